Source: an optimization exercise on an open RTL-to-GDS flow (aim: small area). Production flows keep margins and buffers that such runs may drop. At most, simulation tests tie the RTL to the original design; equivalence was not proved. Runs are listed by start time; runs that overlapped did not see each other's results, and the first one shown may already differ from the original design. Not every run is shown, and edits may drop behaviour that the tests do not exercise. The RTL of runs 4 to 6 was laid out without a check of its function.

## run.sh

```bash
#!/bin/bash
# synth_recipe.tcl (not shown) runs the flow's synth.tcl, then flattens the netlist and writes it again
# the make line also repeats each setting of config.mk as NAME=value (left out here)
make -C /OpenROAD-flow-scripts/flow DESIGN_CONFIG=/design/flow/config.mk WORK_HOME=/design/flow/orfs CLKGATE_MAP_FILE= SYNTH_SCRIPT=/design/flow/synth_recipe.tcl finish
```

## config.mk

```make
export PLATFORM = sky130hd
export DESIGN_NAME = tamagotchi
export DESIGN_NICKNAME = tamagotchi
export VERILOG_FILES = /design/flow/design.v
export SDC_FILE = /design/flow/constraint.sdc
export NUM_CORES = 4
export LEC_CHECK = 0
export CAP_MARGIN = 20
export CORE_MARGIN = 2
export CORE_UTILIZATION = 40
export PLACE_DENSITY = 0.6
export SLEW_MARGIN = 20
```

## design.v

```verilog
module BCDtoSSeg (BCD, SSeg);
  input [4:0] BCD;
  output reg [0:6] SSeg;
always @ ( * ) begin
  case (BCD)
   5'd0: SSeg = 7'b0000001; 	 
	5'd1: SSeg = 7'b1001111; 	 
	5'd2: SSeg = 7'b0010010; 	 
	5'd3: SSeg = 7'b0000110; 	 
	5'd4: SSeg = 7'b1001100; 	 
	5'd5: SSeg = 7'b0100100; 	 
	5'd6: SSeg = 7'b0100000; 	 
	5'd7: SSeg = 7'b0001111; 	 
	5'd8: SSeg = 7'b0000000; 	 
	5'd9: SSeg = 7'b0001100; 	 
   5'd10: SSeg = 7'b1001000;   
   5'd11: SSeg = 7'b0001001;	 
   5'd12: SSeg = 7'b0000100;	 
   5'd13: SSeg = 7'b0100100;	 
   5'd14: SSeg = 7'b1110001;	 
   5'd15: SSeg = 7'b0011000;	 
   5'd16: SSeg = 7'b1100000;   
   5'd17: SSeg = 7'b1110000;	 
   5'd18: SSeg = 7'b0111000;	 
   5'd19: SSeg = 7'b1000001;	 
   5'd20: SSeg = 7'b1001111;	 
   5'd21: SSeg = 7'b1000010;	 
   5'd22: SSeg = 7'b0110000;	 
   5'd23: SSeg = 7'b0001000;	 
   default:
   SSeg = 7'b1111110;
  endcase
end
endmodule
`timescale 1ns / 1ps
module display_hex(
    input [39:0] num,
    input clk,
    output [0:6] sseg,
    output reg [7:0] an,
	 input rst
    );
reg [4:0]bcd;
BCDtoSSeg bcdtosseg(.BCD(bcd), .SSeg(sseg));
reg [26:0] cfreq;
wire enable;
assign enable = (cfreq[6:0] == 7'b0111111);
always @(posedge clk or negedge rst) begin
  if(!rst) begin
		cfreq <= 0;
	end else begin
		cfreq <=cfreq+1;
	end
end
reg [2:0] count;
always @(posedge clk or negedge rst) begin
		if(!rst) begin
			count<= 0;
			an<=8'b11111111;
			bcd<=0;
		end else if (enable) begin 
			count<= count + 1;
			case (count) 
				3'h0: begin bcd <= num[4:0];   	an<=8'b11111110; end 
				3'h1: begin bcd <= num[9:5];   	an<=8'b11111101; end 
				3'h2: begin bcd <= num[14:10];  	an<=8'b11111011; end 
				3'h3: begin bcd <= num[19:15]; 	an<=8'b11110111; end 
				3'h4: begin bcd <= num[24:20];   an<=8'b11101111; end 
				3'h5: begin bcd <= num[29:25];   an<=8'b11011111; end 
				3'h6: begin bcd <= num[34:30];  	an<=8'b10111111; end 
				3'h7: begin bcd <= num[39:35]; 	an<=8'b01111111; end 
			endcase
		end
end
endmodule
module spi_master(
   input clk,                	 
   input reset,              	 
   input [7:0] data_in,      	 
   input start,              	 
   input [15:0] div_factor,    
   input  miso,          		 
	input cmd,
   output reg mosi,            
   output reg sclk,          	 
   output reg ce,            	 
   output reg [7:0] data_out,  
   output reg busy,          	 
   output reg avail,  			 
	output reg dc,
	output reg lcd_rst			 
);
   reg [7:0] shift_reg;
   reg [3:0] bit_count;
   reg [15:0] clk_count;
	reg active;
	always @(posedge clk or posedge reset) begin
	  if (reset) begin
			lcd_rst <= 0;
			mosi <= 0;
			dc <= 0;
			sclk <= 0;
			ce <= 1;
			shift_reg <= 0;
			bit_count <= 0;
			clk_count <= 0;
			active <= 0;
			busy <= 0;
			avail <= 0;
	  end else if (start && !active) begin
			lcd_rst <= 1;
			active <= 1;
			busy <= 1;
			avail <= 0;
			ce <= 0;
			dc <= cmd;
			shift_reg <= data_in;
			bit_count <= 7;
	  end else if (active) begin
			mosi <= shift_reg[7];
			if (clk_count < div_factor - 1) begin
				 clk_count <= clk_count + 1;
			end else begin
				 clk_count <= 0;
				 sclk <= !sclk;
				 if (!sclk) begin
						mosi <= shift_reg[7];
				 end else begin
					  if (bit_count > 0) begin
							bit_count <= bit_count - 1;
							shift_reg <= {shift_reg[6:0], miso};
					  end else begin
							data_out <= shift_reg;
							ce <= 1;
							active <= 0;
							busy <= 0;
							avail <= 1;
					  end
				 end
			end
	  end
	end
endmodule
module FSM_pet (
	input clk,                	 
   input reset,              	 
	input [2:0] face,
	input [2:0] icon,
	output mosi,                
   output sclk,          		 
   output ce,           		 
	output dc,					 
	output lcd_rst
);
   reg [7:0] data_in;
	reg start;
	reg cmd;
	wire [25:0] div_factor = 31; 
	reg [7:0] initline[0:5];
	reg [7:0] cmdline[0:5];
	reg [7:0] dataline[0:15];
	reg [7:0] iconline[0:7];
	reg [5:0] initindex;
	reg [5:0] cmdindex;
	reg [5:0] dataindex;
	reg [5:0] iconindex;
	reg [8:0] count;
	reg [8:0] line;
	reg [3:0] state;
   wire busy;
   wire avail;
	parameter INIT = 4'h0, WIPE = 4'h1, WAIT = 4'h2, DRAWPET = 4'h3, DRAWICON = 4'h4;
	spi_master spi (
       .clk(clk),
       .reset(~reset),
       .data_in(data_in),
       .start(start),
       .miso(1'b0),
       .div_factor(div_factor),
		 .cmd(cmd),
       .mosi(mosi),
       .sclk(sclk),
       .ce(ce),
       .data_out(data_out),
       .busy(busy),
       .avail(avail),
		 .dc(dc),
		 .lcd_rst(lcd_rst)
   );
   always @(posedge clk) begin
		 if (~reset) begin
           start <= 0;
			  cmdindex <= 0;
			  dataindex <= 0;	  
			  initindex <= 0;
			  iconindex <= 0;
			  state <= 0;
			  count <= 0;
			  line <= 0;
			  cmd <= 0;
			  data_in <= 0;
			  initline[0] <= 8'h21;
			  initline[1] <= 8'h90;
			  initline[2] <= 8'h20;
			  initline[3] <= 8'h0C;
			  initline[4] <= 8'h80;
			  initline[5] <= 8'h00;
			  cmdline[0] <= 8'hA0;			
			  cmdline[1] <= 8'h42;
			  cmdline[2] <= 8'hA0;	
			  cmdline[3] <= 8'h41;
			  cmdline[4] <= 8'hA4;	
			  cmdline[5] <= 8'h44;
       end else begin
			case(state)
				INIT: begin  
							case(count)
								0:	begin  
										start <= 1; 
										cmd <= 0;
										if (avail) begin
											count <= 1;
										end
									end
								1: begin
										data_in <= initline[initindex];
										if (avail) begin
											if (initindex < 5) begin
												initindex <= initindex + 1;
											end else begin
												state <= 1;
												initindex <= 0;
												count <= 0;
											end
										end
									end
								endcase
							end
		WIPE: begin  
					case(count)
						0: begin
								cmd <= 1;
								data_in <= 8'h0; 
								if (avail) begin
									if (line <= 510) begin 
										line <= line + 1;
									end else begin 
										state <= 2;
										line <= 0;
									end
								end
							end			
					endcase
				end
		WAIT: begin
						case (face)
							0: begin
										  dataline[0] <= 8'b00001110;
										  dataline[1] <= 8'b00010001;
									  	  dataline[2] <= 8'b01100000;
										  dataline[3] <= 8'b10000100;
										  dataline[4] <= 8'b10110010;
										  dataline[5] <= 8'b10000010;	
										  dataline[6] <= 8'b01100011; 
										  dataline[7] <= 8'b00100011; 
										  dataline[8] <= 8'b00001111; 
										  dataline[9] <= 8'b00010001;	
										  dataline[10] <= 8'b10100001;
										  dataline[11] <= 8'b10101110;
										  dataline[12] <= 8'b01000001;
										  dataline[13] <= 8'b00001001; 
										  dataline[14] <= 8'b00000110;	 
										  dataline[15] <= 8'b00000010; 
										end
							1: 	begin
										  dataline[0] <= 8'b00001110;
										  dataline[1] <= 8'b00010001;
									  	  dataline[2] <= 8'b01100000;
										  dataline[3] <= 8'b10000100;
										  dataline[4] <= 8'b10110110;
										  dataline[5] <= 8'b10000101;	
										  dataline[6] <= 8'b01100101; 
										  dataline[7] <= 8'b00100101;
										  dataline[8] <= 8'b00001111; 
										  dataline[9] <= 8'b00010001;	
										  dataline[10] <= 8'b10100001;
										  dataline[11] <= 8'b10101110;
										  dataline[12] <= 8'b01000001;
										  dataline[13] <= 8'b00001001; 
										  dataline[14] <= 8'b00000110;	 
										  dataline[15] <= 8'b00000010; 
										end
							2: 		begin
										  dataline[0] <= 8'b00001110;
										  dataline[1] <= 8'b00010001;
									  	  dataline[2] <= 8'b01100000;
										  dataline[3] <= 8'b10010010;
										  dataline[4] <= 8'b10110100;
										  dataline[5] <= 8'b10000100;	
										  dataline[6] <= 8'b01100111; 
										  dataline[7] <= 8'b00100101; 
										  dataline[8] <= 8'b00001111; 
										  dataline[9] <= 8'b00010001;	
										  dataline[10] <= 8'b10100001;
										  dataline[11] <= 8'b10101110;
										  dataline[12] <= 8'b01000001;
										  dataline[13] <= 8'b00001001; 
										  dataline[14] <= 8'b00000110;	 
										  dataline[15] <= 8'b00000010; 
										end
							3: 	begin
										  dataline[0] <= 8'b00001110;
										  dataline[1] <= 8'b00010001;
									  	  dataline[2] <= 8'b01100000;
										  dataline[3] <= 8'b10010000;
										  dataline[4] <= 8'b10001000;
										  dataline[5] <= 8'b10010000;	
										  dataline[6] <= 8'b01100000; 
										  dataline[7] <= 8'b00100001; 
										  dataline[8] <= 8'b00001111; 
										  dataline[9] <= 8'b00010001;	
										  dataline[10] <= 8'b10100001;
										  dataline[11] <= 8'b10101110;
										  dataline[12] <= 8'b01000001;
										  dataline[13] <= 8'b00001001; 
										  dataline[14] <= 8'b00000110;	 
										  dataline[15] <= 8'b00000010;
										end
							4: 	begin
										  dataline[0] <= 8'b00001110;
										  dataline[1] <= 8'b00010001;
									  	  dataline[2] <= 8'b01100000;
										  dataline[3] <= 8'b10010000;
										  dataline[4] <= 8'b10111000;
										  dataline[5] <= 8'b10010000;	
										  dataline[6] <= 8'b01100011; 
										  dataline[7] <= 8'b00100100; 
										  dataline[8] <= 8'b00001111; 
										  dataline[9] <= 8'b00010001;	
										  dataline[10] <= 8'b10100001;
										  dataline[11] <= 8'b10101110;
										  dataline[12] <= 8'b01000001;
										  dataline[13] <= 8'b00001001; 
										  dataline[14] <= 8'b00000110;	 
										  dataline[15] <= 8'b00000010; 
										end
							5: 	begin
										  dataline[0] <= 8'b00000000;
										  dataline[1] <= 8'b00000000;
										  dataline[2] <= 8'b00000011;	
										  dataline[3] <= 8'b00001100;
										  dataline[4] <= 8'b00010010;
										  dataline[5] <= 8'b00100001;	
										  dataline[6] <= 8'b00100010; 
										  dataline[7] <= 8'b00100000; 
										  dataline[8] <= 8'b00000111; 
										  dataline[9] <= 8'b00001001;	
										  dataline[10] <= 8'b11111111;
										  dataline[11] <= 8'b00000001;
										  dataline[12] <= 8'b10000001;
										  dataline[13] <= 8'b00011001; 
										  dataline[14] <= 8'b10100001;	 
										  dataline[15] <= 8'b00100001; 
										end
						endcase
						case (icon)			
							0: 	begin
										  iconline[0] <= 8'b00000000; 
										  iconline[1] <= 8'b00110010;	
										  iconline[2] <= 8'b00101010;
										  iconline[3] <= 8'b00100110;
										  iconline[4] <= 8'b00000000;
										  iconline[5] <= 8'b11001000; 
										  iconline[6] <= 8'b10101000;	 
										  iconline[7] <= 8'b10011000;  
										end
							1: 	begin
										  iconline[7] <= 8'b00011100; 
										  iconline[6] <= 8'b00100010;	
										  iconline[5] <= 8'b00100001;
										  iconline[4] <= 8'b01110001;
										  iconline[3] <= 8'b10010001;
										  iconline[2] <= 8'b10100001; 
										  iconline[1] <= 8'b00100010;	 
										  iconline[0] <= 8'b00011100; 
										end
							2: 	begin
										  iconline[7] <= 8'b01111100; 
										  iconline[6] <= 8'b10010010;	
										  iconline[5] <= 8'b01010001;
										  iconline[4] <= 8'b00010001;
										  iconline[3] <= 8'b00010001;
										  iconline[2] <= 8'b00010001; 
										  iconline[1] <= 8'b00010010;	 
										  iconline[0] <= 8'b00011100;  
										end
							3: 	begin
										  iconline[7] <= 8'b00000010; 
										  iconline[6] <= 8'b00000111;	
										  iconline[5] <= 8'b11111110;
										  iconline[4] <= 8'b10000000;
										  iconline[3] <= 8'b10000000;
										  iconline[2] <= 8'b10000010; 
										  iconline[1] <= 8'b10000111;	 
										  iconline[0] <= 8'b11111110;
										end
							4: 	begin
										  iconline[7] <= 8'b01111110; 
										  iconline[6] <= 8'b10000001;	
										  iconline[5] <= 8'b11111111;
										  iconline[4] <= 8'b00011000;
										  iconline[3] <= 8'b00011000;
										  iconline[2] <= 8'b11111111; 
										  iconline[1] <= 8'b10000001;	 
										  iconline[0] <= 8'b01111110; 
										end
							5: 	begin
										  iconline[7] <= 8'b00000000; 
										  iconline[6] <= 8'b00000000;	
										  iconline[5] <= 8'b00000000;
										  iconline[4] <= 8'b00000000;
										  iconline[3] <= 8'b00000000;
										  iconline[2] <= 8'b00000000; 
										  iconline[1] <= 8'b00000000;	 
										  iconline[0] <= 8'b00000000; 
										end
						endcase
						state <= 3;
				end
		DRAWPET: begin  
						case(count)
							0:	begin
									cmd <= 0;
									cmdindex <= 0;
									if (avail) begin
										count <= 1;
									end
								end
							1: begin
									data_in <= cmdline[cmdindex];
									if (avail) begin
										if (cmdindex < 1) begin
											cmdindex <= cmdindex + 1;
										end else begin
											count <= 2;
											dataindex <= 0;
											cmd <= 1;
										end
									end
								end
							2: begin
									data_in <= dataline[dataindex];
									if (avail) begin
										if (dataindex < 7) begin
											dataindex <= dataindex + 1;
										end else begin
											count <= 3;
											cmd <= 1;
											dataindex <= 7;
										end
									end
								end
							3: begin
									data_in <= dataline[dataindex];
									if (avail) begin
										if (dataindex > 0) begin
											dataindex <= dataindex - 1;
										end else begin
											count <= 4;
											cmd <= 0;
											cmdindex <= 2;
										end
									end
								end
							4: begin
									data_in <= cmdline[cmdindex];
									if (avail) begin
										if (cmdindex < 3) begin
											cmdindex <= cmdindex + 1;
										end else begin
											count <= 5;
											dataindex <= 8;
											cmd <= 1;
										end
									end
								end
							5: begin
									data_in <= dataline[dataindex];
									if (avail) begin
										if (dataindex < 15) begin
											dataindex <= dataindex + 1;
										end else begin
											count <= 6;
											cmd <= 1;
											dataindex <= 15;
										end
									end
								end
							6: begin
									data_in <= dataline[dataindex];
									if (avail) begin
										if (dataindex > 8) begin
											dataindex <= dataindex - 1;
										end else begin
											state <= 4;
											count <= 0;
											cmd <= 0;
										end
									end
								end
							endcase
						end
		DRAWICON: 	begin  
							case(count)
							0:	begin
									cmd <= 0;
									cmdindex <= 4;
									iconindex <= 0;
									if (avail) begin
										count <= 1;
									end
								end
							1: begin
									data_in <= cmdline[cmdindex];
									if (avail) begin
										if (cmdindex < 5) begin
											cmdindex <= cmdindex + 1;
										end else begin
											count <= 2;
											cmd <= 1;
										end
									end
								end
							2: begin
									data_in <= iconline[iconindex];
									if (avail) begin
										if (iconindex < 7) begin
											iconindex <= iconindex + 1;
										end else begin
											count <= 0;
											cmd <= 0;
											state <= 2;
										end
									end
								end
							endcase
						end
			endcase
       end
   end
endmodule
module buzzer(
    input clk,
    input reset,
    input trigger,
    output reg buzzer_out
);
    parameter CLK_FREQ = 50_000_000;   
    parameter DURATION = 1;            
    reg [31:0] counter;
    reg trigger_prev;
    reg active;
    wire trigger_posedge = trigger & ~trigger_prev;
    always @(posedge clk or negedge reset) begin
        if (~reset) begin
            counter <= 0;
            trigger_prev <= 0;
            active <= 0;
            buzzer_out <= 1;   
        end else begin
            trigger_prev <= trigger;
            if (trigger_posedge) begin
                active <= 1;
                counter <= 0;
                buzzer_out <= 0;   
            end else if (active) begin
                if (counter < CLK_FREQ * DURATION - 1) begin
                    counter <= counter + 1;
                end else begin
                    active <= 0;
                    buzzer_out <= 1;   
                end
            end
        end
    end
endmodule
module debounce #(parameter COUNT_BOT=50000)(
	input reset,
	input clk,
	input boton_in,
	output reg boton_out
);
reg [$clog2(COUNT_BOT)-1:0] counter;
always @(posedge clk) begin
	if (~reset)begin
		counter <=0;
		boton_out<=~boton_in;
	end else begin
		if (boton_in==boton_out) begin
			counter <= counter+1;			
		end else begin
			counter<=0;			
		end
		if (boton_in==0 && counter==COUNT_BOT)begin
	 			boton_out<=1;
				counter<=0;
		end
		if (boton_in==1 && counter==COUNT_BOT/100+1)begin
	 			boton_out<=0;
				counter<=0;
		end
	end
end	
endmodule
module i2c_master ( 
    input wire clk,
    input wire reset_n,
    input wire sync_reset,
    input wire internal_clk,
    input wire [7:0] data_in,
    output reg [7:0] data_out,
    input wire read_enable,
    input wire write_enable,
    output reg nack,
    output reg queued,
    output reg data_valid,
    output reg stop,
    output reg [2:0] status,
    input wire scl_in,
    output reg scl_out,
    input wire sda_in,
    output reg sda_out
);
    parameter DEVICE_ADDRESS = 8'h68;
    parameter IDLE = 5'b00000,
              START = 5'b00001,
              SEND_BIT = 5'b00010,
              WAIT_SCL_HIGH = 5'b00011,
              WAIT_SCL_LOW = 5'b00100,
              CHECK_ACK = 5'b00101,
              CHECK_ACK_HIGH = 5'b00110,
              CHECK_ACK_LOW = 5'b00111,
              WRITE = 5'b01000,
              PREP_STOP = 5'b01001,
              STOP = 5'b01010,
              READ = 5'b01011,
              RECEIVE_BIT = 5'b01100,
              RD_SCL_HIGH = 5'b01101,
              RD_SCL_LOW = 5'b01110,
              SEND_ACK = 5'b01111,
              SEND_ACK_HIGH = 5'b10000,
              SEND_ACK_LOW = 5'b10001,
              RESTART = 5'b10010;
    reg [4:0] state, next_state;
    reg [3:0] counter, next_counter;
    reg [7:0] shift;
    reg nack_detected;
    reg sda_in_q, sda_in_qq;
    always @(*) begin
        next_counter = counter + 1;
    end
    always @(posedge clk or negedge reset_n) begin
        if (!reset_n) begin
            sda_in_q <= 1'b1;
            sda_in_qq <= 1'b1;
        end else if (clk) begin
            sda_in_q <= sda_in;
            sda_in_qq <= sda_in_q;
        end
    end
    always @(posedge clk or negedge reset_n) begin
        if (!reset_n) begin
            status <= 3'b000;
            state <= IDLE;
            scl_out <= 1'b1;
            sda_out <= 1'b1;
            nack <= 1'b0;
            queued <= 1'b0;
            data_valid <= 1'b0;
            data_out <= 8'b0;
            counter <= 4'b0;
            nack_detected <= 1'b0;
            shift <= 8'b0;
            stop <= 1'b0;
        end else if (clk) begin
            if (sync_reset) begin
                state <= IDLE;
            end else begin
                case (state)
                    IDLE: begin
                        status <= 3'b000;
                        scl_out <= 1'b1;
                        sda_out <= 1'b1;
                        nack <= 1'b0;
                        queued <= 1'b0;
                        data_valid <= 1'b0;
                        data_out <= 8'h01;
                        counter <= 4'b0;
                        stop <= 1'b0;
                        if (internal_clk) begin
                            if (write_enable || read_enable) begin
                                state <= START;
                            end
                        end
                    end
                    START: begin
                        status <= 3'b001;
                        scl_out <= 1'b1;
                        sda_out <= 1'b0;
                        nack <= 1'b0;
                        queued <= 1'b0;
                        stop <= 1'b0;
                        data_valid <= 1'b0;
                        if (internal_clk) begin
                            scl_out <= 1'b0;
                            counter <= 4'b0000;
                            shift[7:1] <= DEVICE_ADDRESS[6:0];
                            if (write_enable) begin
                                shift[0] <= 1'b0;
                                next_state <= WRITE; 
                            end else begin
                                shift[0] <= 1'b1;
                                next_state <= READ;
                            end
                            state <= SEND_BIT;
                        end
                    end
                    SEND_BIT: begin
                        if (internal_clk) begin
                            status <= 3'b010;
                            scl_out <= 1'b0;
                            sda_out <= shift[7];
                            shift[7:1] <= shift[6:0];
                            counter <= next_counter; 
                            nack <= 1'b0;
                            queued <= 1'b0;
                            stop <= 1'b0;
                            data_valid <= 1'b0;
                            state <= WAIT_SCL_HIGH;
                        end
                    end
                    WAIT_SCL_HIGH: begin
                        if (internal_clk) begin
                            nack <= 1'b0;
                            queued <= 1'b0;
                            data_valid <= 1'b0;
                            scl_out <= 1'b1;
                            state <= WAIT_SCL_LOW;
                        end
                    end
                    WAIT_SCL_LOW: begin
                        if (internal_clk) begin
                            nack <= 1'b0;
                            queued <= 1'b0;
                            stop <= 1'b0;
                            data_valid <= 1'b0;
                            scl_out <= 1'b0;
                            if (counter[3]) begin
                                state <= CHECK_ACK;
                            end else begin
                                state <= SEND_BIT;
                            end
                        end
                    end
                    CHECK_ACK: begin
                        if (internal_clk) begin
                            status <= 3'b011;
                            sda_out <= 1'b1;
                            nack <= 1'b0;
                            queued <= 1'b0;
                            stop <= 1'b0;
                            data_valid <= 1'b0;
                            scl_out <= 1'b0;
                            state <= CHECK_ACK_HIGH;    
                        end
                    end
                    CHECK_ACK_HIGH: begin
                        if (internal_clk) begin
                            nack <= 1'b0;
                            queued <= 1'b0;
                            stop <= 1'b0;
                            scl_out <= 1'b1;
                            nack_detected <= (sda_in_qq == 1'b1) ? 1'b1 : 1'b0;
                            state <= CHECK_ACK_LOW;    
                        end
                    end
                    CHECK_ACK_LOW: begin
                        if (internal_clk) begin
                            nack <= 1'b0;
                            queued <= 1'b0;
                            stop <= 1'b0;
                            data_valid <= 1'b0;
                            scl_out <= 1'b0;
                            state <= next_state;
                        end
                    end
                    WRITE: begin
                        if (nack_detected) begin
                            nack <= 1'b1;
                            scl_out <= 1'b0;
                            if (internal_clk) begin
                                nack_detected <= 1'b0;
                                sda_out <= 1'b0;
                                state <= PREP_STOP;
                            end
                        end else begin
                            if (write_enable) begin
                                shift <= data_in;
                                counter <= 4'b0000;
                                queued <= 1'b1;
                                data_valid <= 1'b0;
                                state <= SEND_BIT;
                            end else if (read_enable) begin    
                                scl_out <= 1'b0;
                                sda_out <= 1'b1;
                                if (internal_clk) begin
                                    state <= RESTART;
                                end
                            end else begin
                                scl_out <= 1'b0;
                                if (internal_clk) begin
                                    sda_out <= 1'b0;
                                    state <= PREP_STOP;
                                end
                            end
                        end
                    end
                    RESTART: begin
                        if (internal_clk) begin
                            state <= IDLE;
                        end
                    end
                    READ: begin
                        if (nack_detected) begin
                            nack <= 1'b1;
                            scl_out <= 1'b0;
                            if (internal_clk) begin
                                nack_detected <= 1'b0;
                                sda_out <= 1'b0;
                                state <= PREP_STOP;
                            end
                        end else begin
                            if (read_enable) begin
                                shift <= 8'b0;
                                counter <= 4'b0000;
                                queued <= 1'b1;
                                state <= RECEIVE_BIT;
                            end else if (write_enable) begin    
                                scl_out <= 1'b0;
                                sda_out <= 1'b1;
                                if (internal_clk) begin
                                    state <= IDLE;
                                end
                            end else begin
                                scl_out <= 1'b0;
                                if (internal_clk) begin
                                    sda_out <= 1'b0;
                                    state <= PREP_STOP;
                                end
                            end
                        end
                    end
                    RECEIVE_BIT: begin
                        if (internal_clk) begin
                            status <= 3'b101;
                            sda_out <= 1'b1;
                            scl_out <= 1'b0;
                            counter <= next_counter; 
                            nack <= 1'b0;
                            queued <= 1'b0;
                            stop <= 1'b0;
                            data_valid <= 1'b0;
                            state <= RD_SCL_HIGH;
                        end
                    end
                    RD_SCL_HIGH: begin
                        if (internal_clk) begin
                            nack <= 1'b0;
                            queued <= 1'b0;
                            stop <= 1'b0;
                            data_valid <= 1'b0;
                            scl_out <= 1'b1;
                            shift[7:1] <= shift[6:0];
                            shift[0] <= sda_in_qq;
                            state <= RD_SCL_LOW;
                        end
                    end
                    RD_SCL_LOW: begin
                        if (internal_clk) begin
                            nack <= 1'b0;
                            queued <= 1'b0;
                            stop <= 1'b0;
                            data_valid <= 1'b0;
                            scl_out <= 1'b0;
                            if (counter[3]) begin
                                state <= SEND_ACK;
                            end else begin
                                state <= RECEIVE_BIT;
                            end
                        end
                    end
                    SEND_ACK: begin
                        if (internal_clk) begin
                            status <= 3'b110;
                            sda_out <= (read_enable) ? 1'b0 : 1'b1;
                            data_out <= shift;
                            nack <= 1'b0;
                            queued <= 1'b0;
                            stop <= 1'b0;
                            data_valid <= 1'b1;
                            scl_out <= 1'b0;
                            state <= SEND_ACK_HIGH;
                        end
                    end
                    SEND_ACK_HIGH: begin
                        if (internal_clk) begin
                            nack <= 1'b0;
                            queued <= 1'b0;
                            stop <= 1'b0;
                            data_valid <= 1'b0;
                            scl_out <= 1'b1;
                            state <= SEND_ACK_LOW;
                        end
                    end
                    SEND_ACK_LOW: begin
                        if (internal_clk) begin
                            nack <= 1'b0;
                            queued <= 1'b0;
                            stop <= 1'b0;
                            data_valid <= 1'b0;
                            scl_out <= 1'b0;
                            state <= READ;
                        end
                    end
                    PREP_STOP: begin
                        if (internal_clk) begin
                            status <= 3'b111;
                            stop <= 1'b1;
                            scl_out <= 1'b1;
                            sda_out <= 1'b0;
                            nack <= 1'b0;
                            state <= STOP;
                        end
                    end
                    STOP: begin
                        if (internal_clk) begin
                            scl_out <= 1'b1;
                            sda_out <= 1'b1;
                            state <= IDLE;
                        end
                    end
                    default: state <= IDLE;
                endcase
            end
        end
    end
endmodule
module mpu6050_controller (
    input wire clk,
    input wire reset_n,
    input wire internal_clk,
    output reg sync_reset,
    output reg [7:0] data_out,
    output reg read_enable,
    output reg write_enable,
    input wire queued,
    input wire nack,
    input wire stop,
    input wire data_valid,
    input wire [7:0] data_in,
    output reg [3:0] address,
    output reg [7:0] data,
    output reg load,
    output reg completed,
    input wire rescan
);
    localparam IDLE = 3'b000,
               POWER_MGMT_0 = 3'b001,
               POWER_MGMT_1 = 3'b010,
               READ_0 = 3'b011,
               READ_1 = 3'b100,
               STABLE = 3'b101;
    reg [2:0] state;
    reg [3:0] address_internal;
    always @(posedge clk or negedge reset_n) begin
        if (!reset_n) begin
            sync_reset <= 1'b0;
            data_out <= 8'b0;
            read_enable <= 1'b0;
            write_enable <= 1'b0;
            address_internal <= 4'b0;
            load <= 1'b0;
            data <= 8'b11111111;
            completed <= 1'b0;
            state <= IDLE;
        end else begin
            case (state)
                IDLE: begin
                    if (internal_clk) begin
                        sync_reset <= 1'b0;
                        data_out <= 8'b0;
                        read_enable <= 1'b0;
                        write_enable <= 1'b0;
                        address_internal <= 4'b0;
                        load <= 1'b0;
                        data <= 8'b11111111;
                        completed <= 1'b0;
                        state <= POWER_MGMT_0;
                    end
                end
                POWER_MGMT_0: begin
                    if (internal_clk) begin
                        data_out <= 8'h6B;
                        write_enable <= 1'b1;
                        read_enable <= 1'b0;
                        if (queued) begin
                            data_out <= 8'h00;
                            write_enable <= 1'b1;
                            read_enable <= 1'b0;
                            state <= POWER_MGMT_1;
                        end else if (nack) begin
                            state <= IDLE;
                        end
                    end
                end
                POWER_MGMT_1: begin
                    if (internal_clk) begin
                        if (queued) begin
                            data_out <= 8'h00;
                            write_enable <= 1'b0;
                            read_enable <= 1'b0;
                            state <= READ_0;
                        end else if (nack) begin
                            state <= IDLE;
                        end
                    end
                end
                READ_0: begin    
                    if (internal_clk) begin
                        if (stop) begin
                            data_out <= 8'h3B;
                            write_enable <= 1'b1;
                            read_enable <= 1'b0;
                        end else if (queued) begin
                            write_enable <= 1'b0;
                            read_enable <= 1'b1;
                            address_internal <= 4'b0;
                        end else if (data_valid) begin
                            load <= 1'b1;
                            data <= data_in;
                            state <= READ_1;
                        end else if (nack) begin
                            state <= IDLE;
                        end    
                    end
                end
                READ_1: begin
                    if (internal_clk) begin
                        if (data_valid) begin
                            load <= 1'b1;
                            data <= data_in;
                        end else if (queued) begin
                            address_internal <= address_internal + 1;
                            if (address_internal == 4'b1100) begin
                                write_enable <= 1'b0;
                                read_enable <= 1'b0;
                            end else begin
                                write_enable <= 1'b0;
                                read_enable <= 1'b1;
                            end
                        end else if (stop) begin
                            state <= STABLE;
                        end else begin
                            load <= 1'b0;
                        end
                    end
                end
                STABLE: begin
                    completed <= 1'b1;
                    if (internal_clk) begin
                        if (rescan) begin
                            state <= IDLE;
                        end
                    end
                end
            endcase
        end
    end
    always @* begin
        address = address_internal;
    end
endmodule
module movement_detect (
    input wire clk,
    input wire reset_n,
    input wire internal_clk,
    input wire completed,
    output reg rescan,
    input wire [7:0] x_reg,
    output reg movement
);
    function [7:0] magnitude;
        input [7:0] a;
        reg [7:0] ret;
        begin
            if (a[7] == 1'b1) begin
                ret = ~a + 1'b1;
            end else begin
                ret = a;
            end
            magnitude = ret;
        end
    endfunction
    wire [7:0] x_magnitude = magnitude(x_reg);
    wire x_greater = (x_magnitude > 80) ? 1'b1 : 1'b0;
    wire active = x_greater;
    always @(posedge clk or negedge reset_n) begin
        if (!reset_n) begin
            movement <= 1'b1;
            rescan <= 1'b0;
        end else begin
            if (internal_clk) begin
                if (completed) begin
                    movement <= 1'b0;
                    if (active) begin
                        movement <= ~x_reg[7];
                    end
                    rescan <= 1'b1;
                end else begin
                    rescan <= 1'b0;
                end
            end
        end
    end
endmodule
module mpu6050_interface (
    input wire clk,
    input wire reset_n,
    input wire sda_i,
    output wire sda_o,
    output wire scl_o,
    output wire movement
);
    wire internal_clk;
    wire sync_reset;
    wire [7:0] data_out;
    wire read_enable;
    wire write_enable;
    wire queued;
    wire nack;
    wire stop;
    wire data_valid;
    wire [7:0] data_in;
    wire [3:0] address;
    wire [7:0] data;
    wire load;
    wire completed;
    wire rescan;
    wire [2:0] status;
    wire scl_in;
    wire scl_out;
    wire sda_in;
    wire sda_out;
    reg [7:0] counter;
    reg [7:0] x_reg;
    mpu6050_controller mpu6050_ctrl (
        .clk(clk),
        .reset_n(reset_n),
        .internal_clk(internal_clk),
        .sync_reset(sync_reset),
        .data_out(data_in),
        .read_enable(read_enable),
        .write_enable(write_enable),
        .queued(queued),
        .nack(nack),
        .stop(stop),
        .data_valid(data_valid),
        .data_in(data_out),
        .address(address),
        .data(data),
        .load(load),
        .completed(completed),
        .rescan(rescan)
    );
    i2c_master #(.DEVICE_ADDRESS(8'h68)) i2c_master (
        .clk(clk),
        .reset_n(reset_n),
        .sync_reset(sync_reset),
        .internal_clk(internal_clk),
        .data_in(data_in),
        .data_out(data_out),
        .read_enable(read_enable),
        .write_enable(write_enable),
        .nack(nack),
        .queued(queued),
        .data_valid(data_valid),
        .stop(stop),
        .status(status),
        .scl_in(scl_in),
        .scl_out(scl_out),
        .sda_in(sda_in),
        .sda_out(sda_out)
    );
    movement_detect detector (
        .clk(clk),
        .reset_n(reset_n),
        .internal_clk(internal_clk),
        .completed(completed),
        .rescan(rescan),
        .x_reg(x_reg),
        .movement(movement)
    );
    assign internal_clk = counter[7] & counter[5];
    always @(posedge clk or negedge reset_n) begin
        if (!reset_n) begin
            counter <= 8'b0;
        end else if (internal_clk) begin
            counter <= 8'b0;
        end else begin
            counter <= counter + 1;
        end
    end
    always @(posedge clk or negedge reset_n) begin
        if (!reset_n) begin
            x_reg <= 8'b0;
        end else if (internal_clk && load) begin
            case (address)
                4'h0: x_reg <= data;
            endcase
        end
    end
    assign scl_o = scl_out;
    assign scl_in = scl_o;
    assign sda_o = sda_out;
    assign sda_in = sda_i;
endmodule
module tamagotchi (
    input clk,
    input reset,
    input b2, b3, b4,
    input light_sensor,
    input sound_sensor,
    input sda_i,
    output scl_o,
    output sda_o,
    output mosi,
    output sclk,
    output ce,
    output dc,
    output lcd_rst,
    output [0:6] sseg,
    output [7:0] an,
    output test_led,
    output buzzer_out
);
    localparam SLEEP = 3'd0, FOOD = 3'd1, BATH = 3'd2, MUSIC = 3'd3, EXERCISE = 3'd4, DEAD = 3'd5;
	 wire movement;
	 mpu6050_interface mpu6050 (
	 .clk(clk),
	 .reset_n(reset),
	 .sda_i(sda_i),
	 .sda_o(sda_o),
	 .scl_o(scl_o),
	 .movement(movement)
	 );
    wire b2_deb, b3_deb, b4_deb, movement_deb;
    debounce #(1500) b2_debounce (.reset(reset), .clk(clk), .boton_in(b2), .boton_out(b2_deb));
    debounce #(1500) b3_debounce (.reset(reset), .clk(clk), .boton_in(b3), .boton_out(b3_deb));
    debounce #(1500) b4_debounce (.reset(reset), .clk(clk), .boton_in(b4), .boton_out(b4_deb));
    debounce #(15000) movement_debounce (.reset(reset), .clk(clk), .boton_in(movement), .boton_out(movement_deb));
    reg [2:0] sleep_state, food_state, bath_state, music_state, exercise_state, health_state;
    reg [2:0] current, face;
    reg [27:0] test_timer, face_timer, sleep_hold_timer, music_hold_timer;
    reg sleep_hold_active, music_hold_active, sound_detected;
    reg test_mode;
    assign test_led = !test_mode;
    localparam ONE_SECOND = 50_000;   
    localparam SLEEP_TIME = 180;   
    localparam FOOD_TIME = 60;   
    localparam BATH_TIME = 120;   
    localparam MUSIC_TIME = 90;   
    localparam EXERCISE_TIME = 150;  
    localparam HOLD_TIME = 5 * ONE_SECOND;     
    localparam FACE_TIME = 2 * ONE_SECOND;     
    reg [27:0] second_counter;
    reg [7:0] sleep_timer, food_timer, bath_timer, music_timer, exercise_timer;
    FSM_pet pet_display (
        .clk(clk),
        .reset(reset),
        .face(face),
        .icon(current),
        .mosi(mosi),
        .sclk(sclk),
        .ce(ce),
        .dc(dc),
        .lcd_rst(lcd_rst)
    );
    reg [39:0] display_data;
    display_hex seg_display (
        .num(display_data),
        .clk(clk),
        .sseg(sseg),
        .an(an),
        .rst(reset)
    );
	 reg buzzer_trigger;
	 buzzer #(
        .CLK_FREQ(50_000),
        .DURATION(1)
    ) buzzer_inst (
        .clk(clk),
        .reset(reset),
        .trigger(buzzer_trigger),
        .buzzer_out(buzzer_out)
    );
    always @(*) begin
        case (current)
            SLEEP:   display_data = {5'd13, 5'd14, 5'd15, 2'b0, sleep_state[2:0], 5'd10, 5'd14, 5'd17, 2'b0, health_state[2:0]};
            FOOD:    display_data = {5'd10, 5'd11, 5'd12, 2'b0, food_state[2:0], 5'd10, 5'd14, 5'd17, 2'b0, health_state[2:0]};
            BATH:    display_data = {5'd16, 5'd17, 5'd10, 2'b0, bath_state[2:0], 5'd10, 5'd14, 5'd17, 2'b0, health_state[2:0]};
            MUSIC:   display_data = {5'd18, 5'd19, 5'd11, 2'b0, music_state[2:0], 5'd10, 5'd14, 5'd17, 2'b0, health_state[2:0]};
            EXERCISE: display_data = {5'd18, 5'd20, 5'd17, 2'b0, exercise_state[2:0], 5'd10, 5'd14, 5'd17, 2'b0, health_state[2:0]};
            default: display_data = {5'd21, 5'd22, 5'd23, 5'd21, 5'd21, 5'd22, 5'd23, 5'd21};
        endcase
    end
    reg b2_prev, b3_prev, b4_prev, movement_prev;
    wire b2_posedge, b3_posedge, b4_posedge, movement_posedge;
    always @(posedge clk or negedge reset) begin
        if (~reset) begin
            b2_prev <= 0;
            b3_prev <= 0;
            b4_prev <= 0;
				movement_prev <= 0;
        end else begin
            b2_prev <= b2_deb;
            b3_prev <= b3_deb;
				b4_prev <= b4_deb;
				movement_prev <= movement_deb;
        end
    end
    assign b2_posedge = b2_deb & ~b2_prev;
    assign b3_posedge = b3_deb & ~b3_prev;
	 assign b4_posedge = b4_deb & ~b4_prev;
	 assign movement_posedge = movement_deb & ~movement_prev;
    always @(posedge clk or negedge reset) begin
        if (~reset) begin
            second_counter <= 0;
            sleep_state <= 3'd7;
            food_state <= 3'd7;
            bath_state <= 3'd7;
            music_state <= 3'd7;
            exercise_state <= 3'd7;
            health_state <= 3'd7;
            current <= SLEEP;
            face <= 0;
            test_mode <= 0;
            test_timer <= 0;
            sleep_timer <= 0;
            food_timer <= 0;
            bath_timer <= 0;
            music_timer <= 0;
            exercise_timer <= 0;
            face_timer <= 0;
            sleep_hold_timer <= 0;
            sleep_hold_active <= 0;
            music_hold_timer <= 0;
            music_hold_active <= 0;
            sound_detected <= 0;
				buzzer_trigger <= 0;
        end else begin
				buzzer_trigger <= 0;
            if (second_counter < ONE_SECOND - 1) begin
                second_counter <= second_counter + 1;
            end else begin
                second_counter <= 0;
                sleep_timer <= sleep_timer + 1;
                food_timer <= food_timer + 1;
                bath_timer <= bath_timer + 1;
                music_timer <= music_timer + 1;
                exercise_timer <= exercise_timer + 1;
            end
            if (sleep_timer >= SLEEP_TIME) begin
                sleep_timer <= 0;
                if (sleep_state == 3'd7) begin
                    sleep_state <= sleep_state - 1;
                    if (health_state < 3'd7) health_state <= health_state + 1;
                end else if (sleep_state > 0) begin
                    sleep_state <= sleep_state - 1;
                end else if (health_state > 0) begin
                    health_state <= health_state - 1;
                end
            end
            if (food_timer >= FOOD_TIME) begin
                food_timer <= 0;
                if (food_state == 3'd7) begin
                    food_state <= food_state - 1;
                    if (health_state < 3'd7) health_state <= health_state + 1;
                end else if (food_state > 0) begin
                    food_state <= food_state - 1;
                end else if (health_state > 0) begin
                    health_state <= health_state - 1;
                end
            end
            if (bath_timer >= BATH_TIME) begin
                bath_timer <= 0;
                if (bath_state == 3'd7) begin
                    bath_state <= bath_state - 1;
                    if (health_state < 3'd7) health_state <= health_state + 1;
                end else if (bath_state > 0) begin
                    bath_state <= bath_state - 1;
                end else if (health_state > 0) begin
                    health_state <= health_state - 1;
                end
            end
            if (music_timer >= MUSIC_TIME) begin
                music_timer <= 0;
                if (music_state == 3'd7) begin
                    music_state <= music_state - 1;
                    if (health_state < 3'd7) health_state <= health_state + 1;
                end else if (music_state > 0) begin
                    music_state <= music_state - 1;
                end else if (health_state > 0) begin
                    health_state <= health_state - 1;
                end
            end
            if (exercise_timer >= EXERCISE_TIME) begin
                exercise_timer <= 0;
                if (exercise_state == 3'd7) begin
                    exercise_state <= exercise_state - 1;
                    if (health_state < 3'd7) health_state <= health_state + 1;
                end else if (exercise_state > 0) begin
                    exercise_state <= exercise_state - 1;
                end else if (health_state > 0) begin
                    health_state <= health_state - 1;
                end
            end
            if (b2_deb && current != DEAD) begin
                if (test_timer == HOLD_TIME - 1) begin
                    test_mode <= ~test_mode;
                    test_timer <= 0;
                end else begin
                    test_timer <= test_timer + 1;
                end
            end else begin
                test_timer <= 0;
            end
            if (b2_posedge && test_mode && current != DEAD) begin
                case (current)
                    SLEEP:   	if (sleep_state == 3'd7) begin
											sleep_state <= sleep_state - 1;
											if (health_state < 3'd7) health_state <= health_state + 1;
										end else if (sleep_state > 0) begin
											sleep_state <= sleep_state - 1;
										 end else if (health_state > 0) begin
											health_state <= health_state - 1;
										 end
                    FOOD:    	if (food_state == 3'd7) begin
											food_state <= food_state - 1;
											if (health_state < 3'd7) health_state <= health_state + 1;
										end else if (food_state > 0) begin
											food_state <= food_state - 1;
										 end else if (health_state > 0) begin
											health_state <= health_state - 1;
										 end
                    BATH:    	if (bath_state == 3'd7) begin
											bath_state <= bath_state - 1;
											if (health_state < 3'd7) health_state <= health_state + 1;
										end else if (bath_state > 0) begin
											bath_state <= bath_state - 1;
										 end else if (health_state > 0) begin
											health_state <= health_state - 1;
										 end
                    MUSIC:   	if (music_state == 3'd7) begin
											music_state <= music_state - 1;
											if (health_state < 3'd7) health_state <= health_state + 1;
										end else if (music_state > 0) begin
											music_state <= music_state - 1;
										 end else if (health_state > 0) begin
											health_state <= health_state - 1;
										 end
                    EXERCISE: if (exercise_state == 3'd7) begin
											exercise_state <= exercise_state - 1;
											if (health_state < 3'd7) health_state <= health_state + 1;
										end else if (exercise_state > 0) begin
											exercise_state <= exercise_state - 1;
										 end else if (health_state > 0) begin
											health_state <= health_state - 1;
										 end
                endcase
            end
            if (b3_posedge && current != DEAD) begin
                case (current)
                    SLEEP: current <= FOOD;
                    FOOD: current <= BATH;
                    BATH: current <= MUSIC;
                    MUSIC: current <= EXERCISE;
                    EXERCISE: current <= SLEEP;
                    default: current <= SLEEP;
                endcase
            end
            if (b4_posedge && current != DEAD) begin
                case (current)
                    FOOD: begin
                        if (food_state < 3'd7) begin
                            food_state <= food_state + 1;
                            face <= 1;
									 buzzer_trigger <= 1;
                            face_timer <= 0;
                        end else if (health_state > 0) begin
                            health_state <= health_state - 1;
                            face <= 2;
									 buzzer_trigger <= 1;
                            face_timer <= 0;
                        end
                    end
                    BATH: begin
                        if (bath_state < 3'd7) begin
                            bath_state <= bath_state + 1;
                            face <= 1;
									 buzzer_trigger <= 1;
                            face_timer <= 0;
                        end else if (health_state > 0) begin
                            health_state <= health_state - 1;
                            face <= 2;
									 buzzer_trigger <= 1;
                            face_timer <= 0;
                        end
                    end
                endcase
            end
            if (current == SLEEP && !sleep_hold_active) begin
                if (b4_posedge && light_sensor) begin
                    face <= 3;
                    sleep_hold_active <= 1;
                    sleep_hold_timer <= 0;
                end
            end
            if (sleep_hold_active) begin
                if (sleep_hold_timer < HOLD_TIME - 1) begin
                    sleep_hold_timer <= sleep_hold_timer + 1;
                end else begin
                    sleep_hold_active <= 0;
                    sleep_hold_timer <= 0;
                    if (sleep_state < 3'd7) begin
                        sleep_state <= sleep_state + 1;
                        face <= 1;
								buzzer_trigger <= 1;
                        face_timer <= 0;
                    end else if (health_state > 0) begin
                        health_state <= health_state - 1;
                        face <= 2;
								buzzer_trigger <= 1;
                        face_timer <= 0;
                    end
                end
            end
            if (current == MUSIC && !music_hold_active) begin
                if (b4_posedge) begin
                    music_hold_active <= 1;
                    music_hold_timer <= 0;
                    sound_detected <= 0;
                end
            end
            if (music_hold_active) begin
                if (music_hold_timer < HOLD_TIME - 1) begin
                    music_hold_timer <= music_hold_timer + 1;
                    if (music_hold_timer >= ONE_SECOND) begin
                        if (sound_sensor == 0 && !sound_detected) begin
                            sound_detected <= 1;
                        end
                    end
                end else begin
                    music_hold_active <= 0;
                    if (sound_detected) begin
                        if (music_state < 3'd7) begin
                            music_state <= music_state + 1;
                            face <= 1;
									 buzzer_trigger <= 1;
                            face_timer <= 0;
                        end else if (health_state > 0) begin
                            health_state <= health_state - 1;
                            face <= 2;
									 buzzer_trigger <= 1;
                            face_timer <= 0;
                        end
                    end
                    music_hold_timer <= 0;
                    sound_detected <= 0;
                end
            end
				if (current == EXERCISE && movement_posedge) begin
                        if (exercise_state < 3'd7) begin
                            exercise_state <= exercise_state + 1;
                            face <= 1;
									 buzzer_trigger <= 1;
                            face_timer <= 0;
                        end else if (health_state > 0) begin
                            health_state <= health_state - 1;
                            face <= 2;
									 buzzer_trigger <= 1;
                            face_timer <= 0;
                        end
                    end
            if (current != DEAD && !sleep_hold_active) begin
                if (face_timer < FACE_TIME - 1) begin
                    face_timer <= face_timer + 1;
                end else if (face != 0) begin
                    if (health_state <= 3) begin
                        face <= 4;
                    end else begin
                        face <= 0;
                    end
                    face_timer <= 0;
                end
            end
            if (current != DEAD && face != 1 && face != 2 && face != 3 && face != 5) begin
                if (health_state <= 3 && face != 4) begin
                    face <= 4;
                end else if (health_state > 3 && face == 4) begin
                    face <= 0;
                end
            end
            if (health_state == 0) begin
                current <= DEAD;
                face <= 5;
            end
        end
    end
endmodule
```

## constraint.sdc

```tcl
create_clock -name core_clock -period 20.0 [get_ports {clk}]
set_input_delay 4.0000 -clock core_clock [delete_from_list [all_inputs] [get_ports {clk}]]
set_output_delay 4.0000 -clock core_clock [all_outputs]
set_load 0.01 [all_outputs]
```

==> metrics list, run 1 <==
- Count of clock tree sinks: 542
- Share of synthesized area occupied by flip-flops and latches: 45.73%
- Initial core utilization: 40.31%
* Source of the worst hold timing path: mpu6050.i2c_master.sda_in_q
- Die Span Y: 274.7 um
* Register name with the most flops: buzzer_inst.counter
- Sorting the synthesized cells by how often they occur yields 482 x sky130_fd_sc_hd__nor2_1, 339 x sky130_fd_sc_hd__dfrtp_1, 328 x sky130_fd_sc_hd__nand2_1.
- Cells with a size suffix above 1 make up 7.179% of the layout.
- Number of buffers added on ports: 31
* TritonCTS clock tree: done
- In this run the worst path has a maximum fanout of 10.
- Max-cap violations in this run came to 0.
* Proportion of register bits with asynchronous set or reset after synthesis: 70.11%
* Most area-consuming cells after synthesis: sky130_fd_sc_hd__dfrtp_1 29%, sky130_fd_sc_hd__dfxtp_1 7.0%, sky130_fd_sc_hd__nor2_1 6.2%, sky130_fd_sc_hd__edfxtp_1 6.1%, sky130_fd_sc_hd__o21ai_0 4.4%
- Rows: 99
* Net count reported at finish: 3418
- Highest achievable clock rate: 152.7 MHz
- Share of the clock period used by the worst path: 32.74%
* Worst path arrival time: 2550 ps
* Largest buffer count on any clock path: 3
- In this run the remaining antenna-violating nets after routing total 0.
- Detailed-router iteration count before antenna repair: 6
- Capturing element type of the critical path: primary output
* Most frequent cell after synthesis: sky130_fd_sc_hd__nor2_1
* Cell at the root of the clock tree: sky130_fd_sc_hd__clkbuf_16
- Total half-perimeter wirelength after legalization and detailed placement: 46.06 mm
- Via count: 23840
* Worst Skew: 25.61 ps
- The floorplan step defined a core boundary enclosing 72710 um^2.
- Gates resized during post-CTS repair numbered 0.
- Combined area of all synthesized cells: 29310 um^2
- Overflow left after global routing: 0
* Number of flops mapped to enable cells by yosys: 60
* Quantity of hold-fixing buffers added after cts: 0
* Launching element type of the critical path: flop
* Maximum level of the CTS H-tree: 2
* Unrepaired setup endpoints after global routing: no
* Vias in the first global route: 22330
- Number of vias per cell after detailed routing: 5.506
- Synth Instances: 3342
* Chip width: 274.7 um
- Placer's final routability congestion estimate: 0.8841
- Slew Viols, Final: 0
* Antenna violations before repair: 0
- Worst reg2reg path endpoint: health_state[1]
- Required time of the critical path: 16000 ps
* Result of the run: no timing/DRC/antenna violations
- Summed over all layers, the routed wires come to 68.32 mm.
- Depth of the worst register-to-register path: 12
- Among all flip-flop cells after synthesis, the most frequent one is sky130_fd_sc_hd__dfrtp_1.
* End point of the most critical hold path: mpu6050.i2c_master.sda_in_qq
* Pin slew with the least headroom to its limit: 959.0 ps
- CTS buffer count: 61
- After layout, the minimum clock period comes to 6548 ps.
* Antenna Cells: 0
- In this run, synthesis produced a sequential element count of 542.
* Top-area cell type share of the netlist area: 28.94%
- Worst slew margin relative to its limit: 35.52%
- # DRC: 0
- The area growth from synthesis to layout is 11.36%.
- Hold path depth: 0
- For this design the top-level I/O count stands at 32.
- In this run the worst hold path is classified as flop to flop.
- Global routing consumed, over all layers together, 17.96% of the routing resources.
- Dividing the detail-routed wire length by the instance count gives 15.78 um.
* Number of fill cells in the layout: 6970
* Critical Setup Path Class: flop to primary output
- Mean Syn Cell Area: 8.770 um^2
- 1st-iter DRT viols: 1869
* Number of warning messages in the yosys log: 19
* R2R Path Start: health_state[0]
* Maximum number of pins on one net before global-route repair: 72
- sky130_fd_sc_hd__dfrtp_1 takes more of the synthesized area than any other cell.
- Biggest registers after layout: buzzer_inst.counter: 32 flops, pet_display.iconline: 29 flops
- Summed over all failing endpoints, the final setup total negative slack is 0 ps.
* Clock input transition at the sequential cells of the worst setup and hold paths: 60 ps
* Reg2reg setup slack: 16020 ps
- Unique masters post-synth: 102
* Flip-flop count of the largest register, all copies and words added: 32
- For the worst-skew pair, the clock arrives at the later sink with an insertion delay of 630 ps.
* Wire length of the first global-routing pass: 114.4 mm
- The die covers 75450 um^2.
* Count of final setup violators: 0
- Final hold violations: 0
* Number of buffers inserted by post-CTS setup repair: 0
## placed cells by master (no fill, tap or decap), types with 50 or more instances in the layout
cell	n
sky130_fd_sc_hd__dfxtp_1	102
sky130_fd_sc_hd__o21ai_0	260
sky130_fd_sc_hd__ha_1	92
sky130_fd_sc_hd__a31oi_1	61
sky130_fd_sc_hd__edfxtp_1	60
sky130_fd_sc_hd__nand4_1	50
sky130_fd_sc_hd__and3_1	58
sky130_fd_sc_hd__nor3_1	62
sky130_fd_sc_hd__xnor2_1	67
sky130_fd_sc_hd__xor2_1	94
sky130_fd_sc_hd__and2_1	61
sky130_fd_sc_hd__dfrtp_1	339
sky130_fd_sc_hd__inv_1	120
sky130_fd_sc_hd__nand2_1	328
sky130_fd_sc_hd__nor2_1	482
sky130_fd_sc_hd__a21oi_1	209
sky130_fd_sc_hd__clkbuf_16	63
sky130_fd_sc_hd__nand3_1	126
## layout make-up
cell class | count | area [um^2] | area share [%]
multi-input combinational | 2532 | 14920 | 45.71
tap | 959 | 1200 | 3.676
inverter | 125 | 469.2 | 1.437
sequential | 542 | 13400 | 41.07
timing repair buffer | 56 | 503.0 | 1.541
clock inverter | 31 | 374.1 | 1.146
clock buffer | 85 | 1769 | 5.420
## critical path: stages, from the launching register on
cell	delay [ps]
sky130_fd_sc_hd__dfrtp_1	510
sky130_fd_sc_hd__inv_1	120
sky130_fd_sc_hd__ha_1	310
sky130_fd_sc_hd__nand2_1	100
sky130_fd_sc_hd__o21ai_0	120
sky130_fd_sc_hd__a2bb2oi_1	190
sky130_fd_sc_hd__clkdlybuf4s50_1	560
## through the flow
| stage | util (%) | std cells | hold WS (ps) | setup slack (ps) | instance area [um^2] |
|---|---|---|---|---|---|
| global route | 44.89 | 4330 | 367.7 | 13200 | 32640 |
| floorplan | - | 3357 | 345.2 | 13470 | 29370 |
| CTS | 44.86 | 4330 | 365.0 | 13380 | 32620 |
| detailed placement | 41.91 | 4214 | 347.8 | 13240 | 30480 |
| global placement | 41.91 | 4214 | 358.0 | 13230 | 30470 |
| finish | 44.89 | 4330 | 362.3 | 13450 | 32640 |
## cells by family after synthesis
group,share of synthesized area (%)
multiplexers,1.349
AO/OA/AOI/OAI,17.67
adder cells (fa/ha/maj),3.996
flip-flops,45.73
other,0.01279
XOR/XNOR,4.811
buffers and inverters,3.710
AND/OR/NAND/NOR,22.72
## how the worst max path moves through the flow
stage | startpoint | to | slack, ps | cells past startpoint
after global routing | seg_display.bcd[1] | sseg[0] | 13200 | 8
after global placement | reset | pet_display.iconline[6][1] | 13230 | 5
final | seg_display.bcd[1] | sseg[3] | 13450 | 6
after detailed placement | reset | pet_display.iconline[5][0] | 13240 | 5
after CTS | seg_display.bcd[1] | sseg[0] | 13380 | 8
after floorplan | reset | pet_display.iconline[1][1] | 13470 | 5
## routing by layer
metal  part of all wire, %  global-route usage, %  vias to the layer above  wire (um)
met4                   2.3                  5.506                        0       1593
met5                     0                      0                        -          0
li1                      -                      -                    11830          -
met2                    45                  28.43                      587      30950
met3                   4.5                  2.514                      120       3068
met1                    48                  25.46                    11310      32700
Power of run 1 is not shown: the default activity estimate is doubtful for this run.
==> run 2, diff against run 1 <==
==> design.v (replaced) <==
module BCDtoSSeg (BCD, SSeg);
  input [4:0] BCD;
  output reg [0:6] SSeg;
always @ ( * ) begin
  case (BCD)
   5'd0: SSeg = 7'b0000001; 	 
	5'd1: SSeg = 7'b1001111; 	 
	5'd2: SSeg = 7'b0010010; 	 
	5'd3: SSeg = 7'b0000110; 	 
	5'd4: SSeg = 7'b1001100; 	 
	5'd5: SSeg = 7'b0100100; 	 
	5'd6: SSeg = 7'b0100000; 	 
	5'd7: SSeg = 7'b0001111; 	 
	5'd8: SSeg = 7'b0000000; 	 
	5'd9: SSeg = 7'b0001100; 	 
   5'd10: SSeg = 7'b1001000;   
   5'd11: SSeg = 7'b0001001;	 
   5'd12: SSeg = 7'b0000100;	 
   5'd13: SSeg = 7'b0100100;	 
   5'd14: SSeg = 7'b1110001;	 
   5'd15: SSeg = 7'b0011000;	 
   5'd16: SSeg = 7'b1100000;   
   5'd17: SSeg = 7'b1110000;	 
   5'd18: SSeg = 7'b0111000;	 
   5'd19: SSeg = 7'b1000001;	 
   5'd20: SSeg = 7'b1001111;	 
   5'd21: SSeg = 7'b1000010;	 
   5'd22: SSeg = 7'b0110000;	 
   5'd23: SSeg = 7'b0001000;	 
   default:
   SSeg = 7'b1111110;
  endcase
end
endmodule
module display_hex(
    input [39:0] num,
    input clk,
    input [9:0] k,
    output [0:6] sseg,
    output [7:0] an,
    input rst
    );
reg [4:0] bcd;
reg started;
BCDtoSSeg bcdtosseg(.BCD(bcd), .SSeg(sseg));
wire enable = &k[6:0];
wire [2:0] shown = k[9:7] - 3'd1;
assign an = started ? ~(8'b1 << shown) : 8'hff;
always @(posedge clk or negedge rst) begin
    if (!rst) begin
        bcd <= 0;
        started <= 0;
    end else if (enable) begin
        started <= 1;
        case (k[9:7])
            3'h0: bcd <= num[4:0];
            3'h1: bcd <= num[9:5];
            3'h2: bcd <= num[14:10];
            3'h3: bcd <= num[19:15];
            3'h4: bcd <= num[24:20];
            3'h5: bcd <= num[29:25];
            3'h6: bcd <= num[34:30];
            3'h7: bcd <= num[39:35];
        endcase
    end
end
endmodule
module spi_master(
   input clk,
   input reset,             
   input go,                
   input bit_in,
   input dc_in,
   output [2:0] bitsel,
   output load,             
   output fin,              
   output t0,               
   output reg mosi,
   output sclk,
   output ce,
   output reg dc,
   output reg lcd_rst
);
   reg [4:0] cc;
   reg [3:0] h;
   reg active;
   wire last = cc[4] & cc[3] & cc[2] & cc[1];    
   assign sclk   = h[0];
   assign ce     = ~active;
   assign bitsel = h[3:1];
   assign load   = ~active & (lcd_rst | go);
   assign fin    = active & last & (&h);
   assign t0     = active & ~(|cc) & ~(|h);
   always @(posedge clk or posedge reset) begin
      if (reset) begin
         cc <= 0;
         h <= 0;
         active <= 0;
         mosi <= 0;
         dc <= 0;
         lcd_rst <= 0;
      end else if (load) begin
         active <= 1;
         dc <= dc_in;
         lcd_rst <= 1;
      end else if (active) begin
         mosi <= bit_in;
         if (last) begin
            cc <= 0;
            h <= h + 1;
            if (&h) active <= 0;
         end else begin
            cc <= cc + 1;
         end
      end
   end
endmodule
module FSM_pet (
   input clk,
   input reset,           
   input go,
   input [2:0] face,
   input [2:0] icon,
   output mosi,
   output sclk,
   output ce,
   output dc,
   output lcd_rst
);
   reg [9:0] r;           
   reg [2:0] fs;          
   reg [2:0] ni;          
   reg [2:0] is;          
   wire load, fin, t0;
   wire [2:0] bs;
   function [7:0] dl;
      input [2:0] f;
      input [3:0] i;
      begin
         case (i)
            4'd0:  dl = (f == 5) ? 8'b00000000 : 8'b00001110;
            4'd1:  dl = (f == 5) ? 8'b00000000 : 8'b00010001;
            4'd2:  dl = (f == 5) ? 8'b00000011 : 8'b01100000;
            4'd3:  case (f)
                      0, 1:    dl = 8'b10000100;
                      2:       dl = 8'b10010010;
                      3, 4:    dl = 8'b10010000;
                      default: dl = 8'b00001100;
                   endcase
            4'd4:  case (f)
                      0:       dl = 8'b10110010;
                      1:       dl = 8'b10110110;
                      2:       dl = 8'b10110100;
                      3:       dl = 8'b10001000;
                      4:       dl = 8'b10111000;
                      default: dl = 8'b00010010;
                   endcase
            4'd5:  case (f)
                      0:       dl = 8'b10000010;
                      1:       dl = 8'b10000101;
                      2:       dl = 8'b10000100;
                      3, 4:    dl = 8'b10010000;
                      default: dl = 8'b00100001;
                   endcase
            4'd6:  case (f)
                      0, 4:    dl = 8'b01100011;
                      1:       dl = 8'b01100101;
                      2:       dl = 8'b01100111;
                      3:       dl = 8'b01100000;
                      default: dl = 8'b00100010;
                   endcase
            4'd7:  case (f)
                      0:       dl = 8'b00100011;
                      1, 2:    dl = 8'b00100101;
                      3:       dl = 8'b00100001;
                      4:       dl = 8'b00100100;
                      default: dl = 8'b00100000;
                   endcase
            4'd8:  dl = (f == 5) ? 8'b00000111 : 8'b00001111;
            4'd9:  dl = (f == 5) ? 8'b00001001 : 8'b00010001;
            4'd10: dl = (f == 5) ? 8'b11111111 : 8'b10100001;
            4'd11: dl = (f == 5) ? 8'b00000001 : 8'b10101110;
            4'd12: dl = (f == 5) ? 8'b10000001 : 8'b01000001;
            4'd13: dl = (f == 5) ? 8'b00011001 : 8'b00001001;
            4'd14: dl = (f == 5) ? 8'b10100001 : 8'b00000110;
            default: dl = (f == 5) ? 8'b00100001 : 8'b00000010;
         endcase
      end
   endfunction
   function [7:0] il;
      input [2:0] n;
      input [2:0] i;
      begin
         case (n)
            0: case (i)
                  0: il = 8'b00000000;
                  1: il = 8'b00110010;
                  2: il = 8'b00101010;
                  3: il = 8'b00100110;
                  4: il = 8'b00000000;
                  5: il = 8'b11001000;
                  6: il = 8'b10101000;
                  default: il = 8'b10011000;
               endcase
            1: case (i)
                  7: il = 8'b00011100;
                  6: il = 8'b00100010;
                  5: il = 8'b00100001;
                  4: il = 8'b01110001;
                  3: il = 8'b10010001;
                  2: il = 8'b10100001;
                  1: il = 8'b00100010;
                  default: il = 8'b00011100;
               endcase
            2: case (i)
                  7: il = 8'b01111100;
                  6: il = 8'b10010010;
                  5: il = 8'b01010001;
                  4: il = 8'b00010001;
                  3: il = 8'b00010001;
                  2: il = 8'b00010001;
                  1: il = 8'b00010010;
                  default: il = 8'b00011100;
               endcase
            3: case (i)
                  7: il = 8'b00000010;
                  6: il = 8'b00000111;
                  5: il = 8'b11111110;
                  4: il = 8'b10000000;
                  3: il = 8'b10000000;
                  2: il = 8'b10000010;
                  1: il = 8'b10000111;
                  default: il = 8'b11111110;
               endcase
            4: case (i)
                  7: il = 8'b01111110;
                  6: il = 8'b10000001;
                  5: il = 8'b11111111;
                  4: il = 8'b00011000;
                  3: il = 8'b00011000;
                  2: il = 8'b11111111;
                  1: il = 8'b10000001;
                  default: il = 8'b01111110;
               endcase
            default: il = 8'b00000000;
         endcase
      end
   endfunction
   wire fr = (r[9:6] == 4'd0);
   wire [2:0] g = r[5:3];
   wire [2:0] j = r[2:0];
   wire rev = (g == 3'd2) | (g == 3'd5);
   wire [3:0] di = {g[2], j ^ {3{rev}}};
   wire [2:0] ii = (g == 3'd0) ? 3'd7 : j;
   wire [7:0] dbyte = dl(fs, di);
   wire [7:0] ibyte = il(is, ii);
   reg [7:0] cbyte;
   reg [1:0] src;      
   reg dc_cur;
   always @(*) begin
      cbyte = 8'h00;
      src = 2'd0;
      dc_cur = 1'b0;
      if (!fr) begin
         dc_cur = r[9];
         if (!r[9])
            case (j)
               2: cbyte = 8'h21;
               3: cbyte = 8'h90;
               4: cbyte = 8'h20;
               5: cbyte = 8'h0C;
               6: cbyte = 8'h80;
               default: cbyte = 8'h00;
            endcase
      end else begin
         case (g)
            3'd0: case (j[1:0])
                     2'd0: src = 2'd2;
                     2'd1: cbyte = 8'hA0;
                     default: cbyte = 8'h42;
                  endcase
            3'd3: cbyte = j[0] ? 8'h41 : 8'hA0;
            3'd6: case (j[1:0])
                     2'd0: src = 2'd1;
                     2'd1: cbyte = 8'hA4;
                     default: cbyte = 8'h44;
                  endcase
            3'd7: begin src = 2'd2; dc_cur = 1'b1; end
            default: begin src = 2'd1; dc_cur = 1'b1; end
         endcase
      end
   end
   wire [7:0] byte_cur = (src == 2'd1) ? dbyte : (src == 2'd2) ? ibyte : cbyte;
   wire bit_cur = byte_cur[~bs];
   spi_master spi (
      .clk(clk),
      .reset(~reset),
      .go(go),
      .bit_in(bit_cur),
      .dc_in(dc_cur),
      .bitsel(bs),
      .load(load),
      .fin(fin),
      .t0(t0),
      .mosi(mosi),
      .sclk(sclk),
      .ce(ce),
      .dc(dc),
      .lcd_rst(lcd_rst)
   );
   wire c_end = (&r[5:0]) & (fr | (&r[9:6]));
   wire g_end = (g == 3'd3) ? j[0] :
                (g == 3'd0 || g == 3'd6) ? j[1] : (&j);
   always @(posedge clk or negedge reset) begin
      if (~reset) begin
         r <= 10'd504;
         is <= 3'd5;
      end else begin
         if (fin) begin
            if (!fr) r <= r + 1;
            else if (g_end) r <= {4'd0, g + 3'd1, 3'd0};
            else r <= r + 1;
            if (fr && r[5:0] == 6'd0) is <= ni;
         end
      end
   end
   always @(posedge clk) begin
      if (t0 && c_end) begin
         fs <= face;
         ni <= icon;
      end
   end
endmodule
module buzzer(
    input clk,
    input reset,
    input trigger,
    output buzzer_out
);
    parameter CLK_FREQ = 50_000;
    localparam [15:0] LAST = CLK_FREQ - 1;    
    reg [15:0] counter;
    reg trigger_prev;
    reg active;
    assign buzzer_out = ~active;
    always @(posedge clk or negedge reset) begin
        if (~reset) begin
            counter <= 0;
            trigger_prev <= 0;
            active <= 0;
        end else begin
            trigger_prev <= trigger;
            if (trigger & ~trigger_prev) begin
                active <= 1;
                counter <= 0;
            end else if (active) begin
                if ((counter & LAST) == LAST)
                    active <= 0;
                else
                    counter <= counter + 1;
            end
        end
    end
endmodule
module debounce #(parameter COUNT_BOT=50000,
                  parameter PRESS_MASK=COUNT_BOT,
                  parameter REL_MASK=COUNT_BOT/100+1)(
	input reset,
	input clk,
	input boton_in,
	output reg boton_out
);
localparam W = $clog2(COUNT_BOT);
reg [W-1:0] counter;
wire hit = boton_out ? ((counter & REL_MASK) == REL_MASK)
                     : ((counter & PRESS_MASK) == PRESS_MASK);
always @(posedge clk) begin
	if (~reset) begin
		counter <= 0;
		boton_out <= ~boton_in;
	end else if (boton_in != boton_out) begin
		counter <= 0;
	end else if (hit) begin
		boton_out <= ~boton_out;
		counter <= 0;
	end else begin
		counter <= counter + 1;
	end
end
endmodule
module i2c_master (
    input wire clk,
    input wire reset_n,
    input wire internal_clk,
    input wire [1:0] wr_code,
    output reg rx_pos,
    input wire read_enable,
    input wire write_enable,
    output reg nack,
    output reg queued,
    output reg data_valid,
    output reg stop,
    output reg scl_out,
    input wire sda_in,
    output reg sda_out
);
    parameter IDLE = 5'b00000,
              START = 5'b00001,
              SEND_BIT = 5'b00010,
              WAIT_SCL_HIGH = 5'b00011,
              WAIT_SCL_LOW = 5'b00100,
              CHECK_ACK = 5'b00101,
              CHECK_ACK_HIGH = 5'b00110,
              CHECK_ACK_LOW = 5'b00111,
              WRITE = 5'b01000,
              PREP_STOP = 5'b01001,
              STOP = 5'b01010,
              READ = 5'b01011,
              RECEIVE_BIT = 5'b01100,
              RD_SCL_HIGH = 5'b01101,
              RD_SCL_LOW = 5'b01110,
              SEND_ACK = 5'b01111,
              SEND_ACK_HIGH = 5'b10000,
              SEND_ACK_LOW = 5'b10001,
              RESTART = 5'b10010;
    reg [4:0] state;
    reg rd;                  
    reg [3:0] counter;
    reg [1:0] sel;
    reg nack_detected;
    reg sda_in_q, sda_in_qq;
    reg [7:0] tx_byte;
    always @(*) begin
        case (sel)
            2'd0: tx_byte = 8'h00;
            2'd1: tx_byte = 8'h6B;
            2'd2: tx_byte = 8'h3B;
            default: tx_byte = {7'h68, rd};
        endcase
    end
    wire tx_bit = tx_byte[~counter[2:0]];
    always @(posedge clk or negedge reset_n) begin
        if (!reset_n) begin
            sda_in_q <= 1'b1;
            sda_in_qq <= 1'b1;
        end else begin
            sda_in_q <= sda_in;
            sda_in_qq <= sda_in_q;
        end
    end
    always @(posedge clk or negedge reset_n) begin
        if (!reset_n) begin
            state <= IDLE;
            scl_out <= 1'b1;
            sda_out <= 1'b1;
            nack <= 1'b0;
            queued <= 1'b0;
            data_valid <= 1'b0;
            rx_pos <= 1'b0;
            counter <= 4'b0;
            nack_detected <= 1'b0;
            sel <= 2'b0;
            stop <= 1'b0;
        end else begin
            case (state)
                IDLE: begin
                    scl_out <= 1'b1;
                    sda_out <= 1'b1;
                    nack <= 1'b0;
                    queued <= 1'b0;
                    data_valid <= 1'b0;
                    rx_pos <= 1'b0;
                    counter <= 4'b0;
                    stop <= 1'b0;
                    if (internal_clk) begin
                        if (write_enable || read_enable) begin
                            state <= START;
                        end
                    end
                end
                START: begin
                    scl_out <= 1'b1;
                    sda_out <= 1'b0;
                    nack <= 1'b0;
                    queued <= 1'b0;
                    stop <= 1'b0;
                    data_valid <= 1'b0;
                    if (internal_clk) begin
                        scl_out <= 1'b0;
                        counter <= 4'b0000;
                        sel <= 2'd3;
                        rd <= ~write_enable;
                        state <= SEND_BIT;
                    end
                end
                SEND_BIT: begin
                    if (internal_clk) begin
                        scl_out <= 1'b0;
                        sda_out <= tx_bit;
                        counter <= counter + 1;
                        nack <= 1'b0;
                        queued <= 1'b0;
                        stop <= 1'b0;
                        data_valid <= 1'b0;
                        state <= WAIT_SCL_HIGH;
                    end
                end
                WAIT_SCL_HIGH: begin
                    if (internal_clk) begin
                        nack <= 1'b0;
                        queued <= 1'b0;
                        data_valid <= 1'b0;
                        scl_out <= 1'b1;
                        state <= WAIT_SCL_LOW;
                    end
                end
                WAIT_SCL_LOW: begin
                    if (internal_clk) begin
                        nack <= 1'b0;
                        queued <= 1'b0;
                        stop <= 1'b0;
                        data_valid <= 1'b0;
                        scl_out <= 1'b0;
                        if (counter[3]) begin
                            state <= CHECK_ACK;
                        end else begin
                            state <= SEND_BIT;
                        end
                    end
                end
                CHECK_ACK: begin
                    if (internal_clk) begin
                        sda_out <= 1'b1;
                        nack <= 1'b0;
                        queued <= 1'b0;
                        stop <= 1'b0;
                        data_valid <= 1'b0;
                        scl_out <= 1'b0;
                        state <= CHECK_ACK_HIGH;
                    end
                end
                CHECK_ACK_HIGH: begin
                    if (internal_clk) begin
                        nack <= 1'b0;
                        queued <= 1'b0;
                        stop <= 1'b0;
                        scl_out <= 1'b1;
                        nack_detected <= sda_in_qq;
                        state <= CHECK_ACK_LOW;
                    end
                end
                CHECK_ACK_LOW: begin
                    if (internal_clk) begin
                        nack <= 1'b0;
                        queued <= 1'b0;
                        stop <= 1'b0;
                        data_valid <= 1'b0;
                        scl_out <= 1'b0;
                        state <= rd ? READ : WRITE;
                    end
                end
                WRITE: begin
                    if (nack_detected) begin
                        nack <= 1'b1;
                        scl_out <= 1'b0;
                        if (internal_clk) begin
                            nack_detected <= 1'b0;
                            sda_out <= 1'b0;
                            state <= PREP_STOP;
                        end
                    end else begin
                        if (write_enable) begin
                            sel <= wr_code;
                            counter <= 4'b0000;
                            queued <= 1'b1;
                            data_valid <= 1'b0;
                            state <= SEND_BIT;
                        end else if (read_enable) begin
                            scl_out <= 1'b0;
                            sda_out <= 1'b1;
                            if (internal_clk) begin
                                state <= RESTART;
                            end
                        end else begin
                            scl_out <= 1'b0;
                            if (internal_clk) begin
                                sda_out <= 1'b0;
                                state <= PREP_STOP;
                            end
                        end
                    end
                end
                RESTART: begin
                    if (internal_clk) begin
                        state <= IDLE;
                    end
                end
                READ: begin
                    if (nack_detected) begin
                        nack <= 1'b1;
                        scl_out <= 1'b0;
                        if (internal_clk) begin
                            nack_detected <= 1'b0;
                            sda_out <= 1'b0;
                            state <= PREP_STOP;
                        end
                    end else begin
                        if (read_enable) begin
                            sel <= 2'b01;
                            counter <= 4'b0000;
                            queued <= 1'b1;
                            state <= RECEIVE_BIT;
                        end else if (write_enable) begin
                            scl_out <= 1'b0;
                            sda_out <= 1'b1;
                            if (internal_clk) begin
                                state <= IDLE;
                            end
                        end else begin
                            scl_out <= 1'b0;
                            if (internal_clk) begin
                                sda_out <= 1'b0;
                                state <= PREP_STOP;
                            end
                        end
                    end
                end
                RECEIVE_BIT: begin
                    if (internal_clk) begin
                        sda_out <= 1'b1;
                        scl_out <= 1'b0;
                        counter <= counter + 1;
                        nack <= 1'b0;
                        queued <= 1'b0;
                        stop <= 1'b0;
                        data_valid <= 1'b0;
                        state <= RD_SCL_HIGH;
                    end
                end
                RD_SCL_HIGH: begin
                    if (internal_clk) begin
                        nack <= 1'b0;
                        queued <= 1'b0;
                        stop <= 1'b0;
                        data_valid <= 1'b0;
                        scl_out <= 1'b1;
                        case (counter[3:0])
                            4'd1: if (sda_in_qq) sel[0] <= 1'b0;
                            4'd2: if (!sda_in_qq) sel[0] <= 1'b0;
                            4'd3: if (sda_in_qq) sel[1] <= 1'b1;
                            4'd4: if (!sda_in_qq && !sel[1]) sel[0] <= 1'b0;
                            default: if (sda_in_qq) sel[1] <= 1'b1;
                        endcase
                        state <= RD_SCL_LOW;
                    end
                end
                RD_SCL_LOW: begin
                    if (internal_clk) begin
                        nack <= 1'b0;
                        queued <= 1'b0;
                        stop <= 1'b0;
                        data_valid <= 1'b0;
                        scl_out <= 1'b0;
                        if (counter[3]) begin
                            state <= SEND_ACK;
                        end else begin
                            state <= RECEIVE_BIT;
                        end
                    end
                end
                SEND_ACK: begin
                    if (internal_clk) begin
                        sda_out <= (read_enable) ? 1'b0 : 1'b1;
                        rx_pos <= sel[0] & sel[1];
                        nack <= 1'b0;
                        queued <= 1'b0;
                        stop <= 1'b0;
                        data_valid <= 1'b1;
                        scl_out <= 1'b0;
                        state <= SEND_ACK_HIGH;
                    end
                end
                SEND_ACK_HIGH: begin
                    if (internal_clk) begin
                        nack <= 1'b0;
                        queued <= 1'b0;
                        stop <= 1'b0;
                        data_valid <= 1'b0;
                        scl_out <= 1'b1;
                        state <= SEND_ACK_LOW;
                    end
                end
                SEND_ACK_LOW: begin
                    if (internal_clk) begin
                        nack <= 1'b0;
                        queued <= 1'b0;
                        stop <= 1'b0;
                        data_valid <= 1'b0;
                        scl_out <= 1'b0;
                        state <= READ;
                    end
                end
                PREP_STOP: begin
                    if (internal_clk) begin
                        stop <= 1'b1;
                        scl_out <= 1'b1;
                        sda_out <= 1'b0;
                        nack <= 1'b0;
                        state <= STOP;
                    end
                end
                STOP: begin
                    if (internal_clk) begin
                        scl_out <= 1'b1;
                        sda_out <= 1'b1;
                        state <= IDLE;
                    end
                end
                default: state <= IDLE;
            endcase
        end
    end
endmodule
module mpu6050_controller (
    input wire clk,
    input wire reset_n,
    input wire internal_clk,
    output reg [1:0] wr_code,
    output reg read_enable,
    output reg write_enable,
    input wire queued,
    input wire nack,
    input wire stop,
    input wire data_valid,
    input wire rx_pos,
    output reg [3:0] address,
    output reg data_pos,
    output reg load,
    output reg completed,
    input wire rescan
);
    localparam IDLE = 3'b000,
               POWER_MGMT_0 = 3'b001,
               POWER_MGMT_1 = 3'b010,
               READ_0 = 3'b011,
               READ_1 = 3'b100,
               STABLE = 3'b101;
    reg [2:0] state;
    always @(posedge clk or negedge reset_n) begin
        if (!reset_n) begin
            wr_code <= 2'd0;
            read_enable <= 1'b0;
            write_enable <= 1'b0;
            address <= 4'b0;
            load <= 1'b0;
            data_pos <= 1'b0;
            completed <= 1'b0;
            state <= IDLE;
        end else begin
            case (state)
                IDLE: begin
                    if (internal_clk) begin
                        wr_code <= 2'd0;
                        read_enable <= 1'b0;
                        write_enable <= 1'b0;
                        address <= 4'b0;
                        load <= 1'b0;
                        data_pos <= 1'b0;
                        completed <= 1'b0;
                        state <= POWER_MGMT_0;
                    end
                end
                POWER_MGMT_0: begin
                    if (internal_clk) begin
                        wr_code <= 2'd1;
                        write_enable <= 1'b1;
                        read_enable <= 1'b0;
                        if (queued) begin
                            wr_code <= 2'd0;
                            state <= POWER_MGMT_1;
                        end else if (nack) begin
                            state <= IDLE;
                        end
                    end
                end
                POWER_MGMT_1: begin
                    if (internal_clk) begin
                        if (queued) begin
                            wr_code <= 2'd0;
                            write_enable <= 1'b0;
                            read_enable <= 1'b0;
                            state <= READ_0;
                        end else if (nack) begin
                            state <= IDLE;
                        end
                    end
                end
                READ_0: begin
                    if (internal_clk) begin
                        if (stop) begin
                            wr_code <= 2'd2;
                            write_enable <= 1'b1;
                            read_enable <= 1'b0;
                        end else if (queued) begin
                            write_enable <= 1'b0;
                            read_enable <= 1'b1;
                            address <= 4'b0;
                        end else if (data_valid) begin
                            load <= 1'b1;
                            data_pos <= rx_pos;
                            state <= READ_1;
                        end else if (nack) begin
                            state <= IDLE;
                        end
                    end
                end
                READ_1: begin
                    if (internal_clk) begin
                        if (data_valid) begin
                            load <= 1'b1;
                            data_pos <= rx_pos;
                        end else if (queued) begin
                            address <= address + 1;
                            if (address == 4'b1100) begin
                                write_enable <= 1'b0;
                                read_enable <= 1'b0;
                            end else begin
                                write_enable <= 1'b0;
                                read_enable <= 1'b1;
                            end
                        end else if (stop) begin
                            state <= STABLE;
                        end else begin
                            load <= 1'b0;
                        end
                    end
                end
                STABLE: begin
                    completed <= 1'b1;
                    if (internal_clk) begin
                        if (rescan) begin
                            state <= IDLE;
                        end
                    end
                end
                default: ;
            endcase
        end
    end
endmodule
module movement_detect (
    input wire clk,
    input wire reset_n,
    input wire internal_clk,
    input wire completed,
    output reg rescan,
    input wire x_pos,
    output reg movement
);
    always @(posedge clk or negedge reset_n) begin
        if (!reset_n) begin
            movement <= 1'b1;
            rescan <= 1'b0;
        end else begin
            if (internal_clk) begin
                if (completed) begin
                    movement <= x_pos;
                    rescan <= 1'b1;
                end else begin
                    rescan <= 1'b0;
                end
            end
        end
    end
endmodule
module mpu6050_interface (
    input wire clk,
    input wire reset_n,
    input wire sda_i,
    output wire sda_o,
    output wire scl_o,
    output wire movement
);
    wire internal_clk;
    wire [1:0] wr_code;
    wire read_enable;
    wire write_enable;
    wire queued;
    wire nack;
    wire stop;
    wire data_valid;
    wire rx_pos;
    wire [3:0] address;
    wire data_pos;
    wire load;
    wire completed;
    wire rescan;
    reg [7:0] counter;
    reg x_pos;
    mpu6050_controller mpu6050_ctrl (
        .clk(clk),
        .reset_n(reset_n),
        .internal_clk(internal_clk),
        .wr_code(wr_code),
        .read_enable(read_enable),
        .write_enable(write_enable),
        .queued(queued),
        .nack(nack),
        .stop(stop),
        .data_valid(data_valid),
        .rx_pos(rx_pos),
        .address(address),
        .data_pos(data_pos),
        .load(load),
        .completed(completed),
        .rescan(rescan)
    );
    i2c_master i2c_master (
        .clk(clk),
        .reset_n(reset_n),
        .internal_clk(internal_clk),
        .wr_code(wr_code),
        .rx_pos(rx_pos),
        .read_enable(read_enable),
        .write_enable(write_enable),
        .nack(nack),
        .queued(queued),
        .data_valid(data_valid),
        .stop(stop),
        .scl_out(scl_o),
        .sda_in(sda_i),
        .sda_out(sda_o)
    );
    movement_detect detector (
        .clk(clk),
        .reset_n(reset_n),
        .internal_clk(internal_clk),
        .completed(completed),
        .rescan(rescan),
        .x_pos(x_pos),
        .movement(movement)
    );
    assign internal_clk = counter[7] & counter[5];
    always @(posedge clk or negedge reset_n) begin
        if (!reset_n) begin
            counter <= 8'b0;
        end else if (internal_clk) begin
            counter <= 8'b0;
        end else begin
            counter <= counter + 1;
        end
    end
    always @(posedge clk or negedge reset_n) begin
        if (!reset_n) begin
            x_pos <= 1'b0;
        end else if (internal_clk && load && address == 4'h0) begin
            x_pos <= data_pos;
        end
    end
endmodule
module tamagotchi (
    input clk,
    input reset,
    input b2, b3, b4,
    input light_sensor,
    input sound_sensor,
    input sda_i,
    output scl_o,
    output sda_o,
    output mosi,
    output sclk,
    output ce,
    output dc,
    output lcd_rst,
    output [0:6] sseg,
    output [7:0] an,
    output test_led,
    output buzzer_out
);
    localparam ONE_SECOND = 50_000;
    localparam HOLD_TIME = 5 * ONE_SECOND;
    localparam FACE_TIME = 2 * ONE_SECOND;
    localparam SLEEP = 3'd0, FOOD = 3'd1, BATH = 3'd2, MUSIC = 3'd3, EXERCISE = 3'd4, DEAD = 3'd5;
    wire movement;
    mpu6050_interface mpu6050 (
        .clk(clk),
        .reset_n(reset),
        .sda_i(sda_i),
        .sda_o(sda_o),
        .scl_o(scl_o),
        .movement(movement)
    );
    wire b2_deb, b3_deb, b4_deb, movement_deb;
    debounce #(1500) b2_debounce (.reset(reset), .clk(clk), .boton_in(b2), .boton_out(b2_deb));
    debounce #(1500) b3_debounce (.reset(reset), .clk(clk), .boton_in(b3), .boton_out(b3_deb));
    debounce #(1500) b4_debounce (.reset(reset), .clk(clk), .boton_in(b4), .boton_out(b4_deb));
    debounce #(15000) movement_debounce (.reset(reset), .clk(clk), .boton_in(movement), .boton_out(movement_deb));
    reg [2:0] sleep_state, food_state, bath_state, music_state, exercise_state, health_state;
    reg [2:0] current, face;
    reg [17:0] test_timer, sleep_hold_timer, music_hold_timer;
    reg [16:0] face_timer;
    reg sleep_hold_active, music_hold_active, sound_detected;
    reg test_mode;
    assign test_led = !test_mode;
    reg [9:0] k;
    reg [11:0] q;
    localparam [11:0] QLAST = ONE_SECOND / 16 - 1;
    wire tick = (&k[3:0]) && (q == QLAST);
    reg [4:0] a;
    reg [1:0] t4;
    reg [1:0] t3;
    reg [2:0] t5;
    reg evt;
    always @(posedge clk or negedge reset) begin
        if (~reset) begin
            k <= 10'd64;
            q <= 0;
            a <= 0;
            t4 <= 0;
            t3 <= 0;
            t5 <= 0;
            evt <= 0;
        end else begin
            k <= k + 1;
            q <= (q == QLAST) ? 12'd0 : q + 1;
            evt <= 0;
            if (tick) begin
                if (a == 5'd29) begin
                    a <= 0;
                    evt <= 1;
                    t4 <= t4 + 1;
                    t3 <= (t3 == 2'd2) ? 2'd0 : t3 + 1;
                    t5 <= (t5 == 3'd4) ? 3'd0 : t5 + 1;
                end else begin
                    a <= a + 1;
                end
            end
        end
    end
    wire ev_food     = evt & ~t4[0];                  
    wire ev_bath     = evt & (t4 == 2'd0);            
    wire ev_music    = evt & (t3 == 2'd0);            
    wire ev_exercise = evt & (t5 == 3'd0);            
    wire ev_sleep    = ev_food & (t3 == 2'd0);        
    FSM_pet pet_display (
        .clk(clk),
        .reset(reset),
        .go(k[0]),
        .face(face),
        .icon(current),
        .mosi(mosi),
        .sclk(sclk),
        .ce(ce),
        .dc(dc),
        .lcd_rst(lcd_rst)
    );
    reg [39:0] display_data;
    display_hex seg_display (
        .num(display_data),
        .clk(clk),
        .k(k),
        .sseg(sseg),
        .an(an),
        .rst(reset)
    );
    reg buzzer_trigger;
    buzzer #(.CLK_FREQ(ONE_SECOND)) buzzer_inst (
        .clk(clk),
        .reset(reset),
        .trigger(buzzer_trigger),
        .buzzer_out(buzzer_out)
    );
    always @(*) begin
        case (current)
            SLEEP:   display_data = {5'd13, 5'd14, 5'd15, 2'b0, sleep_state[2:0], 5'd10, 5'd14, 5'd17, 2'b0, health_state[2:0]};
            FOOD:    display_data = {5'd10, 5'd11, 5'd12, 2'b0, food_state[2:0], 5'd10, 5'd14, 5'd17, 2'b0, health_state[2:0]};
            BATH:    display_data = {5'd16, 5'd17, 5'd10, 2'b0, bath_state[2:0], 5'd10, 5'd14, 5'd17, 2'b0, health_state[2:0]};
            MUSIC:   display_data = {5'd18, 5'd19, 5'd11, 2'b0, music_state[2:0], 5'd10, 5'd14, 5'd17, 2'b0, health_state[2:0]};
            EXERCISE: display_data = {5'd18, 5'd20, 5'd17, 2'b0, exercise_state[2:0], 5'd10, 5'd14, 5'd17, 2'b0, health_state[2:0]};
            default: display_data = {5'd21, 5'd22, 5'd23, 5'd21, 5'd21, 5'd22, 5'd23, 5'd21};
        endcase
    end
    reg b2_prev, b3_prev, b4_prev, movement_prev;
    wire b2_posedge, b3_posedge, b4_posedge, movement_posedge;
    always @(posedge clk or negedge reset) begin
        if (~reset) begin
            b2_prev <= 0;
            b3_prev <= 0;
            b4_prev <= 0;
            movement_prev <= 0;
        end else begin
            b2_prev <= b2_deb;
            b3_prev <= b3_deb;
            b4_prev <= b4_deb;
            movement_prev <= movement_deb;
        end
    end
    assign b2_posedge = b2_deb & ~b2_prev;
    assign b3_posedge = b3_deb & ~b3_prev;
    assign b4_posedge = b4_deb & ~b4_prev;
    assign movement_posedge = movement_deb & ~movement_prev;
    always @(posedge clk or negedge reset) begin
        if (~reset) begin
            sleep_state <= 3'd7;
            food_state <= 3'd7;
            bath_state <= 3'd7;
            music_state <= 3'd7;
            exercise_state <= 3'd7;
            health_state <= 3'd7;
            current <= SLEEP;
            face <= 0;
            test_mode <= 0;
            test_timer <= 0;
            face_timer <= 0;
            sleep_hold_timer <= 0;
            sleep_hold_active <= 0;
            music_hold_timer <= 0;
            music_hold_active <= 0;
            sound_detected <= 0;
            buzzer_trigger <= 0;
        end else begin
            buzzer_trigger <= 0;
            if (ev_sleep) begin
                if (sleep_state == 3'd7) begin
                    sleep_state <= sleep_state - 1;
                    if (health_state < 3'd7) health_state <= health_state + 1;
                end else if (sleep_state > 0) begin
                    sleep_state <= sleep_state - 1;
                end else if (health_state > 0) begin
                    health_state <= health_state - 1;
                end
            end
            if (ev_food) begin
                if (food_state == 3'd7) begin
                    food_state <= food_state - 1;
                    if (health_state < 3'd7) health_state <= health_state + 1;
                end else if (food_state > 0) begin
                    food_state <= food_state - 1;
                end else if (health_state > 0) begin
                    health_state <= health_state - 1;
                end
            end
            if (ev_bath) begin
                if (bath_state == 3'd7) begin
                    bath_state <= bath_state - 1;
                    if (health_state < 3'd7) health_state <= health_state + 1;
                end else if (bath_state > 0) begin
                    bath_state <= bath_state - 1;
                end else if (health_state > 0) begin
                    health_state <= health_state - 1;
                end
            end
            if (ev_music) begin
                if (music_state == 3'd7) begin
                    music_state <= music_state - 1;
                    if (health_state < 3'd7) health_state <= health_state + 1;
                end else if (music_state > 0) begin
                    music_state <= music_state - 1;
                end else if (health_state > 0) begin
                    health_state <= health_state - 1;
                end
            end
            if (ev_exercise) begin
                if (exercise_state == 3'd7) begin
                    exercise_state <= exercise_state - 1;
                    if (health_state < 3'd7) health_state <= health_state + 1;
                end else if (exercise_state > 0) begin
                    exercise_state <= exercise_state - 1;
                end else if (health_state > 0) begin
                    health_state <= health_state - 1;
                end
            end
            if (b2_deb && current != DEAD) begin
                if (test_timer == HOLD_TIME - 1) begin
                    test_mode <= ~test_mode;
                    test_timer <= 0;
                end else begin
                    test_timer <= test_timer + 1;
                end
            end else begin
                test_timer <= 0;
            end
            if (b2_posedge && test_mode && current != DEAD) begin
                case (current)
                    SLEEP:  if (sleep_state == 3'd7) begin
                                sleep_state <= sleep_state - 1;
                                if (health_state < 3'd7) health_state <= health_state + 1;
                            end else if (sleep_state > 0) begin
                                sleep_state <= sleep_state - 1;
                            end else if (health_state > 0) begin
                                health_state <= health_state - 1;
                            end
                    FOOD:   if (food_state == 3'd7) begin
                                food_state <= food_state - 1;
                                if (health_state < 3'd7) health_state <= health_state + 1;
                            end else if (food_state > 0) begin
                                food_state <= food_state - 1;
                            end else if (health_state > 0) begin
                                health_state <= health_state - 1;
                            end
                    BATH:   if (bath_state == 3'd7) begin
                                bath_state <= bath_state - 1;
                                if (health_state < 3'd7) health_state <= health_state + 1;
                            end else if (bath_state > 0) begin
                                bath_state <= bath_state - 1;
                            end else if (health_state > 0) begin
                                health_state <= health_state - 1;
                            end
                    MUSIC:  if (music_state == 3'd7) begin
                                music_state <= music_state - 1;
                                if (health_state < 3'd7) health_state <= health_state + 1;
                            end else if (music_state > 0) begin
                                music_state <= music_state - 1;
                            end else if (health_state > 0) begin
                                health_state <= health_state - 1;
                            end
                    EXERCISE: if (exercise_state == 3'd7) begin
                                exercise_state <= exercise_state - 1;
                                if (health_state < 3'd7) health_state <= health_state + 1;
                            end else if (exercise_state > 0) begin
                                exercise_state <= exercise_state - 1;
                            end else if (health_state > 0) begin
                                health_state <= health_state - 1;
                            end
                    default: ;
                endcase
            end
            if (b3_posedge && current != DEAD) begin
                case (current)
                    SLEEP: current <= FOOD;
                    FOOD: current <= BATH;
                    BATH: current <= MUSIC;
                    MUSIC: current <= EXERCISE;
                    EXERCISE: current <= SLEEP;
                    default: current <= SLEEP;
                endcase
            end
            if (b4_posedge && current != DEAD) begin
                case (current)
                    FOOD: begin
                        if (food_state < 3'd7) begin
                            food_state <= food_state + 1;
                            face <= 1;
                            buzzer_trigger <= 1;
                            face_timer <= 0;
                        end else if (health_state > 0) begin
                            health_state <= health_state - 1;
                            face <= 2;
                            buzzer_trigger <= 1;
                            face_timer <= 0;
                        end
                    end
                    BATH: begin
                        if (bath_state < 3'd7) begin
                            bath_state <= bath_state + 1;
                            face <= 1;
                            buzzer_trigger <= 1;
                            face_timer <= 0;
                        end else if (health_state > 0) begin
                            health_state <= health_state - 1;
                            face <= 2;
                            buzzer_trigger <= 1;
                            face_timer <= 0;
                        end
                    end
                    default: ;
                endcase
            end
            if (current == SLEEP && !sleep_hold_active) begin
                if (b4_posedge && light_sensor) begin
                    face <= 3;
                    sleep_hold_active <= 1;
                    sleep_hold_timer <= 0;
                end
            end
            if (sleep_hold_active) begin
                if (sleep_hold_timer < HOLD_TIME - 1) begin
                    sleep_hold_timer <= sleep_hold_timer + 1;
                end else begin
                    sleep_hold_active <= 0;
                    sleep_hold_timer <= 0;
                    if (sleep_state < 3'd7) begin
                        sleep_state <= sleep_state + 1;
                        face <= 1;
                        buzzer_trigger <= 1;
                        face_timer <= 0;
                    end else if (health_state > 0) begin
                        health_state <= health_state - 1;
                        face <= 2;
                        buzzer_trigger <= 1;
                        face_timer <= 0;
                    end
                end
            end
            if (current == MUSIC && !music_hold_active) begin
                if (b4_posedge) begin
                    music_hold_active <= 1;
                    music_hold_timer <= 0;
                    sound_detected <= 0;
                end
            end
            if (music_hold_active) begin
                if (music_hold_timer < HOLD_TIME - 1) begin
                    music_hold_timer <= music_hold_timer + 1;
                    if (music_hold_timer >= ONE_SECOND) begin
                        if (sound_sensor == 0 && !sound_detected) begin
                            sound_detected <= 1;
                        end
                    end
                end else begin
                    music_hold_active <= 0;
                    if (sound_detected) begin
                        if (music_state < 3'd7) begin
                            music_state <= music_state + 1;
                            face <= 1;
                            buzzer_trigger <= 1;
                            face_timer <= 0;
                        end else if (health_state > 0) begin
                            health_state <= health_state - 1;
                            face <= 2;
                            buzzer_trigger <= 1;
                            face_timer <= 0;
                        end
                    end
                    music_hold_timer <= 0;
                    sound_detected <= 0;
                end
            end
            if (current == EXERCISE && movement_posedge) begin
                if (exercise_state < 3'd7) begin
                    exercise_state <= exercise_state + 1;
                    face <= 1;
                    buzzer_trigger <= 1;
                    face_timer <= 0;
                end else if (health_state > 0) begin
                    health_state <= health_state - 1;
                    face <= 2;
                    buzzer_trigger <= 1;
                    face_timer <= 0;
                end
            end
            if (current != DEAD && !sleep_hold_active) begin
                if (face_timer < FACE_TIME - 1) begin
                    face_timer <= face_timer + 1;
                end else if (face != 0) begin
                    if (health_state <= 3) begin
                        face <= 4;
                    end else begin
                        face <= 0;
                    end
                    face_timer <= 0;
                end
            end
            if (current != DEAD && face != 1 && face != 2 && face != 3 && face != 5) begin
                if (health_state <= 3 && face != 4) begin
                    face <= 4;
                end else if (health_state > 3 && face == 4) begin
                    face <= 0;
                end
            end
            if (health_state == 0) begin
                current <= DEAD;
                face <= 5;
            end
        end
    end
endmodule
==> metrics list, run 2 <==
* Via count: 17640
- In the synthesized netlist the async set-or-reset flop fraction comes to 80.20%.
- For this run, the number of Yosys warnings is 12.
- Worst slew margin relative to its limit: 26.06%
- Among all cell types in the netlist, the one instantiated most often is sky130_fd_sc_hd__nor2_1.
* Worst reg2reg path endpoint: health_state[0]
- Share of synthesized area occupied by flip-flops and latches: 37.38%
- Count of state elements after synthesis: 293
- Maxcap violations: 0
- Among cell families on the critical path, the largest total delay comes from buffers and inverters.
- Synth Instances: 2412
- The H-tree was split into 2 levels.
* Detailed-router iteration count before antenna repair: 6
- At the end of the flow, the number of nets in the layout was 2446.
- Vias in the first global route: 16670
- Rows: 80
* Antenna Cells: 0
* Final hold violations: 0
- The floorplan step defined a die boundary enclosing 49880 um^2.
- Most used DFF post-synth: sky130_fd_sc_hd__dfrtp_1
- The count of nets left with antenna violations once routing finished came out at 0.
* Initial core utilization: 40.39%
* Final worst path period need: 6542 ps
- STA puts the critical path data arrival time at 2540 ps.
- Slew Viols, Final: 0
* TritonCTS clock tree: done
* Most area-consuming cells after synthesis: sky130_fd_sc_hd__dfrtp_1 26%, sky130_fd_sc_hd__o21ai_0 6.2%, sky130_fd_sc_hd__nor2_1 6.0%, sky130_fd_sc_hd__nand2_1 5.4%, sky130_fd_sc_hd__ha_1 4.9%
- The first global-routing pass estimated 84.10 mm of wire.
* Count of clock tree sinks: 293
* List of most frequent post-synthesis cells: 307 x sky130_fd_sc_hd__nor2_1, 278 x sky130_fd_sc_hd__nand2_1, 238 x sky130_fd_sc_hd__o21ai_0
- The floorplan step set the die width to 223.3 um.
* Die Span Y: 223.3 um
- Total Wirelength: 50.11 mm
- Number of buffers inserted by post-CTS setup repair: 0
- Number of flops mapped to enable cells by yosys: 11
* WL/cell: 16.68 um
- Unrepaired setup endpoints after global routing: no
- CTS buffer count: 36
- Count of final setup violators: 0
* Clock network latency to the later pin of the worst-skew pair: 580 ps
* Highest cell delay on the worst timing path: 570 ps
- Overall global routing resource usage: 20.13%
- Combined area of all synthesized cells: 19240 um^2
- Number of buffers added on ports: 31
* Buf+Inv Stages, Crit Path: 2
* Unique masters post-synth: 92
- Commonest cells after routing, fill and taps aside: 307 x sky130_fd_sc_hd__nor2_1, 278 x sky130_fd_sc_hd__nand2_1, 236 x sky130_fd_sc_hd__o21ai_0
- Biggest registers after layout: music_hold_timer: 18 flops, sleep_hold_timer: 18 flops, test_timer: 18 flops
- In this run the biggest area consumer among cell types represents 26.40% of the synthesized area.
* Total I/O pin count: 32
- The worst hold path begins at mpu6050.i2c_master.sda_in_q.
- After the first detailed-routing iteration, the DRC count stood at 1490.
- Placer's final routability congestion estimate: 0.9473
- Entering global routing, the biggest net connects 181 pins.
- R2R Path Start: health_state[0]
- Count of cells resized by post-cts repair: 0
- CP most frequent cell: sky130_fd_sc_hd__a21oi_1
- The wire-length estimate of the detail-placed layout is 34.13 mm.
- The number of antenna violations at the first check in global routing came to 0.
- Launching element type of the critical path: flop
- In the final timing run, aggregate negative setup slack is 0 ps.
- Highest achievable clock rate: 152.9 MHz
- In this run the clock root is driven by a sky130_fd_sc_hd__clkbuf_16.
* Hold path depth: 0
- Highest-delay cell along the critical path: sky130_fd_sc_hd__clkdlybuf4s50_1
* Largest buffer count on any clock path: 3
* Share of the clock period used by the worst path: 32.71%
* Biggest area consumer among synthesized cells: sky130_fd_sc_hd__dfrtp_1
- End point of the most critical hold path: mpu6050.i2c_master.sda_in_qq
* # DRC: 0
- Depth of the worst register-to-register path: 12
- For the worst setup path, the data required time is 16000 ps.
- The post-route netlist has 6.153% of its cells at a drive strength greater than 1.
- Critical Setup Path Class: flop to primary output
- Clock input transition at the sequential cells of the worst setup and hold paths: 60 ps
- Between clock sinks in the finished design, the worst skew comes to 39.51 ps.
* Mean Syn Cell Area: 7.978 um^2
- Floorplan core area: 47650 um^2
- In this run the register-to-register setup slack is 15930 ps.
- For this design, the CTS-stage hold fixing added 0 buffers.
* Result of the run: no timing/DRC/antenna violations
- The critical path runs through a total of 8 cells.
- Peak fanout along the critical path: 11
- Most frequent standard cell in the layout excluding fill and tap cells: sky130_fd_sc_hd__nor2_1
- The path class of the tightest hold or removal check is flop to flop.
- Capturing element type of the critical path: primary output
- Pin slew with the least headroom to its limit: 1107 ps
- P&R area growth vs syn: 9.916%
- Number of vias per cell after detailed routing: 5.872
- The critical path goes through inv_1 > ha_1 > nor2b_1 > a21oi_1 > nor2_1 > a21oi_1 > o21ai_0 > clkdlybuf4s50_1.
- Overflow left after global routing: 0
==> run 2: worst max path at each step <==
stage	from	endpoint	slack [ps]
after detailed placement	seg_display.bcd[1]	sseg[0]	14020
after floorplan	seg_display.bcd[1]	sseg[0]	14680
after CTS	seg_display.bcd[1]	sseg[0]	13430
after global routing	seg_display.bcd[1]	sseg[0]	13310
after global placement	seg_display.bcd[1]	sseg[0]	14120
final	seg_display.bcd[1]	sseg[0]	13460
==> run 2: cell type report <==
class | count | area (um^2)
flip-flops and latches | 293 | 7192
clock buffers | 48 | 975.9
fillers | 4673 | 26500
well taps | 615 | 769.5
inverters | 88 | 330.3
multi-input cells | 1899 | 11190
repair buffers | 44 | 425.4
clock inverters | 17 | 266.5
==> run 2: kinds of logic (layout without fill, tap and decap cells) <==
| group | Yosys count | count (layout) | synth area share [%] |
|---|---|---|---|
| mux | 33 | 33 | 1.931 |
| compound gates | 674 | 674 | 21.57 |
| simple gates | 1005 | 1005 | 24.61 |
| xor+xnor | 111 | 111 | 5.091 |
| fa+ha+maj | 76 | 76 | 4.942 |
| flops | 293 | 293 | 37.38 |
| buf+inv | 220 | 197 | 4.480 |
==> run 2: per-layer routing <==
metal  vias to the layer above  wire (um)  global-route usage, %
li1                       8554          -                      -
met1                      8385      23110                  27.39
met2                       555      22120                  31.70
met3                       146       3050                  3.648
met4                         0       1826                  8.129
met5                         -          0                      0
==> run 2: per-stage QoR <==
stage	util (%)	worst slack (ps)	area (um^2)	cells	hold slack, ps
final	44.39	13460	21150	3004	354.9
after global routing	44.39	13310	21150	3004	356.7
after CTS	44.39	13430	21150	3004	355.8
after detailed placement	41.78	14020	19910	2939	347.9
after global placement	41.78	14120	19910	2939	347.0
after floorplan	-	14680	19240	2412	345.2
Power of run 2 is not shown: the default activity estimate is doubtful for this run.
==> run 3, diff against run 2 <==
--- a/config.mk
+++ b/config.mk
@@ -5,8 +5,9 @@
 export SDC_FILE = /design/flow/constraint.sdc
 export NUM_CORES = 4
 export LEC_CHECK = 0
+export ABC_AREA = 1
 export CAP_MARGIN = 20
 export CORE_MARGIN = 2
-export CORE_UTILIZATION = 40
-export PLACE_DENSITY = 0.6
+export CORE_UTILIZATION = 65
+export PLACE_DENSITY = 0.75
 export SLEW_MARGIN = 20
==> metrics list, run 3 <==
* Result of the run: no timing/DRC/antenna violations
- The tool flagged a number of max-cap violations equal to 0.
* Setup total negative slack: 0 ps
- Along the worst path, the maximum fanout reaches 6.
* Largest buffer count on any clock path: 3
* Area taken by flip-flops and latches: 7192 um^2
- The number of antenna violations at the first check in global routing was 0.
* Proportion of register bits with asynchronous set or reset after synthesis: 80.20%
- Combined area of all synthesized cells: 18480 um^2
- In the layout the commonest cells are 457 x sky130_fd_sc_hd__nand2_1, 399 x sky130_fd_sc_hd__inv_1, 354 x sky130_fd_sc_hd__nor2_1.
- During synthesis, Yosys emitted a total of 12 warnings.
* Placed Instances: 2948
* Count of final setup violators: 0
* P&R area growth vs syn: 9.942%
- Entering global routing, the biggest net connects 92 pins.
* Worst slew margin relative to its limit: 21.26%
* Count of clock tree sinks: 293
- Capturing element type of the critical path: primary output
- For this run, design rule violations remaining after detail routing come to 0.
- Rows: 61
* Number of buffers inserted by post-CTS setup repair: 0
* Total Wirelength: 45.36 mm
- Overflow left after global routing: 0
* Highest-delay cell along the critical path: sky130_fd_sc_hd__clkdlybuf4s50_1
- Total half-perimeter wirelength after legalization and detailed placement: 33.16 mm
* Detailed-router iteration count before antenna repair: 6
- Highest achievable clock rate: 153.9 MHz
- The worst path uses 32.49% of the clock period.
* CTS buffer count: 34
* Number of vias per cell after detailed routing: 5.843
* Most frequent standard cell in the layout excluding fill and tap cells: sky130_fd_sc_hd__nand2_1
- Once routing completed, OpenROAD measured the worst setup slack at 13500 ps.
- Input and output buffers added on the ports amount to 31.
- Walking the worst path, the cells encountered are inv_1 > ha_1 > inv_1 > o21ai_0 > o21ai_0 > o311ai_0 > clkdlybuf4s50_1.
- Floorplan core area: 27860 um^2
- Top-area cell type share of the netlist area: 27.50%
- After layout, the minimum clock period comes to 6498 ps.
* Unrepaired setup endpoints after global routing: no
- Synthesis instantiated 63 different standard cells from the library.
* Slew Viols, Final: 0
- Maximum level of the CTS H-tree: 2
* Biggest area consumer among synthesized cells: sky130_fd_sc_hd__dfrtp_1
- Ranked by total cell area, the synthesized netlist is headed by sky130_fd_sc_hd__dfrtp_1 27%, sky130_fd_sc_hd__nand2_1 9.3%, sky130_fd_sc_hd__inv_1 8.1%, sky130_fd_sc_hd__nor2_1 7.2%, sky130_fd_sc_hd__ha_1 5.1%.
- After the first detailed-routing iteration, the DRC count stood at 1744.
- Synth Instances: 2563
- For this run, the register share of the synthesized area comes to 38.93%.
- Worst path arrival time: 2500 ps
- Chip width: 172.6 um
* Required time of the critical path: 16000 ps
* Launching element type of the critical path: flop
- List of most frequent post-synthesis cells: 457 x sky130_fd_sc_hd__nand2_1, 399 x sky130_fd_sc_hd__inv_1, 354 x sky130_fd_sc_hd__nor2_1
* Finished Layout Cells: 3011
* WL/cell: 15.06 um
- CTS placed an instance of sky130_fd_sc_hd__clkbuf_16 at the clock tree root.
- Placer's final routability congestion estimate: 0.9971
* TritonCTS clock tree: done
- Vias in the first global route: 16560
- Final hold violations: 0
- Most used DFF post-synth: sky130_fd_sc_hd__dfrtp_1
- The first global-routing pass estimated 77.16 mm of wire.
* Class of the tightest hold or removal check: flop to flop
* Quantity of hold-fixing buffers added after cts: 0
- Count of cells resized by post-cts repair: 0
* Most frequent cell after synthesis: sky130_fd_sc_hd__nand2_1
- Via count: 17590
- Initial core utilization: 66.32%
- From bottom edge to top edge, the die measures 172.6 um.
- Count of state elements after synthesis: 293
* Biggest registers after layout: music_hold_timer: 18 flops, sleep_hold_timer: 18 flops, test_timer: 18 flops
* Number of fill cells in the layout: 2220
- In the final layout, the share of cells above drive strength 1 is 4.861%.
* Count of nets left with antenna violations after detail routing: 0
* Multi-input gate area: 9593 um^2
- Critical Setup Path Class: flop to primary output
- Total die area: 29790 um^2
* Antenna Cells: 0
- Number of flops mapped to enable cells by yosys: 11
- On the final layout, the worst clock skew is 29.06 ps.
- Pin slew with the least headroom to its limit: 1177 ps
* Highest cell delay on the worst timing path: 530 ps
- Overall global routing resource usage: 30.30%
* Final core utilization: 72.91%
* Clock network latency to the later pin of the worst-skew pair: 540 ps
- After the last flow step, the layout net total stands at 2691.
* Clock input transition at the sequential cells of the worst setup and hold paths: 60 ps
- Place WS: 13720 ps
* Mean Syn Cell Area: 7.208 um^2
* Total I/O pin count: 32
==> run 3: cell count changes after synthesis, moves of 28 or more <==
cell | before | now
sky130_fd_sc_hd__nor2_1 | 307 | 354
sky130_fd_sc_hd__nand3_1 | 109 | 156
sky130_fd_sc_hd__nand2b_1 | 28 | 0
sky130_fd_sc_hd__inv_1 | 82 | 399
sky130_fd_sc_hd__clkbuf_1 | 100 | 25
sky130_fd_sc_hd__and3_1 | 55 | 2
sky130_fd_sc_hd__o21ai_0 | 238 | 180
sky130_fd_sc_hd__xnor2_1 | 58 | 17
sky130_fd_sc_hd__nand2_1 | 278 | 457
==> run 3: per-layer routing <==
| metal | GRT usage (%) | vias to the layer above | routed length, um | part of all wire [%] |
|---|---|---|---|---|
| li1 | - | 8645 | - | - |
| met4 | 8.868 | 0 | 1185 | 2.6 |
| met3 | 4.090 | 114 | 2875 | 6.3 |
| met2 | 51.02 | 663 | 21280 | 47 |
| met1 | 41.09 | 8172 | 20020 | 44 |
| met5 | 0 | - | 0 | 0 |
==> run 3: cell type report <==
type	instances	area share, %
repair buffers	38	1.817
inverters	419	7.743
well taps	378	2.328
clock buffers	50	4.780
flip-flops and latches	293	35.41
clock inverters	12	0.6961
multi-input cells	1821	47.23
==> run 3: cell families after synthesis <==
logic type	count (synthesis)	share of synthesized area, %
XOR/XNOR	75	3.555
multiplexers	6	0.3657
AO/OA/AOI/OAI	514	16.25
flip-flops	293	38.93
buffers and inverters	449	9.156
adder cells (fa/ha/maj)	76	5.147
AND/OR/NAND/NOR	1150	26.59
==> run 3: path summary, 6_finish.rpt <==
| check | startpoint | end | slack, ps | cells after the start |
|---|---|---|---|---|
| min | mpu6050.i2c_master.sda_in_q | mpu6050.i2c_master.sda_in_qq | 360 | 0 |
| min reg2reg | mpu6050.i2c_master.sda_in_q | mpu6050.i2c_master.sda_in_qq | 360 | 0 |
| max | seg_display.bcd[1] | sseg[2] | 13500 | 7 |
| max in group asynchronous | reset | evt | 15150 | 2 |
| min in group asynchronous | reset | sleep_hold_timer[17] | 3480 | 1 |
| max reg2reg | health_state[0] | health_state[1] | 15520 | 34 |
==> run 3: critical path: cells and delay by family, from the launching register on <==
family,cells,cell delay (ps)
fa+ha+maj,1,320
compound gates,3,470
flops,1,430
buf+inv,3,760
==> run 3: through the flow <==
step	instance area, um^2	hold WS [ps]
2_1_floorplan	18480	345.2
3_3_place_gp	19190	345.3
3_5_place_dp	19190	349.7
4_1_cts	20300	358.2
5_1_grt	20310	360.7
6_report	20310	356.0
Power of run 3 is not shown: the default activity estimate is doubtful for this run.
==> run 4, diff against run 3 <==
--- a/design.v
+++ b/design.v
@@ -84,7 +84,7 @@
    reg [4:0] cc;
    reg [3:0] h;
    reg active;
-   wire last = cc[4] & cc[3] & cc[2] & cc[1];    
+   wire last = (cc == 5'h10);
    assign sclk   = h[0];
    assign ce     = ~active;
    assign bitsel = h[3:1];
@@ -105,12 +105,10 @@
          lcd_rst <= 1;
       end else if (active) begin
          mosi <= bit_in;
+         cc <= {cc[3:0], ~(cc[4] ^ cc[1])};
          if (last) begin
-            cc <= 0;
             h <= h + 1;
             if (&h) active <= 0;
-         end else begin
-            cc <= cc + 1;
          end
       end
    end
@@ -338,11 +336,13 @@
     output buzzer_out
 );
     parameter CLK_FREQ = 50_000;
-    localparam [15:0] LAST = CLK_FREQ - 1;    
+    localparam [15:0] S_END = 16'h8488;   
     reg [15:0] counter;
     reg trigger_prev;
     reg active;
     assign buzzer_out = ~active;
+    wire start = trigger & ~trigger_prev;
+    wire done = (counter == S_END);
     always @(posedge clk or negedge reset) begin
         if (~reset) begin
             counter <= 0;
@@ -350,43 +350,62 @@
             active <= 0;
         end else begin
             trigger_prev <= trigger;
-            if (trigger & ~trigger_prev) begin
+            if (start)
                 active <= 1;
+            else if (done)
+                active <= 0;
+            if (active && !start && !done)
+                counter <= {counter[14:0], ~(counter[15] ^ counter[2])};
+            else
                 counter <= 0;
-            end else if (active) begin
-                if ((counter & LAST) == LAST)
-                    active <= 0;
-                else
-                    counter <= counter + 1;
-            end
         end
     end
 endmodule
-module debounce #(parameter COUNT_BOT=50000,
-                  parameter PRESS_MASK=COUNT_BOT,
-                  parameter REL_MASK=COUNT_BOT/100+1)(
+module debounce #(parameter COUNT_BOT=1500, parameter MOV=0)(
 	input reset,
 	input clk,
 	input boton_in,
 	output reg boton_out
 );
-localparam W = $clog2(COUNT_BOT);
-reg [W-1:0] counter;
-wire hit = boton_out ? ((counter & REL_MASK) == REL_MASK)
-                     : ((counter & PRESS_MASK) == PRESS_MASK);
-always @(posedge clk) begin
-	if (~reset) begin
-		counter <= 0;
-		boton_out <= ~boton_in;
-	end else if (boton_in != boton_out) begin
-		counter <= 0;
-	end else if (hit) begin
-		boton_out <= ~boton_out;
-		counter <= 0;
-	end else begin
-		counter <= counter + 1;
+generate if (!MOV) begin : g
+	localparam W = 11;
+	localparam [10:0] S_PRESS = 11'h2ff;   
+	localparam [10:0] S_REL   = 11'h2b3;   
+	reg [W-1:0] counter;
+	wire hit = (counter == (boton_out ? S_REL : S_PRESS));
+	always @(posedge clk) begin
+		if (~reset) begin
+			counter <= 0;
+			boton_out <= ~boton_in;
+		end else if (boton_in != boton_out) begin
+			counter <= 0;
+		end else if (hit) begin
+			boton_out <= ~boton_out;
+			counter <= 0;
+		end else begin
+			counter <= {counter[9:0], ~(counter[10] ^ counter[0])};
+		end
+	end
+end else begin : g
+	localparam W = 14;
+	localparam [13:0] S_PRESS = 14'h1b37;   
+	localparam [13:0] S_REL   = 14'h1009;   
+	reg [W-1:0] counter;
+	wire hit = (counter == (boton_out ? S_REL : S_PRESS));
+	always @(posedge clk) begin
+		if (~reset) begin
+			counter <= 0;
+			boton_out <= ~boton_in;
+		end else if (boton_in != boton_out) begin
+			counter <= 0;
+		end else if (hit) begin
+			boton_out <= ~boton_out;
+			counter <= 0;
+		end else begin
+			counter <= {counter[12:0], ~(counter[13] ^ counter[0] ^ counter[1])};
+		end
 	end
-end
+end endgenerate
 endmodule
 module i2c_master (
     input wire clk,
@@ -940,14 +959,15 @@
         .x_pos(x_pos),
         .movement(movement)
     );
-    assign internal_clk = counter[7] & counter[5];
+    localparam [7:0] S_TIC = 8'hcf;   
+    assign internal_clk = (counter == S_TIC);
     always @(posedge clk or negedge reset_n) begin
         if (!reset_n) begin
             counter <= 8'b0;
         end else if (internal_clk) begin
             counter <= 8'b0;
         end else begin
-            counter <= counter + 1;
+            counter <= {counter[6:0], ~(counter[7] ^ counter[2])};
         end
     end
     always @(posedge clk or negedge reset_n) begin
@@ -994,18 +1014,34 @@
     debounce #(1500) b2_debounce (.reset(reset), .clk(clk), .boton_in(b2), .boton_out(b2_deb));
     debounce #(1500) b3_debounce (.reset(reset), .clk(clk), .boton_in(b3), .boton_out(b3_deb));
     debounce #(1500) b4_debounce (.reset(reset), .clk(clk), .boton_in(b4), .boton_out(b4_deb));
-    debounce #(15000) movement_debounce (.reset(reset), .clk(clk), .boton_in(movement), .boton_out(movement_deb));
+    debounce #(.COUNT_BOT(15000), .MOV(1)) movement_debounce (.reset(reset), .clk(clk), .boton_in(movement), .boton_out(movement_deb));
     reg [2:0] sleep_state, food_state, bath_state, music_state, exercise_state, health_state;
     reg [2:0] current, face;
     reg [17:0] test_timer, sleep_hold_timer, music_hold_timer;
     reg [16:0] face_timer;
     reg sleep_hold_active, music_hold_active, sound_detected;
+    reg music_past;    
+    localparam [17:0] S_HOLD = 18'h39923;   
+    localparam [17:0] S_1S   = 18'h1c355;   
+    localparam [16:0] S_FACE = 17'h1b2da;   
+    localparam [11:0] S_Q    = 12'hbea;     
+    function [17:0] st18;
+        input [17:0] s;
+        st18 = {s[16:0], ~(s[17] ^ s[0])};
+    endfunction
+    function [16:0] st17;
+        input [16:0] s;
+        st17 = {s[15:0], ~(s[16] ^ s[1])};
+    endfunction
+    function [11:0] st12;
+        input [11:0] s;
+        st12 = {s[10:0], ~(s[11] ^ s[0])};
+    endfunction
     reg test_mode;
     assign test_led = !test_mode;
     reg [9:0] k;
     reg [11:0] q;
-    localparam [11:0] QLAST = ONE_SECOND / 16 - 1;
-    wire tick = (&k[3:0]) && (q == QLAST);
+    wire tick = (&k[3:0]) && (q == S_Q);
     reg [4:0] a;
     reg [1:0] t4;
     reg [1:0] t3;
@@ -1022,7 +1058,7 @@
             evt <= 0;
         end else begin
             k <= k + 1;
-            q <= (q == QLAST) ? 12'd0 : q + 1;
+            q <= (q == S_Q) ? 12'd0 : st12(q);
             evt <= 0;
             if (tick) begin
                 if (a == 5'd29) begin
@@ -1099,6 +1135,54 @@
     assign b3_posedge = b3_deb & ~b3_prev;
     assign b4_posedge = b4_deb & ~b4_prev;
     assign movement_posedge = movement_deb & ~movement_prev;
+    wire alive = (current != DEAD);
+    wire tm = b2_posedge & test_mode & alive;
+    wire cS = (current == SLEEP), cF = (current == FOOD), cB = (current == BATH),
+         cM = (current == MUSIC), cE = (current == EXERCISE);
+    wire dS = ev_sleep    | (tm & cS);
+    wire dF = ev_food     | (tm & cF);
+    wire dB = ev_bath     | (tm & cB);
+    wire dM = ev_music    | (tm & cM);
+    wire dE = ev_exercise | (tm & cE);
+    wire b4go = b4_posedge & alive;
+    wire sleep_start = cS & ~sleep_hold_active & b4_posedge & light_sensor;
+    wire sleep_end = sleep_hold_active & (sleep_hold_timer == S_HOLD);
+    wire music_end = music_hold_active & (music_hold_timer == S_HOLD);
+    wire rF = b4go & cF;
+    wire rB = b4go & cB;
+    wire rS = sleep_end;
+    wire rM = music_end & sound_detected;
+    wire rE = cE & movement_posedge;
+    wire fullS = (sleep_state == 3'd7), fullF = (food_state == 3'd7), fullB = (bath_state == 3'd7),
+         fullM = (music_state == 3'd7), fullE = (exercise_state == 3'd7);
+    wire zS = (sleep_state == 3'd0), zF = (food_state == 3'd0), zB = (bath_state == 3'd0),
+         zM = (music_state == 3'd0), zE = (exercise_state == 3'd0);
+    wire hfull = (health_state == 3'd7);
+    wire hzero = (health_state == 3'd0);
+    reg h_chg, h_up;
+    always @(*) begin
+        h_chg = 1'b0;
+        h_up = 1'b0;
+        if (ev_sleep)    begin if (fullS & ~hfull) begin h_chg = 1; h_up = 1; end else if (zS & ~hzero) begin h_chg = 1; h_up = 0; end end
+        if (ev_food)     begin if (fullF & ~hfull) begin h_chg = 1; h_up = 1; end else if (zF & ~hzero) begin h_chg = 1; h_up = 0; end end
+        if (ev_bath)     begin if (fullB & ~hfull) begin h_chg = 1; h_up = 1; end else if (zB & ~hzero) begin h_chg = 1; h_up = 0; end end
+        if (ev_music)    begin if (fullM & ~hfull) begin h_chg = 1; h_up = 1; end else if (zM & ~hzero) begin h_chg = 1; h_up = 0; end end
+        if (ev_exercise) begin if (fullE & ~hfull) begin h_chg = 1; h_up = 1; end else if (zE & ~hzero) begin h_chg = 1; h_up = 0; end end
+        if (tm) begin
+            if ((cS & fullS) | (cF & fullF) | (cB & fullB) | (cM & fullM) | (cE & fullE)) begin
+                if (~hfull) begin h_chg = 1; h_up = 1; end
+            end else if ((cS & zS) | (cF & zF) | (cB & zB) | (cM & zM) | (cE & zE)) begin
+                if (~hzero) begin h_chg = 1; h_up = 0; end
+            end
+        end
+        if (((rF & fullF) | (rB & fullB) | (rS & fullS) | (rM & fullM) | (rE & fullE)) & ~hzero) begin
+            h_chg = 1; h_up = 0;
+        end
+    end
+    wire okFB = (rF & (~fullF | ~hzero)) | (rB & (~fullB | ~hzero));
+    wire okS = rS & (~fullS | ~hzero);
+    wire okM = rM & (~fullM | ~hzero);
+    wire okE = rE & (~fullE | ~hzero);
     always @(posedge clk or negedge reset) begin
         if (~reset) begin
             sleep_state <= 3'd7;
@@ -1117,231 +1201,89 @@
             music_hold_timer <= 0;
             music_hold_active <= 0;
             sound_detected <= 0;
+            music_past <= 0;
             buzzer_trigger <= 0;
         end else begin
-            buzzer_trigger <= 0;
-            if (ev_sleep) begin
-                if (sleep_state == 3'd7) begin
-                    sleep_state <= sleep_state - 1;
-                    if (health_state < 3'd7) health_state <= health_state + 1;
-                end else if (sleep_state > 0) begin
-                    sleep_state <= sleep_state - 1;
-                end else if (health_state > 0) begin
-                    health_state <= health_state - 1;
-                end
-            end
-            if (ev_food) begin
-                if (food_state == 3'd7) begin
-                    food_state <= food_state - 1;
-                    if (health_state < 3'd7) health_state <= health_state + 1;
-                end else if (food_state > 0) begin
-                    food_state <= food_state - 1;
-                end else if (health_state > 0) begin
-                    health_state <= health_state - 1;
-                end
-            end
-            if (ev_bath) begin
-                if (bath_state == 3'd7) begin
-                    bath_state <= bath_state - 1;
-                    if (health_state < 3'd7) health_state <= health_state + 1;
-                end else if (bath_state > 0) begin
-                    bath_state <= bath_state - 1;
-                end else if (health_state > 0) begin
-                    health_state <= health_state - 1;
-                end
-            end
-            if (ev_music) begin
-                if (music_state == 3'd7) begin
-                    music_state <= music_state - 1;
-                    if (health_state < 3'd7) health_state <= health_state + 1;
-                end else if (music_state > 0) begin
-                    music_state <= music_state - 1;
-                end else if (health_state > 0) begin
-                    health_state <= health_state - 1;
-                end
-            end
-            if (ev_exercise) begin
-                if (exercise_state == 3'd7) begin
-                    exercise_state <= exercise_state - 1;
-                    if (health_state < 3'd7) health_state <= health_state + 1;
-                end else if (exercise_state > 0) begin
-                    exercise_state <= exercise_state - 1;
-                end else if (health_state > 0) begin
-                    health_state <= health_state - 1;
-                end
-            end
-            if (b2_deb && current != DEAD) begin
-                if (test_timer == HOLD_TIME - 1) begin
+            if (rS & ~fullS) sleep_state <= sleep_state + 1;
+            else if (dS & ~zS) sleep_state <= sleep_state - 1;
+            if (rF & ~fullF) food_state <= food_state + 1;
+            else if (dF & ~zF) food_state <= food_state - 1;
+            if (rB & ~fullB) bath_state <= bath_state + 1;
+            else if (dB & ~zB) bath_state <= bath_state - 1;
+            if (rM & ~fullM) music_state <= music_state + 1;
+            else if (dM & ~zM) music_state <= music_state - 1;
+            if (rE & ~fullE) exercise_state <= exercise_state + 1;
+            else if (dE & ~zE) exercise_state <= exercise_state - 1;
+            if (h_chg) health_state <= h_up ? health_state + 1 : health_state - 1;
+            buzzer_trigger <= okFB | okS | okM | okE;
+            if (b2_deb && alive) begin
+                if (test_timer == S_HOLD) begin
                     test_mode <= ~test_mode;
                     test_timer <= 0;
                 end else begin
-                    test_timer <= test_timer + 1;
+                    test_timer <= st18(test_timer);
                 end
             end else begin
                 test_timer <= 0;
             end
-            if (b2_posedge && test_mode && current != DEAD) begin
-                case (current)
-                    SLEEP:  if (sleep_state == 3'd7) begin
-                                sleep_state <= sleep_state - 1;
-                                if (health_state < 3'd7) health_state <= health_state + 1;
-                            end else if (sleep_state > 0) begin
-                                sleep_state <= sleep_state - 1;
-                            end else if (health_state > 0) begin
-                                health_state <= health_state - 1;
-                            end
-                    FOOD:   if (food_state == 3'd7) begin
-                                food_state <= food_state - 1;
-                                if (health_state < 3'd7) health_state <= health_state + 1;
-                            end else if (food_state > 0) begin
-                                food_state <= food_state - 1;
-                            end else if (health_state > 0) begin
-                                health_state <= health_state - 1;
-                            end
-                    BATH:   if (bath_state == 3'd7) begin
-                                bath_state <= bath_state - 1;
-                                if (health_state < 3'd7) health_state <= health_state + 1;
-                            end else if (bath_state > 0) begin
-                                bath_state <= bath_state - 1;
-                            end else if (health_state > 0) begin
-                                health_state <= health_state - 1;
-                            end
-                    MUSIC:  if (music_state == 3'd7) begin
-                                music_state <= music_state - 1;
-                                if (health_state < 3'd7) health_state <= health_state + 1;
-                            end else if (music_state > 0) begin
-                                music_state <= music_state - 1;
-                            end else if (health_state > 0) begin
-                                health_state <= health_state - 1;
-                            end
-                    EXERCISE: if (exercise_state == 3'd7) begin
-                                exercise_state <= exercise_state - 1;
-                                if (health_state < 3'd7) health_state <= health_state + 1;
-                            end else if (exercise_state > 0) begin
-                                exercise_state <= exercise_state - 1;
-                            end else if (health_state > 0) begin
-                                health_state <= health_state - 1;
-                            end
-                    default: ;
-                endcase
-            end
-            if (b3_posedge && current != DEAD) begin
+            if (b3_posedge && alive) begin
                 case (current)
                     SLEEP: current <= FOOD;
                     FOOD: current <= BATH;
                     BATH: current <= MUSIC;
                     MUSIC: current <= EXERCISE;
-                    EXERCISE: current <= SLEEP;
                     default: current <= SLEEP;
                 endcase
             end
-            if (b4_posedge && current != DEAD) begin
-                case (current)
-                    FOOD: begin
-                        if (food_state < 3'd7) begin
-                            food_state <= food_state + 1;
-                            face <= 1;
-                            buzzer_trigger <= 1;
-                            face_timer <= 0;
-                        end else if (health_state > 0) begin
-                            health_state <= health_state - 1;
-                            face <= 2;
-                            buzzer_trigger <= 1;
-                            face_timer <= 0;
-                        end
-                    end
-                    BATH: begin
-                        if (bath_state < 3'd7) begin
-                            bath_state <= bath_state + 1;
-                            face <= 1;
-                            buzzer_trigger <= 1;
-                            face_timer <= 0;
-                        end else if (health_state > 0) begin
-                            health_state <= health_state - 1;
-                            face <= 2;
-                            buzzer_trigger <= 1;
-                            face_timer <= 0;
-                        end
-                    end
-                    default: ;
-                endcase
+            if (okFB) begin
+                face <= (rF ? fullF : fullB) ? 3'd2 : 3'd1;
+                face_timer <= 0;
             end
-            if (current == SLEEP && !sleep_hold_active) begin
-                if (b4_posedge && light_sensor) begin
-                    face <= 3;
-                    sleep_hold_active <= 1;
-                    sleep_hold_timer <= 0;
-                end
+            if (sleep_start) begin
+                face <= 3;
+                sleep_hold_active <= 1;
+                sleep_hold_timer <= 0;
             end
             if (sleep_hold_active) begin
-                if (sleep_hold_timer < HOLD_TIME - 1) begin
-                    sleep_hold_timer <= sleep_hold_timer + 1;
+                if (!sleep_end) begin
+                    sleep_hold_timer <= st18(sleep_hold_timer);
                 end else begin
                     sleep_hold_active <= 0;
                     sleep_hold_timer <= 0;
-                    if (sleep_state < 3'd7) begin
-                        sleep_state <= sleep_state + 1;
-                        face <= 1;
-                        buzzer_trigger <= 1;
-                        face_timer <= 0;
-                    end else if (health_state > 0) begin
-                        health_state <= health_state - 1;
-                        face <= 2;
-                        buzzer_trigger <= 1;
-                        face_timer <= 0;
-                    end
                 end
             end
-            if (current == MUSIC && !music_hold_active) begin
-                if (b4_posedge) begin
-                    music_hold_active <= 1;
-                    music_hold_timer <= 0;
-                    sound_detected <= 0;
-                end
+            if (okS) begin
+                face <= fullS ? 3'd2 : 3'd1;
+                face_timer <= 0;
+            end
+            if (cM && !music_hold_active && b4_posedge) begin
+                music_hold_active <= 1;
+                music_hold_timer <= 0;
+                sound_detected <= 0;
             end
             if (music_hold_active) begin
-                if (music_hold_timer < HOLD_TIME - 1) begin
-                    music_hold_timer <= music_hold_timer + 1;
-                    if (music_hold_timer >= ONE_SECOND) begin
-                        if (sound_sensor == 0 && !sound_detected) begin
-                            sound_detected <= 1;
-                        end
-                    end
+                if (!music_end) begin
+                    music_hold_timer <= st18(music_hold_timer);
+                    if (music_hold_timer == S_1S) music_past <= 1;
+                    if (music_past && !sound_sensor) sound_detected <= 1;
                 end else begin
                     music_hold_active <= 0;
-                    if (sound_detected) begin
-                        if (music_state < 3'd7) begin
-                            music_state <= music_state + 1;
-                            face <= 1;
-                            buzzer_trigger <= 1;
-                            face_timer <= 0;
-                        end else if (health_state > 0) begin
-                            health_state <= health_state - 1;
-                            face <= 2;
-                            buzzer_trigger <= 1;
-                            face_timer <= 0;
-                        end
-                    end
                     music_hold_timer <= 0;
                     sound_detected <= 0;
+                    music_past <= 0;
                 end
             end
-            if (current == EXERCISE && movement_posedge) begin
-                if (exercise_state < 3'd7) begin
-                    exercise_state <= exercise_state + 1;
-                    face <= 1;
-                    buzzer_trigger <= 1;
-                    face_timer <= 0;
-                end else if (health_state > 0) begin
-                    health_state <= health_state - 1;
-                    face <= 2;
-                    buzzer_trigger <= 1;
-                    face_timer <= 0;
-                end
+            if (okM) begin
+                face <= fullM ? 3'd2 : 3'd1;
+                face_timer <= 0;
+            end
+            if (okE) begin
+                face <= fullE ? 3'd2 : 3'd1;
+                face_timer <= 0;
             end
-            if (current != DEAD && !sleep_hold_active) begin
-                if (face_timer < FACE_TIME - 1) begin
-                    face_timer <= face_timer + 1;
+            if (alive && !sleep_hold_active) begin
+                if (face_timer != S_FACE) begin
+                    face_timer <= st17(face_timer);
                 end else if (face != 0) begin
                     if (health_state <= 3) begin
                         face <= 4;
@@ -1351,14 +1293,14 @@
                     face_timer <= 0;
                 end
             end
-            if (current != DEAD && face != 1 && face != 2 && face != 3 && face != 5) begin
+            if (alive && face != 1 && face != 2 && face != 3 && face != 5) begin
                 if (health_state <= 3 && face != 4) begin
                     face <= 4;
                 end else if (health_state > 3 && face == 4) begin
                     face <= 0;
                 end
             end
-            if (health_state == 0) begin
+            if (hzero) begin
                 current <= DEAD;
                 face <= 5;
             end
--- a/config.mk
+++ b/config.mk
@@ -5,7 +5,7 @@
 export SDC_FILE = /design/flow/constraint.sdc
 export NUM_CORES = 4
 export LEC_CHECK = 0
-export ABC_AREA = 1
+export ABC_AREA = 0
 export CAP_MARGIN = 20
 export CORE_MARGIN = 2
 export CORE_UTILIZATION = 65
==> metrics list, run 4 <==
- In this run the remaining antenna-violating nets after routing total 0.
* Rows: 58
- Highest achievable clock rate: 151.7 MHz
* Share of layout cells above drive strength 1: 8.599%
- Count of cells resized by post-cts repair: 0
- In this run the worst path has a maximum fanout of 11.
- In this run the biggest area consumer among cell types represents 30.75% of the synthesized area.
- Pin slew with the least headroom to its limit: 1090 ps
* Class of the tightest hold or removal check: flop to flop
- Maximum number of pins on one net before global-route repair: 108
* Unique masters post-synth: 97
- 32 I/O pins were placed.
* End point of the most critical hold path: mpu6050.i2c_master.sda_in_qq
- For this run, the post-layout net count is 1818.
- Overflow left after global routing: 0
- Worst slew margin relative to its limit: 26.77%
- Number of buffers added on ports: 31
- In the layout the commonest cells are 204 x sky130_fd_sc_hd__dfrtp_1, 148 x sky130_fd_sc_hd__nand2_1, 132 x sky130_fd_sc_hd__o21ai_0.
* Share of synthesized area occupied by flip-flops and latches: 43.48%
- Overall global routing resource usage: 28.68%
* Antenna violations before repair: 0
- Final worst path period need: 6594 ps
- TritonCTS built the clock tree.
- Counting every instance in the synthesized netlist gives 1810.
- Worst path arrival time: 2590 ps
- Counting instances, the worst hold path has a depth of 0.
- Of the total synthesized cell area, the portion taken by full adders, half adders and majority gates is 3.573%.
* Largest buffer count on any clock path: 3
- Maxcap violations: 0
- Combined area of all synthesized cells: 16600 um^2
- sky130_fd_sc_hd__dfrtp_1 takes more of the synthesized area than any other cell.
* Share of synthesized cell area in and, or, nand and nor gates: 21.82%
* Critical Setup Path Class: flop to primary output
- Most area-consuming cells after synthesis: sky130_fd_sc_hd__dfrtp_1 31%, sky130_fd_sc_hd__dfxtp_1 5.7%, sky130_fd_sc_hd__dfstp_2 5.1%, sky130_fd_sc_hd__o21ai_0 4.0%, sky130_fd_sc_hd__nand2_1 3.3%
* Reg2reg setup slack: 16110 ps
- Number of vias per cell after detailed routing: 6.508
- Mean Syn Cell Area: 9.171 um^2
* Antenna Cells: 0
* Share of the clock period used by the worst path: 32.97%
- Vias in the first global route: 12970
- Final hold violations: 0
- Most frequent standard cell in the layout excluding fill and tap cells: sky130_fd_sc_hd__dfrtp_1
- Between clock sinks in the finished design, the worst skew comes to 36.43 ps.
* Most used DFF post-synth: sky130_fd_sc_hd__dfrtp_1
- The floorplan step defined a core boundary enclosing 25110 um^2.
* Total die area: 26830 um^2
- For the worst setup path, the data required time is 16000 ps.
- P&R area growth vs syn: 8.111%
- In this run the critical register-to-register path is launched from pet_display.r[0].
* Placer's final routability congestion estimate: 0.9413
- Unrepaired setup endpoints after global routing: no
- The pre-antenna-repair detailed-routing pass consisted of 6 iterations.
- The synthesized netlist devotes 20.36% of its cell area to compound gates.
- Synthesized-area fraction occupied by xor and xnor cells: 2.796%
* Launching element type of the critical path: flop
- In this run, synthesis inferred 11 flip-flops with an integrated enable.
- Total Wirelength: 38.23 mm
- Via count: 13800
* Number of warning messages in the yosys log: 12
* Biggest registers after layout: music_hold_timer: 18 flops, sleep_hold_timer: 18 flops, test_timer: 18 flops
- Worst reg2reg path endpoint: pet_display.spi.mosi
- CTS built an H-tree with a depth of 1.
- Counting flops and latches in the post-synthesis netlist gives 294.
- Total half-perimeter wirelength after legalization and detailed placement: 25.44 mm
* Combinational family with the most area after synthesis: simple AND/OR/NAND/NOR gates
- Number of buffers inserted by post-CTS setup repair: 0
- In this run the horizontal extent of the chip is 163.8 um.
* Slew Viols, Final: 0
- After routing, the total negative slack on setup checks comes to 0 ps.
- 1st-iter DRT viols: 1809
- In the synthesized netlist, mux cells make up 3.505% of the area.
- Hold repair after CTS inserted 0 buffers.
- The first global-routing pass estimated 63.85 mm of wire.
- Clock network latency to the later pin of the worst-skew pair: 580 ps
- Source of the worst hold timing path: mpu6050.i2c_master.sda_in_q
- Counting instances in the post-synthesis netlist gives the leading cell types as 204 x sky130_fd_sc_hd__dfrtp_1, 148 x sky130_fd_sc_hd__nand2_1, 132 x sky130_fd_sc_hd__o21ai_0.
- Result of the run: no timing/DRC/antenna violations
* Most frequent cell after synthesis: sky130_fd_sc_hd__dfrtp_1
- Once the floorplan was initialized, standard cells occupied 66.11% of the core.
- Clock-pin slew was measured on the worst setup and hold paths at 60 ps.
- The number of cells on the worst reg-to-reg path is 10.
- Capturing element type of the critical path: primary output
- Of all flip-flops after synthesis, the portion carrying an async set or reset was 80.27%.
* CTS buffer count: 30
- The clock drives 294 sinks.
- # DRC: 0
- WL/cell: 18.02 um
- Cell at the root of the clock tree: sky130_fd_sc_hd__clkbuf_16
- Die Span Y: 163.8 um
- Count of final setup violators: 0
[run 4: layout make-up]
cell class,count,area (um^2)
Multi-Input combinational cell,1332,8657
Sequential cell,294,7217
Fill cell,1980,7163
Clock buffer,41,862.1
Timing Repair Buffer,47,435.4
Tap cell,330,412.9
Inverter,62,232.7
Clock inverter,15,128.9
[run 4: logic make-up after synthesis]
logic type                 Yosys count
DFF                                294
xor gates and xnor gates            53
buffers and inverters              184
adders and majority gates           44
and+or+nand+nor                    677
AOI/OAI and AO/OA                  506
muxes                               52
[run 4: worst max-delay path by stage]
stage | to | startpoint | cells past startpoint
3_5_place_dp | movement_debounce.boton_out | reset | 4
5_1_grt | sseg[0] | seg_display.bcd[1] | 6
3_3_place_gp | movement_debounce.boton_out | reset | 4
4_1_cts | sseg[0] | seg_display.bcd[1] | 6
2_1_floorplan | sseg[0] | seg_display.bcd[1] | 5
6_report | sseg[0] | seg_display.bcd[1] | 6
[run 4: critical path, stage by stage (launching register included)]
cell and delay [ps]:
sky130_fd_sc_hd__dfrtp_1 490, sky130_fd_sc_hd__inv_1 130, sky130_fd_sc_hd__ha_1 180, sky130_fd_sc_hd__inv_1 60, sky130_fd_sc_hd__mux4_2 450, sky130_fd_sc_hd__a2bb2oi_1 160
sky130_fd_sc_hd__clkdlybuf4s50_1 550
[run 4: per-stage QoR]
step	worst slack, ps	hold WS (ps)	std cells	utilization (%)	cell area [um^2]
final	13410	360.9	2121	71.47	17950
after global routing	13280	364.6	2121	71.47	17950
after CTS	13370	362.0	2121	71.47	17950
after detailed placement	13910	349.9	2065	67.53	16960
after global placement	13930	350.3	2065	67.50	16950
after floorplan	14560	345.2	1810	-	16600
[run 4: per-layer routing]
layer  GRT usage (%)  part of all wire [%]  up-vias
li1                -                     -     6548
met1           40.89                    45     6650
met2           45.59                    46      508
met3           4.015                   6.1       98
met4           9.330                   3.0        0
met5               0                     0        -
Power of run 4 is not shown: the default activity estimate is doubtful for this run.
==> run 5, diff against run 4 <==
--- a/design.v
+++ b/design.v
@@ -415,10 +415,10 @@
     output reg rx_pos,
     input wire read_enable,
     input wire write_enable,
-    output reg nack,
-    output reg queued,
-    output reg data_valid,
-    output reg stop,
+    output wire nack,
+    output wire queued,
+    output wire data_valid,
+    output wire stop,
     output reg scl_out,
     input wire sda_in,
     output reg sda_out
@@ -458,6 +458,12 @@
         endcase
     end
     wire tx_bit = tx_byte[~counter[2:0]];
+    assign data_valid = (state == SEND_ACK_HIGH);
+    assign stop = (state == STOP);
+    assign queued = (counter == 4'd0) &&
+                    ((state == RECEIVE_BIT) || (state == SEND_BIT && sel != 2'd3));
+    assign nack = nack_detected &&
+                  ((state == WRITE) || (state == READ) || (state == PREP_STOP));
     always @(posedge clk or negedge reset_n) begin
         if (!reset_n) begin
             sda_in_q <= 1'b1;
@@ -472,25 +478,17 @@
             state <= IDLE;
             scl_out <= 1'b1;
             sda_out <= 1'b1;
-            nack <= 1'b0;
-            queued <= 1'b0;
-            data_valid <= 1'b0;
             rx_pos <= 1'b0;
             counter <= 4'b0;
             nack_detected <= 1'b0;
             sel <= 2'b0;
-            stop <= 1'b0;
         end else begin
             case (state)
                 IDLE: begin
                     scl_out <= 1'b1;
                     sda_out <= 1'b1;
-                    nack <= 1'b0;
-                    queued <= 1'b0;
-                    data_valid <= 1'b0;
                     rx_pos <= 1'b0;
                     counter <= 4'b0;
-                    stop <= 1'b0;
                     if (internal_clk) begin
                         if (write_enable || read_enable) begin
                             state <= START;
@@ -500,10 +498,6 @@
                 START: begin
                     scl_out <= 1'b1;
                     sda_out <= 1'b0;
-                    nack <= 1'b0;
-                    queued <= 1'b0;
-                    stop <= 1'b0;
-                    data_valid <= 1'b0;
                     if (internal_clk) begin
                         scl_out <= 1'b0;
                         counter <= 4'b0000;
@@ -517,28 +511,17 @@
                         scl_out <= 1'b0;
                         sda_out <= tx_bit;
                         counter <= counter + 1;
-                        nack <= 1'b0;
-                        queued <= 1'b0;
-                        stop <= 1'b0;
-                        data_valid <= 1'b0;
                         state <= WAIT_SCL_HIGH;
                     end
                 end
                 WAIT_SCL_HIGH: begin
                     if (internal_clk) begin
-                        nack <= 1'b0;
-                        queued <= 1'b0;
-                        data_valid <= 1'b0;
                         scl_out <= 1'b1;
                         state <= WAIT_SCL_LOW;
                     end
                 end
                 WAIT_SCL_LOW: begin
                     if (internal_clk) begin
-                        nack <= 1'b0;
-                        queued <= 1'b0;
-                        stop <= 1'b0;
-                        data_valid <= 1'b0;
                         scl_out <= 1'b0;
                         if (counter[3]) begin
                             state <= CHECK_ACK;
@@ -550,19 +533,12 @@
                 CHECK_ACK: begin
                     if (internal_clk) begin
                         sda_out <= 1'b1;
-                        nack <= 1'b0;
-                        queued <= 1'b0;
-                        stop <= 1'b0;
-                        data_valid <= 1'b0;
                         scl_out <= 1'b0;
                         state <= CHECK_ACK_HIGH;
                     end
                 end
                 CHECK_ACK_HIGH: begin
                     if (internal_clk) begin
-                        nack <= 1'b0;
-                        queued <= 1'b0;
-                        stop <= 1'b0;
                         scl_out <= 1'b1;
                         nack_detected <= sda_in_qq;
                         state <= CHECK_ACK_LOW;
@@ -570,20 +546,14 @@
                 end
                 CHECK_ACK_LOW: begin
                     if (internal_clk) begin
-                        nack <= 1'b0;
-                        queued <= 1'b0;
-                        stop <= 1'b0;
-                        data_valid <= 1'b0;
                         scl_out <= 1'b0;
                         state <= rd ? READ : WRITE;
                     end
                 end
                 WRITE: begin
                     if (nack_detected) begin
-                        nack <= 1'b1;
                         scl_out <= 1'b0;
                         if (internal_clk) begin
-                            nack_detected <= 1'b0;
                             sda_out <= 1'b0;
                             state <= PREP_STOP;
                         end
@@ -591,8 +561,6 @@
                         if (write_enable) begin
                             sel <= wr_code;
                             counter <= 4'b0000;
-                            queued <= 1'b1;
-                            data_valid <= 1'b0;
                             state <= SEND_BIT;
                         end else if (read_enable) begin
                             scl_out <= 1'b0;
@@ -616,10 +584,8 @@
                 end
                 READ: begin
                     if (nack_detected) begin
-                        nack <= 1'b1;
                         scl_out <= 1'b0;
                         if (internal_clk) begin
-                            nack_detected <= 1'b0;
                             sda_out <= 1'b0;
                             state <= PREP_STOP;
                         end
@@ -627,7 +593,6 @@
                         if (read_enable) begin
                             sel <= 2'b01;
                             counter <= 4'b0000;
-                            queued <= 1'b1;
                             state <= RECEIVE_BIT;
                         end else if (write_enable) begin
                             scl_out <= 1'b0;
@@ -649,19 +614,11 @@
                         sda_out <= 1'b1;
                         scl_out <= 1'b0;
                         counter <= counter + 1;
-                        nack <= 1'b0;
-                        queued <= 1'b0;
-                        stop <= 1'b0;
-                        data_valid <= 1'b0;
                         state <= RD_SCL_HIGH;
                     end
                 end
                 RD_SCL_HIGH: begin
                     if (internal_clk) begin
-                        nack <= 1'b0;
-                        queued <= 1'b0;
-                        stop <= 1'b0;
-                        data_valid <= 1'b0;
                         scl_out <= 1'b1;
                         case (counter[3:0])
                             4'd1: if (sda_in_qq) sel[0] <= 1'b0;
@@ -675,10 +632,6 @@
                 end
                 RD_SCL_LOW: begin
                     if (internal_clk) begin
-                        nack <= 1'b0;
-                        queued <= 1'b0;
-                        stop <= 1'b0;
-                        data_valid <= 1'b0;
                         scl_out <= 1'b0;
                         if (counter[3]) begin
                             state <= SEND_ACK;
@@ -691,40 +644,27 @@
                     if (internal_clk) begin
                         sda_out <= (read_enable) ? 1'b0 : 1'b1;
                         rx_pos <= sel[0] & sel[1];
-                        nack <= 1'b0;
-                        queued <= 1'b0;
-                        stop <= 1'b0;
-                        data_valid <= 1'b1;
                         scl_out <= 1'b0;
                         state <= SEND_ACK_HIGH;
                     end
                 end
                 SEND_ACK_HIGH: begin
                     if (internal_clk) begin
-                        nack <= 1'b0;
-                        queued <= 1'b0;
-                        stop <= 1'b0;
-                        data_valid <= 1'b0;
                         scl_out <= 1'b1;
                         state <= SEND_ACK_LOW;
                     end
                 end
                 SEND_ACK_LOW: begin
                     if (internal_clk) begin
-                        nack <= 1'b0;
-                        queued <= 1'b0;
-                        stop <= 1'b0;
-                        data_valid <= 1'b0;
                         scl_out <= 1'b0;
                         state <= READ;
                     end
                 end
                 PREP_STOP: begin
                     if (internal_clk) begin
-                        stop <= 1'b1;
+                        nack_detected <= 1'b0;
                         scl_out <= 1'b1;
                         sda_out <= 1'b0;
-                        nack <= 1'b0;
                         state <= STOP;
                     end
                 end
==> flow/run.sh (new file) <==
#!/bin/bash
set -euo pipefail
W="$(pwd)"
rm -rf "$W/scripts_mod"
cp -r "$FLOW_HOME/scripts" "$W/scripts_mod"
cp "$W/flow/abc_area.script" "$W/scripts_mod/abc_area.script"
bash "$W/standard.sh" SCRIPTS_DIR="$W/scripts_mod" finish > "$W/flow_make.log" 2>&1
==> flow/abc_area.script (new file) <==
strash
&get -n
&fraig -x
&put
scorr
dc2
dretime
strash
&get -n
&dch -f
&nf -a -p -R 1000 -C 32 -F 8 -A 6
&put
==> standard.sh (new file) <==
#!/bin/bash
# synth_recipe.tcl (not shown) runs the flow's synth.tcl, then flattens the netlist and writes it again
# the make line also repeats each setting of config.mk as NAME=value (left out here)
make -C /OpenROAD-flow-scripts/flow DESIGN_CONFIG=/design/flow/config.mk WORK_HOME=/design/flow/orfs CLKGATE_MAP_FILE= SYNTH_SCRIPT=/design/flow/synth_recipe.tcl "${@:-finish}"
--- a/config.mk
+++ b/config.mk
@@ -5,7 +5,7 @@
 export SDC_FILE = /design/flow/constraint.sdc
 export NUM_CORES = 4
 export LEC_CHECK = 0
-export ABC_AREA = 0
+export ABC_AREA = 1
 export CAP_MARGIN = 20
 export CORE_MARGIN = 2
 export CORE_UTILIZATION = 65
removed: run.sh
==> metrics list, run 5 <==
- The flow ran to the end and the layout has no timing, DRC or antenna violations.
* Routed length on met3: 1.946 mm
* Clock input transition at the sequential cells of the worst setup and hold paths: 60 ps
* Share of the clock period used by the worst path: 34.03%
- Overflow left after global routing: 0
- The hold violation total from the final report is 0.
* Count of cells resized by post-cts repair: 0
- The synthesized design contains 11 enable-type register cells.
- In the synthesized netlist the dominant register cell turns out to be sky130_fd_sc_hd__dfrtp_1.
- Hold path depth: 0
- The worst hold path belongs to the class flop to flop.
- The congestion estimate from routability-driven global placement came to 0.9710.
- Unrepaired setup endpoints after global routing: no
- The worst register-to-register path begins at pet_display.r[3].
* Pin slew with the least headroom to its limit: 1124 ps
- Peak fanout along the critical path: 10
- P&R area growth vs syn: 11.82%
- The top cell type by area accounts for 34.18% of the synthesized area.
- The setup check on the worst reg-to-reg path leaves a slack of 16000 ps.
- In this run the tightest slew margin relative to its limit is 24.90%.
- For this configuration, the core starts out at a cell density of 66.69%.
- The library cell used most frequently in the layout, excluding fill and tap cells, is sky130_fd_sc_hd__dfrtp_1.
- End point of the most critical hold path: mpu6050.i2c_master.sda_in_qq
- Proportion of register bits with asynchronous set or reset after synthesis: 80.00%
- TritonCTS built the clock tree.
* Highest achievable clock rate: 146.9 MHz
* Synth Instances: 1530
- Maximum level of the CTS H-tree: 1
- After synthesis, the most frequently instantiated cells are 200 x sky130_fd_sc_hd__dfrtp_1, 147 x sky130_fd_sc_hd__nand2_1, 132 x sky130_fd_sc_hd__a21oi_1, 132 x sky130_fd_sc_hd__nor2_1, 86 x sky130_fd_sc_hd__o21ai_0.
- The tree is rooted in a sky130_fd_sc_hd__clkbuf_16.
* Die Span Y: 154.1 um
- # DRC: 0
- In the final design database the tool counted 1644 nets.
- Required time of the critical path: 16000 ps
- Number of warning messages in the yosys log: 12
- For this block, the initial DRC count from the detailed router was 1077.
- Quantity of hold-fixing buffers added after cts: 0
* Depth of the worst register-to-register path: 13
- Most frequent cell after synthesis: sky130_fd_sc_hd__dfrtp_1
* Critical Setup Path Class: flop to primary output
* Biggest registers after layout: music_hold_timer: 18 flops, sleep_hold_timer: 18 flops, test_timer: 18 flops
- The number of antenna diodes in the final layout is 0.
- Via count: 12220
- Post-CTS timing repair inserted 0 buffers for setup.
* Met1 wire length: 15.04 mm
- Maximum number of pins on one net before global-route repair: 114
* Count of clock tree sinks: 290
- After synthesis, the mean cell area works out to 9.571 um^2.
* Share of synthesized area occupied by flip-flops and latches: 48.60%
- Maxcap violations: 0
- The mapped netlist covers 14640 um^2.
* Launching element type of the critical path: flop
- For the worst-skew pair, the clock arrives at the later sink with an insertion delay of 590 ps.
* Unique masters post-synth: 70
- After detailed routing, the average wire length per cell comes to 17.62 um.
- Number of vias per cell after detailed routing: 6.439
* Overall global routing resource usage: 28.58%
- The first global-routing pass estimated 56.85 mm of wire.
- In the layout the commonest cells are 200 x sky130_fd_sc_hd__dfrtp_1, 147 x sky130_fd_sc_hd__nand2_1, 132 x sky130_fd_sc_hd__a21oi_1.
* Total Wirelength: 33.45 mm
- Antenna violations before repair: 0
- Row generation in the floorplan step produced 54 rows.
- The biggest area contributor in the post-synthesis netlist is sky130_fd_sc_hd__dfrtp_1.
* Total I/O pin count: 32
- Worst path arrival time: 2810 ps
* Worst reg2reg path endpoint: pet_display.spi.mosi
- The startpoint identified for the worst hold timing path is mpu6050.i2c_master.sda_in_q.
- The count of nets left with antenna violations once routing finished came out at 0.
* Most area-consuming cells after synthesis: sky130_fd_sc_hd__dfrtp_1 34%, sky130_fd_sc_hd__dfxtp_1 6.4%, sky130_fd_sc_hd__dfstp_2 5.7%, sky130_fd_sc_hd__a21oi_1 4.5%, sky130_fd_sc_hd__nand2_1 3.8%
- Count of final setup violators: 0
* Worst Skew: 42.94 ps
- The post-route netlist has 5.748% of its cells at a drive strength greater than 1.
- Floorplan core area: 21960 um^2
- Final worst path period need: 6806 ps
- Measured on the finished design, the core utilization comes to 74.57%.
- The synthesized design contains 290 register bits.
* Number of buffers added on ports: 31
* Chip width: 154.1 um
* Setup total negative slack: 0 ps
* Total die area: 23750 um^2
* Slew Viols, Final: 0
* Largest buffer count on any clock path: 3
- CTS buffer count: 30
- Uppermost layer routed: met4
* Vias in the first global route: 11620
- The first TritonRoute pass finished after 5 iterations.
* Total half-perimeter wirelength after legalization and detailed placement: 22.95 mm
- WL met2: 15.62 mm
* Capturing element type of the critical path: primary output
[run 5: worst max-delay path by stage]
stage | start | end | slack [ps]
floorplan | seg_display.bcd[1] | sseg[5] | 14700
global placement | reset | b4_debounce.g.counter[3] | 13810
detailed placement | reset | b2_debounce.g.counter[3] | 13690
CTS | seg_display.bcd[1] | sseg[2] | 13190
global route | seg_display.bcd[1] | sseg[2] | 13050
finish | seg_display.bcd[1] | sseg[2] | 13190
[run 5: logic make-up after synthesis]
group                      after synthesis  share of synthesized area (%)
and+or+nand+nor                        659                          23.20
AOI/OAI and AO/OA                      404                          17.67
DFF                                    290                          48.60
buffers and inverters                   54                          1.384
xor gates and xnor gates                53                          3.170
adders and majority gates               42                          3.896
muxes                                   28                          2.085
[run 5: cell type report]
type	instances	area [um^2]
multi-input combinational	1186	7346
sequential	290	7117
fill	1568	5584
clock buffer	41	822.0
timing repair buffer	38	367.9
tap	280	350.3
clock inverter	15	191.4
inverter	48	180.2
[run 5: through the flow]
step	std cells	hold WS [ps]	setup slack (ps)	area, um^2
global route	1898	358.2	13050	16370
global placement	1842	345.9	13810	15350
floorplan	1530	345.2	14700	14640
detailed placement	1842	347.5	13690	15350
CTS	1898	356.7	13190	16360
finish	1898	355.7	13190	16370
[run 5: metal layers]
metal  GRT usage, %  vias up
li1               -     5796
met4          7.922        0
met5              0        -
met3          3.608       81
met2          46.72      444
met1          40.65     5901
[run 5: critical path, cell delays in order (launching register included)]
cell and delay, ps:
sky130_fd_sc_hd__dfrtp_1 520, sky130_fd_sc_hd__ha_1 310, sky130_fd_sc_hd__clkinv_1 110, sky130_fd_sc_hd__o41ai_1 640, sky130_fd_sc_hd__clkdlybuf4s50_1 680
Power of run 5 is not shown: the default activity estimate is doubtful for this run.
==> run 6, diff against run 5 <==
--- a/design.v
+++ b/design.v
@@ -345,7 +345,6 @@
     wire done = (counter == S_END);
     always @(posedge clk or negedge reset) begin
         if (~reset) begin
-            counter <= 0;
             trigger_prev <= 0;
             active <= 0;
         end else begin
@@ -354,12 +353,14 @@
                 active <= 1;
             else if (done)
                 active <= 0;
-            if (active && !start && !done)
-                counter <= {counter[14:0], ~(counter[15] ^ counter[2])};
-            else
-                counter <= 0;
         end
     end
+    always @(posedge clk) begin
+        if (active && !start && !done)
+            counter <= {counter[14:0], ~(counter[15] ^ counter[2])};
+        else
+            counter <= 0;
+    end
 endmodule
 module debounce #(parameter COUNT_BOT=1500, parameter MOV=0)(
 	input reset,
@@ -407,6 +408,51 @@
 	end
 end endgenerate
 endmodule
+module debounce_b2 (
+	input reset,
+	input clk,
+	input boton_in,
+	input alive,
+	output reg boton_out,
+	output toggle
+);
+localparam [17:0] S_PRESS = 18'h1fd29;   
+localparam [17:0] S_HOLD  = 18'h39923;   
+localparam [4:0] REL = 5'd16;   
+reg [17:0] c;
+reg [4:0] rc;
+wire [17:0] c_next = {c[16:0], ~(c[17] ^ c[0])};
+assign toggle = boton_out & alive & (c == S_HOLD);
+always @(posedge clk) begin
+	if (~reset) begin
+		c <= 0;
+		rc <= 0;
+		boton_out <= ~boton_in;
+	end else if (!boton_out) begin
+		rc <= 0;
+		if (boton_in)
+			c <= 0;
+		else if (c == S_PRESS) begin
+			boton_out <= 1;
+			c <= 0;
+		end else
+			c <= c_next;
+	end else begin
+		if (!alive || c == S_HOLD)
+			c <= 0;
+		else
+			c <= c_next;
+		if (!boton_in)
+			rc <= 0;
+		else if ((rc & REL) == REL) begin
+			boton_out <= 0;
+			c <= 0;
+			rc <= 0;
+		end else
+			rc <= rc + 1;
+	end
+end
+endmodule
 module i2c_master (
     input wire clk,
     input wire reset_n,
@@ -838,8 +884,9 @@
     input wire sda_i,
     output wire sda_o,
     output wire scl_o,
-    output wire movement
+    output reg movement_deb
 );
+    wire movement;
     wire internal_clk;
     wire [1:0] wr_code;
     wire read_enable;
@@ -910,6 +957,25 @@
             counter <= {counter[6:0], ~(counter[7] ^ counter[2])};
         end
     end
+    localparam [6:0] P_PRESS = 7'd93;    
+    localparam [7:0] S_PRESS = 8'hbe;     
+    localparam [7:0] S_REL   = 8'h84;     
+    reg [6:0] p;
+    wire hit = movement_deb ? (counter == S_REL)
+                            : (((p & P_PRESS) == P_PRESS) && (counter == S_PRESS));
+    always @(posedge clk) begin
+        if (~reset_n) begin
+            p <= 0;
+            movement_deb <= ~movement;
+        end else if (movement != movement_deb) begin
+            p <= 0;
+        end else if (hit) begin
+            movement_deb <= ~movement_deb;
+            p <= 0;
+        end else if (internal_clk) begin
+            p <= p + 1;
+        end
+    end
     always @(posedge clk or negedge reset_n) begin
         if (!reset_n) begin
             x_pos <= 1'b0;
@@ -941,23 +1007,22 @@
     localparam HOLD_TIME = 5 * ONE_SECOND;
     localparam FACE_TIME = 2 * ONE_SECOND;
     localparam SLEEP = 3'd0, FOOD = 3'd1, BATH = 3'd2, MUSIC = 3'd3, EXERCISE = 3'd4, DEAD = 3'd5;
-    wire movement;
     mpu6050_interface mpu6050 (
         .clk(clk),
         .reset_n(reset),
         .sda_i(sda_i),
         .sda_o(sda_o),
         .scl_o(scl_o),
-        .movement(movement)
+        .movement_deb(movement_deb)
     );
     wire b2_deb, b3_deb, b4_deb, movement_deb;
-    debounce #(1500) b2_debounce (.reset(reset), .clk(clk), .boton_in(b2), .boton_out(b2_deb));
+    wire b2_toggle;
+    debounce_b2 b2_debounce (.reset(reset), .clk(clk), .boton_in(b2), .alive(current != DEAD), .boton_out(b2_deb), .toggle(b2_toggle));
     debounce #(1500) b3_debounce (.reset(reset), .clk(clk), .boton_in(b3), .boton_out(b3_deb));
     debounce #(1500) b4_debounce (.reset(reset), .clk(clk), .boton_in(b4), .boton_out(b4_deb));
-    debounce #(.COUNT_BOT(15000), .MOV(1)) movement_debounce (.reset(reset), .clk(clk), .boton_in(movement), .boton_out(movement_deb));
     reg [2:0] sleep_state, food_state, bath_state, music_state, exercise_state, health_state;
     reg [2:0] current, face;
-    reg [17:0] test_timer, sleep_hold_timer, music_hold_timer;
+    reg [17:0] sleep_hold_timer, music_hold_timer;
     reg [16:0] face_timer;
     reg sleep_hold_active, music_hold_active, sound_detected;
     reg music_past;    
@@ -1088,6 +1153,7 @@
     wire sleep_start = cS & ~sleep_hold_active & b4_posedge & light_sensor;
     wire sleep_end = sleep_hold_active & (sleep_hold_timer == S_HOLD);
     wire music_end = music_hold_active & (music_hold_timer == S_HOLD);
+    wire music_start = cM & ~music_hold_active & b4_posedge;
     wire rF = b4go & cF;
     wire rB = b4go & cB;
     wire rS = sleep_end;
@@ -1123,6 +1189,16 @@
     wire okS = rS & (~fullS | ~hzero);
     wire okM = rM & (~fullM | ~hzero);
     wire okE = rE & (~fullE | ~hzero);
+    always @(posedge clk) begin
+        if (sleep_start | sleep_end)
+            sleep_hold_timer <= 0;
+        else if (sleep_hold_active)
+            sleep_hold_timer <= st18(sleep_hold_timer);
+        if (music_start | music_end)
+            music_hold_timer <= 0;
+        else if (music_hold_active)
+            music_hold_timer <= st18(music_hold_timer);
+    end
     always @(posedge clk or negedge reset) begin
         if (~reset) begin
             sleep_state <= 3'd7;
@@ -1134,11 +1210,8 @@
             current <= SLEEP;
             face <= 0;
             test_mode <= 0;
-            test_timer <= 0;
             face_timer <= 0;
-            sleep_hold_timer <= 0;
             sleep_hold_active <= 0;
-            music_hold_timer <= 0;
             music_hold_active <= 0;
             sound_detected <= 0;
             music_past <= 0;
@@ -1156,16 +1229,7 @@
             else if (dE & ~zE) exercise_state <= exercise_state - 1;
             if (h_chg) health_state <= h_up ? health_state + 1 : health_state - 1;
             buzzer_trigger <= okFB | okS | okM | okE;
-            if (b2_deb && alive) begin
-                if (test_timer == S_HOLD) begin
-                    test_mode <= ~test_mode;
-                    test_timer <= 0;
-                end else begin
-                    test_timer <= st18(test_timer);
-                end
-            end else begin
-                test_timer <= 0;
-            end
+            if (b2_toggle) test_mode <= ~test_mode;
             if (b3_posedge && alive) begin
                 case (current)
                     SLEEP: current <= FOOD;
@@ -1182,33 +1246,22 @@
             if (sleep_start) begin
                 face <= 3;
                 sleep_hold_active <= 1;
-                sleep_hold_timer <= 0;
-            end
-            if (sleep_hold_active) begin
-                if (!sleep_end) begin
-                    sleep_hold_timer <= st18(sleep_hold_timer);
-                end else begin
-                    sleep_hold_active <= 0;
-                    sleep_hold_timer <= 0;
-                end
             end
+            if (sleep_end) sleep_hold_active <= 0;
             if (okS) begin
                 face <= fullS ? 3'd2 : 3'd1;
                 face_timer <= 0;
             end
-            if (cM && !music_hold_active && b4_posedge) begin
+            if (music_start) begin
                 music_hold_active <= 1;
-                music_hold_timer <= 0;
                 sound_detected <= 0;
             end
             if (music_hold_active) begin
                 if (!music_end) begin
-                    music_hold_timer <= st18(music_hold_timer);
                     if (music_hold_timer == S_1S) music_past <= 1;
                     if (music_past && !sound_sensor) sound_detected <= 1;
                 end else begin
                     music_hold_active <= 0;
-                    music_hold_timer <= 0;
                     sound_detected <= 0;
                     music_past <= 0;
                 end
--- a/config.mk
+++ b/config.mk
@@ -9,5 +9,7 @@
 export CAP_MARGIN = 20
 export CORE_MARGIN = 2
 export CORE_UTILIZATION = 65
+export CTS_CLUSTER_DIAMETER = 100
+export CTS_CLUSTER_SIZE = 30
 export PLACE_DENSITY = 0.75
 export SLEW_MARGIN = 20
==> metrics list, run 6 <==
- Sequence of cells on the critical path: clkinv_1 > ha_1 > nor2b_1 > a2111oi_0 > nor2_1 > clkdlybuf4s50_1
* Antenna Cells: 0
- Count of nets left with antenna violations after detail routing: 0
- Wire length of the first global-routing pass: 53.94 mm
* Met1 wire length: 14.11 mm
- Along the worst path, the maximum fanout reaches 9.
* Worst Skew: 23.48 ps
- Signal routing reaches up to met4.
* CTS buffer count: 13
- Count of final setup violators: 0
* Biggest registers after layout: b2_debounce.c: 18 flops, music_hold_timer: 18 flops, sleep_hold_timer: 18 flops
* Most frequent cell after synthesis: sky130_fd_sc_hd__nand2_1
- WL/cell: 16.47 um
* 1st-iter DRT viols: 888
- The worst hold path begins at mpu6050.i2c_master.sda_in_q.
- Number of buffers inserted by post-CTS setup repair: 0
* Count of cells resized by post-cts repair: 0
- Net count reported at finish: 1668
- Cell class contributing the biggest share of worst-path delay: buffers and inverters
- During placement, the flow inserted port buffers numbering 31.
- TritonCTS built the clock tree.
- Counting instances, the worst hold path has a depth of 0.
- Count of state elements after synthesis: 277
- For the pin with the worst max-slew slack, the measured transition is 1028 ps.
* Share of the clock period used by the worst path: 32.72%
- Floorplan core area: 21690 um^2
- Class of the tightest hold or removal check: flop to flop
- After detailed routing, the number of vias per cell comes to 6.269.
- Unique masters post-synth: 66
- Once the floorplan was initialized, standard cells occupied 65.69% of the core.
- Measured in cells, the most critical reg-to-reg path has a length of 14.
- End point of the most critical hold path: mpu6050.i2c_master.sda_in_qq
- Required time of the critical path: 16000 ps
- Across the run, the number of max-cap violations was 0.
* Placer's final routability congestion estimate: 0.9881
* Largest buffer count on any clock path: 3
- Quantity of hold-fixing buffers added after cts: 0
- Synth Instances: 1564
* Worst slew margin relative to its limit: 30.80%
- For flop-to-flop paths, the worst setup slack is 15980 ps.
* Cell at the root of the clock tree: sky130_fd_sc_hd__clkbuf_16
- # DRC: 0
- Yosys printed 12 warnings.
- Via count: 11920
* R2R Path Start: pet_display.r[3]
- The run finished with no timing, DRC or antenna violations.
- Summed over its instances, the top area cell type makes up 22.83% of the synthesized netlist area.
- Commonest cells after routing, fill and taps aside: 162 x sky130_fd_sc_hd__nand2_1, 158 x sky130_fd_sc_hd__nor2_1, 130 x sky130_fd_sc_hd__dfrtp_1
* Share of layout cells above drive strength 1: 3.884%
* Maximum number of pins on one net before global-route repair: 74
- The tree built by TritonCTS fans out to 277 sinks.
* Rows: 54
* Overall global routing resource usage: 26.89%
* Setup total negative slack: 0 ps
- The slowest stage of the critical path is the sky130_fd_sc_hd__dfrtp_1 cell.
- After synthesis, the cell types taking the most area are sky130_fd_sc_hd__dfrtp_1 23%, sky130_fd_sc_hd__dfxtp_1 15%, sky130_fd_sc_hd__dfstp_2 5.9%, sky130_fd_sc_hd__a21oi_1 4.5%, sky130_fd_sc_hd__nand2_1 4.3%.
- The worst path in the final design needs a cycle of 6544 ps, including I/O delays and setup.
- WL met2: 14.67 mm
- Total Wirelength: 31.33 mm
- Final hold violations: 0
- Of all flip-flops after synthesis, the portion carrying an async set or reset was 58.48%.
- Worst path arrival time: 2540 ps
- Die Span Y: 152.1 um
- Combined area of all synthesized cells: 14250 um^2
- CTS built an H-tree with a depth of 1.
* Highest cell delay on the worst timing path: 520 ps
- For the worst-skew pair, the clock arrives at the later sink with an insertion delay of 490 ps.
* Number of fill cells in the layout: 1700
* List of most frequent post-synthesis cells: 162 x sky130_fd_sc_hd__nand2_1, 158 x sky130_fd_sc_hd__nor2_1, 130 x sky130_fd_sc_hd__dfrtp_1
- For this run the aggregate overflow at the end of global routing stands at 0.
* Buf+Inv Stages, Crit Path: 2
- Counting flops with a built-in enable in the synthesized netlist gives 10.
- The routed design uses 1.690 mm of met3 wire.
* Chip width: 152.1 um
- Most used DFF post-synth: sky130_fd_sc_hd__dfrtp_1
- The area growth from synthesis to layout is 8.018%.
- Total die area: 23120 um^2
- Clock input transition at the sequential cells of the worst setup and hold paths: 110 ps
- 32 I/O pins were placed.
- Slew Viols, Final: 0
- Launching element type of the critical path: flop
* Total half-perimeter wirelength after legalization and detailed placement: 22.43 mm
* Share of synthesized area occupied by flip-flops and latches: 45.60%
- Critical Setup Path Class: flop to primary output
* Most frequent standard cell in the layout excluding fill and tap cells: sky130_fd_sc_hd__nand2_1
- Detailed-router iteration count before antenna repair: 6
- Antenna violations before repair: 0
- Vias in the first global route: 11300
- In this run the mean area of a mapped cell was 9.110 um^2.
- The endpoint identified for the worst register-to-register timing path is pet_display.spi.mosi.
- The synthesized design spends more area on one cell type than any other, namely sky130_fd_sc_hd__dfrtp_1.
- Unrepaired setup endpoints after global routing: no
- STA classifies the critical path endpoint as a primary output.
- Derived from the worst setup path, the maximum achievable clock frequency is 152.8 MHz.
- The critical path crosses 6 cells after its start point.
[run 6: cell types whose count changed in the layout (fill, tap and decap cells not counted), sizes merged, moves of 20 or more]
cell / change
dfxtp: +58
a22o: -34
clkbuf: -20
mux2i: +28
and2: -24
nor2: +26
dfrtp: -70
[run 6: per-layer routing]
metal / up-vias / GRT usage (%)
li1: 5843 / -
met1: 5619 / 37.35
met2: 385 / 44.34
met3: 77 / 3.195
met4: 0 / 8.767
met5: - / 0
[run 6: how the worst max path moves through the flow]
stage	start	end
after detailed placement	reset	b4_debounce.g.counter[9]
after CTS	seg_display.bcd[1]	sseg[0]
after floorplan	seg_display.bcd[1]	sseg[0]
final	seg_display.bcd[1]	sseg[0]
after global routing	seg_display.bcd[1]	sseg[0]
after global placement	reset	b4_debounce.g.counter[3]
[run 6: cell type report]
cell class	count	area [um^2]	area share, %
multi-input combinational	1233	7566	49.16
clock inverter	1	20.02	0.1301
sequential	277	6496	42.21
timing repair buffer	43	404.1	2.626
tap	280	350.3	2.276
clock buffer	20	372.9	2.423
inverter	48	180.2	1.171
[run 6: per-stage QoR]
stage	worst slack [ps]	area, um^2	hold slack (ps)	util (%)	cells
global route	13250	15390	377.2	70.96	1902
finish	13460	15390	374.6	70.96	1902
global placement	13240	14990	348.8	69.10	1881
CTS	13450	15380	377.7	70.91	1902
floorplan	14620	14250	345.2	-	1564
detailed placement	13170	14990	361.5	69.10	1881
[run 6: kinds of logic after synthesis]
family                   after synthesis  share of synthesized area, %
adder cells (fa/ha/maj)               44                         4.180
AO/OA/AOI/OAI                        370                         16.08
XOR/XNOR                              53                         3.258
multiplexers                          54                         3.952
buffers and inverters                 54                         1.423
AND/OR/NAND/NOR                      712                         25.51
flip-flops                           277                         45.60
Power of run 6 is not shown: the default activity estimate is doubtful for this run.
==> run 7, diff against run 6 <==
--- a/design.v
+++ b/design.v
@@ -141,36 +141,36 @@
             4'd2:  dl = (f == 5) ? 8'b00000011 : 8'b01100000;
             4'd3:  case (f)
                       0, 1:    dl = 8'b10000100;
-                      2:       dl = 8'b10010010;
-                      3, 4:    dl = 8'b10010000;
+                      2, 6:       dl = 8'b10010010;
+                      3, 4, 7:    dl = 8'b10010000;
                       default: dl = 8'b00001100;
                    endcase
             4'd4:  case (f)
                       0:       dl = 8'b10110010;
                       1:       dl = 8'b10110110;
-                      2:       dl = 8'b10110100;
-                      3:       dl = 8'b10001000;
+                      2, 6:       dl = 8'b10110100;
+                      3, 7:       dl = 8'b10001000;
                       4:       dl = 8'b10111000;
                       default: dl = 8'b00010010;
                    endcase
             4'd5:  case (f)
                       0:       dl = 8'b10000010;
                       1:       dl = 8'b10000101;
-                      2:       dl = 8'b10000100;
-                      3, 4:    dl = 8'b10010000;
+                      2, 6:       dl = 8'b10000100;
+                      3, 4, 7:    dl = 8'b10010000;
                       default: dl = 8'b00100001;
                    endcase
             4'd6:  case (f)
                       0, 4:    dl = 8'b01100011;
                       1:       dl = 8'b01100101;
-                      2:       dl = 8'b01100111;
-                      3:       dl = 8'b01100000;
+                      2, 6:       dl = 8'b01100111;
+                      3, 7:       dl = 8'b01100000;
                       default: dl = 8'b00100010;
                    endcase
             4'd7:  case (f)
                       0:       dl = 8'b00100011;
-                      1, 2:    dl = 8'b00100101;
-                      3:       dl = 8'b00100001;
+                      1, 2, 6:    dl = 8'b00100101;
+                      3, 7:       dl = 8'b00100001;
                       4:       dl = 8'b00100100;
                       default: dl = 8'b00100000;
                    endcase
@@ -469,25 +469,25 @@
     input wire sda_in,
     output reg sda_out
 );
-    parameter IDLE = 5'b00000,
-              START = 5'b00001,
-              SEND_BIT = 5'b00010,
-              WAIT_SCL_HIGH = 5'b00011,
-              WAIT_SCL_LOW = 5'b00100,
-              CHECK_ACK = 5'b00101,
-              CHECK_ACK_HIGH = 5'b00110,
-              CHECK_ACK_LOW = 5'b00111,
-              WRITE = 5'b01000,
-              PREP_STOP = 5'b01001,
-              STOP = 5'b01010,
-              READ = 5'b01011,
-              RECEIVE_BIT = 5'b01100,
-              RD_SCL_HIGH = 5'b01101,
-              RD_SCL_LOW = 5'b01110,
-              SEND_ACK = 5'b01111,
-              SEND_ACK_HIGH = 5'b10000,
-              SEND_ACK_LOW = 5'b10001,
-              RESTART = 5'b10010;
+    parameter IDLE = 5'b10000,
+              START = 5'b10001,
+              SEND_BIT = 5'b00000,
+              WAIT_SCL_HIGH = 5'b00001,
+              WAIT_SCL_LOW = 5'b00010,
+              CHECK_ACK = 5'b00100,
+              CHECK_ACK_HIGH = 5'b00101,
+              CHECK_ACK_LOW = 5'b00110,
+              WRITE = 5'b10010,
+              PREP_STOP = 5'b10100,
+              STOP = 5'b10101,
+              READ = 5'b10011,
+              RECEIVE_BIT = 5'b01000,
+              RD_SCL_HIGH = 5'b01001,
+              RD_SCL_LOW = 5'b01010,
+              SEND_ACK = 5'b01100,
+              SEND_ACK_HIGH = 5'b01101,
+              SEND_ACK_LOW = 5'b01110,
+              RESTART = 5'b10110;
     reg [4:0] state;
     reg rd;                  
     reg [3:0] counter;
@@ -510,216 +510,132 @@
                     ((state == RECEIVE_BIT) || (state == SEND_BIT && sel != 2'd3));
     assign nack = nack_detected &&
                   ((state == WRITE) || (state == READ) || (state == PREP_STOP));
-    always @(posedge clk or negedge reset_n) begin
-        if (!reset_n) begin
-            sda_in_q <= 1'b1;
-            sda_in_qq <= 1'b1;
-        end else begin
-            sda_in_q <= sda_in;
-            sda_in_qq <= sda_in_q;
-        end
+    always @(posedge clk) begin
+        sda_in_q <= sda_in;
+        sda_in_qq <= sda_in_q;
+        case (state)
+            IDLE: begin
+                rx_pos <= 1'b0;
+                counter <= 4'b0;
+            end
+            START: if (internal_clk) begin
+                counter <= 4'b0;
+                sel <= 2'd3;
+                rd <= ~write_enable;
+            end
+            SEND_BIT, RECEIVE_BIT: if (internal_clk) counter <= counter + 1;
+            CHECK_ACK_HIGH: if (internal_clk) nack_detected <= sda_in_qq;
+            WRITE: if (!nack_detected && write_enable) begin
+                sel <= wr_code;
+                counter <= 4'b0;
+            end
+            READ: if (!nack_detected && read_enable) begin
+                sel <= 2'b01;
+                counter <= 4'b0;
+            end
+            RD_SCL_HIGH: if (internal_clk) begin
+                case (counter)
+                    4'd1: if (sda_in_qq) sel[0] <= 1'b0;
+                    4'd2: if (!sda_in_qq) sel[0] <= 1'b0;
+                    4'd3: if (sda_in_qq) sel[1] <= 1'b1;
+                    4'd4: if (!sda_in_qq && !sel[1]) sel[0] <= 1'b0;
+                    default: if (sda_in_qq) sel[1] <= 1'b1;
+                endcase
+            end
+            SEND_ACK: if (internal_clk) rx_pos <= sel[0] & sel[1];
+            PREP_STOP: if (internal_clk) nack_detected <= 1'b0;
+            default: ;
+        endcase
     end
+    wire scl_rise = (state == WAIT_SCL_HIGH) || (state == CHECK_ACK_HIGH) ||
+                    (state == RD_SCL_HIGH) || (state == SEND_ACK_HIGH) ||
+                    (state == PREP_STOP) || (state == STOP);
     always @(posedge clk or negedge reset_n) begin
         if (!reset_n) begin
             state <= IDLE;
             scl_out <= 1'b1;
             sda_out <= 1'b1;
-            rx_pos <= 1'b0;
-            counter <= 4'b0;
-            nack_detected <= 1'b0;
-            sel <= 2'b0;
         end else begin
+            if (state == IDLE)
+                scl_out <= 1'b1;
+            else if (state == START)
+                scl_out <= ~internal_clk;
+            else if (internal_clk)
+                scl_out <= scl_rise;
             case (state)
                 IDLE: begin
-                    scl_out <= 1'b1;
                     sda_out <= 1'b1;
-                    rx_pos <= 1'b0;
-                    counter <= 4'b0;
-                    if (internal_clk) begin
-                        if (write_enable || read_enable) begin
-                            state <= START;
-                        end
-                    end
+                    if (internal_clk && (write_enable || read_enable))
+                        state <= START;
                 end
                 START: begin
-                    scl_out <= 1'b1;
                     sda_out <= 1'b0;
-                    if (internal_clk) begin
-                        scl_out <= 1'b0;
-                        counter <= 4'b0000;
-                        sel <= 2'd3;
-                        rd <= ~write_enable;
-                        state <= SEND_BIT;
-                    end
-                end
-                SEND_BIT: begin
-                    if (internal_clk) begin
-                        scl_out <= 1'b0;
-                        sda_out <= tx_bit;
-                        counter <= counter + 1;
-                        state <= WAIT_SCL_HIGH;
-                    end
-                end
-                WAIT_SCL_HIGH: begin
-                    if (internal_clk) begin
-                        scl_out <= 1'b1;
-                        state <= WAIT_SCL_LOW;
-                    end
-                end
-                WAIT_SCL_LOW: begin
-                    if (internal_clk) begin
-                        scl_out <= 1'b0;
-                        if (counter[3]) begin
-                            state <= CHECK_ACK;
-                        end else begin
-                            state <= SEND_BIT;
-                        end
-                    end
-                end
-                CHECK_ACK: begin
-                    if (internal_clk) begin
-                        sda_out <= 1'b1;
-                        scl_out <= 1'b0;
-                        state <= CHECK_ACK_HIGH;
-                    end
+                    if (internal_clk) state <= SEND_BIT;
                 end
-                CHECK_ACK_HIGH: begin
-                    if (internal_clk) begin
-                        scl_out <= 1'b1;
-                        nack_detected <= sda_in_qq;
-                        state <= CHECK_ACK_LOW;
-                    end
-                end
-                CHECK_ACK_LOW: begin
-                    if (internal_clk) begin
-                        scl_out <= 1'b0;
-                        state <= rd ? READ : WRITE;
-                    end
+                SEND_BIT: if (internal_clk) begin
+                    sda_out <= tx_bit;
+                    state <= WAIT_SCL_HIGH;
+                end
+                WAIT_SCL_HIGH: if (internal_clk) state <= WAIT_SCL_LOW;
+                WAIT_SCL_LOW: if (internal_clk) state <= counter[3] ? CHECK_ACK : SEND_BIT;
+                CHECK_ACK: if (internal_clk) begin
+                    sda_out <= 1'b1;
+                    state <= CHECK_ACK_HIGH;
                 end
+                CHECK_ACK_HIGH: if (internal_clk) state <= CHECK_ACK_LOW;
+                CHECK_ACK_LOW: if (internal_clk) state <= rd ? READ : WRITE;
                 WRITE: begin
                     if (nack_detected) begin
-                        scl_out <= 1'b0;
                         if (internal_clk) begin
                             sda_out <= 1'b0;
                             state <= PREP_STOP;
                         end
-                    end else begin
-                        if (write_enable) begin
-                            sel <= wr_code;
-                            counter <= 4'b0000;
-                            state <= SEND_BIT;
-                        end else if (read_enable) begin
-                            scl_out <= 1'b0;
-                            sda_out <= 1'b1;
-                            if (internal_clk) begin
-                                state <= RESTART;
-                            end
-                        end else begin
-                            scl_out <= 1'b0;
-                            if (internal_clk) begin
-                                sda_out <= 1'b0;
-                                state <= PREP_STOP;
-                            end
-                        end
-                    end
-                end
-                RESTART: begin
-                    if (internal_clk) begin
-                        state <= IDLE;
+                    end else if (write_enable) begin
+                        state <= SEND_BIT;
+                    end else if (read_enable) begin
+                        sda_out <= 1'b1;
+                        if (internal_clk) state <= RESTART;
+                    end else if (internal_clk) begin
+                        sda_out <= 1'b0;
+                        state <= PREP_STOP;
                     end
                 end
+                RESTART: if (internal_clk) state <= IDLE;
                 READ: begin
                     if (nack_detected) begin
-                        scl_out <= 1'b0;
                         if (internal_clk) begin
                             sda_out <= 1'b0;
                             state <= PREP_STOP;
                         end
-                    end else begin
-                        if (read_enable) begin
-                            sel <= 2'b01;
-                            counter <= 4'b0000;
-                            state <= RECEIVE_BIT;
-                        end else if (write_enable) begin
-                            scl_out <= 1'b0;
-                            sda_out <= 1'b1;
-                            if (internal_clk) begin
-                                state <= IDLE;
-                            end
-                        end else begin
-                            scl_out <= 1'b0;
-                            if (internal_clk) begin
-                                sda_out <= 1'b0;
-                                state <= PREP_STOP;
-                            end
-                        end
-                    end
-                end
-                RECEIVE_BIT: begin
-                    if (internal_clk) begin
+                    end else if (read_enable) begin
+                        state <= RECEIVE_BIT;
+                    end else if (write_enable) begin
                         sda_out <= 1'b1;
-                        scl_out <= 1'b0;
-                        counter <= counter + 1;
-                        state <= RD_SCL_HIGH;
-                    end
-                end
-                RD_SCL_HIGH: begin
-                    if (internal_clk) begin
-                        scl_out <= 1'b1;
-                        case (counter[3:0])
-                            4'd1: if (sda_in_qq) sel[0] <= 1'b0;
-                            4'd2: if (!sda_in_qq) sel[0] <= 1'b0;
-                            4'd3: if (sda_in_qq) sel[1] <= 1'b1;
-                            4'd4: if (!sda_in_qq && !sel[1]) sel[0] <= 1'b0;
-                            default: if (sda_in_qq) sel[1] <= 1'b1;
-                        endcase
-                        state <= RD_SCL_LOW;
-                    end
-                end
-                RD_SCL_LOW: begin
-                    if (internal_clk) begin
-                        scl_out <= 1'b0;
-                        if (counter[3]) begin
-                            state <= SEND_ACK;
-                        end else begin
-                            state <= RECEIVE_BIT;
-                        end
-                    end
-                end
-                SEND_ACK: begin
-                    if (internal_clk) begin
-                        sda_out <= (read_enable) ? 1'b0 : 1'b1;
-                        rx_pos <= sel[0] & sel[1];
-                        scl_out <= 1'b0;
-                        state <= SEND_ACK_HIGH;
-                    end
-                end
-                SEND_ACK_HIGH: begin
-                    if (internal_clk) begin
-                        scl_out <= 1'b1;
-                        state <= SEND_ACK_LOW;
+                        if (internal_clk) state <= IDLE;
+                    end else if (internal_clk) begin
+                        sda_out <= 1'b0;
+                        state <= PREP_STOP;
                     end
                 end
-                SEND_ACK_LOW: begin
-                    if (internal_clk) begin
-                        scl_out <= 1'b0;
-                        state <= READ;
-                    end
+                RECEIVE_BIT: if (internal_clk) begin
+                    sda_out <= 1'b1;
+                    state <= RD_SCL_HIGH;
                 end
-                PREP_STOP: begin
-                    if (internal_clk) begin
-                        nack_detected <= 1'b0;
-                        scl_out <= 1'b1;
-                        sda_out <= 1'b0;
-                        state <= STOP;
-                    end
+                RD_SCL_HIGH: if (internal_clk) state <= RD_SCL_LOW;
+                RD_SCL_LOW: if (internal_clk) state <= counter[3] ? SEND_ACK : RECEIVE_BIT;
+                SEND_ACK: if (internal_clk) begin
+                    sda_out <= ~read_enable;
+                    state <= SEND_ACK_HIGH;
+                end
+                SEND_ACK_HIGH: if (internal_clk) state <= SEND_ACK_LOW;
+                SEND_ACK_LOW: if (internal_clk) state <= READ;
+                PREP_STOP: if (internal_clk) begin
+                    sda_out <= 1'b0;
+                    state <= STOP;
                 end
-                STOP: begin
-                    if (internal_clk) begin
-                        scl_out <= 1'b1;
-                        sda_out <= 1'b1;
-                        state <= IDLE;
-                    end
+                STOP: if (internal_clk) begin
+                    sda_out <= 1'b1;
+                    state <= IDLE;
                 end
                 default: state <= IDLE;
             endcase
--- a/config.mk
+++ b/config.mk
@@ -9,7 +9,7 @@
 export CAP_MARGIN = 20
 export CORE_MARGIN = 2
 export CORE_UTILIZATION = 65
-export CTS_CLUSTER_DIAMETER = 100
-export CTS_CLUSTER_SIZE = 30
+export CTS_CLUSTER_DIAMETER = 80
+export CTS_CLUSTER_SIZE = 25
 export PLACE_DENSITY = 0.75
 export SLEW_MARGIN = 20
==> metrics list, run 7 <==
* Result of the run: no timing/DRC/antenna violations
- Unrepaired setup endpoints after global routing: no
- Worst path arrival time: 2400 ps
- Antenna Cells: 0
* Mean Syn Cell Area: 9.329 um^2
- Clock network latency to the later pin of the worst-skew pair: 500 ps
* End point of the most critical hold path: mpu6050.i2c_master.sda_in_qq
- In this run, synthesis produced a sequential element count of 277.
* Commonest cells after routing, fill and taps aside: 158 x sky130_fd_sc_hd__nor2_1, 142 x sky130_fd_sc_hd__nand2_1, 121 x sky130_fd_sc_hd__dfrtp_1
- Number of warning messages in the yosys log: 12
- In this run, synthesis inferred 18 flip-flops with an integrated enable.
- Measured along the y axis, the die boundary spans 150.6 um.
* Total Wirelength: 30.45 mm
- 1st-iter DRT viols: 843
* Count of cells resized by post-cts repair: 0
- In this run the core area contains 53 standard-cell rows.
- After clock tree synthesis, the clock-pin slew on the worst setup and hold paths is 90 ps.
- The number of setup buffers added after CTS is 0.
- Post-synthesis mux area share: 4.856%
* Unique masters post-synth: 67
- The worst register-to-register path begins at pet_display.r[3].
* Final hold violations: 0
- Required time of the critical path: 16000 ps
* Biggest registers after layout: b2_debounce.c: 18 flops, music_hold_timer: 18 flops, sleep_hold_timer: 18 flops
* Total half-perimeter wirelength after legalization and detailed placement: 21.74 mm
* Slew Viols, Final: 0
- For this run, the slowest stage of the critical path takes 640 ps.
- Placed Instances: 1810
- After layout, the minimum clock period comes to 6400 ps.
* Count of final setup violators: 0
- The tool flagged a number of max-cap violations equal to 0.
- The signal on the critical path passes through clkinv_1 > nor2_1 > o32ai_1 > a21oi_1 > clkdlybuf4s50_1.
* Number of fill cells in the layout: 1623
- Buf+Inv Stages, Crit Path: 2
* Highest-delay cell along the critical path: sky130_fd_sc_hd__dfrtp_1
- The floorplan step defined a die boundary enclosing 22670 um^2.
- Peak fanout along the critical path: 18
- For this block, the via count after detailed routing is 11530.
- Summed over all failing endpoints, the final setup total negative slack is 0 ps.
- In the post-synthesis netlist, the cell with the most instances is sky130_fd_sc_hd__nor2_1.
- CTS buffer count: 16
- Worst reg2reg path endpoint: pet_display.spi.mosi
- The cell sitting at the root of the clock tree is a sky130_fd_sc_hd__clkbuf_16.
* Top-area cell type share of the netlist area: 21.68%
- TritonCTS clock tree: done
- Overall global routing resource usage: 27.10%
* Combined area of all synthesized cells: 13970 um^2
* Total I/O pin count: 32
* Worst slew margin relative to its limit: 31.23%
* Most frequent standard cell in the layout excluding fill and tap cells: sky130_fd_sc_hd__nor2_1
- In this run, post-CTS hold repair placed 0 buffers.
- Synth Instances: 1497
- Sequential cells were found to cover 46.72% of the synthesized design area.
- Static timing analysis puts the maximum clock frequency at 156.2 MHz.
* Wire length of the first global-routing pass: 51.52 mm
- Dividing the final minimum period by the clock period gives 32.00%.
- Overflow left after global routing: 0
- WL/cell: 16.57 um
- The worst setup path is captured at a primary output.
- Share of synthesized cell area in and, or, nand and nor gates: 24.44%
- Number of buffers added on ports: 31
- Proportion of register bits with asynchronous set or reset after synthesis: 54.87%
- Most used DFF post-synth: sky130_fd_sc_hd__dfrtp_1
* Most area-consuming cells after synthesis: sky130_fd_sc_hd__dfrtp_1 22%, sky130_fd_sc_hd__dfxtp_1 15%, sky130_fd_sc_hd__dfstp_2 5.8%, sky130_fd_sc_hd__nor2_1 4.2%, sky130_fd_sc_hd__a21oi_1 4.0%
* List of most frequent post-synthesis cells: 158 x sky130_fd_sc_hd__nor2_1, 142 x sky130_fd_sc_hd__nand2_1, 121 x sky130_fd_sc_hd__dfrtp_1
* Placer's final routability congestion estimate: 0.9208
* Combinational family with the most area after synthesis: simple AND/OR/NAND/NOR gates
- At the pin with the least slew margin, the transition time is 1032 ps.
- Initial core utilization: 66.23%
* Detailed-router iteration count before antenna repair: 7
- After Yosys synthesis, full adders, half adders and majority gates account for 4.264% of the synthesized area.
* Maximum number of pins on one net before global-route repair: 103
* Area fraction in compound gates after synthesis: 15.15%
* Maximum level of the CTS H-tree: 1
- The post-route netlist has 4.479% of its cells at a drive strength greater than 1.
* Largest buffer count on any clock path: 3
- Leaving out filler cells and counting taps, the final layout contains 1838.
- # DRC: 0
* P&R area growth vs syn: 8.878%
- Critical Setup Path Class: flop to primary output
* Source of the worst hold timing path: mpu6050.i2c_master.sda_in_q
- Count of clock tree sinks: 277
- STA classifies the critical path startpoint as a flop.
* Cell class contributing the biggest share of worst-path delay: buffers and inverters
* Chip width: 150.6 um
- The number of antenna violations at the first check in global routing came to 0.
- Depth of the worst register-to-register path: 13
- After the last flow step, the layout net total stands at 1605.
- Floorplan core area: 21090 um^2
- Hold path depth: 0
* Worst Skew: 17.11 ps
* Number of vias per cell after detailed routing: 6.273
* Count of nets left with antenna violations after detail routing: 0
- Synthesized-area fraction occupied by xor and xnor cells: 3.198%
* Vias in the first global route: 10840
- The min-delay analysis places its worst path in the category flop to flop.
- Reg2reg setup slack: 16100 ps
- Biggest area consumer among synthesized cells: sky130_fd_sc_hd__dfrtp_1
[run 7: cell families after synthesis]
| logic type | Yosys count |
|---|---|
| multiplexers | 64 |
| buffers and inverters | 51 |
| adder cells (fa/ha/maj) | 44 |
| XOR/XNOR | 51 |
| flip-flops | 277 |
| AO/OA/AOI/OAI | 343 |
| AND/OR/NAND/NOR | 667 |
[run 7: per-layer routing]
metal	vias to the layer above	routed length, um	track usage [%]
li1	5588	-	-
met1	5479	13740	37.87
met2	381	14430	44.98
met3	81	1600	3.576
met4	0	687	6.822
met5	-	0	0
[run 7: stage by stage]
step                      hold slack (ps)  setup slack [ps]  utilization [%]  area, um^2
final                               335.8             13600            72.11       15210
after global routing                344.7             13370            72.11       15210
after CTS                           340.8             13600            72.08       15200
after detailed placement            320.0             14120            69.70       14700
after global placement              315.7             14130            69.70       14700
after floorplan                     309.6             14650                -       13970
[run 7: worst max-delay path by stage]
stage	start	to	slack, ps	cells after the start
floorplan	seg_display.bcd[1]	sseg[2]	14650	4
global placement	seg_display.bcd[1]	sseg[2]	14130	5
detailed placement	seg_display.bcd[1]	sseg[2]	14120	5
CTS	seg_display.bcd[1]	sseg[2]	13600	5
global route	seg_display.bcd[2]	sseg[4]	13370	5
finish	seg_display.bcd[2]	sseg[0]	13600	5
[run 7: cell type report]
cell class	count	area (um^2)	area share, %
Inverter	45	168.9	1.111
Tap cell	275	344.1	2.263
Sequential cell	277	6525	42.91
Clock buffer	22	444.2	2.921
Timing Repair Buffer	44	409.1	2.691
Clock inverter	6	58.81	0.3867
Multi-Input combinational cell	1169	7256	47.72
Power of run 7 is not shown: the default activity estimate is doubtful for this run.
==> run 8, diff against run 7 <==
==> flow/abc_area.script (replaced) <==
strash
&get -n
&fraig -x
&put
scorr
dc2
dretime
strash
dc2
balance
rewrite
refactor
balance
rewrite
rewrite -z
balance
refactor -z
rewrite -z
balance
dc2
&get -n
&dch -f
&nf -a -p -R 1000 -C 32 -F 8 -A 6
&put
==> metrics list, run 8 <==
* Result of the run: no timing/DRC/antenna violations
- Cell at the root of the clock tree: sky130_fd_sc_hd__clkbuf_16
- Share of synthesized area occupied by flip-flops and latches: 47.23%
* TritonCTS clock tree: done
- Counting both buffers and inverters, the worst setup path holds a total of 2.
- Setup violations remaining at the end of the flow were counted as 0.
- Antenna Cells: 0
- Sequence of cells on the critical path: clkinv_1 > ha_1 > a21o_1 > o21ai_0 > a21oi_1 > clkdlybuf4s50_1
* Highest-delay cell along the critical path: sky130_fd_sc_hd__clkdlybuf4s50_1
- Unrepaired setup endpoints after global routing: no
- Number of vias per cell after detailed routing: 6.253
- By area the synthesized netlist is led by sky130_fd_sc_hd__dfrtp_1 22%, sky130_fd_sc_hd__dfxtp_1 16%, sky130_fd_sc_hd__dfstp_2 5.9%, sky130_fd_sc_hd__nor2_1 4.7%, sky130_fd_sc_hd__edfxtp_1 3.9%.
* Most frequent cell after synthesis: sky130_fd_sc_hd__nor2_1
* Final worst path period need: 6605 ps
* Overflow left after global routing: 0
- Of all flip-flops after synthesis, the portion carrying an async set or reset was 54.87%.
- Die Span Y: 149.8 um
- The min-delay analysis places its worst path in the category flop to flop.
* Setup slack after layout: 13400 ps
- In this run the biggest area consumer among cell types represents 21.92% of the synthesized area.
* Count of state elements after synthesis: 277
- Quantity of hold-fixing buffers added after cts: 0
* Number of warning messages in the yosys log: 12
- At the pin with the least slew margin, the transition time is 1148 ps.
- Mean Syn Cell Area: 9.404 um^2
- Biggest registers after layout: b2_debounce.c: 18 flops, music_hold_timer: 18 flops, sleep_hold_timer: 18 flops
- CTS buffer count: 16
- Synth Instances: 1469
- The clock drives 277 sinks.
* Overall global routing resource usage: 26.96%
- Chip width: 149.8 um
- Entering global routing, the biggest net connects 71 pins.
- Placer's final routability congestion estimate: 0.9254
- Slew Viols, Final: 0
- During placement, the flow inserted port buffers numbering 31.
- Initial core utilization: 65.92%
- Wire length of the first global-routing pass: 50.57 mm
- STA classifies the critical path endpoint as a primary output.
- Count of nets left with antenna violations after detail routing: 0
- Combined area of all synthesized cells: 13810 um^2
- P&R area growth vs syn: 9.229%
- Critical Setup Path Class: flop to primary output
* Largest buffer count on any clock path: 3
- Antenna violations before repair: 0
- Maxcap violations: 0
- Setup total negative slack: 0 ps
* # DRC: 0
- After floorplanning, the core was divided into 53 placement rows.
- Floorplan core area: 20960 um^2
* 1st-iter DRT viols: 854
- After detailed routing, the average wire length per cell comes to 16.46 um.
* Unique masters post-synth: 69
- The worst setup path is launched from a flop.
- Most frequent standard cell in the layout excluding fill and tap cells: sky130_fd_sc_hd__nor2_1
- Cell class contributing the biggest share of worst-path delay: buffers and inverters
- For the worst setup path, the data arrival time is 2600 ps.
* Count of cells resized by post-cts repair: 0
- Via count: 11310
- Worst Skew: 28.70 ps
* Commonest cells after routing, fill and taps aside: 173 x sky130_fd_sc_hd__nor2_1, 122 x sky130_fd_sc_hd__nand2_1, 121 x sky130_fd_sc_hd__dfrtp_1
- Total die area: 22440 um^2
- Most used DFF post-synth: sky130_fd_sc_hd__dfrtp_1
- For flop-to-flop paths, the worst setup slack is 16130 ps.
- Cells with a size suffix above 1 make up 4.305% of the layout.
- CTS built an H-tree with a depth of 1.
* Net count reported at finish: 1575
- Data on the critical path is required at its endpoint by 16000 ps.
- Total half-perimeter wirelength after legalization and detailed placement: 21.29 mm
- The via count of the first global-routing pass was 10400.
- Total Wirelength: 29.76 mm
- Sorting the synthesized cells by how often they occur yields 173 x sky130_fd_sc_hd__nor2_1, 122 x sky130_fd_sc_hd__nand2_1, 121 x sky130_fd_sc_hd__dfrtp_1.
* Detailed-router iteration count before antenna repair: 5
- The hold violation total from the final report was 0.
- Timing would allow up to 151.4 MHz.
- In this run the worst path has a maximum fanout of 8.
- The later pin in the worst-skew pair is clocked with a latency of 500 ps.
* Number of flops mapped to enable cells by yosys: 18
- Measured against its own limit, the worst slew margin works out to 22.76%.
- Highest cell delay on the worst timing path: 570 ps
- Biggest area consumer among synthesized cells: sky130_fd_sc_hd__dfrtp_1
* Final core utilization: 72.01%
- Clock-pin slew was measured on the worst setup and hold paths at 100 ps.
* Place WS: 13980 ps
- Share of the clock period used by the worst path: 33.02%
* Total I/O pin count: 32
- The number of setup buffers added after CTS is 0.
[run 8: cell count changes after synthesis, sizes merged, moves of 9 or more]
| cell | before | now |
|---|---|---|
| a21oi | 113 | 92 |
| a221o | 2 | 11 |
| and2 | 47 | 57 |
| nand2 | 142 | 122 |
| nand2b | 32 | 22 |
| nor2 | 158 | 173 |
| nor3 | 50 | 60 |
| o21ai | 90 | 81 |
[run 8: per-stage QoR]
step | cells | hold WS (ps) | cell area [um^2]
global placement | 1780 | 311.3 | 14530
CTS | 1808 | 342.6 | 15090
floorplan | 1469 | 309.6 | 13810
finish | 1808 | 339.6 | 15090
detailed placement | 1780 | 317.9 | 14530
global route | 1808 | 356.1 | 15090
[run 8: cell families after synthesis]
kind of cell    after synthesis  synth area share [%]
compound gates              320                 14.85
xor+xnor                     52                 3.297
fa+ha+maj                    44                 4.311
buf+inv                      53                 1.440
flops                       277                 47.23
mux                          57                 4.293
simple gates                666                 24.57
[run 8: area by class of cell]
| cell class | instances | area (um^2) |
|---|---|---|
| flip-flops and latches | 277 | 6525 |
| inverters | 47 | 176.4 |
| fillers | 1608 | 5866 |
| repair buffers | 42 | 394.1 |
| multi-input cells | 1139 | 7094 |
| clock inverters | 4 | 82.58 |
| clock buffers | 24 | 473.0 |
| well taps | 275 | 344.1 |
[run 8: path summary, 6_finish.rpt]
path | startpoint | end | cells after the start
setup / recovery | seg_display.bcd[1] | sseg[2] | 6
min in group asynchronous | reset | seg_display.bcd[4] | 1
max in group asynchronous | reset | mpu6050.mpu6050_ctrl.wr_code[0] | 2
hold / removal | mpu6050.i2c_master.sda_in_q | mpu6050.i2c_master.sda_in_qq | 0
setup reg to reg | sleep_hold_active | face_timer[13] | 8
hold reg to reg | mpu6050.i2c_master.sda_in_q | mpu6050.i2c_master.sda_in_qq | 0
[run 8: metal layers]
| metal | vias up | part of all wire [%] | global-route usage, % | routed length [um] |
|---|---|---|---|---|
| met1 | 5435 | 45 | 38.45 | 13520 |
| met3 | 51 | 4.7 | 2.896 | 1391 |
| li1 | 5489 | - | - | - |
| met4 | 0 | 2.0 | 6.179 | 608 |
| met5 | - | 0 | 0 | 0 |
| met2 | 330 | 48 | 44.82 | 14240 |
[run 8: worst reg2reg max path, delay by kind of cell, from the launching register on]
| kind | cells | cell delay [ps] |
|---|---|---|
| buffers and inverters | 1 | 80 |
| AND/OR/NAND/NOR | 6 | 2200 |
| AO/OA/AOI/OAI | 1 | 460 |
| flip-flops | 1 | 1020 |
Power of run 8 is not shown: the default activity estimate is doubtful for this run.
==> run 9, diff against run 8 <==
--- a/design.v
+++ b/design.v
@@ -968,7 +968,7 @@
     reg [1:0] t3;
     reg [2:0] t5;
     reg evt;
-    always @(posedge clk or negedge reset) begin
+    always @(posedge clk) begin
         if (~reset) begin
             k <= 10'd64;
             q <= 0;
@@ -1115,6 +1115,16 @@
         else if (music_hold_active)
             music_hold_timer <= st18(music_hold_timer);
     end
+    always @(posedge clk) begin
+        if (~reset)
+            face_timer <= 0;
+        else if (alive && !sleep_hold_active && face_timer != S_FACE)
+            face_timer <= st17(face_timer);
+        else if (alive && !sleep_hold_active && face != 0)
+            face_timer <= 0;
+        else if (okFB | okS | okM | okE)
+            face_timer <= 0;
+    end
     always @(posedge clk or negedge reset) begin
         if (~reset) begin
             sleep_state <= 3'd7;
@@ -1126,7 +1136,6 @@
             current <= SLEEP;
             face <= 0;
             test_mode <= 0;
-            face_timer <= 0;
             sleep_hold_active <= 0;
             music_hold_active <= 0;
             sound_detected <= 0;
@@ -1157,7 +1166,6 @@
             end
             if (okFB) begin
                 face <= (rF ? fullF : fullB) ? 3'd2 : 3'd1;
-                face_timer <= 0;
             end
             if (sleep_start) begin
                 face <= 3;
@@ -1166,7 +1174,6 @@
             if (sleep_end) sleep_hold_active <= 0;
             if (okS) begin
                 face <= fullS ? 3'd2 : 3'd1;
-                face_timer <= 0;
             end
             if (music_start) begin
                 music_hold_active <= 1;
@@ -1184,22 +1191,17 @@
             end
             if (okM) begin
                 face <= fullM ? 3'd2 : 3'd1;
-                face_timer <= 0;
             end
             if (okE) begin
                 face <= fullE ? 3'd2 : 3'd1;
-                face_timer <= 0;
             end
             if (alive && !sleep_hold_active) begin
-                if (face_timer != S_FACE) begin
-                    face_timer <= st17(face_timer);
-                end else if (face != 0) begin
+                if (face_timer == S_FACE && face != 0) begin
                     if (health_state <= 3) begin
                         face <= 4;
                     end else begin
                         face <= 0;
                     end
-                    face_timer <= 0;
                 end
             end
             if (alive && face != 1 && face != 2 && face != 3 && face != 5) begin
==> metrics list, run 9 <==
* Clock input transition at the sequential cells of the worst setup and hold paths: 90 ps
* Largest buffer count on any clock path: 3
- The mapped netlist covers 13660 um^2.
- The commonest cells after synthesis are 161 x sky130_fd_sc_hd__nor2_1, 159 x sky130_fd_sc_hd__dfxtp_1, 132 x sky130_fd_sc_hd__nand2_1.
* # DRC: 0
- Die Span Y: 148.9 um
- Mean Syn Cell Area: 9.227 um^2
- Together, buffers and inverters on the worst path number 2.
- TritonCTS built the clock tree.
- Data on the critical path is required at its endpoint by 16000 ps.
- Antenna Cells: 0
* Highest cell delay on the worst timing path: 550 ps
* Number of vias per cell after detailed routing: 6.238
- Walking the worst path, the cells encountered are clkinv_1 > ha_1 > a22oi_1 > nor2_1 > a31oi_1 > clkdlybuf4s50_1.
* Net count reported at finish: 1583
* Antenna violations before repair: 0
* Worst Skew: 27.75 ps
- Number of buffers inserted by post-CTS setup repair: 0
- CTS placed an instance of sky130_fd_sc_hd__clkbuf_16 at the clock tree root.
* Synth Instances: 1480
* Count of final setup violators: 0
- In the synthesized netlist the async set-or-reset flop fraction comes to 36.10%.
- Worst slew margin relative to its limit: 33.92%
- Most area-consuming cells after synthesis: sky130_fd_sc_hd__dfxtp_1 23%, sky130_fd_sc_hd__dfrtp_1 13%, sky130_fd_sc_hd__dfstp_2 5.8%, sky130_fd_sc_hd__nor2_1 4.4%, sky130_fd_sc_hd__edfxtp_1 4.0%
- Once detail routing completed, the nets flagged for antenna violations numbered 0.
* Count of clock tree sinks: 277
- For this design, the slowest cell found on the critical path is sky130_fd_sc_hd__clkdlybuf4s50_1.
- In this run, synthesis produced a sequential element count of 277.
* Quantity of hold-fixing buffers added after cts: 0
- Final hold violations: 0
- Leaving out fill and tap cells, the most frequent cell in the layout is sky130_fd_sc_hd__nor2_1.
- In this run, the number of DRC markers left after iteration 0 of detailed routing was 968.
* Share of the clock period used by the worst path: 32.28%
- Share of synthesized area occupied by flip-flops and latches: 45.87%
- Across the run, the number of max-cap violations was 0.
* Maximum level of the CTS H-tree: 1
- The startpoint identified for the worst hold timing path is mpu6050.i2c_master.sda_in_q.
* Setup total negative slack: 0 ps
- Class of the tightest hold or removal check: flop to flop
- The pre-antenna-repair detailed-routing pass consisted of 7 iterations.
- Highest achievable clock rate: 154.9 MHz
- Launching element type of the critical path: flop
- Total half-perimeter wirelength after legalization and detailed placement: 20.82 mm
* Critical Setup Path Class: flop to primary output
- TritonCTS created 16 clock buffers.
* Total I/O pin count: 32
- Floorplan core area: 20820 um^2
- Of all cell types, the one taking the most synthesized area is sky130_fd_sc_hd__dfxtp_1.
- The most used flip-flop cell after synthesis is sky130_fd_sc_hd__dfxtp_1.
- Vias in the first global route: 10420
* Peak fanout along the critical path: 8
- The floorplan has 53 rows.
* Crit path from: seg_display.bcd[1]
- The startpoint identified for the worst register-to-register timing path is pet_display.r[3].
- Once the floorplan was initialized, standard cells occupied 65.58% of the core.
- Summing over every cut layer, the via total after detailed routing is 11330.
- Maximum number of pins on one net before global-route repair: 95
- Biggest registers after layout: b2_debounce.c: 18 flops, music_hold_timer: 18 flops, sleep_hold_timer: 18 flops
* Pin slew with the least headroom to its limit: 991.2 ps
- Chip width: 148.9 um
- The worst setup path is captured at a primary output.
- Wires add up to 29.56 mm.
- Result of the run: no timing/DRC/antenna violations
- Routability-driven placement finished with a final weighted congestion of 0.9398.
* Number of flops mapped to enable cells by yosys: 18
* Cell class contributing the biggest share of worst-path delay: buffers and inverters
- Of the cells placed in the final design, the portion with a size suffix greater than 1 is 3.894%.
- Overall global routing resource usage: 27.04%
- WL/cell: 16.28 um
- Commonest cells after routing, fill and taps aside: 160 x sky130_fd_sc_hd__nor2_1, 159 x sky130_fd_sc_hd__dfxtp_1, 132 x sky130_fd_sc_hd__nand2_1
- Number of buffers added on ports: 31
* Worst path arrival time: 2460 ps
- Number of warning messages in the yosys log: 12
- Slew Viols, Final: 0
- P&R area growth vs syn: 8.805%
* Count of cells resized by post-cts repair: 0
- Overflow left after global routing: 0
* Wire length of the first global-routing pass: 50.45 mm
- Clock network latency to the later pin of the worst-skew pair: 520 ps
* Top-area cell type share of the netlist area: 23.31%
- Unrepaired setup endpoints after global routing: no
* Total die area: 22180 um^2
- In the post-synthesis netlist, the cell with the most instances is sky130_fd_sc_hd__nor2_1.
- Unique masters post-synth: 69
- Number of fill cells in the layout: 1663
* Final worst path period need: 6455 ps
[run 9: changes by cell type after synthesis, sizes merged, moves of 7 or more]
cell / before / now
nor2b: 43 / 55
nor2: 173 / 161
and3: 23 / 38
dfrtp: 121 / 70
a22oi: 6 / 20
dfxtp: 107 / 159
a221o: 11 / 3
nor4: 18 / 11
o31ai: 7 / 14
nand2: 122 / 132
[run 9: worst paths after layout]
kind / cells after the start / end / slack (ps)
max reg2reg: 15 / pet_display.spi.mosi / 15910
min: 0 / mpu6050.i2c_master.sda_in_qq / 340
max in group asynchronous: 2 / pet_display.r[1] / 15140
min in group asynchronous: 1 / mpu6050.i2c_master.state[0] / 3530
max: 6 / sseg[3] / 13540
min reg2reg: 0 / mpu6050.i2c_master.sda_in_qq / 340
[run 9: per-stage QoR]
| stage | util (%) | hold WS [ps] | setup slack [ps] | instance area [um^2] | cells |
|---|---|---|---|---|---|
| after floorplan | - | 309.6 | 14670 | 13660 | 1480 |
| after global placement | 68.84 | 311.9 | 13840 | 14340 | 1788 |
| after detailed placement | 68.84 | 319.1 | 13770 | 14340 | 1788 |
| after CTS | 71.32 | 341.2 | 13540 | 14850 | 1816 |
| after global routing | 71.36 | 350.9 | 13390 | 14860 | 1816 |
| final | 71.36 | 336.2 | 13540 | 14860 | 1816 |
[run 9: layout make-up]
class	instances	area, um^2	share of cell area (%)
Clock buffer	23	446.7	3.006
Clock inverter	5	68.82	0.4632
Inverter	44	165.2	1.112
Multi-Input combinational cell	1157	7228	48.65
Sequential cell	277	6264	42.16
Tap cell	275	344.1	2.316
Timing Repair Buffer	35	341.6	2.299
[run 9: cell families (layout without fill, tap and decap cells)]
kind of cell / Yosys count / in the layout / synth area share [%]
simple gates: 674 / 674 / 25.27
xor+xnor: 47 / 47 / 3.015
mux: 59 / 59 / 4.499
buf+inv: 46 / 107 / 1.264
fa+ha+maj: 44 / 44 / 4.361
flops: 277 / 277 / 45.87
compound gates: 333 / 333 / 15.72
[run 9: per-layer routing]
layer	wire [um]	global-route usage (%)	share of wire [%]	up-vias
met1	13640	39.15	46	5385
li1	-	-	-	5550
met5	0	0	0	-
met3	1645	3.028	5.6	48
met2	13710	44.03	46	346
met4	556	6.143	1.9	0
[run 9: worst reg2reg max path, cell delays in order, from the launching register on]
cell and delay (ps):
sky130_fd_sc_hd__dfstp_2 600, sky130_fd_sc_hd__clkinv_1 140, sky130_fd_sc_hd__ha_1 230, sky130_fd_sc_hd__nor2b_1 230, sky130_fd_sc_hd__nor2_1 320, sky130_fd_sc_hd__nand2_1 170
sky130_fd_sc_hd__o32ai_1 450, sky130_fd_sc_hd__nor2_1 130, sky130_fd_sc_hd__o21ai_0 280, sky130_fd_sc_hd__nand2b_1 160, sky130_fd_sc_hd__a2111oi_0 660, sky130_fd_sc_hd__a31oi_1 100
sky130_fd_sc_hd__o21ai_0 180, sky130_fd_sc_hd__a31oi_1 100, sky130_fd_sc_hd__o22ai_1 140, sky130_fd_sc_hd__a41oi_1 60
Power of run 9 is not shown: the default activity estimate is doubtful for this run.
==> run 10, diff against run 9 <==
--- a/design.v
+++ b/design.v
@@ -309,7 +309,7 @@
    wire c_end = (&r[5:0]) & (fr | (&r[9:6]));
    wire g_end = (g == 3'd3) ? j[0] :
                 (g == 3'd0 || g == 3'd6) ? j[1] : (&j);
-   always @(posedge clk or negedge reset) begin
+   always @(posedge clk) begin
       if (~reset) begin
          r <= 10'd504;
          is <= 3'd5;
@@ -667,7 +667,7 @@
                READ_1 = 3'b100,
                STABLE = 3'b101;
     reg [2:0] state;
-    always @(posedge clk or negedge reset_n) begin
+    always @(posedge clk) begin
         if (!reset_n) begin
             wr_code <= 2'd0;
             read_enable <= 1'b0;
@@ -778,7 +778,7 @@
     input wire x_pos,
     output reg movement
 );
-    always @(posedge clk or negedge reset_n) begin
+    always @(posedge clk) begin
         if (!reset_n) begin
             movement <= 1'b1;
             rescan <= 1'b0;
@@ -864,7 +864,7 @@
     );
     localparam [7:0] S_TIC = 8'hcf;   
     assign internal_clk = (counter == S_TIC);
-    always @(posedge clk or negedge reset_n) begin
+    always @(posedge clk) begin
         if (!reset_n) begin
             counter <= 8'b0;
         end else if (internal_clk) begin
@@ -882,7 +882,7 @@
     always @(posedge clk) begin
         if (~reset_n) begin
             p <= 0;
-            movement_deb <= ~movement;
+            movement_deb <= 1'b0;    
         end else if (movement != movement_deb) begin
             p <= 0;
         end else if (hit) begin
@@ -892,7 +892,7 @@
             p <= p + 1;
         end
     end
-    always @(posedge clk or negedge reset_n) begin
+    always @(posedge clk) begin
         if (!reset_n) begin
             x_pos <= 1'b0;
         end else if (internal_clk && load && address == 4'h0) begin
@@ -1039,7 +1039,7 @@
     end
     reg b2_prev, b3_prev, b4_prev, movement_prev;
     wire b2_posedge, b3_posedge, b4_posedge, movement_posedge;
-    always @(posedge clk or negedge reset) begin
+    always @(posedge clk) begin
         if (~reset) begin
             b2_prev <= 0;
             b3_prev <= 0;
@@ -1115,6 +1115,10 @@
         else if (music_hold_active)
             music_hold_timer <= st18(music_hold_timer);
     end
+    always @(posedge clk or negedge reset) begin
+        if (~reset) test_mode <= 0;
+        else if (b2_toggle) test_mode <= ~test_mode;
+    end
     always @(posedge clk) begin
         if (~reset)
             face_timer <= 0;
@@ -1125,7 +1129,7 @@
         else if (okFB | okS | okM | okE)
             face_timer <= 0;
     end
-    always @(posedge clk or negedge reset) begin
+    always @(posedge clk) begin
         if (~reset) begin
             sleep_state <= 3'd7;
             food_state <= 3'd7;
@@ -1135,7 +1139,6 @@
             health_state <= 3'd7;
             current <= SLEEP;
             face <= 0;
-            test_mode <= 0;
             sleep_hold_active <= 0;
             music_hold_active <= 0;
             sound_detected <= 0;
@@ -1154,7 +1157,6 @@
             else if (dE & ~zE) exercise_state <= exercise_state - 1;
             if (h_chg) health_state <= h_up ? health_state + 1 : health_state - 1;
             buzzer_trigger <= okFB | okS | okM | okE;
-            if (b2_toggle) test_mode <= ~test_mode;
             if (b3_posedge && alive) begin
                 case (current)
                     SLEEP: current <= FOOD;
==> metrics list, run 10 <==
* Wire length of the first global-routing pass: 50.74 mm
* Unrepaired setup endpoints after global routing: no
- The later pin in the worst-skew pair is clocked with a latency of 500 ps.
- The synthesized netlist occupies a cell area of 13420 um^2.
- Buffers inserted to repair hold after CTS numbered 0.
- Traced cell by cell, the critical path runs through clkinv_1 > ha_1 > a21oi_1 > nand2_1 > o211ai_1 > o311ai_0 > clkdlybuf4s50_1.
- The slowest stage of the critical path belongs to the cell sky130_fd_sc_hd__dfrtp_1.
- Share of synthesized area occupied by flip-flops and latches: 43.69%
- For the worst setup path, the data required time is 16000 ps.
* Slew Viols, Final: 0
* Launching element type of the critical path: flop
- Across the run, the number of max-cap violations was 0.
* Peak fanout along the critical path: 10
- The synthesized netlist devotes 4.437% of its cell area to adder and majority cells.
- Counting the buffers created by CTS gives 15.
- Setup total negative slack on the finished layout was measured at 0 ps.
- Most area-consuming cells after synthesis: sky130_fd_sc_hd__dfxtp_1 34%, sky130_fd_sc_hd__nor2_1 5.2%, sky130_fd_sc_hd__dfrtp_1 4.8%, sky130_fd_sc_hd__a21oi_1 4.3%, sky130_fd_sc_hd__edfxtp_1 3.8%
* Number of buffers inserted by post-CTS setup repair: 0
- The post-route netlist has 2.247% of its cells at a drive strength greater than 1.
- The number of antenna diodes in the final layout is 0.
- # DRC: 0
- Highest achievable clock rate: 155.0 MHz
- Worst path arrival time: 2450 ps
- Count of clock tree sinks: 277
* Number of buffers added on ports: 31
- Floorplan core area: 20230 um^2
- The HPWL after detailed placement is 21.18 mm.
- Commonest cells after routing, fill and taps aside: 231 x sky130_fd_sc_hd__dfxtp_1, 185 x sky130_fd_sc_hd__nor2_1, 128 x sky130_fd_sc_hd__nand2_1
* Share of synthesized cell area in and, or, nand and nor gates: 26.58%
* List of most frequent post-synthesis cells: 231 x sky130_fd_sc_hd__dfxtp_1, 185 x sky130_fd_sc_hd__nor2_1, 128 x sky130_fd_sc_hd__nand2_1
- The run finished with no timing, DRC or antenna violations.
- Summing the areas of all compound-gate instances in the mapped netlist gives 17.26% of the synthesized area.
- After clock tree synthesis, the repair step resized 0 gates.
- Post-synthesis mux area share: 3.924%
- Mean Syn Cell Area: 8.762 um^2
* Initial core utilization: 66.34%
* Rows: 52
- Die Span Y: 147.7 um
- The hold violation total from the final report came to 0.
- The count of nets left with antenna violations once routing finished came out at 0.
- Capturing element type of the critical path: primary output
- Number of warning messages in the yosys log: 12
- For the final database, setup skew stands at 18.05 ps.
- Summing the areas of all xor and xnor instances in the mapped netlist gives 2.740% of the synthesized area.
* Number of vias per cell after detailed routing: 6.285
* Overflow left after global routing: 0
* Unique masters post-synth: 66
- Count of final setup violators: 0
* Most frequent standard cell in the layout excluding fill and tap cells: sky130_fd_sc_hd__dfxtp_1
- Counting flops with an async set or reset pin after synthesis yields a share of 10.47%.
* Detailed-router iteration count before antenna repair: 5
* Highest cell delay on the worst timing path: 520 ps
- Cell class contributing the biggest share of worst-path delay: buffers and inverters
- The number of antenna violations at the first check in global routing came to 0.
- Critical Setup Path Class: flop to primary output
* Share of the clock period used by the worst path: 32.27%
- No sink is reached through more buffers than the 3 on the longest clock path.
- Smallest hold slack: 338.8 ps
- The startpoint identified for the worst hold timing path is mpu6050.i2c_master.sda_in_q.
- TritonCTS built the clock tree.
- For the pin with the worst max-slew slack, the measured transition is 1064 ps.
- Vias in the first global route: 10650
* Via count: 11770
* Cell at the root of the clock tree: sky130_fd_sc_hd__clkbuf_16
* Total I/O pin count: 32
- In the global route stage, overall resource usage came out at 27.27%.
- Compared with the post-synthesis result, the final layout area differs by 8.929%.
- After synthesis, the largest family of logic cells by area is simple AND/OR/NAND/NOR gates.
* Synth Instances: 1532
* Crit path from: seg_display.bcd[1]
* Biggest registers after layout: b2_debounce.c: 18 flops, music_hold_timer: 18 flops, sleep_hold_timer: 18 flops
- At the end of routability-driven placement, the weighted congestion stood at 0.9091.
- The worst hold path belongs to the class flop to flop.
- Total Wirelength: 30.01 mm
* Net count reported at finish: 1645
* Worst slew margin relative to its limit: 27.21%
- Buf+Inv Stages, Crit Path: 2
* Clock input transition at the sequential cells of the worst setup and hold paths: 100 ps
- The synthesized design spends more area on one cell type than any other, namely sky130_fd_sc_hd__dfxtp_1.
- Total die area: 21820 um^2
* Top-area cell type share of the netlist area: 34.45%
- Number of fill cells in the layout: 1607
- After detailed routing, the average wire length per cell comes to 16.03 um.
- Maximum level of the CTS H-tree: 1
- Number of flops mapped to enable cells by yosys: 17
* R2R Path Start: pet_display.r[3]
* Final worst path period need: 6453 ps
- In this run, synthesis produced a sequential element count of 277.
- Maximum number of pins on one net before global-route repair: 68
- 1st-iter DRT viols: 986
* Most used DFF post-synth: sky130_fd_sc_hd__dfxtp_1
- Most frequent cell after synthesis: sky130_fd_sc_hd__dfxtp_1
* Chip width: 147.7 um
==> run 10: changes by cell type after synthesis, sizes merged, moves of 21 or more <==
cell / change
dfstp: -27
nor2b: -28
a21oi: +21
dfxtp: +72
dfrtp: -44
nor2: +24
==> run 10: metal layers <==
| metal | vias to the layer above | GRT usage, % | routed length [um] | share of wire, % |
|---|---|---|---|---|
| met2 | 401 | 43.40 | 13440 | 45 |
| met5 | - | 0 | 0 | 0 |
| li1 | 5791 | - | - | - |
| met3 | 72 | 3.241 | 1759 | 5.9 |
| met4 | 0 | 8.462 | 833 | 2.8 |
| met1 | 5502 | 39.19 | 13980 | 47 |
==> run 10: final timing paths <==
kind / to / slack (ps) / depth (start not counted)
max: sseg[0] / 13550 / 7
min: mpu6050.i2c_master.sda_in_qq / 340 / 0
max reg2reg: pet_display.spi.mosi / 16250 / 18
min reg2reg: mpu6050.i2c_master.sda_in_qq / 340 / 0
max in group asynchronous: buzzer_inst.active / 15480 / 2
min in group asynchronous: mpu6050.i2c_master.state[2] / 3470 / 1
==> run 10: worst reg2reg max path: cells and delay by family (launching register included) <==
family	cells	cell delay, ps
AND/OR/NAND/NOR	7	1130
AO/OA/AOI/OAI	8	1450
flip-flops	1	440
buffers and inverters	2	370
adder cells (fa/ha/maj)	1	240
==> run 10: layout make-up <==
cell class / instances / area, um^2 / area share (%)
Timing Repair Buffer: 44 / 405.4 / 2.772
Tap cell: 270 / 337.8 / 2.310
Clock inverter: 3 / 41.29 / 0.2824
Clock buffer: 23 / 405.4 / 2.772
Inverter: 49 / 183.9 / 1.258
Sequential cell: 277 / 5864 / 40.10
Multi-Input combinational cell: 1206 / 7385 / 50.50
==> run 10: metrics by stage <==
stage | std cells | instance area, um^2 | utilization [%] | setup slack (ps)
final | 1872 | 14620 | 72.27 | 13550
after global placement | 1846 | 14170 | 70.05 | 14010
after CTS | 1872 | 14620 | 72.26 | 13540
after floorplan | 1532 | 13420 | - | 14650
after detailed placement | 1846 | 14170 | 70.05 | 14010
after global routing | 1872 | 14620 | 72.27 | 13370
==> run 10: logic make-up after synthesis <==
logic type	Yosys count
AOI/OAI and AO/OA	372
xor gates and xnor gates	42
adders and majority gates	44
buffers and inverters	49
DFF	277
muxes	52
and+or+nand+nor	696
Power of run 10 is not shown: the default activity estimate is doubtful for this run.
==> run 11, diff against run 10 <==
--- a/design.v
+++ b/design.v
@@ -646,7 +646,7 @@
     input wire clk,
     input wire reset_n,
     input wire internal_clk,
-    output reg [1:0] wr_code,
+    output wire [1:0] wr_code,
     output reg read_enable,
     output reg write_enable,
     input wire queued,
@@ -667,9 +667,9 @@
                READ_1 = 3'b100,
                STABLE = 3'b101;
     reg [2:0] state;
+    assign wr_code = (state == POWER_MGMT_0) ? 2'd1 : (state == READ_0) ? 2'd2 : 2'd0;
     always @(posedge clk) begin
         if (!reset_n) begin
-            wr_code <= 2'd0;
             read_enable <= 1'b0;
             write_enable <= 1'b0;
             address <= 4'b0;
@@ -681,7 +681,6 @@
             case (state)
                 IDLE: begin
                     if (internal_clk) begin
-                        wr_code <= 2'd0;
                         read_enable <= 1'b0;
                         write_enable <= 1'b0;
                         address <= 4'b0;
@@ -693,11 +692,9 @@
                 end
                 POWER_MGMT_0: begin
                     if (internal_clk) begin
-                        wr_code <= 2'd1;
                         write_enable <= 1'b1;
                         read_enable <= 1'b0;
                         if (queued) begin
-                            wr_code <= 2'd0;
                             state <= POWER_MGMT_1;
                         end else if (nack) begin
                             state <= IDLE;
@@ -707,7 +704,6 @@
                 POWER_MGMT_1: begin
                     if (internal_clk) begin
                         if (queued) begin
-                            wr_code <= 2'd0;
                             write_enable <= 1'b0;
                             read_enable <= 1'b0;
                             state <= READ_0;
@@ -719,7 +715,6 @@
                 READ_0: begin
                     if (internal_clk) begin
                         if (stop) begin
-                            wr_code <= 2'd2;
                             write_enable <= 1'b1;
                             read_enable <= 1'b0;
                         end else if (queued) begin
==> metrics list, run 11 <==
- Number of vias per cell after detailed routing: 6.276
* Antenna Cells: 0
- The die covers 21700 um^2.
- Cell at the root of the clock tree: sky130_fd_sc_hd__clkbuf_16
* Total I/O pin count: 32
- Multi-input gate area: 7355 um^2
- Maximum number of pins on one net before global-route repair: 65
- Most area-consuming cells after synthesis: sky130_fd_sc_hd__dfxtp_1 34%, sky130_fd_sc_hd__nor2_1 5.3%, sky130_fd_sc_hd__dfrtp_1 4.9%, sky130_fd_sc_hd__a21oi_1 4.2%, sky130_fd_sc_hd__edfxtp_1 3.8%
- The final layout contains routed wiring with a total length of 29.49 mm.
- WL/cell: 15.83 um
- The core region is 20170 um^2.
* Net count reported at finish: 1637
- Leaving out filler cells and counting taps, the final layout contains 1863.
- Count of cells resized by post-cts repair: 0
* Count of final setup violators: 0
- Sequential elements use 43.62% of the synthesized area.
* Launching element type of the critical path: flop
- The first global-routing pass estimated 50.60 mm of wire.
- Leaving out fill and tap cells, the most frequent cell in the layout is sky130_fd_sc_hd__dfxtp_1.
- The number of cells on the worst reg-to-reg path is 16.
* Vias in the first global route: 10850
* Number of buffers inserted by post-CTS setup repair: 0
- The initialized floorplan defines 52 standard-cell rows.
- The top cell types in the final layout, fill and taps aside, are 229 x sky130_fd_sc_hd__dfxtp_1, 189 x sky130_fd_sc_hd__nor2_1, 132 x sky130_fd_sc_hd__nand2_1.
- Number of warning messages in the yosys log: 12
- Timing would allow up to 153.0 MHz.
- Worst slew margin relative to its limit: 29.55%
- List of most frequent post-synthesis cells: 229 x sky130_fd_sc_hd__dfxtp_1, 189 x sky130_fd_sc_hd__nor2_1, 132 x sky130_fd_sc_hd__nand2_1
- Setup repair after global routing left no endpoint under its margin.
- Proportion of register bits with asynchronous set or reset after synthesis: 10.55%
- For the final routed database, the setup TNS stands at 0 ps.
- The later pin in the worst-skew pair is clocked with a latency of 500 ps.
- Worst Skew: 16.35 ps
- Once the floorplan was initialized, standard cells occupied 66.20% of the core.
- The most common cell in the synthesized netlist is sky130_fd_sc_hd__dfxtp_1.
- The worst setup path is of the flop to primary output kind.
* Combined area of all synthesized cells: 13350 um^2
* Class of the tightest hold or removal check: flop to flop
- Largest buffer count on any clock path: 3
- # DRC: 0
* Top-area cell type share of the netlist area: 34.33%
- Of all cell types, the one taking the most synthesized area is sky130_fd_sc_hd__dfxtp_1.
* Capturing element type of the critical path: primary output
* TritonCTS clock tree: done
* Required time of the critical path: 16000 ps
* Overall global routing resource usage: 27.05%
- Chip width: 147.3 um
- Result of the run: no timing/DRC/antenna violations
* Maxcap violations: 0
* CTS buffer count: 16
- CTS built an H-tree with a depth of 1.
* Pin slew with the least headroom to its limit: 1053 ps
- Overflow left after global routing: 0
- Unique masters post-synth: 69
- Final hold violations: 0
- The worst hold path was traced through 0 stages.
* Placer's final routability congestion estimate: 0.9589
- Area taken by flip-flops and latches: 5824 um^2
- Biggest registers after layout: b2_debounce.c: 18 flops, music_hold_timer: 18 flops, sleep_hold_timer: 18 flops
- From synthesis to final layout, the design area changed by 9.080%.
- Number of buffers added on ports: 31
- Count of state elements after synthesis: 275
- Share of the clock period used by the worst path: 32.67%
- Worst path arrival time: 2530 ps
- The wire-length estimate of the detail-placed layout is 20.73 mm.
* Via count: 11690
- In the final layout, the share of cells above drive strength 1 is 2.323%.
- Count of clock tree sinks: 275
* Number of flops mapped to enable cells by yosys: 17
- Most used DFF post-synth: sky130_fd_sc_hd__dfxtp_1
- Synth Instances: 1528
- Detailed-router iteration count before antenna repair: 5
- Die Span Y: 147.3 um
- Slew Viols, Final: 0
- Antenna violations before repair: 0
- Buffers inserted to repair hold after CTS numbered 0.
* Count of nets left with antenna violations after detail routing: 0
- The layout has 1597 filler cells.
- Mean Syn Cell Area: 8.739 um^2
* Placed Instances: 1837
- Clock-pin slew was measured on the worst setup and hold paths at 90 ps.
- 1st-iter DRT viols: 1006
- Final worst path period need: 6534 ps
* Peak fanout along the critical path: 8
[run 11: cell count changes after synthesis, sizes merged, moves of 8 or more]
cell and change:
a211oi +8, o211ai -10, nor4 -8, nand3 +9, nand4 +9, o21ai -8
[run 11: layer usage]
layer	part of all wire, %	GRT usage (%)
met5	0	0
met1	46	38.24
met3	5.7	3.602
met4	1.8	7.356
met2	47	43.97
[run 11: worst max-delay path, stage by stage, from the launching register on]
cell,delay (ps)
sky130_fd_sc_hd__dfrtp_1,490
sky130_fd_sc_hd__clkinv_1,190
sky130_fd_sc_hd__ha_1,340
sky130_fd_sc_hd__clkinv_1,80
sky130_fd_sc_hd__o21ai_0,140
sky130_fd_sc_hd__o21ai_0,100
sky130_fd_sc_hd__a31oi_1,150
sky130_fd_sc_hd__clkdlybuf4s50_1,550
[run 11: cell type report]
type / count / area share (%)
Multi-Input combinational cell: 1205 / 50.49
Sequential cell: 275 / 39.99
Clock buffer: 20 / 2.998
Timing Repair Buffer: 39 / 2.526
Tap cell: 270 / 2.319
Inverter: 48 / 1.237
Clock inverter: 6 / 0.4381
[run 11: metrics by stage]
| stage | setup slack, ps | utilization [%] | hold WS, ps | instance area, um^2 |
|---|---|---|---|---|
| 2_1_floorplan | 14320 | - | 309.6 | 13350 |
| 3_3_place_gp | 14010 | 69.73 | 316.2 | 14060 |
| 3_5_place_dp | 13970 | 69.73 | 316.1 | 14060 |
| 4_1_cts | 13440 | 72.21 | 343.9 | 14570 |
| 5_1_grt | 13260 | 72.21 | 350.2 | 14570 |
| 6_report | 13470 | 72.21 | 341.9 | 14570 |
[run 11: kinds of logic after synthesis]
| logic type | Yosys count | share of synthesized area (%) |
|---|---|---|
| and+or+nand+nor | 703 | 26.63 |
| DFF | 275 | 43.62 |
| adders and majority gates | 44 | 4.460 |
| AOI/OAI and AO/OA | 370 | 17.69 |
| muxes | 47 | 3.561 |
| xor gates and xnor gates | 41 | 2.689 |
| buffers and inverters | 48 | 1.349 |
[run 11: worst paths after layout]
path / endpoint / slack [ps] / from
max in group asynchronous: mpu6050.i2c_master.state[2] / 15540 / reset
max reg2reg: pet_display.spi.mosi / 16010 / pet_display.r[3]
min: mpu6050.i2c_master.sda_in_qq / 340 / mpu6050.i2c_master.sda_in_q
max: sseg[2] / 13470 / seg_display.bcd[1]
min reg2reg: mpu6050.i2c_master.sda_in_qq / 340 / mpu6050.i2c_master.sda_in_q
min in group asynchronous: pet_display.spi.lcd_rst / 3460 / reset
Power of run 11 is not shown: the default activity estimate is doubtful for this run.

## static timing again, ports no longer ideal
The flow's constraints put no driver on any port. The routed layouts listed below were extracted and timed again, unchanged, in two steps.
Step 1 assumes that a clkbuf_16 drives the clock port and a buf_2 every other input.
Step 2 moves the port delays by t, midway between the first and last clock arrival at a register: inputs arrive t later, outputs are due t later. That takes back most of the time a late clock gives input paths.
a / b / c = ideal ports / drivers / drivers and shift; a / b = the first two.
run | t, ns | setup slack, ns | pins driven straight from the clock port
run 1 | 0.681 | 13.452 / 13.392 / 13.504 | 1
run 2 | 0.619 | 13.458 / 13.400 / 14.019 | 1
run 3 | 0.576 | 13.502 / 13.447 / 13.651 | 1
run 4 | 0.609 | 13.406 / 13.358 / 13.890 | 1
run 5 | 0.617 | 13.194 / 13.142 / 13.734 | 1
run 6 | 0.524 | 13.456 / 13.409 / 13.275 | 1
run 7 | 0.534 | 13.600 / 13.554 / 14.087 | 1
run 8 | 0.536 | 13.395 / 13.345 / 13.881 | 1
run 9 | 0.555 | 13.545 / 13.496 / 13.805 | 1
run 10 | 0.536 | 13.547 / 13.499 / 13.993 | 1
run 11 | 0.540 | 13.466 / 13.416 / 13.944 | 1
After both steps setup and hold are still met in every run listed. The setup slack of run 6, which loses most, moves by -0.047 ns with the drivers and by -0.181 ns with both steps.
